Source: an optimization exercise on an open RTL-to-GDS flow (aim: small area, a short achievable clock period and few clock cycles per item). Production flows keep margins and buffers that such runs may drop. RTL that was checked went through simulation tests only; none was proved equivalent to the original. The runs stand in the order in which they began. Some may have run side by side, so a run need not build on the results above it, and the first need not be the original design. Not every run is shown, and edits may drop behaviour that the tests do not exercise. Function not checked in runs 3, 5 and 8: the RTL went through the layout flow alone. Power figures rest on the tool's default switching activity, not on a simulated workload.

--- flow/run.sh ---
#!/bin/bash
# synth_recipe.tcl (not shown) runs the flow's synth.tcl, then flattens the netlist and writes it again
# the make line also repeats each setting of config.mk as NAME=value (left out here)
make -C /OpenROAD-flow-scripts/flow DESIGN_CONFIG=/design/flow/config.mk WORK_HOME=/design/flow/orfs CLKGATE_MAP_FILE= SYNTH_SCRIPT=/design/flow/synth_recipe.tcl finish
--- flow/config.mk ---
export PLATFORM = sky130hd
export DESIGN_NAME = pm32
export DESIGN_NICKNAME = pm32
export VERILOG_FILES = /design/flow/design.v
export SDC_FILE = /design/flow/constraint.sdc
export NUM_CORES = 4
export LEC_CHECK = 0
export CAP_MARGIN = 20
export CORE_MARGIN = 2
export CORE_UTILIZATION = 40
export PLACE_DENSITY = 0.6
export SLEW_MARGIN = 20
--- flow/constraint.sdc ---
create_clock -name core_clock -period 3.0 [get_ports {clk}]
set_input_delay 0.6000 -clock core_clock [delete_from_list [all_inputs] [get_ports {clk}]]
set_output_delay 0.6000 -clock core_clock [all_outputs]
set_load 0.01 [all_outputs]
--- flow/design.v ---
`timescale    1ns/1ps
`default_nettype    none
module spm #(parameter SIZE = 32)(
    input wire              clk,
    input wire              rst,
    input wire              clr,
    input wire              y,
    input wire [SIZE-1:0]   x,
    output wire             p
);
    wire [SIZE-1:1]     pp;
    wire [SIZE-1:0]     xy;
    genvar i;
    CSADD csa0 (.clk(clk), .rst(rst), .clr(clr), .x(x[0]&y), .y(pp[1]), .sum(p));
    generate
        for(i=1; i<SIZE-1; i=i+1) begin : gen_csa
            CSADD csa (.clk(clk), .rst(rst), .clr(clr), .x(x[i]&y), .y(pp[i+1]), .sum(pp[i]));
        end
    endgenerate
    TCMP tcmp (.clk(clk), .rst(rst), .clr(clr), .a(x[SIZE-1]&y), .s(pp[SIZE-1]));
endmodule
module CSADD(
    input wire  clk,
    input wire  rst,
    input wire  clr,
    input wire  x,
    input wire  y,
    output reg  sum
);
    reg sc;
    wire hsum1, hco1;
    assign hsum1 = y ^ sc;
    assign hco1 = y & sc;
    wire hsum2, hco2;
    assign hsum2 = x ^ hsum1;
    assign hco2 = x & hsum1;
    always @(posedge clk or posedge rst) begin
        if (rst) begin
            sum <= 1'b0;
            sc <= 1'b0;
        end
        else if (clr) begin
            sum <= 1'b0;
            sc <= 1'b0;
        end
        else begin
            sum <= hsum2;
            sc <= hco1 ^ hco2;
        end
    end
endmodule
module TCMP (
    input wire  clk,
    input wire  rst,
    input wire  clr,
    input wire  a,
    output reg  s
);
    reg z;
    always @(posedge clk or posedge rst) begin
        if (rst) begin
            s <= 1'b0;
            z <= 1'b0;
        end
        else if (clr) begin
            s <= 1'b0;
            z <= 1'b0;
        end
        else begin
            z <= a | z;
            s <= a ^ z;
        end
    end
endmodule
`timescale    1ns/1ps
`default_nettype    none
/*verilator lint_off TIMESCALEMOD*/
module pm32 (
    input wire          clk,
    input wire          rst,
    input wire          start,
    input wire  [31:0]  mc,
    input wire  [31:0]  mp,
    output reg  [63:0]  p,
    output wire         done,
    input wire          op  
);
    wire        pw;
    reg [31:0]  Y;
    reg [7:0]   cnt, ncnt;
    reg [1:0]   state, nstate;
    localparam  IDLE=0, RUNNING=1, DONE=2;
    always @(posedge clk or posedge rst)
        if(rst)
            state  <= IDLE;
        else
            state <= nstate;
    always_comb
        case(state)
            IDLE    :   if(start) nstate = RUNNING; else nstate = IDLE;
            RUNNING :   if(cnt == 64) nstate = DONE; else nstate = RUNNING;
            DONE    :   if(start) nstate = RUNNING; else nstate = DONE;
            default :   nstate = IDLE;
        endcase
    always @(posedge clk)
        cnt <= ncnt;
    always_comb
        case(state)
            IDLE    :   ncnt = 0;
            RUNNING :   ncnt = cnt + 1;
            DONE    :   ncnt = 0;
            default :   ncnt = 0;
        endcase
    always @(posedge clk or posedge rst)
        if(rst)
            Y <= 32'b0;
        else if((start == 1'b1))
            Y <= mp;
        else if(state==RUNNING)
            Y <= (Y >> 1);
    always @(posedge clk or posedge rst)
        if(rst)
            p <= 64'b0;
        else if(start)
            p <= 64'b0;
        else if(state==RUNNING)
            p <= {pw, p[63:1]};
    wire y = (state==RUNNING) ? Y[0] : 1'b0;
    spm #(.SIZE(32)) spm32(
        .clk(clk),
        .rst(rst),
        .clr(start),
        .x(mc),
        .y(y),
        .p(pw)
    );
    assign done = (state == DONE);
endmodule
==> results of run 1 <==
-- layer usage --
layer  vias up  GRT usage
met5         -          0
met4         0    0.05369
met3        11    0.03923
met2       119     0.2330
met1      2468     0.2227
li1       2403          -
-- per-stage QoR --
stage	area, um^2	hold WS, ns	util	setup WS, ns	cells
2_1_floorplan	7347	0.4531	-	0.3432	672
6_report	9376	0.4943	0.5220	0.7726	1026
5_1_grt	9376	0.5446	0.5220	0.7087	1026
3_5_place_dp	8792	0.4877	0.4894	0.9119	994
3_3_place_gp	8792	0.4652	0.4894	0.9380	994
4_1_cts	9376	0.5000	0.5220	0.7351	1026
-- cells in the mapped netlist --
| cell | count |
|---|---|
| nand2_1 | 162 |
| nor2_1 | 6 |
| xor2_1 | 2 |
| nand4_2 | 1 |
| buf_2 | 14 |
| and2_1 | 1 |
| nand2b_1 | 1 |
| buf_4 | 5 |
| fa_1 | 31 |
| and2b_1 | 1 |
| nor4b_1 | 1 |
| xnor2_1 | 1 |
| or3_1 | 3 |
| o21ai_0 | 35 |
| dfrtp_1 | 162 |
| dfxtp_1 | 8 |
| nand3_1 | 6 |
| mux2i_1 | 31 |
| buf_6 | 6 |
| and3_1 | 31 |
| inv_1 | 6 |
| nor2b_1 | 64 |
| ha_1 | 3 |
| buf_8 | 1 |
| o2bb2ai_1 | 2 |
| a21oi_1 | 67 |
| clkbuf_1 | 21 |
-- final timing paths --
check / from / end / slack, ns / cells after the start
max: state[0] / done / 0.77 / 2
min: cnt[0] / cnt[0] / 0.49 / 1
max reg2reg: state[1] / spm32.gen_csa[22].csa.sum / 0.92 / 4
min reg2reg: cnt[0] / cnt[0] / 0.49 / 1
max in group asynchronous: rst / Y[19] / 1.73 / 3
min in group asynchronous: rst / spm32.gen_csa[16].csa.sum / 0.65 / 3
-- sequential cells by signal, summed over array words and instances (netlist names), 2 cells and up --
register and cells:
spm32.gen_csa.csa.sc 30, p 64, cnt 8, spm32.gen_csa.csa.sum 30, state 2, Y 32
-- final cells by class --
class,instances,area (um^2),area share
flip-flops and latches,170,4214,0.4494
multi-input cells,449,2848,0.3037
repair buffers,140,1418,0.1512
clock buffers,19,442.9,0.04724
well taps,229,286.5,0.03056
clock inverters,13,141.4,0.01508
inverters,6,26.28,0.002802
-- kinds of logic after synthesis --
kind of cell / Yosys count / share of synthesized area
buffers and inverters: 53 / 0.03970
adders and majority gates: 34 / 0.08962
and+or+nand+nor: 277 / 0.1791
muxes: 31 / 0.04226
AOI/OAI and AO/OA: 104 / 0.07190
DFF: 170 / 0.5739
xor gates and xnor gates: 3 / 0.003579
-- power groups by stage --
| stage | Combinational [mW] | Clock (mW) | Sequential, mW |
|---|---|---|---|
| floorplan | 0.540 | 0 | 2.61 |
| detailed placement | 0.720 | 0 | 2.65 |
| global route | 0.823 | 2.33 | 2.63 |
| CTS | 0.729 | 2.23 | 2.61 |
| global placement | 0.703 | 0 | 2.64 |
| finish | 0.712 | 2.16 | 2.60 |
-- placed cells by master (no fill, tap or decap) --
cell | synthesis | routed
dfrtp_1 | 162 | 162
nand2_1 | 162 | 162
clkdlybuf4s50_1 | 0 | 130
a21oi_1 | 67 | 67
nor2b_1 | 64 | 64
o21ai_0 | 35 | 35
and3_1 | 31 | 31
mux2i_1 | 31 | 31
fa_1 | 31 | 31
clkbuf_16 | 0 | 17
dfxtp_1 | 8 | 8
nand3_1 | 6 | 6
nor2_1 | 6 | 6
buf_4 | 5 | 6
inv_1 | 6 | 5
clkinvlp_4 | 0 | 4
inv_6 | 0 | 4
or3_1 | 3 | 3
ha_1 | 3 | 3
clkinv_2 | 0 | 3
buf_12 | 0 | 3
xor2_1 | 2 | 2
o2bb2ai_1 | 2 | 2
bufinv_16 | 0 | 2
and2b_4 | 0 | 1
nand2b_4 | 0 | 1
and2_1 | 1 | 1
nand4_2 | 1 | 1
xnor2_1 | 1 | 1
nor4b_1 | 1 | 1
clkinv_4 | 0 | 1
clkbuf_1 | 21 | 1
clkbuf_8 | 0 | 1
buf_6 | 6 | 1
==> summary.md, run 1 <==
| Metric | Value |
|---|---|
| Largest stage delay, worst path | approximately 0.6 ns |
| Final hold vios | 0 |
| Tightest Pin Transition | 0.9797 ns |
| Cell area after synthesis | around 7300 um^2 |
| Slew HR | 0.3469 |
| Combinational fraction of design power | 0.130 |
| Worst-case clock skew | 0.01042 ns |
| Pwr/cell area | 584.3 nW/um^2 |
| Post-synth top area share | 0.5521 |
| Worst-path clk slew | approximately 0.060 ns |
| Fillers | 1584 |
| WL met2 | ~6.7 mm |
| Area Overhead vs Synth | 27.69% |
| CP Max Fanout | 4 |
| Max layer used | met4 |
| Io pins | ~130 |
| Post-Route M1 WL | 7.019 mm |
| Core footprint | 17960 um^2 |
| Met3 wire len | 605 um |
| Die X | approximately 140 um |
| CTS tree | yes |
| Critical path type | reg2out |
| Root buffer cell | clkbuf_16 |
| Placement row count | about 50 |
| Seq cells post-synth | 170 |
| Vias in the first global route | between 4000 and 5000 |
| Final Power | 5.479 mW |
| Initial core utilization | 0.4088 |
| P_leak | around 4.2 nW |
| Clock buffer count from CTS | 17 |
| CTS sink count | 170 |
| Layout cell share with drive strength beyond 1 | 0.05646 |
| Highest-delay cell along the critical path | clkdlybuf4s50_1 |
| Crit-path cells | nor2b_1 -> clkdlybuf4s50_1 |
| Avg WL per Cell | ~14 um |
| GRT Util Overall | 0.1557 |
| Yosys warning total | 3 |
| Routed vias | around 5000 |
| First-pass GRT wire length | 24.43 mm |
| Status | no timing/DRC/antenna violations |
| Antenna cells | 0 |
| DRT Pass-1 Iters | 5 |
| Reg power frac | 0.475 |
| CTS Buffer Depth | 2 |
| CP Capture Type | primary output |
| Peak supply drop | roughly 0.39 mV |
| Largest cells by area after synthesis | dfrtp_1, fa_1, nand2_1 |
| TNS Setup | 0 ns |
| Initial antenna violation count | 0 |
| Unrepaired setup endpoints after global routing | false |
| Netlist cell types | 27 |
| Post-Syn Area per Cell | roughly 11 um^2 |
| Total grt overflow | 0 |
| Sw frac | 0.2610 |
| Post-CTS setup buffer count | 0 |
| Syn Inst Count | between 600 and 700 |
| Post-CTS Resized | 0 |
| # nets final | 886 |
| Syn Nets | just under 800 |
| Top cell type by total area after synthesis | dfrtp_1 |
| Final setup fails | 0 |
| CP top delay family | buffers and inverters |
| Pins Over Slew Limit | 0 |
| Crit path buffers/inverters | 1 |
| Max Cap Violations | 0 |
| Post-Route WL | between 10 and 15 mm |
| Min cycle time layout | roughly 2.2 ns |
| # hold bufs at CTS | 0 |
| DP HPWL | roughly 8.9 mm |
| Final ANT Viol Nets | 0 |
| Die area | 19460 um^2 |
| Worst Path Arrival | ~1.6 ns |
| Via/cell ratio | 4.874 |
| CP startpoint kind | flip-flop |
| Hold Path Class | reg2reg |
| IO Port Bufs | around 130 |
| Period Utilization, post-route | 0.7425 |
| Worst EP required | approximately 2.4 ns |
| Psw | ~1.4 mW |
| RePlAce Congestion | about 0.73 |
| Fmax | between 0.4 and 0.5 GHz |
| Sequential area share after synthesis | 0.5739 |
| DRC viols | 0 |
| Largest net degree at the start of global routing | 135 |
| Chip height | 139.5 um |
| Pint | 4.049 mW |
| CTS HTree Levels | 4 |
| Clock power share | 0.395 |
| Initial drt markers | 250 |
| Clk Latency, worst-skew pair | 0.42 ns |
Testbench counts, summed over its fixed seeds: cycles 158,408, items 2,400.
==> run 2: changes to the inputs <==
==> flow/design.v (replaced) <==
`timescale 1ns/1ps
`default_nettype none
module pm32 (
    input wire          clk,
    input wire          rst,
    input wire          start,
    input wire  [31:0]  mc,
    input wire  [31:0]  mp,
    output reg  [63:0]  p,
    output reg          done,
    input wire          op  
);
    reg  [1:0]      sx;
    reg  [33:0]     cs;
    reg             ci;
    reg  [3:0]      cnt;      
    reg             busy;     
    reg             fin;      
    reg  [1:0]      ng_r, one_r, two_r;    
    reg  [4:0]     wn;        
    always @* begin
        case (cnt)
            4'd0: wn = {mc[7], mc[6], mc[5], mc[4], mc[3]};
            4'd1: wn = {mc[11], mc[10], mc[9], mc[8], mc[7]};
            4'd2: wn = {mc[15], mc[14], mc[13], mc[12], mc[11]};
            4'd3: wn = {mc[19], mc[18], mc[17], mc[16], mc[15]};
            4'd4: wn = {mc[23], mc[22], mc[21], mc[20], mc[19]};
            4'd5: wn = {mc[27], mc[26], mc[25], mc[24], mc[23]};
            4'd6: wn = {mc[31], mc[30], mc[29], mc[28], mc[27]};
            default: wn = {5{1'b0}};
        endcase
    end
    wire [4:0] w0 = {mc[3:0], 1'b0};
    wire [1:0] ng0, one0, two0, ngn, onen, twon;
    assign ng0[0]  = w0[2] & ~(w0[1] & w0[0]);
    assign one0[0] = w0[1] ^ w0[0];
    assign two0[0] = (w0[2] & ~w0[1] & ~w0[0]) | (~w0[2] & w0[1] & w0[0]);
    assign ngn[0]  = wn[2] & ~(wn[1] & wn[0]);
    assign onen[0] = wn[1] ^ wn[0];
    assign twon[0] = (wn[2] & ~wn[1] & ~wn[0]) | (~wn[2] & wn[1] & wn[0]);
    assign ng0[1]  = w0[4] & ~(w0[3] & w0[2]);
    assign one0[1] = w0[3] ^ w0[2];
    assign two0[1] = (w0[4] & ~w0[3] & ~w0[2]) | (~w0[4] & w0[3] & w0[2]);
    assign ngn[1]  = wn[4] & ~(wn[3] & wn[2]);
    assign onen[1] = wn[3] ^ wn[2];
    assign twon[1] = (wn[4] & ~wn[3] & ~wn[2]) | (~wn[4] & wn[3] & wn[2]);
    wire [1:0] ng  = busy ? ng_r  : ng0;
    wire [1:0] one = busy ? one_r : one0;
    wire [1:0] two = busy ? two_r : two0;
    wire [32:0] mx = {1'b0, mp};
    wire [32:0] m2 = {mp, 1'b0};
    wire [32:0] e0 = (({33{one[0]}} & mx) | ({33{two[0]}} & m2)) ^ {33{ng[0]}};
    wire [32:0] e1 = (({33{one[1]}} & mx) | ({33{two[1]}} & m2)) ^ {33{ng[1]}};
    wire s1 = (p[32] & busy) ^ (cs[0] & busy);
    wire c2 = (p[32] & busy) & (cs[0] & busy);
    wire s3 = (p[34] & busy) ^ (cs[2] & busy);
    wire c4 = (p[34] & busy) & (cs[2] & busy);
    wire s5 = (p[35] & busy) ^ (cs[3] & busy);
    wire c6 = (p[35] & busy) & (cs[3] & busy);
    wire s7 = (p[36] & busy) ^ (cs[4] & busy);
    wire c8 = (p[36] & busy) & (cs[4] & busy);
    wire s9 = (p[37] & busy) ^ (cs[5] & busy);
    wire c10 = (p[37] & busy) & (cs[5] & busy);
    wire s11 = (p[38] & busy) ^ (cs[6] & busy);
    wire c12 = (p[38] & busy) & (cs[6] & busy);
    wire s13 = (p[39] & busy) ^ (cs[7] & busy);
    wire c14 = (p[39] & busy) & (cs[7] & busy);
    wire s15 = (p[40] & busy) ^ (cs[8] & busy);
    wire c16 = (p[40] & busy) & (cs[8] & busy);
    wire s17 = (p[41] & busy) ^ (cs[9] & busy);
    wire c18 = (p[41] & busy) & (cs[9] & busy);
    wire s19 = (p[42] & busy) ^ (cs[10] & busy);
    wire c20 = (p[42] & busy) & (cs[10] & busy);
    wire s21 = (p[43] & busy) ^ (cs[11] & busy);
    wire c22 = (p[43] & busy) & (cs[11] & busy);
    wire s23 = (p[44] & busy) ^ (cs[12] & busy);
    wire c24 = (p[44] & busy) & (cs[12] & busy);
    wire s25 = (p[45] & busy) ^ (cs[13] & busy);
    wire c26 = (p[45] & busy) & (cs[13] & busy);
    wire s27 = (p[46] & busy) ^ (cs[14] & busy);
    wire c28 = (p[46] & busy) & (cs[14] & busy);
    wire s29 = (p[47] & busy) ^ (cs[15] & busy);
    wire c30 = (p[47] & busy) & (cs[15] & busy);
    wire s31 = (p[48] & busy) ^ (cs[16] & busy);
    wire c32 = (p[48] & busy) & (cs[16] & busy);
    wire s33 = (p[49] & busy) ^ (cs[17] & busy);
    wire c34 = (p[49] & busy) & (cs[17] & busy);
    wire s35 = (p[50] & busy) ^ (cs[18] & busy);
    wire c36 = (p[50] & busy) & (cs[18] & busy);
    wire s37 = (p[51] & busy) ^ (cs[19] & busy);
    wire c38 = (p[51] & busy) & (cs[19] & busy);
    wire s39 = (p[52] & busy) ^ (cs[20] & busy);
    wire c40 = (p[52] & busy) & (cs[20] & busy);
    wire s41 = (p[53] & busy) ^ (cs[21] & busy);
    wire c42 = (p[53] & busy) & (cs[21] & busy);
    wire s43 = (p[54] & busy) ^ (cs[22] & busy);
    wire c44 = (p[54] & busy) & (cs[22] & busy);
    wire s45 = (p[55] & busy) ^ (cs[23] & busy);
    wire c46 = (p[55] & busy) & (cs[23] & busy);
    wire s47 = (p[56] & busy) ^ (cs[24] & busy);
    wire c48 = (p[56] & busy) & (cs[24] & busy);
    wire s49 = (p[57] & busy) ^ (cs[25] & busy);
    wire c50 = (p[57] & busy) & (cs[25] & busy);
    wire s51 = (p[58] & busy) ^ (cs[26] & busy);
    wire c52 = (p[58] & busy) & (cs[26] & busy);
    wire s53 = (p[59] & busy) ^ (cs[27] & busy);
    wire c54 = (p[59] & busy) & (cs[27] & busy);
    wire s55 = (p[60] & busy) ^ (cs[28] & busy);
    wire c56 = (p[60] & busy) & (cs[28] & busy);
    wire s57 = (p[61] & busy) ^ (cs[29] & busy);
    wire c58 = (p[61] & busy) & (cs[29] & busy);
    wire s59 = (p[62] & busy) ^ (cs[30] & busy);
    wire c60 = (p[62] & busy) & (cs[30] & busy);
    wire s61 = (p[63] & busy) ^ (cs[31] & busy);
    wire c62 = (p[63] & busy) & (cs[31] & busy);
    wire s63 = (sx[0] & busy) ^ (cs[32] & busy);
    wire c64 = (sx[0] & busy) & (cs[32] & busy);
    wire s65 = (sx[1] | ~busy) ^ (cs[33] & busy);
    wire c66 = (sx[1] | ~busy) & (cs[33] & busy);
    wire s67 = (ci & busy) ^ ng[0];
    wire c68 = (ci & busy) & ng[0];
    wire s69 = (p[33] & busy) ^ (cs[1] & busy) ^ c2;
    wire c70 = ((p[33] & busy) & (cs[1] & busy)) | ((p[33] & busy) & c2) | ((cs[1] & busy) & c2);
    wire s71 = ng[1] ^ s3 ^ e0[2];
    wire c72 = (ng[1] & s3) | (ng[1] & e0[2]) | (s3 & e0[2]);
    wire s73 = c4 ^ s5 ^ e0[3];
    wire c74 = (c4 & s5) | (c4 & e0[3]) | (s5 & e0[3]);
    wire s75 = c6 ^ s7 ^ e0[4];
    wire c76 = (c6 & s7) | (c6 & e0[4]) | (s7 & e0[4]);
    wire s77 = c8 ^ s9 ^ e0[5];
    wire c78 = (c8 & s9) | (c8 & e0[5]) | (s9 & e0[5]);
    wire s79 = c10 ^ s11 ^ e0[6];
    wire c80 = (c10 & s11) | (c10 & e0[6]) | (s11 & e0[6]);
    wire s81 = c12 ^ s13 ^ e0[7];
    wire c82 = (c12 & s13) | (c12 & e0[7]) | (s13 & e0[7]);
    wire s83 = c14 ^ s15 ^ e0[8];
    wire c84 = (c14 & s15) | (c14 & e0[8]) | (s15 & e0[8]);
    wire s85 = c16 ^ s17 ^ e0[9];
    wire c86 = (c16 & s17) | (c16 & e0[9]) | (s17 & e0[9]);
    wire s87 = c18 ^ s19 ^ e0[10];
    wire c88 = (c18 & s19) | (c18 & e0[10]) | (s19 & e0[10]);
    wire s89 = c20 ^ s21 ^ e0[11];
    wire c90 = (c20 & s21) | (c20 & e0[11]) | (s21 & e0[11]);
    wire s91 = c22 ^ s23 ^ e0[12];
    wire c92 = (c22 & s23) | (c22 & e0[12]) | (s23 & e0[12]);
    wire s93 = c24 ^ s25 ^ e0[13];
    wire c94 = (c24 & s25) | (c24 & e0[13]) | (s25 & e0[13]);
    wire s95 = c26 ^ s27 ^ e0[14];
    wire c96 = (c26 & s27) | (c26 & e0[14]) | (s27 & e0[14]);
    wire s97 = c28 ^ s29 ^ e0[15];
    wire c98 = (c28 & s29) | (c28 & e0[15]) | (s29 & e0[15]);
    wire s99 = c30 ^ s31 ^ e0[16];
    wire c100 = (c30 & s31) | (c30 & e0[16]) | (s31 & e0[16]);
    wire s101 = c32 ^ s33 ^ e0[17];
    wire c102 = (c32 & s33) | (c32 & e0[17]) | (s33 & e0[17]);
    wire s103 = c34 ^ s35 ^ e0[18];
    wire c104 = (c34 & s35) | (c34 & e0[18]) | (s35 & e0[18]);
    wire s105 = c36 ^ s37 ^ e0[19];
    wire c106 = (c36 & s37) | (c36 & e0[19]) | (s37 & e0[19]);
    wire s107 = c38 ^ s39 ^ e0[20];
    wire c108 = (c38 & s39) | (c38 & e0[20]) | (s39 & e0[20]);
    wire s109 = c40 ^ s41 ^ e0[21];
    wire c110 = (c40 & s41) | (c40 & e0[21]) | (s41 & e0[21]);
    wire s111 = c42 ^ s43 ^ e0[22];
    wire c112 = (c42 & s43) | (c42 & e0[22]) | (s43 & e0[22]);
    wire s113 = c44 ^ s45 ^ e0[23];
    wire c114 = (c44 & s45) | (c44 & e0[23]) | (s45 & e0[23]);
    wire s115 = c46 ^ s47 ^ e0[24];
    wire c116 = (c46 & s47) | (c46 & e0[24]) | (s47 & e0[24]);
    wire s117 = c48 ^ s49 ^ e0[25];
    wire c118 = (c48 & s49) | (c48 & e0[25]) | (s49 & e0[25]);
    wire s119 = c50 ^ s51 ^ e0[26];
    wire c120 = (c50 & s51) | (c50 & e0[26]) | (s51 & e0[26]);
    wire s121 = c52 ^ s53 ^ e0[27];
    wire c122 = (c52 & s53) | (c52 & e0[27]) | (s53 & e0[27]);
    wire s123 = c54 ^ s55 ^ e0[28];
    wire c124 = (c54 & s55) | (c54 & e0[28]) | (s55 & e0[28]);
    wire s125 = c56 ^ s57 ^ e0[29];
    wire c126 = (c56 & s57) | (c56 & e0[29]) | (s57 & e0[29]);
    wire s127 = c58 ^ s59 ^ e0[30];
    wire c128 = (c58 & s59) | (c58 & e0[30]) | (s59 & e0[30]);
    wire s129 = c60 ^ s61 ^ e0[31];
    wire c130 = (c60 & s61) | (c60 & e0[31]) | (s61 & e0[31]);
    wire s131 = c62 ^ s63 ^ e0[32];
    wire c132 = (c62 & s63) | (c62 & e0[32]) | (s63 & e0[32]);
    wire s133 = ~ng[0] ^ c64 ^ s65;
    wire c134 = (~ng[0] & c64) | (~ng[0] & s65) | (c64 & s65);
    wire s135 = 1'b1 ^ c66;
    wire c136 = 1'b1 & c66;
    wire s137 = s1 ^ e0[0];
    wire c138 = s1 & e0[0];
    wire s139 = c68 ^ e0[1] ^ s69;
    wire c140 = (c68 & e0[1]) | (c68 & s69) | (e0[1] & s69);
    wire s141 = e1[0] ^ c70 ^ s71;
    wire c142 = (e1[0] & c70) | (e1[0] & s71) | (c70 & s71);
    wire s143 = e1[1] ^ c72 ^ s73;
    wire c144 = (e1[1] & c72) | (e1[1] & s73) | (c72 & s73);
    wire s145 = e1[2] ^ c74 ^ s75;
    wire c146 = (e1[2] & c74) | (e1[2] & s75) | (c74 & s75);
    wire s147 = e1[3] ^ c76 ^ s77;
    wire c148 = (e1[3] & c76) | (e1[3] & s77) | (c76 & s77);
    wire s149 = e1[4] ^ c78 ^ s79;
    wire c150 = (e1[4] & c78) | (e1[4] & s79) | (c78 & s79);
    wire s151 = e1[5] ^ c80 ^ s81;
    wire c152 = (e1[5] & c80) | (e1[5] & s81) | (c80 & s81);
    wire s153 = e1[6] ^ c82 ^ s83;
    wire c154 = (e1[6] & c82) | (e1[6] & s83) | (c82 & s83);
    wire s155 = e1[7] ^ c84 ^ s85;
    wire c156 = (e1[7] & c84) | (e1[7] & s85) | (c84 & s85);
    wire s157 = e1[8] ^ c86 ^ s87;
    wire c158 = (e1[8] & c86) | (e1[8] & s87) | (c86 & s87);
    wire s159 = e1[9] ^ c88 ^ s89;
    wire c160 = (e1[9] & c88) | (e1[9] & s89) | (c88 & s89);
    wire s161 = e1[10] ^ c90 ^ s91;
    wire c162 = (e1[10] & c90) | (e1[10] & s91) | (c90 & s91);
    wire s163 = e1[11] ^ c92 ^ s93;
    wire c164 = (e1[11] & c92) | (e1[11] & s93) | (c92 & s93);
    wire s165 = e1[12] ^ c94 ^ s95;
    wire c166 = (e1[12] & c94) | (e1[12] & s95) | (c94 & s95);
    wire s167 = e1[13] ^ c96 ^ s97;
    wire c168 = (e1[13] & c96) | (e1[13] & s97) | (c96 & s97);
    wire s169 = e1[14] ^ c98 ^ s99;
    wire c170 = (e1[14] & c98) | (e1[14] & s99) | (c98 & s99);
    wire s171 = e1[15] ^ c100 ^ s101;
    wire c172 = (e1[15] & c100) | (e1[15] & s101) | (c100 & s101);
    wire s173 = e1[16] ^ c102 ^ s103;
    wire c174 = (e1[16] & c102) | (e1[16] & s103) | (c102 & s103);
    wire s175 = e1[17] ^ c104 ^ s105;
    wire c176 = (e1[17] & c104) | (e1[17] & s105) | (c104 & s105);
    wire s177 = e1[18] ^ c106 ^ s107;
    wire c178 = (e1[18] & c106) | (e1[18] & s107) | (c106 & s107);
    wire s179 = e1[19] ^ c108 ^ s109;
    wire c180 = (e1[19] & c108) | (e1[19] & s109) | (c108 & s109);
    wire s181 = e1[20] ^ c110 ^ s111;
    wire c182 = (e1[20] & c110) | (e1[20] & s111) | (c110 & s111);
    wire s183 = e1[21] ^ c112 ^ s113;
    wire c184 = (e1[21] & c112) | (e1[21] & s113) | (c112 & s113);
    wire s185 = e1[22] ^ c114 ^ s115;
    wire c186 = (e1[22] & c114) | (e1[22] & s115) | (c114 & s115);
    wire s187 = e1[23] ^ c116 ^ s117;
    wire c188 = (e1[23] & c116) | (e1[23] & s117) | (c116 & s117);
    wire s189 = e1[24] ^ c118 ^ s119;
    wire c190 = (e1[24] & c118) | (e1[24] & s119) | (c118 & s119);
    wire s191 = e1[25] ^ c120 ^ s121;
    wire c192 = (e1[25] & c120) | (e1[25] & s121) | (c120 & s121);
    wire s193 = e1[26] ^ c122 ^ s123;
    wire c194 = (e1[26] & c122) | (e1[26] & s123) | (c122 & s123);
    wire s195 = e1[27] ^ c124 ^ s125;
    wire c196 = (e1[27] & c124) | (e1[27] & s125) | (c124 & s125);
    wire s197 = e1[28] ^ c126 ^ s127;
    wire c198 = (e1[28] & c126) | (e1[28] & s127) | (c126 & s127);
    wire s199 = e1[29] ^ c128 ^ s129;
    wire c200 = (e1[29] & c128) | (e1[29] & s129) | (c128 & s129);
    wire s201 = e1[30] ^ c130 ^ s131;
    wire c202 = (e1[30] & c130) | (e1[30] & s131) | (c130 & s131);
    wire s203 = e1[31] ^ s133 ^ c132;
    wire c204 = (e1[31] & s133) | (e1[31] & c132) | (s133 & c132);
    wire s205 = e1[32] ^ s135 ^ c134;
    wire c206 = (e1[32] & s135) | (e1[32] & c134) | (s135 & c134);
    wire s207 = ~ng[1] ^ c136;
    wire c208 = ~ng[1] & c136;
    wire [37:0] ra = {1'b0, 1'b1, s207, s205, s203, c200, c198, c196, c194, c192, c190, c188, c186, c184, c182, c180, c178, c176, c174, c172, c170, c168, c166, c164, c162, c160, c158, c156, c154, c152, c150, c148, c146, c144, c142, c140, c138, s67};
    wire [37:0] rb = {1'b0, c208, c206, c204, c202, s201, s199, s197, s195, s193, s191, s189, s187, s185, s183, s181, s179, s177, s175, s173, s171, s169, s167, s165, s163, s161, s159, s157, s155, s153, s151, s149, s147, s145, s143, s141, s139, s137};
    wire [4:0] lo = ra[3:0] + rb[3:0];    
    wire [31:0] hi = p[63:32] + cs[31:0] + {31'b0, ci};    
    always @(posedge clk) begin
        if (start | busy) begin
            p  <= {ra[35:4], lo[3:0], p[31:4]};
        end else if (fin) begin
            p[63:32] <= hi;
        end
        sx <= ra[37:36];
        cs <= rb[37:4];
        ci <= lo[4];
        ng_r  <= ngn;
        one_r <= onen;
        two_r <= twon;
    end
    always @(posedge clk or posedge rst) begin
        if (rst) begin
            cnt  <= 4'd0;
            busy <= 1'b0;
            fin  <= 1'b0;
            done <= 1'b0;
        end else begin
            if (start | busy)
                cnt <= cnt + 4'd1;
            else
                cnt <= 4'd0;
            busy <= (start | busy) & (cnt != 4'd7);
            fin  <= (start | busy) & (cnt == 4'd7);
            done <= fin | (done & ~start);
        end
    end
endmodule
==> run 2 against run 1 <==
Against the previous run:
- critical path depth is 9 higher
- global-route usage is 4.1 points higher
- die area is 22% higher
- critical endpoint is now p[31]
- flip-flop and latch count is 60 lower
==> summary.md, run 2 <==
| Metric | Value |
|---|---|
| Io pins | approximately 130 |
| Cell area after synthesis | about 9000 um^2 |
| Syn Nets | 1090 |
| Vias in the first global route | around 7500 |
| Largest cells by area after synthesis | edfxtp_1, fa_1, ha_1 |
| Initial antenna violation count | 1 |
| End of the worst register-to-register path | p[31] |
| Syn Inst Count | about 880 |
| Cell area after placement | approximately 11000 um^2 |
| Hold_ws | 0.4445 ns |
| CTS HTree Levels | 3 |
| Worst-path clk slew | around 0.08 ns |
| Tightest Pin Transition | ~0.61 ns |
| Worst EP required | 3.12 ns |
| Async SR Flop Fraction | 0.06364 |
| # nets final | approximately 1200 |
| DRC viols | 0 |
| Final ANT Viol Nets | 0 |
| DP HPWL | roughly 18 mm |
| Yosys warning total | 1 |
| Worst setup path end | p[31] |
| Top reg by flops | p |
| Seq cells post-synth | between 100 and 150 |
| Sequential area share after synthesis | 0.3195 |
| Period Utilization, post-route | 0.9782 |
| Fillers | 2003 |
| Min cycle time layout | ~2.9 ns |
| Crit-path cells | buf_6 -> and2_1 -> ha_2 -> inv_1 -> fa_1 -> fa_1 -> inv_1 -> ha_1 -> a21o_1 -> a21oi_4 -> xnor2_2 |
| Unrepaired setup endpoints after global routing | true |
| Clk Latency, worst-skew pair | 0.38 ns |
| DRT Pass-1 Iters | 5 |
| CTS sink count | 110 |
| Most common cell after layout, fill and taps aside | clkdlybuf4s50_1 |
| Post-synth EDFFs | 64 |
| R2r startpoint | busy |
| Post-route cell area | about 11000 um^2 |
| FF+latch area | between 2000 and 3000 um^2 |
| Fmax | between 0.3 and 0.4 GHz |
| Via/cell ratio | approximately 5.4 |
| Netlist cell types | 59 |
| Post-synth top area share | 0.2134 |
| Regs by FF count | p x64, cs x32, cnt x4 |
| CTS tree | yes |
| Max Cap Violations | 0 |
| Status | no timing/DRC/antenna violations |
| Initial core utilization | 0.4101 |
| Chip height | between 150 and 200 um |
| Worst-case reg-to-reg path depth | 11 |
| Root buffer cell | clkbuf_16 |
| Largest net degree at the start of global routing | 44 |
| Main synth FF type | edfxtp_1 |
| IO Port Bufs | around 130 |
| Die X | roughly 150 um |
| Initial drt markers | slightly below 500 |
| Die area | around 24000 um^2 |
| Worst Setup SP | busy |
| Worst Path Arrival | just over 3 ns |
| CP startpoint kind | flip-flop |
| GRT Util Overall | 0.1970 |
| Area of the multi-input gates | ~6000 um^2 |
| Area Overhead vs Synth | 26.87% |
| Post-Route WL | between 20 and 25 mm |
| Placement row count | 54 |
| Top cell type by total area after synthesis | edfxtp_1 |
| Post-Syn Area per Cell | slightly above 10 um^2 |
| Slew HR | 0.5906 |
| Avg WL per Cell | around 17 um |
| Largest stage delay, worst path | about 0.52 ns |
| CP Capture Type | flip-flop |
| Post-layout util | 0.5203 |
| Most frequent cells in the layout | clkdlybuf4s50_1, nand2_1, ha_1 |
| CP Max Fanout | 6 |
| Total grt overflow | 0 |
| Reg2reg setup slack | about 0.065 ns |
| CTS Buffer Depth | 2 |
| Worst-case clock skew | approximately 0.018 ns |
| # hold bufs at CTS | 0 |
| First-pass GRT wire length | between 30 and 40 mm |
| Largest register FFs | 64 |
| Layout cell share with drive strength beyond 1 | 0.1003 |
| Hold Path Class | reg2reg |
| Count leader, synth | nand2_1 |
| Final setup fails | 0 |
| Critical path type | reg2reg |
| Pins Over Slew Limit | 0 |
| Core footprint | roughly 22000 um^2 |
| RePlAce Congestion | roughly 0.9 |
| Final hold vios | 0 |
| Clock buffer count from CTS | 9 |
| Routed vias | 7097 |
| Highest-delay cell along the critical path | fa_1 |
| Top cells by count, synth | nand2_1, ha_1, fa_1 |
## run 2: changes by cell type after synthesis, moves of 60 or more
cell and change:
dfrtp_1 -155, nand2_1 -84, ha_1 +72, a22oi_1 +66, edfxtp_1 +64, and2_1 +63
nor2b_1 -60
## run 2: area by class of cell
class / count / share of cell area
well taps: 280 / 0.03066
clock buffers: 9 / 0.01971
multi-input cells: 696 / 0.5228
inverters: 26 / 0.008651
clock inverters: 7 / 0.008432
repair buffers: 189 / 0.1576
diodes: 1 / 0.0002190
flip-flops and latches: 110 / 0.2520
## run 2: layer usage
metal | share of wire | vias to the layer above | GRT usage | routed length [um]
met4 | 0.010 | 0 | 0.04762 | 237
met1 | 0.47 | 3469 | 0.2617 | 10580
met3 | 0.040 | 17 | 0.03354 | 905
met5 | 0 | - | 0 | 0
li1 | - | 3447 | - | -
met2 | 0.48 | 164 | 0.3359 | 10880
## run 2: cell families after synthesis
| kind of cell | count (synthesis) | share of synthesized area |
|---|---|---|
| muxes | 4 | 0.004723 |
| adders and majority gates | 143 | 0.2553 |
| AOI/OAI and AO/OA | 229 | 0.1752 |
| xor gates and xnor gates | 93 | 0.09044 |
| buffers and inverters | 73 | 0.03140 |
| and+or+nand+nor | 227 | 0.1234 |
| DFF | 110 | 0.3195 |
## run 2: what timing repair did
| item | in CTS | in global routing |
|---|---|---|
| buffers inserted | 1 | 3 |
| pin swaps | 5 | 14 |
| resized for setup | 7 | 12 |
| endpoints found under the setup margin | 5 | 11 |
## run 2: stage by stage
stage / std cells / TNS (ns) / setup WS (ns)
5_1_grt: 1318 / -0.07071 / -0.05024
6_report: 1318 / 0 / 0.06531
3_5_place_dp: 1297 / -13.12 / -0.5535
3_3_place_gp: 1297 / -11.24 / -0.4843
4_1_cts: 1314 / 0 / 0.01336
2_1_floorplan: 879 / -0.03709 / -0.03709
## run 2: worst min-delay path by stage
stage / from / to / cells past startpoint
after floorplan: rst / busy / 1
after global placement: p[21] / p[17] / 0
after detailed placement: p[28] / p[24] / 0
after CTS: rst / cnt[1] / 2
after global routing: p[28] / p[24] / 0
final: p[28] / p[24] / 0
## run 2: critical path: cells and delay by family (launching register included)
family | cells | cell delay (ns)
AO/OA/AOI/OAI | 2 | 0.37
adder cells (fa/ha/maj) | 4 | 1.38
flip-flops | 1 | 0.48
XOR/XNOR | 1 | 0.07
buffers and inverters | 3 | 0.27
AND/OR/NAND/NOR | 1 | 0.14
Testbench counts for the RTL of run 2, summed over its fixed seeds: cycles 21,608, items 2,400.
Power of run 2 is not shown: default switching activity piles up to over one toggle a cycle in this logic, so the estimate is an artifact.
==> run 3: changes to the inputs <==
--- a/flow/design.v
+++ b/flow/design.v
@@ -11,9 +11,12 @@
     input wire          op  
 );
-    reg  [1:0]      sx;
-    reg  [33:0]     cs;
+    reg  [33:0]     ss, cs;
     reg             ci;
+    reg  [3:0]      lo_r;
     reg  [3:0]      cnt;      
     reg             busy;     
+    reg             acc;      
+    reg             sel;      
+    reg             sh;       
     reg             fin;      
     reg  [1:0]      ng_r, one_r, two_r;    
@@ -45,81 +48,81 @@
     assign onen[1] = wn[3] ^ wn[2];
     assign twon[1] = (wn[4] & ~wn[3] & ~wn[2]) | (~wn[4] & wn[3] & wn[2]);
-    wire [1:0] ng  = busy ? ng_r  : ng0;
-    wire [1:0] one = busy ? one_r : one0;
-    wire [1:0] two = busy ? two_r : two0;
+    wire [1:0] ng  = sel ? ng_r  : ng0;
+    wire [1:0] one = sel ? one_r : one0;
+    wire [1:0] two = sel ? two_r : two0;
     wire [32:0] mx = {1'b0, mp};
     wire [32:0] m2 = {mp, 1'b0};
     wire [32:0] e0 = (({33{one[0]}} & mx) | ({33{two[0]}} & m2)) ^ {33{ng[0]}};
     wire [32:0] e1 = (({33{one[1]}} & mx) | ({33{two[1]}} & m2)) ^ {33{ng[1]}};
-    wire s1 = (p[32] & busy) ^ (cs[0] & busy);
-    wire c2 = (p[32] & busy) & (cs[0] & busy);
-    wire s3 = (p[34] & busy) ^ (cs[2] & busy);
-    wire c4 = (p[34] & busy) & (cs[2] & busy);
-    wire s5 = (p[35] & busy) ^ (cs[3] & busy);
-    wire c6 = (p[35] & busy) & (cs[3] & busy);
-    wire s7 = (p[36] & busy) ^ (cs[4] & busy);
-    wire c8 = (p[36] & busy) & (cs[4] & busy);
-    wire s9 = (p[37] & busy) ^ (cs[5] & busy);
-    wire c10 = (p[37] & busy) & (cs[5] & busy);
-    wire s11 = (p[38] & busy) ^ (cs[6] & busy);
-    wire c12 = (p[38] & busy) & (cs[6] & busy);
-    wire s13 = (p[39] & busy) ^ (cs[7] & busy);
-    wire c14 = (p[39] & busy) & (cs[7] & busy);
-    wire s15 = (p[40] & busy) ^ (cs[8] & busy);
-    wire c16 = (p[40] & busy) & (cs[8] & busy);
-    wire s17 = (p[41] & busy) ^ (cs[9] & busy);
-    wire c18 = (p[41] & busy) & (cs[9] & busy);
-    wire s19 = (p[42] & busy) ^ (cs[10] & busy);
-    wire c20 = (p[42] & busy) & (cs[10] & busy);
-    wire s21 = (p[43] & busy) ^ (cs[11] & busy);
-    wire c22 = (p[43] & busy) & (cs[11] & busy);
-    wire s23 = (p[44] & busy) ^ (cs[12] & busy);
-    wire c24 = (p[44] & busy) & (cs[12] & busy);
-    wire s25 = (p[45] & busy) ^ (cs[13] & busy);
-    wire c26 = (p[45] & busy) & (cs[13] & busy);
-    wire s27 = (p[46] & busy) ^ (cs[14] & busy);
-    wire c28 = (p[46] & busy) & (cs[14] & busy);
-    wire s29 = (p[47] & busy) ^ (cs[15] & busy);
-    wire c30 = (p[47] & busy) & (cs[15] & busy);
-    wire s31 = (p[48] & busy) ^ (cs[16] & busy);
-    wire c32 = (p[48] & busy) & (cs[16] & busy);
-    wire s33 = (p[49] & busy) ^ (cs[17] & busy);
-    wire c34 = (p[49] & busy) & (cs[17] & busy);
-    wire s35 = (p[50] & busy) ^ (cs[18] & busy);
-    wire c36 = (p[50] & busy) & (cs[18] & busy);
-    wire s37 = (p[51] & busy) ^ (cs[19] & busy);
-    wire c38 = (p[51] & busy) & (cs[19] & busy);
-    wire s39 = (p[52] & busy) ^ (cs[20] & busy);
-    wire c40 = (p[52] & busy) & (cs[20] & busy);
-    wire s41 = (p[53] & busy) ^ (cs[21] & busy);
-    wire c42 = (p[53] & busy) & (cs[21] & busy);
-    wire s43 = (p[54] & busy) ^ (cs[22] & busy);
-    wire c44 = (p[54] & busy) & (cs[22] & busy);
-    wire s45 = (p[55] & busy) ^ (cs[23] & busy);
-    wire c46 = (p[55] & busy) & (cs[23] & busy);
-    wire s47 = (p[56] & busy) ^ (cs[24] & busy);
-    wire c48 = (p[56] & busy) & (cs[24] & busy);
-    wire s49 = (p[57] & busy) ^ (cs[25] & busy);
-    wire c50 = (p[57] & busy) & (cs[25] & busy);
-    wire s51 = (p[58] & busy) ^ (cs[26] & busy);
-    wire c52 = (p[58] & busy) & (cs[26] & busy);
-    wire s53 = (p[59] & busy) ^ (cs[27] & busy);
-    wire c54 = (p[59] & busy) & (cs[27] & busy);
-    wire s55 = (p[60] & busy) ^ (cs[28] & busy);
-    wire c56 = (p[60] & busy) & (cs[28] & busy);
-    wire s57 = (p[61] & busy) ^ (cs[29] & busy);
-    wire c58 = (p[61] & busy) & (cs[29] & busy);
-    wire s59 = (p[62] & busy) ^ (cs[30] & busy);
-    wire c60 = (p[62] & busy) & (cs[30] & busy);
-    wire s61 = (p[63] & busy) ^ (cs[31] & busy);
-    wire c62 = (p[63] & busy) & (cs[31] & busy);
-    wire s63 = (sx[0] & busy) ^ (cs[32] & busy);
-    wire c64 = (sx[0] & busy) & (cs[32] & busy);
-    wire s65 = (sx[1] | ~busy) ^ (cs[33] & busy);
-    wire c66 = (sx[1] | ~busy) & (cs[33] & busy);
-    wire s67 = (ci & busy) ^ ng[0];
-    wire c68 = (ci & busy) & ng[0];
-    wire s69 = (p[33] & busy) ^ (cs[1] & busy) ^ c2;
-    wire c70 = ((p[33] & busy) & (cs[1] & busy)) | ((p[33] & busy) & c2) | ((cs[1] & busy) & c2);
+    wire s1 = (ss[0] & acc) ^ (cs[0] & acc);
+    wire c2 = (ss[0] & acc) & (cs[0] & acc);
+    wire s3 = (ss[2] & acc) ^ (cs[2] & acc);
+    wire c4 = (ss[2] & acc) & (cs[2] & acc);
+    wire s5 = (ss[3] & acc) ^ (cs[3] & acc);
+    wire c6 = (ss[3] & acc) & (cs[3] & acc);
+    wire s7 = (ss[4] & acc) ^ (cs[4] & acc);
+    wire c8 = (ss[4] & acc) & (cs[4] & acc);
+    wire s9 = (ss[5] & acc) ^ (cs[5] & acc);
+    wire c10 = (ss[5] & acc) & (cs[5] & acc);
+    wire s11 = (ss[6] & acc) ^ (cs[6] & acc);
+    wire c12 = (ss[6] & acc) & (cs[6] & acc);
+    wire s13 = (ss[7] & acc) ^ (cs[7] & acc);
+    wire c14 = (ss[7] & acc) & (cs[7] & acc);
+    wire s15 = (ss[8] & acc) ^ (cs[8] & acc);
+    wire c16 = (ss[8] & acc) & (cs[8] & acc);
+    wire s17 = (ss[9] & acc) ^ (cs[9] & acc);
+    wire c18 = (ss[9] & acc) & (cs[9] & acc);
+    wire s19 = (ss[10] & acc) ^ (cs[10] & acc);
+    wire c20 = (ss[10] & acc) & (cs[10] & acc);
+    wire s21 = (ss[11] & acc) ^ (cs[11] & acc);
+    wire c22 = (ss[11] & acc) & (cs[11] & acc);
+    wire s23 = (ss[12] & acc) ^ (cs[12] & acc);
+    wire c24 = (ss[12] & acc) & (cs[12] & acc);
+    wire s25 = (ss[13] & acc) ^ (cs[13] & acc);
+    wire c26 = (ss[13] & acc) & (cs[13] & acc);
+    wire s27 = (ss[14] & acc) ^ (cs[14] & acc);
+    wire c28 = (ss[14] & acc) & (cs[14] & acc);
+    wire s29 = (ss[15] & acc) ^ (cs[15] & acc);
+    wire c30 = (ss[15] & acc) & (cs[15] & acc);
+    wire s31 = (ss[16] & acc) ^ (cs[16] & acc);
+    wire c32 = (ss[16] & acc) & (cs[16] & acc);
+    wire s33 = (ss[17] & acc) ^ (cs[17] & acc);
+    wire c34 = (ss[17] & acc) & (cs[17] & acc);
+    wire s35 = (ss[18] & acc) ^ (cs[18] & acc);
+    wire c36 = (ss[18] & acc) & (cs[18] & acc);
+    wire s37 = (ss[19] & acc) ^ (cs[19] & acc);
+    wire c38 = (ss[19] & acc) & (cs[19] & acc);
+    wire s39 = (ss[20] & acc) ^ (cs[20] & acc);
+    wire c40 = (ss[20] & acc) & (cs[20] & acc);
+    wire s41 = (ss[21] & acc) ^ (cs[21] & acc);
+    wire c42 = (ss[21] & acc) & (cs[21] & acc);
+    wire s43 = (ss[22] & acc) ^ (cs[22] & acc);
+    wire c44 = (ss[22] & acc) & (cs[22] & acc);
+    wire s45 = (ss[23] & acc) ^ (cs[23] & acc);
+    wire c46 = (ss[23] & acc) & (cs[23] & acc);
+    wire s47 = (ss[24] & acc) ^ (cs[24] & acc);
+    wire c48 = (ss[24] & acc) & (cs[24] & acc);
+    wire s49 = (ss[25] & acc) ^ (cs[25] & acc);
+    wire c50 = (ss[25] & acc) & (cs[25] & acc);
+    wire s51 = (ss[26] & acc) ^ (cs[26] & acc);
+    wire c52 = (ss[26] & acc) & (cs[26] & acc);
+    wire s53 = (ss[27] & acc) ^ (cs[27] & acc);
+    wire c54 = (ss[27] & acc) & (cs[27] & acc);
+    wire s55 = (ss[28] & acc) ^ (cs[28] & acc);
+    wire c56 = (ss[28] & acc) & (cs[28] & acc);
+    wire s57 = (ss[29] & acc) ^ (cs[29] & acc);
+    wire c58 = (ss[29] & acc) & (cs[29] & acc);
+    wire s59 = (ss[30] & acc) ^ (cs[30] & acc);
+    wire c60 = (ss[30] & acc) & (cs[30] & acc);
+    wire s61 = (ss[31] & acc) ^ (cs[31] & acc);
+    wire c62 = (ss[31] & acc) & (cs[31] & acc);
+    wire s63 = (ss[32] & acc) ^ (cs[32] & acc);
+    wire c64 = (ss[32] & acc) & (cs[32] & acc);
+    wire s65 = (ss[33] | ~acc) ^ (cs[33] & acc);
+    wire c66 = (ss[33] | ~acc) & (cs[33] & acc);
+    wire s67 = (ci & acc) ^ ng[0];
+    wire c68 = (ci & acc) & ng[0];
+    wire s69 = (ss[1] & acc) ^ (cs[1] & acc) ^ c2;
+    wire c70 = ((ss[1] & acc) & (cs[1] & acc)) | ((ss[1] & acc) & c2) | ((cs[1] & acc) & c2);
     wire s71 = ng[1] ^ s3 ^ e0[2];
     wire c72 = (ng[1] & s3) | (ng[1] & e0[2]) | (s3 & e0[2]);
@@ -263,22 +266,27 @@
     wire [37:0] rb = {1'b0, c208, c206, c204, c202, s201, s199, s197, s195, s193, s191, s189, s187, s185, s183, s181, s179, s177, s175, s173, s171, s169, s167, s165, s163, s161, s159, s157, s155, s153, s151, s149, s147, s145, s143, s141, s139, s137};
     wire [4:0] lo = ra[3:0] + rb[3:0];    
-    wire [31:0] hi = p[63:32] + cs[31:0] + {31'b0, ci};    
+    wire [31:0] hs = ss[31:0] + cs[31:0] + {31'b0, ci};    
+    wire [31:0] ln = {lo_r, p[31:4]};    
     always @(posedge clk) begin
-        if (start | busy) begin
-            p  <= {ra[35:4], lo[3:0], p[31:4]};
-        end else if (fin) begin
-            p[63:32] <= hi;
-        end
-        sx <= ra[37:36];
+        if (sh)
+            p[31:0] <= ln[31:0];
+        if (fin)
+            p[63:32] <= hs;
+        ss <= ra[37:4];
         cs <= rb[37:4];
         ci <= lo[4];
+        lo_r <= lo[3:0];
         ng_r  <= ngn;
         one_r <= onen;
         two_r <= twon;
     end
+    wire more = (start | busy) & (cnt != 4'd7);
     always @(posedge clk or posedge rst) begin
         if (rst) begin
             cnt  <= 4'd0;
             busy <= 1'b0;
+            acc  <= 1'b0;
+            sel  <= 1'b0;
+            sh   <= 1'b0;
             fin  <= 1'b0;
             done <= 1'b0;
@@ -288,5 +296,8 @@
             else
                 cnt <= 4'd0;
-            busy <= (start | busy) & (cnt != 4'd7);
+            busy <= more;
+            acc  <= more;
+            sel  <= more;
+            sh   <= start | busy;
             fin  <= (start | busy) & (cnt == 4'd7);
             done <= fin | (done & ~start);
==> run 3 against run 2 <==
Against the previous run:
- synthesized cell count shrank 1.4%
- via count shrank 2.9%
- core utilization decreased by 0.65 points
- non-clock buffer count shrank 1
- wire length is 1.4% lower
- sequential share of layout area rose by 4.8 points
- critical path depth unchanged
- flip-flop and latch count rose by 37
- fmax grew 1.3%
- count of clock-buffer cells in the layout grew 8
- final cell count increased by 1.4%
- critical endpoint is now ci
==> summary.md, run 3 <==
| Metric | Value |
|---|---|
| CP startpoint kind | flip-flop |
| Chip height | roughly 160 um |
| Count leader, synth | xnor2_1 |
| Period Utilization, post-route | 0.9661 |
| CP Max Fanout | 7 |
| Cell area after synthesis | 9602 um^2 |
| Core footprint | 23540 um^2 |
| Avg WL per Cell | 16.68 um |
| # nets final | between 1000 and 1500 |
| CP Capture Type | flip-flop |
| Slew HR | 0.6004 |
| Worst-path clk slew | 0.07 ns |
| CTS tree | yes |
| Syn Inst Count | between 800 and 900 |
| Via/cell ratio | 5.156 |
| Async SR Flop Fraction | 0.05442 |
| Top cells by count, synth | xnor2_1, dfxtp_1, ha_1 |
| Top cell type by total area after synthesis | edfxtp_1 |
| Post-synth EDFFs | 64 |
| Largest register FFs | 64 |
| Largest net degree at the start of global routing | between 40 and 50 |
| Reg2reg setup slack | around 0.1 ns |
| Syn Nets | about 1100 |
| Max Cap Violations | 0 |
| Yosys warning total | 1 |
| Netlist cell types | slightly below 60 |
| Placement row count | 56 |
| IO Port Bufs | around 130 |
| Root buffer cell | clkbuf_16 |
| Final setup fails | 0 |
| DRT Pass-1 Iters | 6 |
| CTS HTree Levels | 4 |
| Clock buffer count from CTS | 17 |
| Initial core utilization | 0.4078 |
| Final ANT Viol Nets | 0 |
| Die X | between 150 and 200 um |
| Pre-CTS setup slack | -0.4063 ns |
| Crit-path cells | mux2_4 -> a22oi_2 -> xnor2_2 -> fa_1 -> inv_2 -> fa_1 -> inv_2 -> ha_4 -> nor2b_1 -> o21ai_1 -> nand2b_1 |
| CTS sink count | ~150 |
| Regs by FF count | p x64, cs x32, ss x32 |
| Die area | ~25000 um^2 |
| First-pass GRT wire length | around 37 mm |
| Unrepaired setup endpoints after global routing | true |
| Top reg by flops | p |
| Area Overhead vs Synth | 26.00% |
| DRC viols | 0 |
| Total grt overflow | 0 |
| DP HPWL | 17.27 mm |
| Largest cells by area after synthesis | edfxtp_1, dfxtp_1, fa_1 |
| Hold Path Class | in2async |
| Post-Route WL | about 22 mm |
| CTS Buffer Depth | 2 |
| Routed vias | about 6900 |
| Clk Latency, worst-skew pair | between 0.4 and 0.5 ns |
| Worst EP required | ~3.3 ns |
| Layout cell share with drive strength beyond 1 | 0.1150 |
| Antenna cells | 0 |
| Largest stage delay, worst path | around 0.56 ns |
| Post-Syn Area per Cell | ~11 um^2 |
| Fmax | 0.3450 GHz |
| Initial drt markers | ~400 |
| Tightest Pin Transition | around 0.60 ns |
| Main synth FF type | dfxtp_1 |
| # hold bufs at CTS | 0 |
| Seq cells post-synth | 147 |
| Vias in the first global route | ~6900 |
| RePlAce Congestion | between 0.8 and 0.9 |
| Sequential area share after synthesis | 0.3774 |
| Final WS setup | ~0.1 ns |
| Initial antenna violation count | 0 |
| Min cycle time layout | just under 3 ns |
| Most common cell after layout, fill and taps aside | clkdlybuf4s50_1 |
| Pins Over Slew Limit | 0 |
| Critical path type | reg2reg |
| Worst-case clock skew | between 0.01 and 0.015 ns |
| GRT Util Overall | 0.1815 |
| Io pins | 133 |
| Most frequent cells in the layout | clkdlybuf4s50_1, xnor2_1, dfxtp_1 |
| Post-synth top area share | 0.2002 |
| Highest-delay cell along the critical path | fa_1 |
| Worst Path Arrival | about 3.2 ns |
| Status | no timing/DRC/antenna violations |
| Final hold vios | 0 |
-- run 3: stage by stage --
stage / std cells / hold WS, ns / cell area, um^2 / TNS [ns] / utilization
finish: 1336 / 0.4051 / 12100 / 0 / 0.5139
global route: 1336 / 0.4134 / 12100 / -0.01151 / 0.5139
CTS: 1334 / 0.4063 / 12030 / 0 / 0.5109
detailed placement: 1302 / 0.3887 / 11400 / -8.056 / 0.4843
global placement: 1302 / 0.3870 / 11400 / -7.485 / 0.4843
floorplan: 867 / 0.3855 / 9692 / -0.03758 / -
-- run 3: final cells by class --
type | instances | area, um^2
timing repair buffer | 188 | 1754
fill | 2165 | 11440
multi-input combinational | 610 | 5558
tap | 319 | 399.1
clock buffer | 17 | 425.4
inverter | 40 | 152.6
sequential | 147 | 3625
clock inverter | 15 | 183.9
-- run 3: worst paths after layout --
check,start,to,cells after the start
worst max register to register,acc,ci,11
worst max-delay path,acc,ci,11
worst min-delay path,rst,done,2
min in group core_clock,lo_r[0],p[28],0
worst min register to register,lo_r[0],p[28],0
max in group asynchronous,rst,acc,2
-- run 3: timing repair --
action	CTS	global route
gates resized for setup	3	15
pin swaps	0	10
endpoints found under the hold margin	0	0
buffers inserted	0	2
endpoints found under the setup margin	2	9
-- run 3: logic make-up after synthesis --
group                      Yosys count  synth area share
muxes                                2          0.002345
AOI/OAI and AO/OA                  196            0.1430
and+or+nand+nor                    170           0.09239
xor gates and xnor gates            99           0.09030
DFF                                147            0.3774
buffers and inverters              110           0.05512
adders and majority gates          143            0.2395
-- run 3: per-layer routing --
metal  up-vias  GRT usage  share of wire
li1       3326          -              -
met1      3352     0.2404           0.45
met2       181     0.3021           0.48
met3        30    0.03126          0.043
met4         0    0.06281          0.021
met5         -          0              0
-- run 3: critical path: cells and delay by family (launching register included) --
| family | cells | cell delay [ns] |
|---|---|---|
| muxes | 1 | 0.35 |
| AOI/OAI and AO/OA | 2 | 0.34 |
| DFF | 1 | 0.47 |
| xor gates and xnor gates | 1 | 0.09 |
| and+or+nand+nor | 2 | 0.18 |
| buffers and inverters | 2 | 0.09 |
| adders and majority gates | 3 | 1.27 |
Power of run 3 is left out for the same reason.
==> run 4: changes to the inputs <==
==> flow/design.v: back to that of run 2 <==
==> flow/flow/run.sh (new file) <==
#!/bin/bash
# Layout: the standard flow (standard synthesis unchanged), except that the
# port buffers that global placement inserts are sky130_fd_sc_hd__buf_1 cells
# and timing repair aims for 0.3 ns of setup slack.
# The output of each step is kept in its own log file in this folder.
set -euo pipefail
cd "$(dirname "$0")/.."
bash standard.sh synth > flow_synth.log 2>&1
bash standard.sh "BUFFER_PORTS_ARGS=-buffer_cell sky130_fd_sc_hd__buf_1" SETUP_SLACK_MARGIN=0.3 finish > flow_layout.log 2>&1
==> flow/standard.sh (new file) <==
#!/bin/bash
# synth_recipe.tcl (not shown) runs the flow's synth.tcl, then flattens the netlist and writes it again
# the make line also repeats each setting of config.mk as NAME=value (left out here)
make -C /OpenROAD-flow-scripts/flow DESIGN_CONFIG=/design/flow/config.mk WORK_HOME=/design/flow/orfs CLKGATE_MAP_FILE= SYNTH_SCRIPT=/design/flow/synth_recipe.tcl "${@:-finish}"
removed: flow/run.sh
==> run 4 against run 3 <==
Against the previous run:
- clock skew rose by 0.0015 ns
- final cell count decreased by 1.9%
- area after synthesis is 6.2% lower
- wire length rose by 0.80%
- cell area down 9.9%
- critical endpoint is now p[31]
- core utilization down 1.8 points
- setup slack lost 0.013 ns
- critical path depth is the same
- synthesized cell count grew 1.4%
- count of clock-buffer cells in the layout decreased by 8
- hold slack worse by 0.29 ns
- global-route usage increased by 1.4 points
==> summary.md, run 4 <==
| Metric | Value |
|---|---|
| Status | no timing/DRC/antenna violations |
| Area Overhead vs Synth | 21.01% |
| Yosys warning total | 1 |
| Worst-case clock skew | between 0.01 and 0.015 ns |
| Most frequent cells in the layout | buf_1, nand2_1, ha_1 |
| First-pass GRT wire length | 37.43 mm |
| Routed vias | 7015 |
| DRT Pass-1 Iters | 5 |
| DP HPWL | roughly 17 mm |
| Post-Syn Area per Cell | 10.25 um^2 |
| IO Port Bufs | ~130 |
| Largest net degree at the start of global routing | between 60 and 70 |
| Seq cells post-synth | between 100 and 150 |
| Met3 GRT Util | 0.02762 |
| Die X | 154.1 um |
| Initial core utilization | 0.4101 |
| Final setup fails | 0 |
| Min cycle time layout | 2.912 ns |
| Total grt overflow | 0 |
| Worst EP required | between 3 and 4 ns |
| Unrepaired setup endpoints after global routing | true |
| Vias in the first global route | 7316 |
| Regs by FF count | p x64, cs x32, cnt x4 |
| CP Capture Type | flip-flop |
| Crit-path cells | buf_12 -> nand2_2 -> o21ai_4 -> a22oi_2 -> xnor2_2 -> fa_1 -> fa_1 -> inv_2 -> ha_4 -> a21oi_2 -> xnor2_1 |
| End of the worst register-to-register path | p[31] |
| Via/cell ratio | approximately 5.4 |
| Post-synth top area share | 0.2134 |
| CTS tree | yes |
| Period Utilization, post-route | 0.9705 |
| Layout cell share with drive strength beyond 1 | 0.1563 |
| CP Max Fanout | 12 |
| Most Crowded Layer GR | met2 |
| Pins Over Slew Limit | 0 |
| Core footprint | 21960 um^2 |
| RePlAce Congestion | between 0.8 and 0.9 |
| Worst Path Arrival | just over 3 ns |
| Tightest Pin Transition | approximately 0.50 ns |
| Hold Path Class | in2async |
| Avg WL per Cell | 17.15 um |
| Fmax | roughly 0.34 GHz |
| Highest-delay cell along the critical path | fa_1 |
| GRT Util Overall | 0.1959 |
| CTS Buffer Depth | 2 |
| Sequential area share after synthesis | 0.3195 |
| DRC viols | 0 |
| Top cell type by total area after synthesis | edfxtp_1 |
| CTS sink count | 110 |
| R2r startpoint | busy |
| # hold bufs at CTS | 0 |
| Final hold vios | 0 |
| Final ANT Viol Nets | 0 |
| Met2 usage | 0.3327 |
| Worst-case reg-to-reg path depth | 11 |
| Antenna cells | 0 |
| Top reg by flops | p |
| Clk Latency, worst-skew pair | about 0.37 ns |
| Largest register FFs | 64 |
| Most common cell after layout, fill and taps aside | buf_1 |
| # nets final | 1236 |
| Initial drt markers | 395 |
| Die area | about 24000 um^2 |
| Critical path type | reg2reg |
| Largest cells by area after synthesis | edfxtp_1, fa_1, ha_1 |
| Netlist cell types | 59 |
| Count leader, synth | nand2_1 |
| Reg2reg setup slack | 0.09 ns |
| Syn Inst Count | between 800 and 900 |
| Main synth FF type | edfxtp_1 |
| Initial antenna violation count | 0 |
| Cell area after synthesis | about 9000 um^2 |
| Worst-path clk slew | 0.08 ns |
| Fillers | ~2000 |
| Largest stage delay, worst path | around 0.53 ns |
| Met1 GRT Util | 0.2667 |
| Slew HR | 0.6681 |
| Clock buffer count from CTS | 9 |
| Io pins | 133 |
| Most common cell type on the critical path | fa_1 |
| CP startpoint kind | flip-flop |
| Syn Nets | roughly 1100 |
| Post-Route WL | 22.46 mm |
| Async SR Flop Fraction | 0.06364 |
| Root buffer cell | clkbuf_16 |
| Placement row count | 54 |
| Post-synth EDFFs | 64 |
| CTS HTree Levels | 3 |
| Top cells by count, synth | nand2_1, ha_1, fa_1 |
| Chip height | between 150 and 200 um |
| Post-layout util | 0.4963 |
| Max Cap Violations | 0 |
==> run 4: cell types whose count changed after synthesis, sizes merged, moves of 5 or more <==
cell   delta
a31oi     -8
o21ai    +26
inv      -15
xor2     +33
buf      -27
dfxtp    -36
a21o      +5
a21oi     +8
nand2    +36
xnor2    -39
nor2     +13
==> run 4: critical path, delay by kind of cell, from the launching register on <==
kind / cells / cell delay [ns]
xor gates and xnor gates: 2 / 0.22
DFF: 1 / 0.46
AOI/OAI and AO/OA: 3 / 0.47
buffers and inverters: 2 / 0.21
adders and majority gates: 3 / 1.23
and+or+nand+nor: 1 / 0.07
==> run 4: metrics by stage <==
step	setup TNS, ns	std cells	setup slack, ns	hold WS, ns	instance area, um^2
final	0	1310	0.08846	0.1185	10900
after global routing	-0.009143	1310	-0.006809	0.1268	10900
after CTS	0	1306	0.1063	0.1115	10620
after detailed placement	-1.039	1279	-0.2129	0.4317	10050
after global placement	-0.4665	1279	-0.1222	0.4258	10050
after floorplan	-0.03709	879	-0.03709	0.4034	9141
==> run 4: kinds of logic (layout without fill, tap and decap cells) <==
group	count (synthesis)	after routing	synth area share
XOR/XNOR	93	93	0.09044
buffers and inverters	73	224	0.03140
AND/OR/NAND/NOR	227	227	0.1234
AO/OA/AOI/OAI	229	229	0.1752
multiplexers	4	4	0.004723
flip-flops	110	110	0.3195
adder cells (fa/ha/maj)	143	143	0.2553
==> run 4: area by class of cell <==
type	count	area, um^2	area share
clock inverters	7	77.57	0.007118
well taps	280	350.3	0.03215
inverters	26	100.1	0.009185
multi-input cells	696	6282	0.5765
flip-flops and latches	110	2879	0.2642
repair buffers	182	983.4	0.09024
clock buffers	9	225.2	0.02067
==> run 4: worst max-delay path by stage <==
stage	from	end	slack, ns	cells past startpoint
finish	busy	p[31]	0.09	11
global route	busy	p[31]	-0.007	12
detailed placement	mc[0]	p[31]	-0.21	8
CTS	busy	p[31]	0.11	11
global placement	mc[0]	p[31]	-0.12	8
floorplan	mc[0]	p[31]	-0.04	10
==> run 4: timing repair <==
item | in CTS | in global routing
cloned | 0 | 1
pin swaps | 35 | 41
resized for setup | 45 | 49
setup buffers | 11 | 3
endpoints found under the setup margin | 31 | 36
==> run 4: metal layers <==
layer  part of all wire  up-vias  routed length, um
li1                   -     3443                  -
met1               0.47     3425              10640
met2               0.48      134              10820
met3              0.034       13                758
met4              0.010        0                235
met5                  0        -                  0
Testbench counts for the RTL of run 4, summed over its fixed seeds: cycles 21,608, items 2,400.
Power of run 4 is left out for the same reason.
==> run 5: changes to the inputs <==
--- a/flow/design.v
+++ b/flow/design.v
@@ -18,4 +18,6 @@
     reg             fin;      
     reg  [1:0]      ng_r, one_r, two_r;    
+    reg             acc, sel;
+    wire            more = (start | busy) & (cnt != 4'd7);    
     reg  [4:0]     wn;        
     always @* begin
@@ -45,81 +47,81 @@
     assign onen[1] = wn[3] ^ wn[2];
     assign twon[1] = (wn[4] & ~wn[3] & ~wn[2]) | (~wn[4] & wn[3] & wn[2]);
-    wire [1:0] ng  = busy ? ng_r  : ng0;
-    wire [1:0] one = busy ? one_r : one0;
-    wire [1:0] two = busy ? two_r : two0;
+    wire [1:0] ng  = sel ? ng_r  : ng0;
+    wire [1:0] one = sel ? one_r : one0;
+    wire [1:0] two = sel ? two_r : two0;
     wire [32:0] mx = {1'b0, mp};
     wire [32:0] m2 = {mp, 1'b0};
     wire [32:0] e0 = (({33{one[0]}} & mx) | ({33{two[0]}} & m2)) ^ {33{ng[0]}};
     wire [32:0] e1 = (({33{one[1]}} & mx) | ({33{two[1]}} & m2)) ^ {33{ng[1]}};
-    wire s1 = (p[32] & busy) ^ (cs[0] & busy);
-    wire c2 = (p[32] & busy) & (cs[0] & busy);
-    wire s3 = (p[34] & busy) ^ (cs[2] & busy);
-    wire c4 = (p[34] & busy) & (cs[2] & busy);
-    wire s5 = (p[35] & busy) ^ (cs[3] & busy);
-    wire c6 = (p[35] & busy) & (cs[3] & busy);
-    wire s7 = (p[36] & busy) ^ (cs[4] & busy);
-    wire c8 = (p[36] & busy) & (cs[4] & busy);
-    wire s9 = (p[37] & busy) ^ (cs[5] & busy);
-    wire c10 = (p[37] & busy) & (cs[5] & busy);
-    wire s11 = (p[38] & busy) ^ (cs[6] & busy);
-    wire c12 = (p[38] & busy) & (cs[6] & busy);
-    wire s13 = (p[39] & busy) ^ (cs[7] & busy);
-    wire c14 = (p[39] & busy) & (cs[7] & busy);
-    wire s15 = (p[40] & busy) ^ (cs[8] & busy);
-    wire c16 = (p[40] & busy) & (cs[8] & busy);
-    wire s17 = (p[41] & busy) ^ (cs[9] & busy);
-    wire c18 = (p[41] & busy) & (cs[9] & busy);
-    wire s19 = (p[42] & busy) ^ (cs[10] & busy);
-    wire c20 = (p[42] & busy) & (cs[10] & busy);
-    wire s21 = (p[43] & busy) ^ (cs[11] & busy);
-    wire c22 = (p[43] & busy) & (cs[11] & busy);
-    wire s23 = (p[44] & busy) ^ (cs[12] & busy);
-    wire c24 = (p[44] & busy) & (cs[12] & busy);
-    wire s25 = (p[45] & busy) ^ (cs[13] & busy);
-    wire c26 = (p[45] & busy) & (cs[13] & busy);
-    wire s27 = (p[46] & busy) ^ (cs[14] & busy);
-    wire c28 = (p[46] & busy) & (cs[14] & busy);
-    wire s29 = (p[47] & busy) ^ (cs[15] & busy);
-    wire c30 = (p[47] & busy) & (cs[15] & busy);
-    wire s31 = (p[48] & busy) ^ (cs[16] & busy);
-    wire c32 = (p[48] & busy) & (cs[16] & busy);
-    wire s33 = (p[49] & busy) ^ (cs[17] & busy);
-    wire c34 = (p[49] & busy) & (cs[17] & busy);
-    wire s35 = (p[50] & busy) ^ (cs[18] & busy);
-    wire c36 = (p[50] & busy) & (cs[18] & busy);
-    wire s37 = (p[51] & busy) ^ (cs[19] & busy);
-    wire c38 = (p[51] & busy) & (cs[19] & busy);
-    wire s39 = (p[52] & busy) ^ (cs[20] & busy);
-    wire c40 = (p[52] & busy) & (cs[20] & busy);
-    wire s41 = (p[53] & busy) ^ (cs[21] & busy);
-    wire c42 = (p[53] & busy) & (cs[21] & busy);
-    wire s43 = (p[54] & busy) ^ (cs[22] & busy);
-    wire c44 = (p[54] & busy) & (cs[22] & busy);
-    wire s45 = (p[55] & busy) ^ (cs[23] & busy);
-    wire c46 = (p[55] & busy) & (cs[23] & busy);
-    wire s47 = (p[56] & busy) ^ (cs[24] & busy);
-    wire c48 = (p[56] & busy) & (cs[24] & busy);
-    wire s49 = (p[57] & busy) ^ (cs[25] & busy);
-    wire c50 = (p[57] & busy) & (cs[25] & busy);
-    wire s51 = (p[58] & busy) ^ (cs[26] & busy);
-    wire c52 = (p[58] & busy) & (cs[26] & busy);
-    wire s53 = (p[59] & busy) ^ (cs[27] & busy);
-    wire c54 = (p[59] & busy) & (cs[27] & busy);
-    wire s55 = (p[60] & busy) ^ (cs[28] & busy);
-    wire c56 = (p[60] & busy) & (cs[28] & busy);
-    wire s57 = (p[61] & busy) ^ (cs[29] & busy);
-    wire c58 = (p[61] & busy) & (cs[29] & busy);
-    wire s59 = (p[62] & busy) ^ (cs[30] & busy);
-    wire c60 = (p[62] & busy) & (cs[30] & busy);
-    wire s61 = (p[63] & busy) ^ (cs[31] & busy);
-    wire c62 = (p[63] & busy) & (cs[31] & busy);
-    wire s63 = (sx[0] & busy) ^ (cs[32] & busy);
-    wire c64 = (sx[0] & busy) & (cs[32] & busy);
-    wire s65 = (sx[1] | ~busy) ^ (cs[33] & busy);
-    wire c66 = (sx[1] | ~busy) & (cs[33] & busy);
-    wire s67 = (ci & busy) ^ ng[0];
-    wire c68 = (ci & busy) & ng[0];
-    wire s69 = (p[33] & busy) ^ (cs[1] & busy) ^ c2;
-    wire c70 = ((p[33] & busy) & (cs[1] & busy)) | ((p[33] & busy) & c2) | ((cs[1] & busy) & c2);
+    wire s1 = (p[32] & acc) ^ cs[0];
+    wire c2 = (p[32] & acc) & cs[0];
+    wire s3 = (p[34] & acc) ^ cs[2];
+    wire c4 = (p[34] & acc) & cs[2];
+    wire s5 = (p[35] & acc) ^ cs[3];
+    wire c6 = (p[35] & acc) & cs[3];
+    wire s7 = (p[36] & acc) ^ cs[4];
+    wire c8 = (p[36] & acc) & cs[4];
+    wire s9 = (p[37] & acc) ^ cs[5];
+    wire c10 = (p[37] & acc) & cs[5];
+    wire s11 = (p[38] & acc) ^ cs[6];
+    wire c12 = (p[38] & acc) & cs[6];
+    wire s13 = (p[39] & acc) ^ cs[7];
+    wire c14 = (p[39] & acc) & cs[7];
+    wire s15 = (p[40] & acc) ^ cs[8];
+    wire c16 = (p[40] & acc) & cs[8];
+    wire s17 = (p[41] & acc) ^ cs[9];
+    wire c18 = (p[41] & acc) & cs[9];
+    wire s19 = (p[42] & acc) ^ cs[10];
+    wire c20 = (p[42] & acc) & cs[10];
+    wire s21 = (p[43] & acc) ^ cs[11];
+    wire c22 = (p[43] & acc) & cs[11];
+    wire s23 = (p[44] & acc) ^ cs[12];
+    wire c24 = (p[44] & acc) & cs[12];
+    wire s25 = (p[45] & acc) ^ cs[13];
+    wire c26 = (p[45] & acc) & cs[13];
+    wire s27 = (p[46] & acc) ^ cs[14];
+    wire c28 = (p[46] & acc) & cs[14];
+    wire s29 = (p[47] & acc) ^ cs[15];
+    wire c30 = (p[47] & acc) & cs[15];
+    wire s31 = (p[48] & acc) ^ cs[16];
+    wire c32 = (p[48] & acc) & cs[16];
+    wire s33 = (p[49] & acc) ^ cs[17];
+    wire c34 = (p[49] & acc) & cs[17];
+    wire s35 = (p[50] & acc) ^ cs[18];
+    wire c36 = (p[50] & acc) & cs[18];
+    wire s37 = (p[51] & acc) ^ cs[19];
+    wire c38 = (p[51] & acc) & cs[19];
+    wire s39 = (p[52] & acc) ^ cs[20];
+    wire c40 = (p[52] & acc) & cs[20];
+    wire s41 = (p[53] & acc) ^ cs[21];
+    wire c42 = (p[53] & acc) & cs[21];
+    wire s43 = (p[54] & acc) ^ cs[22];
+    wire c44 = (p[54] & acc) & cs[22];
+    wire s45 = (p[55] & acc) ^ cs[23];
+    wire c46 = (p[55] & acc) & cs[23];
+    wire s47 = (p[56] & acc) ^ cs[24];
+    wire c48 = (p[56] & acc) & cs[24];
+    wire s49 = (p[57] & acc) ^ cs[25];
+    wire c50 = (p[57] & acc) & cs[25];
+    wire s51 = (p[58] & acc) ^ cs[26];
+    wire c52 = (p[58] & acc) & cs[26];
+    wire s53 = (p[59] & acc) ^ cs[27];
+    wire c54 = (p[59] & acc) & cs[27];
+    wire s55 = (p[60] & acc) ^ cs[28];
+    wire c56 = (p[60] & acc) & cs[28];
+    wire s57 = (p[61] & acc) ^ cs[29];
+    wire c58 = (p[61] & acc) & cs[29];
+    wire s59 = (p[62] & acc) ^ cs[30];
+    wire c60 = (p[62] & acc) & cs[30];
+    wire s61 = (p[63] & acc) ^ cs[31];
+    wire c62 = (p[63] & acc) & cs[31];
+    wire s63 = (sx[0] & acc) ^ cs[32];
+    wire c64 = (sx[0] & acc) & cs[32];
+    wire s65 = (sx[1] | ~acc) ^ cs[33];
+    wire c66 = (sx[1] | ~acc) & cs[33];
+    wire s67 = ci ^ ng[0];
+    wire c68 = ci & ng[0];
+    wire s69 = (p[33] & acc) ^ cs[1] ^ c2;
+    wire c70 = ((p[33] & acc) & cs[1]) | ((p[33] & acc) & c2) | (cs[1] & c2);
     wire s71 = ng[1] ^ s3 ^ e0[2];
     wire c72 = (ng[1] & s3) | (ng[1] & e0[2]) | (s3 & e0[2]);
@@ -271,6 +273,8 @@
         end
         sx <= ra[37:36];
-        cs <= rb[37:4];
-        ci <= lo[4];
+        cs <= rb[37:4] & {34{start | busy}};
+        ci <= lo[4] & (start | busy);
+        acc <= more;
+        sel <= more;
         ng_r  <= ngn;
         one_r <= onen;
@@ -288,5 +292,5 @@
             else
                 cnt <= 4'd0;
-            busy <= (start | busy) & (cnt != 4'd7);
+            busy <= more;
             fin  <= (start | busy) & (cnt == 4'd7);
             done <= fin | (done & ~start);
==> flow/run.sh (new file) <==
#!/bin/bash
# synth_recipe.tcl (not shown) runs the flow's synth.tcl, then flattens the netlist and writes it again
# the make line also repeats each setting of config.mk as NAME=value (left out here)
make -C /OpenROAD-flow-scripts/flow DESIGN_CONFIG=/design/flow/config.mk WORK_HOME=/design/flow/orfs CLKGATE_MAP_FILE= SYNTH_SCRIPT=/design/flow/synth_recipe.tcl finish
removed: flow/flow/run.sh
removed: flow/standard.sh
==> run 5 against run 4 <==
Against the previous run:
- the layout now fails its checks (negative setup slack)
- area after synthesis rose by 0.93%
- critical endpoint unchanged
- fmax down 4.8%
- count of clock-buffer cells in the layout stayed put
- sequential share of layout area is 1.3 points lower
- critical path depth down 1
- setup slack worse by 0.15 ns
- synthesized cell count increased by 3.2%
- largest cell class unchanged
- cell area grew 6.2%
- die area is 0.90% higher
- clock skew fell by 0.00087 ns
- first-iteration DRC count up 15%
- wire length is 1.2% higher
==> summary.md, run 5 <==
| Metric | Value |
|---|---|
| Status | failed layout checks |
| Violated layout checks | negative setup slack |
| Syn Nets | 1118 |
| Fmax | approximately 0.33 GHz |
| Hold Path Class | reg2reg |
| Top cells by count, synth | inv_1, xnor2_1, ha_1 |
| Most common cell after layout, fill and taps aside | clkdlybuf4s50_1 |
| CP startpoint kind | input pin |
| GRT Util Overall | 0.1938 |
| R2r startpoint | p[32] |
| Netlist cell types | 53 |
| Reg2reg setup slack | -0.03 ns |
| Fillers | ~2000 |
| Slew HR | 0.6104 |
| Initial drt markers | approximately 460 |
| Post-Synth XOR/XNOR Area | 0.09250 |
| Async SR Flop Fraction | 0.06306 |
| Final ANT Viol Nets | 0 |
| Period Utilization, post-route | 1.019 |
| Count leader, synth | inv_1 |
| CTS HTree Levels | 3 |
| CP Max Fanout | 3 |
| Unrepaired setup endpoints after global routing | true |
| Avg WL per Cell | 16.76 um |
| Max Cap Violations | 0 |
| Top reg by flops | p |
| Hold Path End | p[17] |
| Post-synth top area share | 0.2114 |
| Die area | ~24000 um^2 |
| CP Capture Type | flip-flop |
| Largest family of logic cells by synthesized area | adder cells |
| Clock buffer count from CTS | 9 |
| Routed vias | between 7000 and 8000 |
| Total grt overflow | 0 |
| Post-Syn Area per Cell | 10.02 um^2 |
| Clk Latency, worst-skew pair | roughly 0.36 ns |
| Main synth FF type | edfxtp_1 |
| Layout cell share with drive strength beyond 1 | 0.1194 |
| Final hold vios | 0 |
| Yosys warning total | 1 |
| Worst Path Arrival | about 3.2 ns |
| Worst-case reg-to-reg path depth | 13 |
| Area share of and/or/nand/nor cells after synthesis | 0.09842 |
| DP HPWL | roughly 17 mm |
| Root buffer cell | clkbuf_16 |
| CTS tree | yes |
| Final setup fails | 2 |
| End of the worst register-to-register path | p[58] |
| Hold Crit Start | p[21] |
| Worst-path clk slew | roughly 0.08 ns |
| Post-Route WL | between 20 and 25 mm |
| Adder-cell share of the synthesized area | 0.2530 |
| RePlAce Congestion | between 0.8 and 0.9 |
| CTS Buffer Depth | 2 |
| Worst-case clock skew | about 0.012 ns |
| Most frequent cells in the layout | clkdlybuf4s50_1, inv_1, xnor2_1 |
| Via/cell ratio | about 5.2 |
| Regs by FF count | p x64, cs x32, cnt x4 |
| Largest register FFs | 64 |
| Area Overhead vs Synth | 27.32% |
| Synth Area in Compound Gates | 0.1655 |
| DRT Pass-1 Iters | 5 |
| Worst EP required | a little over 3 ns |
| IO Port Bufs | ~130 |
| Antenna cells | 0 |
| Chip height | between 150 and 200 um |
| Vias in the first global route | approximately 7000 |
| Critical path type | in2reg |
| Seq cells post-synth | roughly 110 |
| Pins Over Slew Limit | 0 |
| Largest cells by area after synthesis | edfxtp_1, fa_1, ha_1 |
| Min-Delay Path Depth | 0 |
| Min cycle time layout | 3.058 ns |
| First-pass GRT wire length | about 37 mm |
| Initial antenna violation count | 0 |
| Final WS setup | -0.05793 ns |
| Die X | 154.7 um |
| Io pins | about 130 |
| CTS sink count | between 100 and 150 |
| Top cell type by total area after synthesis | edfxtp_1 |
| Placement row count | 55 |
| Pre-CTS setup slack | -0.6723 ns |
| # hold bufs at CTS | 0 |
| Tightest Pin Transition | approximately 0.58 ns |
| Sequential area share after synthesis | 0.3188 |
| Largest net degree at the start of global routing | slightly above 50 |
| Cell area after synthesis | roughly 9100 um^2 |
| Core footprint | about 23000 um^2 |
| Syn Inst Count | a little over 900 |
| DRC viols | 0 |
| # nets final | between 1000 and 1500 |
| Worst Setup SP | mp[2] |
| Initial core utilization | 0.4039 |
| Mux contribution to synthesized area | 0.01487 |
| Post-synth EDFFs | 64 |
-- run 5: worst max path at each step --
| stage | endpoint | slack (ns) | cells past startpoint |
|---|---|---|---|
| global route | p[60] | -0.14 | 12 |
| finish | p[31] | -0.06 | 10 |
| global placement | p[31] | -0.59 | 12 |
| detailed placement | p[31] | -0.67 | 12 |
| floorplan | p[31] | -0.16 | 11 |
| CTS | p[31] | 0.0006 | 11 |
-- run 5: cell families after synthesis --
kind of cell    after synthesis
buf+inv                     138
flops                       111
compound gates              216
xor+xnor                     96
simple gates                190
mux                          13
fa+ha+maj                   143
-- run 5: worst max-delay path: stages --
cell             delay (ns)
clkdlybuf4s50_1        0.49
a22oi_2                0.30
xnor2_4                0.11
fa_1                   0.54
inv_1                  0.05
fa_1                   0.51
inv_2                  0.05
ha_4                   0.25
a21oi_4                0.18
xnor2_2                0.09
-- run 5: through the flow --
step           utilization  hold slack [ns]  instances  TNS (ns)  area, um^2
3_5_place_dp        0.4959           0.4321       1338    -23.48       11160
4_1_cts             0.5106           0.4477       1354         0       11490
2_1_floorplan            -           0.4034        907   -0.3655        9194
5_1_grt             0.5143           0.4544       1357   -0.7719       11570
6_report            0.5143           0.4432       1357  -0.08328       11570
3_3_place_gp        0.4959           0.4278       1338    -21.09       11160
-- run 5: cell type report --
class,count,area [um^2],area share
multi-input cells,658,5871,0.5072
flip-flops and latches,111,2902,0.2507
clock buffers,9,225.2,0.01946
clock inverters,7,63.81,0.005514
repair buffers,195,1808,0.1562
well taps,285,356.6,0.03081
inverters,92,347.8,0.03005
-- run 5: repair_timing --
item,CTS,global route
gates cloned,0,0
endpoints found under the hold margin,0,0
pin swaps,13,19
endpoints found under the setup margin,22,14
buffers inserted,0,4
resized for setup,15,21
-- run 5: metal layers --
layer,track usage,vias up,wire (um)
met1,0.2707,3401,10670
met3,0.03082,24,1059
met5,0,-,0
met4,0.04718,0,314
li1,-,3462,-
met2,0.3165,197,10690
Power of run 5 is left out for the same reason.
==> run 6: changes to the inputs <==
==> flow/design.v (replaced) <==
`timescale 1ns/1ps
`default_nettype none
module pm32 (
    input wire          clk,
    input wire          rst,
    input wire          start,
    input wire  [31:0]  mc,
    input wire  [31:0]  mp,
    output reg  [63:0]  p,
    output reg          done,
    input wire          op  
);
    reg  [1:0]      sx;
    reg  [33:0]     cs;
    reg             ci;
    reg  [3:0]      cnt;      
    reg             busy;     
    reg             fin;      
    reg  [1:0]      ng_r, one_r, two_r;    
    reg  [4:0]     wn;        
    always @* begin
        case (cnt)
            4'd0: wn = {mc[7], mc[6], mc[5], mc[4], mc[3]};
            4'd1: wn = {mc[11], mc[10], mc[9], mc[8], mc[7]};
            4'd2: wn = {mc[15], mc[14], mc[13], mc[12], mc[11]};
            4'd3: wn = {mc[19], mc[18], mc[17], mc[16], mc[15]};
            4'd4: wn = {mc[23], mc[22], mc[21], mc[20], mc[19]};
            4'd5: wn = {mc[27], mc[26], mc[25], mc[24], mc[23]};
            4'd6: wn = {mc[31], mc[30], mc[29], mc[28], mc[27]};
            default: wn = {5{1'b0}};
        endcase
    end
    wire [4:0] w0 = {mc[3:0], 1'b0};
    wire [1:0] ng0, one0, two0, ngn, onen, twon;
    assign ng0[0]  = w0[2] & ~(w0[1] & w0[0]);
    assign one0[0] = w0[1] ^ w0[0];
    assign two0[0] = (w0[2] & ~w0[1] & ~w0[0]) | (~w0[2] & w0[1] & w0[0]);
    assign ngn[0]  = wn[2] & ~(wn[1] & wn[0]);
    assign onen[0] = wn[1] ^ wn[0];
    assign twon[0] = (wn[2] & ~wn[1] & ~wn[0]) | (~wn[2] & wn[1] & wn[0]);
    assign ng0[1]  = w0[4] & ~(w0[3] & w0[2]);
    assign one0[1] = w0[3] ^ w0[2];
    assign two0[1] = (w0[4] & ~w0[3] & ~w0[2]) | (~w0[4] & w0[3] & w0[2]);
    assign ngn[1]  = wn[4] & ~(wn[3] & wn[2]);
    assign onen[1] = wn[3] ^ wn[2];
    assign twon[1] = (wn[4] & ~wn[3] & ~wn[2]) | (~wn[4] & wn[3] & wn[2]);
    wire [1:0] ng  = busy ? ng_r  : ng0;
    wire [1:0] one = busy ? one_r : one0;
    wire [1:0] two = busy ? two_r : two0;
    wire [32:0] mx = {1'b0, mp};
    wire [32:0] m2 = {mp, 1'b0};
    wire [32:0] e0 = (({33{one[0]}} & mx) | ({33{two[0]}} & m2)) ^ {33{ng[0]}};
    wire [32:0] e1 = (({33{one[1]}} & mx) | ({33{two[1]}} & m2)) ^ {33{ng[1]}};
    wire s1 = (cs[2] & busy) ^ (busy ? p[34] : vng[1]);
    wire c2 = (cs[2] & busy) & (busy ? p[34] : vng[1]);
    wire s3 = (p[35] & busy) ^ (cs[3] & busy) ^ e0[3];
    wire c4 = ((p[35] & busy) & (cs[3] & busy)) | ((p[35] & busy) & e0[3]) | ((cs[3] & busy) & e0[3]);
    wire s5 = (cs[4] & busy) ^ (busy ? p[36] : vng[2]) ^ e0[4];
    wire c6 = ((cs[4] & busy) & (busy ? p[36] : vng[2])) | ((cs[4] & busy) & e0[4]) | ((busy ? p[36] : vng[2]) & e0[4]);
    wire s7 = (p[37] & busy) ^ (cs[5] & busy) ^ e0[5];
    wire c8 = ((p[37] & busy) & (cs[5] & busy)) | ((p[37] & busy) & e0[5]) | ((cs[5] & busy) & e0[5]);
    wire s9 = (cs[6] & busy) ^ (busy ? p[38] : vng[3]) ^ e0[6];
    wire c10 = ((cs[6] & busy) & (busy ? p[38] : vng[3])) | ((cs[6] & busy) & e0[6]) | ((busy ? p[38] : vng[3]) & e0[6]);
    wire s11 = (p[39] & busy) ^ (cs[7] & busy) ^ e0[7];
    wire c12 = ((p[39] & busy) & (cs[7] & busy)) | ((p[39] & busy) & e0[7]) | ((cs[7] & busy) & e0[7]);
    wire s13 = (cs[8] & busy) ^ (busy ? p[40] : vng[4]) ^ e0[8];
    wire c14 = ((cs[8] & busy) & (busy ? p[40] : vng[4])) | ((cs[8] & busy) & e0[8]) | ((busy ? p[40] : vng[4]) & e0[8]);
    wire s15 = (p[41] & busy) ^ (cs[9] & busy) ^ e0[9];
    wire c16 = ((p[41] & busy) & (cs[9] & busy)) | ((p[41] & busy) & e0[9]) | ((cs[9] & busy) & e0[9]);
    wire s17 = (cs[10] & busy) ^ (busy ? p[42] : vng[5]) ^ e0[10];
    wire c18 = ((cs[10] & busy) & (busy ? p[42] : vng[5])) | ((cs[10] & busy) & e0[10]) | ((busy ? p[42] : vng[5]) & e0[10]);
    wire s19 = (p[43] & busy) ^ (cs[11] & busy) ^ e0[11];
    wire c20 = ((p[43] & busy) & (cs[11] & busy)) | ((p[43] & busy) & e0[11]) | ((cs[11] & busy) & e0[11]);
    wire s21 = (cs[12] & busy) ^ (busy ? p[44] : vng[6]) ^ e0[12];
    wire c22 = ((cs[12] & busy) & (busy ? p[44] : vng[6])) | ((cs[12] & busy) & e0[12]) | ((busy ? p[44] : vng[6]) & e0[12]);
    wire s23 = (p[45] & busy) ^ (cs[13] & busy) ^ e0[13];
    wire c24 = ((p[45] & busy) & (cs[13] & busy)) | ((p[45] & busy) & e0[13]) | ((cs[13] & busy) & e0[13]);
    wire s25 = (cs[14] & busy) ^ (busy ? p[46] : vng[7]) ^ e0[14];
    wire c26 = ((cs[14] & busy) & (busy ? p[46] : vng[7])) | ((cs[14] & busy) & e0[14]) | ((busy ? p[46] : vng[7]) & e0[14]);
    wire s27 = (p[47] & busy) ^ (cs[15] & busy) ^ e0[15];
    wire c28 = ((p[47] & busy) & (cs[15] & busy)) | ((p[47] & busy) & e0[15]) | ((cs[15] & busy) & e0[15]);
    wire s29 = (cs[16] & busy) ^ (busy ? p[48] : vng[8]) ^ e0[16];
    wire c30 = ((cs[16] & busy) & (busy ? p[48] : vng[8])) | ((cs[16] & busy) & e0[16]) | ((busy ? p[48] : vng[8]) & e0[16]);
    wire s31 = (p[49] & busy) ^ (cs[17] & busy) ^ e0[17];
    wire c32 = ((p[49] & busy) & (cs[17] & busy)) | ((p[49] & busy) & e0[17]) | ((cs[17] & busy) & e0[17]);
    wire s33 = (cs[18] & busy) ^ (busy ? p[50] : vng[9]) ^ e0[18];
    wire c34 = ((cs[18] & busy) & (busy ? p[50] : vng[9])) | ((cs[18] & busy) & e0[18]) | ((busy ? p[50] : vng[9]) & e0[18]);
    wire s35 = (p[51] & busy) ^ (cs[19] & busy) ^ e0[19];
    wire c36 = ((p[51] & busy) & (cs[19] & busy)) | ((p[51] & busy) & e0[19]) | ((cs[19] & busy) & e0[19]);
    wire s37 = (cs[20] & busy) ^ (busy ? p[52] : vng[10]) ^ e0[20];
    wire c38 = ((cs[20] & busy) & (busy ? p[52] : vng[10])) | ((cs[20] & busy) & e0[20]) | ((busy ? p[52] : vng[10]) & e0[20]);
    wire s39 = (p[53] & busy) ^ (cs[21] & busy) ^ e0[21];
    wire c40 = ((p[53] & busy) & (cs[21] & busy)) | ((p[53] & busy) & e0[21]) | ((cs[21] & busy) & e0[21]);
    wire s41 = (cs[22] & busy) ^ (busy ? p[54] : vng[11]) ^ e0[22];
    wire c42 = ((cs[22] & busy) & (busy ? p[54] : vng[11])) | ((cs[22] & busy) & e0[22]) | ((busy ? p[54] : vng[11]) & e0[22]);
    wire s43 = (p[55] & busy) ^ (cs[23] & busy) ^ e0[23];
    wire c44 = ((p[55] & busy) & (cs[23] & busy)) | ((p[55] & busy) & e0[23]) | ((cs[23] & busy) & e0[23]);
    wire s45 = (cs[24] & busy) ^ (busy ? p[56] : vng[12]) ^ e0[24];
    wire c46 = ((cs[24] & busy) & (busy ? p[56] : vng[12])) | ((cs[24] & busy) & e0[24]) | ((busy ? p[56] : vng[12]) & e0[24]);
    wire s47 = (p[57] & busy) ^ (cs[25] & busy) ^ e0[25];
    wire c48 = ((p[57] & busy) & (cs[25] & busy)) | ((p[57] & busy) & e0[25]) | ((cs[25] & busy) & e0[25]);
    wire s49 = (cs[26] & busy) ^ (busy ? p[58] : vng[13]) ^ e0[26];
    wire c50 = ((cs[26] & busy) & (busy ? p[58] : vng[13])) | ((cs[26] & busy) & e0[26]) | ((busy ? p[58] : vng[13]) & e0[26]);
    wire s51 = (p[59] & busy) ^ (cs[27] & busy) ^ e0[27];
    wire c52 = ((p[59] & busy) & (cs[27] & busy)) | ((p[59] & busy) & e0[27]) | ((cs[27] & busy) & e0[27]);
    wire s53 = (cs[28] & busy) ^ (busy ? p[60] : vng[14]) ^ e0[28];
    wire c54 = ((cs[28] & busy) & (busy ? p[60] : vng[14])) | ((cs[28] & busy) & e0[28]) | ((busy ? p[60] : vng[14]) & e0[28]);
    wire s55 = (p[61] & busy) ^ (cs[29] & busy) ^ e0[29];
    wire c56 = ((p[61] & busy) & (cs[29] & busy)) | ((p[61] & busy) & e0[29]) | ((cs[29] & busy) & e0[29]);
    wire s57 = (cs[30] & busy) ^ (busy ? p[62] : vng[15]) ^ e0[30];
    wire c58 = ((cs[30] & busy) & (busy ? p[62] : vng[15])) | ((cs[30] & busy) & e0[30]) | ((busy ? p[62] : vng[15]) & e0[30]);
    wire s59 = (p[63] & busy) ^ (cs[31] & busy) ^ e0[31];
    wire c60 = ((p[63] & busy) & (cs[31] & busy)) | ((p[63] & busy) & e0[31]) | ((cs[31] & busy) & e0[31]);
    wire s61 = (sx[0] & busy) ^ (cs[32] & busy) ^ e0[32];
    wire c62 = ((sx[0] & busy) & (cs[32] & busy)) | ((sx[0] & busy) & e0[32]) | ((cs[32] & busy) & e0[32]);
    wire s63 = (sx[1] | ~busy) ^ (cs[33] & busy) ^ ~ng[0];
    wire c64 = ((sx[1] | ~busy) & (cs[33] & busy)) | ((sx[1] | ~busy) & ~ng[0]) | ((cs[33] & busy) & ~ng[0]);
    wire s65 = (cs[0] & busy) ^ (busy ? p[32] : vng[0]);
    wire c66 = (cs[0] & busy) & (busy ? p[32] : vng[0]);
    wire s67 = (p[33] & busy) ^ (cs[1] & busy) ^ e0[1];
    wire c68 = ((p[33] & busy) & (cs[1] & busy)) | ((p[33] & busy) & e0[1]) | ((cs[1] & busy) & e0[1]);
    wire s69 = e0[2] ^ e1[0] ^ s1;
    wire c70 = (e0[2] & e1[0]) | (e0[2] & s1) | (e1[0] & s1);
    wire s71 = c2 ^ e1[1] ^ s3;
    wire c72 = (c2 & e1[1]) | (c2 & s3) | (e1[1] & s3);
    wire s73 = e1[2] ^ c4 ^ s5;
    wire c74 = (e1[2] & c4) | (e1[2] & s5) | (c4 & s5);
    wire s75 = e1[3] ^ c6 ^ s7;
    wire c76 = (e1[3] & c6) | (e1[3] & s7) | (c6 & s7);
    wire s77 = e1[4] ^ c8 ^ s9;
    wire c78 = (e1[4] & c8) | (e1[4] & s9) | (c8 & s9);
    wire s79 = e1[5] ^ c10 ^ s11;
    wire c80 = (e1[5] & c10) | (e1[5] & s11) | (c10 & s11);
    wire s81 = e1[6] ^ c12 ^ s13;
    wire c82 = (e1[6] & c12) | (e1[6] & s13) | (c12 & s13);
    wire s83 = e1[7] ^ c14 ^ s15;
    wire c84 = (e1[7] & c14) | (e1[7] & s15) | (c14 & s15);
    wire s85 = e1[8] ^ c16 ^ s17;
    wire c86 = (e1[8] & c16) | (e1[8] & s17) | (c16 & s17);
    wire s87 = e1[9] ^ c18 ^ s19;
    wire c88 = (e1[9] & c18) | (e1[9] & s19) | (c18 & s19);
    wire s89 = e1[10] ^ c20 ^ s21;
    wire c90 = (e1[10] & c20) | (e1[10] & s21) | (c20 & s21);
    wire s91 = e1[11] ^ c22 ^ s23;
    wire c92 = (e1[11] & c22) | (e1[11] & s23) | (c22 & s23);
    wire s93 = e1[12] ^ c24 ^ s25;
    wire c94 = (e1[12] & c24) | (e1[12] & s25) | (c24 & s25);
    wire s95 = e1[13] ^ c26 ^ s27;
    wire c96 = (e1[13] & c26) | (e1[13] & s27) | (c26 & s27);
    wire s97 = e1[14] ^ c28 ^ s29;
    wire c98 = (e1[14] & c28) | (e1[14] & s29) | (c28 & s29);
    wire s99 = e1[15] ^ c30 ^ s31;
    wire c100 = (e1[15] & c30) | (e1[15] & s31) | (c30 & s31);
    wire s101 = e1[16] ^ c32 ^ s33;
    wire c102 = (e1[16] & c32) | (e1[16] & s33) | (c32 & s33);
    wire s103 = e1[17] ^ c34 ^ s35;
    wire c104 = (e1[17] & c34) | (e1[17] & s35) | (c34 & s35);
    wire s105 = e1[18] ^ c36 ^ s37;
    wire c106 = (e1[18] & c36) | (e1[18] & s37) | (c36 & s37);
    wire s107 = e1[19] ^ c38 ^ s39;
    wire c108 = (e1[19] & c38) | (e1[19] & s39) | (c38 & s39);
    wire s109 = e1[20] ^ c40 ^ s41;
    wire c110 = (e1[20] & c40) | (e1[20] & s41) | (c40 & s41);
    wire s111 = e1[21] ^ c42 ^ s43;
    wire c112 = (e1[21] & c42) | (e1[21] & s43) | (c42 & s43);
    wire s113 = e1[22] ^ c44 ^ s45;
    wire c114 = (e1[22] & c44) | (e1[22] & s45) | (c44 & s45);
    wire s115 = e1[23] ^ c46 ^ s47;
    wire c116 = (e1[23] & c46) | (e1[23] & s47) | (c46 & s47);
    wire s117 = e1[24] ^ c48 ^ s49;
    wire c118 = (e1[24] & c48) | (e1[24] & s49) | (c48 & s49);
    wire s119 = e1[25] ^ c50 ^ s51;
    wire c120 = (e1[25] & c50) | (e1[25] & s51) | (c50 & s51);
    wire s121 = e1[26] ^ c52 ^ s53;
    wire c122 = (e1[26] & c52) | (e1[26] & s53) | (c52 & s53);
    wire s123 = e1[27] ^ c54 ^ s55;
    wire c124 = (e1[27] & c54) | (e1[27] & s55) | (c54 & s55);
    wire s125 = e1[28] ^ c56 ^ s57;
    wire c126 = (e1[28] & c56) | (e1[28] & s57) | (c56 & s57);
    wire s127 = e1[29] ^ c58 ^ s59;
    wire c128 = (e1[29] & c58) | (e1[29] & s59) | (c58 & s59);
    wire s129 = e1[30] ^ c60 ^ s61;
    wire c130 = (e1[30] & c60) | (e1[30] & s61) | (c60 & s61);
    wire s131 = e1[31] ^ s63 ^ c62;
    wire c132 = (e1[31] & s63) | (e1[31] & c62) | (s63 & c62);
    wire s133 = 1'b1 ^ e1[32] ^ c64;
    wire c134 = (1'b1 & e1[32]) | (1'b1 & c64) | (e1[32] & c64);
    wire [37:0] ra = {1'b0, 1'b1, ~ng[1], s133, s131, c128, c126, c124, c122, c120, c118, c116, c114, c112, c110, c108, c106, c104, c102, c100, c98, c96, c94, c92, c90, c88, c86, c84, c82, c80, c78, c76, c74, c72, c70, c68, c66, e0[0]};
    wire [37:0] rb = {1'b0, 1'b0, c134, c132, c130, s129, s127, s125, s123, s121, s119, s117, s115, s113, s111, s109, s107, s105, s103, s101, s99, s97, s95, s93, s91, s89, s87, s85, s83, s81, s79, s77, s75, s73, s71, s69, s67, s65};
    wire [15:0] vng;
    wire [32:0] mcx = {mc, 1'b0};
    genvar gd;
    generate
        for (gd = 0; gd < 16; gd = gd + 1) begin : g_vng
            assign vng[gd] = mcx[2*gd+2] & ~(mcx[2*gd+1] & mcx[2*gd]);
        end
    endgenerate
    wire [4:0] lo = ra[3:0] + rb[3:0] + {4'b0, ci & busy};    
    wire [31:0] hi = p[63:32] + cs[31:0] + {31'b0, ci};    
    always @(posedge clk) begin
        if (start | busy) begin
            p  <= {ra[35:4], lo[3:0], p[31:4]};
        end else if (fin) begin
            p[63:32] <= hi;
        end
        sx <= ra[37:36];
        cs <= rb[37:4];
        ci <= lo[4];
        ng_r  <= ngn;
        one_r <= onen;
        two_r <= twon;
    end
    always @(posedge clk or posedge rst) begin
        if (rst) begin
            cnt  <= 4'd0;
            busy <= 1'b0;
            fin  <= 1'b0;
            done <= 1'b0;
        end else begin
            if (start | busy)
                cnt <= cnt + 4'd1;
            else
                cnt <= 4'd0;
            busy <= (start | busy) & (cnt != 4'd7);
            fin  <= (start | busy) & (cnt == 4'd7);
            done <= fin | (done & ~start);
        end
    end
endmodule
==> run 6 against run 5 <==
Against the previous run:
- now clean on timing, DRC and antenna
- final cell count down 1.9%
- cell area down 5.1%
- flip-flop and latch count down 1
- first-iteration DRC count up 8.1%
- fmax up 5.4%
- setup slack better by 0.16 ns
- critical path type unchanged
- hold slack better by 0.0062 ns
- core utilization down 0.61 points
- non-clock buffer count down 14
- sequential share of layout area up 1.1 points
- clock skew down 0.00086 ns
==> summary.md, run 6 <==
| Metric | Value |
|---|---|
| Status | no timing/DRC/antenna violations |
| Count leader, synth | nand2_1 |
| Seq cells post-synth | 110 |
| Core footprint | ~22000 um^2 |
| Initial drt markers | between 400 and 500 |
| Critical path type | in2reg |
| Initial core utilization | 0.4041 |
| CTS Buffer Depth | 2 |
| Syn Nets | ~1100 |
| Avg WL per Cell | 18.26 um |
| Post-synth top area share | 0.2200 |
| Top cell type by total area after synthesis | edfxtp_1 |
| Met3 wire len | approximately 1.1 mm |
| Post-Route WL | ~24 mm |
| Largest register FFs | 64 |
| Area of the multi-input gates | around 5500 um^2 |
| DRC viols | 0 |
| CP top delay family | adder cells |
| CP Max Fanout | 4 |
| FF+latch area | 2879 um^2 |
| DRT Pass-1 Iters | 8 |
| Main synth FF type | edfxtp_1 |
| Crit-path cells | dlygate4sd2_1 -> mux2_4 -> a22oi_2 -> xnor2_1 -> fa_1 -> inv_1 -> fa_1 -> ha_4 -> xnor2_1 |
| # nets final | between 1000 and 1500 |
| Regs by FF count | p x64, cs x32, cnt x4 |
| Max layer used | met4 |
| Largest stage delay, worst path | 0.59 ns |
| Worst Setup SP | mc[0] |
| Post-Syn Area per Cell | between 9 and 10 um^2 |
| Pins Over Slew Limit | 0 |
| Yosys warning total | 1 |
| RePlAce Congestion | 0.8559 |
| TNS Setup | 0 ns |
| Placement row count | 54 |
| Crit path buffers/inverters | 2 |
| Largest cells by area after synthesis | edfxtp_1, fa_1, dfxtp_1 |
| Antenna cells | 0 |
| Worst-case clock skew | around 0.011 ns |
| Routed vias | approximately 7000 |
| Final ANT Viol Nets | 0 |
| Clk Latency, worst-skew pair | 0.37 ns |
| Top cells by count, synth | nand2_1, xnor2_1, inv_1 |
| Final hold vios | 0 |
| Hold Crit Start | p[24] |
| Cell area after synthesis | roughly 8700 um^2 |
| Max Cap Violations | 0 |
| Die X | between 150 and 200 um |
| CTS HTree Levels | 3 |
| Vias in the first global route | between 7000 and 8000 |
| WL met2 | approximately 12 mm |
| Most frequent cells in the layout | nand2_1, clkdlybuf4s50_1, xnor2_1 |
| Period Utilization, post-route | 0.9671 |
| Most common cell after layout, fill and taps aside | nand2_1 |
| Final setup fails | 0 |
| Total grt overflow | 0 |
| Chip height | 151.8 um |
| Largest net degree at the start of global routing | 55 |
| Sequential area share after synthesis | 0.3294 |
| GRT Util Overall | 0.2186 |
| # hold bufs at CTS | 0 |
| Layout cell share with drive strength beyond 1 | 0.09515 |
| Worst Path Arrival | ~3.0 ns |
| CP Capture Type | flip-flop |
| CTS tree | yes |
| Min-Delay Path Depth | 0 |
| Initial antenna violation count | 0 |
| Highest-delay cell along the critical path | fa_1 |
| Post-Route M1 WL | about 11 mm |
| Syn Inst Count | 905 |
| First-pass GRT wire length | between 30 and 40 mm |
| Via/cell ratio | 5.416 |
| Root buffer cell | clkbuf_16 |
| IO Port Bufs | 131 |
| Die area | roughly 23000 um^2 |
| Area Overhead vs Synth | 25.76% |
| Io pins | about 130 |
| Min cycle time layout | approximately 2.9 ns |
| Fillers | between 2000 and 2500 |
| Post-synth EDFFs | 64 |
| Worst EP required | around 3.1 ns |
| R2r startpoint | busy |
| Clock buffer count from CTS | 9 |
| Async SR Flop Fraction | 0.06364 |
| Fmax | between 0.3 and 0.4 GHz |
| CTS sink count | 110 |
| Cell count along the critical path | 9 |
| CP startpoint kind | input pin |
| Top reg by flops | p |
| Worst-path clk slew | 0.09 ns |
| DP HPWL | 18.98 mm |
| Hold Path Class | reg2reg |
| Worst-case reg-to-reg path depth | 8 |
| Slew HR | 0.6251 |
| Netlist cell types | 63 |
| Tightest Pin Transition | ~0.56 ns |
-- run 6: per-stage QoR --
stage	instance area [um^2]	utilization	instances	hold slack (ns)	worst slack (ns)
after floorplan	8780	-	905	0.4034	0.01436
after global placement	10600	0.4903	1314	0.4290	-0.4562
after detailed placement	10600	0.4903	1314	0.4354	-0.5041
after CTS	10940	0.5060	1330	0.4535	0.03427
after global routing	10990	0.5082	1331	0.4638	-0.001352
final	10990	0.5082	1331	0.4495	0.09856
-- run 6: worst paths after layout --
kind                       endpoint  slack [ns]
setup / recovery              p[31]         0.1
hold / removal                p[20]        0.45
setup reg to reg              p[31]        0.12
hold reg to reg               p[20]        0.45
max in group asynchronous      busy        2.28
min in group asynchronous    cnt[2]        0.47
-- run 6: worst reg2reg max path, delay by kind of cell (launching register included) --
kind	cells	cell delay, ns
AOI/OAI and AO/OA	1	0.17
DFF	1	0.48
muxes	1	0.35
buffers and inverters	1	0.06
adders and majority gates	3	1.35
xor gates and xnor gates	2	0.24
-- run 6: cell type report --
class,count,share of cell area
tap,280,0.03188
inverter,70,0.02391
clock buffer,9,0.02050
timing repair buffer,181,0.1561
clock inverter,7,0.008540
sequential,110,0.2620
multi-input combinational,674,0.4970
-- run 6: layer usage --
| metal | global-route usage | up-vias |
|---|---|---|
| met4 | 0.05046 | 0 |
| met5 | 0 | - |
| li1 | - | 3432 |
| met2 | 0.3646 | 221 |
| met1 | 0.3049 | 3538 |
| met3 | 0.02695 | 18 |
-- run 6: kinds of logic after synthesis --
| logic type | Yosys count | share of synthesized area |
|---|---|---|
| buf+inv | 121 | 0.05427 |
| flops | 110 | 0.3294 |
| compound gates | 236 | 0.1847 |
| simple gates | 225 | 0.1128 |
| mux | 5 | 0.006301 |
| fa+ha+maj | 110 | 0.2142 |
| xor+xnor | 98 | 0.09824 |
-- run 6: what timing repair did --
action                     in CTS  in global routing
pin swaps                       2                  1
hold endpoints to repair        0                  0
gates resized for setup         5                  8
setup buffers                   0                  1
setup endpoints to repair       4                 15
Testbench counts for the RTL of run 6, summed over its fixed seeds: cycles 21,608, items 2,400.
Power of run 6 is left out for the same reason.
==> run 7: changes to the inputs <==
==> flow/flow/run.sh (new file) <==
#!/bin/bash
# Layout: the standard flow (standard synthesis unchanged), except that the
# port buffers that global placement inserts are sky130_fd_sc_hd__buf_1 cells
# and timing repair aims for 0.3 ns of setup slack.
# The output of each step is kept in its own log file in this folder.
set -euo pipefail
cd "$(dirname "$0")/.."
bash standard.sh synth > flow_synth.log 2>&1
bash standard.sh "BUFFER_PORTS_ARGS=-buffer_cell sky130_fd_sc_hd__buf_1" SETUP_SLACK_MARGIN=0.3 finish > flow_layout.log 2>&1
==> flow/standard.sh (new file) <==
#!/bin/bash
# synth_recipe.tcl (not shown) runs the flow's synth.tcl, then flattens the netlist and writes it again
# the make line also repeats each setting of config.mk as NAME=value (left out here)
make -C /OpenROAD-flow-scripts/flow DESIGN_CONFIG=/design/flow/config.mk WORK_HOME=/design/flow/orfs CLKGATE_MAP_FILE= SYNTH_SCRIPT=/design/flow/synth_recipe.tcl "${@:-finish}"
removed: flow/run.sh
==> run 7 against run 6 <==
Against the previous run:
- area after synthesis unchanged
- count of clock-buffer cells in the layout unchanged
- highest routed layer unchanged
- first-iteration DRC count down 5.1%
==> summary.md, run 7 <==
| Metric | Value |
|---|---|
| Status | no timing/DRC/antenna violations |
| # hold bufs at CTS | 0 |
| DRC viols | 0 |
| Crit path buffers/inverters | 2 |
| First-pass GRT wire length | just under 40 mm |
| Synth Area in Compound Gates | 0.1847 |
| Cell area after synthesis | 8737 um^2 |
| Syn Nets | 1083 |
| Pins Over Slew Limit | 0 |
| Post-Route WL | 24.97 mm |
| Post-Syn Area per Cell | between 9 and 10 um^2 |
| Hold Path Class | in2async |
| GRT Util Overall | 0.2246 |
| Final ANT Viol Nets | 0 |
| Avg WL per Cell | 18.43 um |
| DP HPWL | 18.83 mm |
| Largest stage delay, worst path | approximately 0.5 ns |
| Area of the multi-input gates | 5746 um^2 |
| Count leader, synth | nand2_1 |
| Initial drt markers | between 400 and 500 |
| Met3 GRT Util | 0.03204 |
| CTS tree | yes |
| Area share of and/or/nand/nor cells after synthesis | 0.1128 |
| DRT Pass-1 Iters | 5 |
| Netlist cell types | 63 |
| Max Cap Violations | 0 |
| Most common cell after layout, fill and taps aside | nand2_1 |
| Post-synth top area share | 0.2200 |
| CP Capture Type | flip-flop |
| Chip height | about 150 um |
| # nets final | approximately 1200 |
| IO Port Bufs | around 130 |
| Tightest Pin Transition | ~0.52 ns |
| Crit-path cells | mux2_4 -> buf_12 -> a22oi_2 -> xnor2_2 -> fa_1 -> inv_1 -> fa_2 -> a211oi_2 -> nand3_1 |
| Via/cell ratio | around 5.4 |
| Main synth FF type | edfxtp_1 |
| Slew HR | 0.6506 |
| Initial antenna violation count | 0 |
| Io pins | between 100 and 150 |
| Highest-delay cell along the critical path | fa_1 |
| Unrepaired setup endpoints after global routing | true |
| Largest cells by area after synthesis | edfxtp_1, fa_1, dfxtp_1 |
| Mux contribution to synthesized area | 0.006301 |
| Yosys warning total | 1 |
| Die area | 23040 um^2 |
| Antenna cells | 0 |
| Final setup fails | 0 |
| Adder-cell share of the synthesized area | 0.2142 |
| Most frequent cells in the layout | nand2_1, buf_1, xnor2_1 |
| CTS HTree Levels | 3 |
| Clk Latency, worst-skew pair | roughly 0.37 ns |
| Initial core utilization | 0.4041 |
| Min cycle time layout | 2.781 ns |
| Sequential area share after synthesis | 0.3294 |
| RePlAce Congestion | just under 0.9 |
| Largest family of logic cells by synthesized area | adder cells |
| FF+latch area | 2879 um^2 |
| Seq cells post-synth | 110 |
| Fmax | 0.3596 GHz |
| Total grt overflow | 0 |
| Critical path type | reg2reg |
| Met2 usage | 0.3743 |
| Worst EP required | 3.11 ns |
| Post-Synth XOR/XNOR Area | 0.09824 |
| Worst Path Arrival | about 2.9 ns |
| Fillers | just over 2000 |
| Root buffer cell | clkbuf_16 |
| CP Max Fanout | 14 |
| Die X | ~150 um |
| Worst-path clk slew | 0.08 ns |
| Placement row count | 54 |
| Layout cell share with drive strength beyond 1 | 0.1600 |
| Top cell type by total area after synthesis | edfxtp_1 |
| Final hold vios | 0 |
| Area Overhead vs Synth | 24.06% |
| Post-synth EDFFs | 64 |
| Syn Inst Count | 905 |
| Regs by FF count | p x64, cs x32, cnt x4 |
| CP startpoint kind | flip-flop |
| R2r startpoint | busy |
| Worst-case clock skew | 0.01230 ns |
| CP top delay family | adder cells |
| Largest register FFs | 64 |
| Vias in the first global route | slightly above 7000 |
| Top cells by count, synth | nand2_1, xnor2_1, inv_1 |
| Finished Layout Cells | 1355 |
| Worst Setup SP | busy |
| Most Crowded Layer GR | met2 |
| CTS Buffer Depth | 2 |
| Placed Instances | 1307 |
| Met1 GRT Util | 0.3023 |
| Clock buffer count from CTS | 9 |
| Period Utilization, post-route | 0.9270 |
| Core footprint | roughly 22000 um^2 |
| Async SR Flop Fraction | 0.06364 |
| Routed vias | between 7000 and 8000 |
| Top reg by flops | p |
| CTS sink count | 110 |
| Largest net degree at the start of global routing | 40 |
run 7: cell type report:
class | instances | area share
multi-input combinational | 674 | 0.5301
sequential | 110 | 0.2656
timing repair buffer | 205 | 0.1176
tap | 280 | 0.03232
inverter | 70 | 0.02424
clock buffer | 9 | 0.02078
clock inverter | 7 | 0.009350
run 7: path summary, 6_finish.rpt:
path | slack (ns) | cells past startpoint | to
setup / recovery | 0.22 | 9 | p[44]
hold / removal | 0.13 | 2 | cnt[0]
setup reg to reg | 0.22 | 9 | p[44]
hold reg to reg | 0.45 | 0 | p[15]
max in group asynchronous | 2.62 | 2 | busy
min in group core_clock | 0.45 | 0 | p[15]
run 7: what timing repair did:
item	CTS	global route
setup endpoints to repair	38	34
cloned	2	2
pin swaps	10	22
resized for setup	33	45
buffers inserted	13	15
run 7: through the flow:
stage / utilization / setup slack [ns] / TNS, ns / cell area [um^2] / hold WS, ns
after floorplan: - / 0.08479 / 0 / 8801 / 0.4034
after global placement: 0.4536 / -0.04991 / -0.09674 / 9808 / 0.4265
after detailed placement: 0.4536 / -0.09466 / -0.2658 / 9808 / 0.4327
after CTS: 0.4843 / 0.2362 / 0 / 10470 / 0.1345
after global routing: 0.5013 / 0.1139 / 0 / 10840 / 0.1621
final: 0.5013 / 0.2191 / 0 / 10840 / 0.1314
run 7: kinds of logic (layout without fill, tap and decap cells):
kind of cell / count (synthesis) / in the layout
simple gates: 225 / 225
compound gates: 236 / 236
xor+xnor: 98 / 98
fa+ha+maj: 110 / 110
buf+inv: 121 / 291
flops: 110 / 110
mux: 5 / 5
run 7: layer usage:
metal | share of wire | routed length (um)
met5 | 0 | 0
met4 | 0.028 | 705
met3 | 0.049 | 1219
met2 | 0.49 | 12130
met1 | 0.44 | 10920
Power of run 7 is left out for the same reason.
==> run 8: changes to the inputs <==
--- a/flow/design.v
+++ b/flow/design.v
@@ -18,4 +18,6 @@
     reg             fin;      
     reg  [1:0]      ng_r, one_r, two_r;    
+    reg             sel;      
+    wire            more = (start | busy) & (cnt != 4'd7);    
     reg  [4:0]     wn;        
     always @* begin
@@ -45,7 +47,7 @@
     assign onen[1] = wn[3] ^ wn[2];
     assign twon[1] = (wn[4] & ~wn[3] & ~wn[2]) | (~wn[4] & wn[3] & wn[2]);
-    wire [1:0] ng  = busy ? ng_r  : ng0;
-    wire [1:0] one = busy ? one_r : one0;
-    wire [1:0] two = busy ? two_r : two0;
+    wire [1:0] ng  = sel ? ng_r  : ng0;
+    wire [1:0] one = sel ? one_r : one0;
+    wire [1:0] two = sel ? two_r : two0;
     wire [32:0] mx = {1'b0, mp};
     wire [32:0] m2 = {mp, 1'b0};
@@ -208,4 +210,5 @@
         ci <= lo[4];
         ng_r  <= ngn;
+        sel   <= more;
         one_r <= onen;
         two_r <= twon;
@@ -222,5 +225,5 @@
             else
                 cnt <= 4'd0;
-            busy <= (start | busy) & (cnt != 4'd7);
+            busy <= more;
             fin  <= (start | busy) & (cnt == 4'd7);
             done <= fin | (done & ~start);
==> flow/run.sh (new file) <==
#!/bin/bash
# synth_recipe.tcl (not shown) runs the flow's synth.tcl, then flattens the netlist and writes it again
# the make line also repeats each setting of config.mk as NAME=value (left out here)
make -C /OpenROAD-flow-scripts/flow DESIGN_CONFIG=/design/flow/config.mk WORK_HOME=/design/flow/orfs CLKGATE_MAP_FILE= SYNTH_SCRIPT=/design/flow/synth_recipe.tcl finish
removed: flow/flow/run.sh
removed: flow/standard.sh
==> run 8 against run 7 <==
Against the previous run:
- sequential share of layout area shrank 1.1 points
- area after synthesis is 3.4% higher
- wire length grew 5.1%
- register-to-register slack worse by 0.12 ns
- via count up 4.1%
- count of clock-buffer cells in the layout unchanged
- critical path type unchanged
- non-clock buffer count fell by 8
- fmax is 4.2% lower
- clock skew rose by 0.0027 ns
- die area grew 3.3%
- synthesized cell count grew 5.2%
==> summary.md, run 8 <==
| Metric | Value |
|---|---|
| Status | no timing/DRC/antenna violations |
| IO Port Bufs | ~130 |
| Crit path buffers/inverters | 1 |
| CTS sink count | about 110 |
| Final ANT Viol Nets | 0 |
| Fmax | between 0.3 and 0.4 GHz |
| Crit-path cells | fa_2 -> fa_2 -> a21o_1 -> a221o_1 -> buf_4 -> a31oi_2 -> o21ai_1 -> a311o_1 -> nand3_1 |
| Most common cell after layout, fill and taps aside | nand2_1 |
| Initial antenna violation count | 0 |
| Largest register FFs | 64 |
| DRT Pass-1 Iters | 7 |
| Top cells by count, synth | nand2_1, inv_1, a22oi_1 |
| Worst Setup SP | p[32] |
| Async SR Flop Fraction | 0.06306 |
| Max Cap Violations | 0 |
| CTS HTree Levels | 3 |
| Worst-case clock skew | 0.01499 ns |
| Period Utilization, post-route | 0.9680 |
| Tightest Pin Transition | around 0.53 ns |
| Final setup fails | 0 |
| Initial drt markers | roughly 630 |
| CP Max Fanout | 3 |
| Largest net degree at the start of global routing | 45 |
| Highest-delay cell along the critical path | edfxtp_1 |
| Min cycle time layout | approximately 2.9 ns |
| Worst EP required | around 3.2 ns |
| Unrepaired setup endpoints after global routing | false |
| CP startpoint kind | flip-flop |
| DRC viols | 0 |
| Hold Path Class | in2async |
| Post-Route WL | ~26 mm |
| Area Overhead vs Synth | 26.16% |
| CP Capture Type | flip-flop |
| Root buffer cell | clkbuf_16 |
| Routed vias | approximately 7600 |
| Regs by FF count | p x64, cs x32, cnt x4 |
| Most common cell type on the critical path | fa_2 |
| R2r startpoint | p[32] |
| Layout cell share with drive strength beyond 1 | 0.1033 |
| Die X | around 150 um |
| Most frequent cells in the layout | nand2_1, clkdlybuf4s50_1, inv_1 |
| Final hold vios | 0 |
| First-pass GRT wire length | just over 40 mm |
| Chip height | about 150 um |
| Clock buffer count from CTS | 9 |
| Seq cells post-synth | 111 |
| Largest stage delay, worst path | roughly 0.43 ns |
| Largest cells by area after synthesis | edfxtp_1, fa_1, dfxtp_1 |
| Clk Latency, worst-skew pair | 0.37 ns |
| Initial core utilization | 0.4101 |
| Worst-path clk slew | 0.09 ns |
| Io pins | approximately 130 |
| CP top delay family | compound AO/OA/AOI/OAI gates |
| Pre-CTS setup slack | -0.4992 ns |
| Total grt overflow | 0 |
| DP HPWL | roughly 21 mm |
| Placement row count | 54 |
| Antenna cells | 0 |
| Vias in the first global route | 7285 |
| Cell area after synthesis | around 9000 um^2 |
| Hold_ws | 0.4517 ns |
| GRT Util Overall | 0.2190 |
| Via/cell ratio | roughly 5.5 |
| Die area | roughly 24000 um^2 |
| Post-synth EDFFs | 64 |
| Critical path type | reg2reg |
| Sequential area share after synthesis | 0.3208 |
| Post-synth top area share | 0.2127 |
| Syn Nets | roughly 1100 |
| Yosys warning total | 1 |
| Netlist cell types | between 60 and 70 |
| Syn Inst Count | roughly 950 |
| Final WS setup | 0.09610 ns |
| Avg WL per Cell | between 15 and 20 um |
| Pins Over Slew Limit | 0 |
| CTS Buffer Depth | 2 |
| Core footprint | between 20000 and 25000 um^2 |
| Top reg by flops | p |
| Worst Path Arrival | 3.15 ns |
| Slew HR | 0.6438 |
| RePlAce Congestion | 0.8926 |
| Post-Syn Area per Cell | roughly 9.5 um^2 |
| Count leader, synth | nand2_1 |
| Top cell type by total area after synthesis | edfxtp_1 |
| CTS tree | yes |
| Main synth FF type | edfxtp_1 |
| # nets final | 1278 |
==> run 8: cell types whose count changed in the layout (fill, tap and decap cells not counted), sizes merged, moves of 7 or more <==
cell	previous run	this run
a21oi	50	57
and3	4	18
buf	201	66
clkdlybuf4s50	0	128
inv	75	85
nand2	142	133
nand4	5	17
o21ai	43	36
xnor2	77	47
xor2	21	41
==> run 8: final cells by class <==
type                            instances  area (um^2)
Clock inverter                          7        106.4
Timing Repair Buffer                  197         1849
Multi-Input combinational cell        697         5655
Fill cell                            2026        10630
Clock buffer                            9        225.2
Tap cell                              280        350.3
Sequential cell                       111         2899
Inverter                               83        311.5
==> run 8: kinds of logic (layout without fill, tap and decap cells) <==
group,after synthesis,count (layout),synth area share
mux,9,9,0.01080
xor+xnor,88,88,0.08532
simple gates,240,240,0.1181
flops,111,111,0.3208
compound gates,249,249,0.1939
fa+ha+maj,111,111,0.2086
buf+inv,144,296,0.06246
==> run 8: stage by stage <==
stage	instance area, um^2	utilization	std cells	setup TNS [ns]
3_5_place_dp	10990	0.4989	1364	-17.43
2_1_floorplan	9079	-	952	0
3_3_place_gp	10990	0.4989	1364	-15.90
6_report	11400	0.5174	1384	0
4_1_cts	11380	0.5167	1383	0
5_1_grt	11400	0.5174	1384	0
==> run 8: worst paths after layout <==
check	cells past startpoint	end	slack, ns
max reg2reg	9	p[44]	0.1
min	2	done	0.45
max in group asynchronous	2	busy	2.32
max	9	p[44]	0.1
min reg2reg	0	p[21]	0.45
min in group core_clock	0	p[21]	0.45
==> run 8: repair_timing <==
| action | 4_1_cts | 5_1_grt |
|---|---|---|
| hold buffers | 0 | 0 |
| pin swaps | 3 | 2 |
| setup buffers | 2 | 1 |
| resized for setup | 10 | 3 |
| cloned | 1 | 0 |
| setup endpoints to repair | 22 | 7 |
==> run 8: layer usage <==
layer,GRT usage,vias to the layer above,part of all wire
met3,0.03502,24,0.058
met2,0.3801,245,0.49
met1,0.2912,3661,0.44
met5,0,-,0
met4,0.04409,0,0.013
li1,-,3649,-
Power of run 8 is left out for the same reason.
==> run 9: changes to the inputs <==
==> flow/design.v (replaced) <==
`timescale 1ns/1ps
`default_nettype none
module pm32 (
    input wire          clk,
    input wire          rst,
    input wire          start,
    input wire  [31:0]  mc,
    input wire  [31:0]  mp,
    output reg  [63:0]  p,
    output reg          done,
    input wire          op  
);
    reg  [33:0]     ss, cs;
    reg             ci;
    reg  [3:0]      lo_r;
    reg  [3:0]      cnt;      
    reg             busy;     
    reg             sh;       
    reg             fin;      
    reg  [1:0]      ng_r, one_r, two_r;    
    reg  [4:0]     wn;        
    always @* begin
        case (cnt)
            4'd0: wn = {mc[7], mc[6], mc[5], mc[4], mc[3]};
            4'd1: wn = {mc[11], mc[10], mc[9], mc[8], mc[7]};
            4'd2: wn = {mc[15], mc[14], mc[13], mc[12], mc[11]};
            4'd3: wn = {mc[19], mc[18], mc[17], mc[16], mc[15]};
            4'd4: wn = {mc[23], mc[22], mc[21], mc[20], mc[19]};
            4'd5: wn = {mc[27], mc[26], mc[25], mc[24], mc[23]};
            4'd6: wn = {mc[31], mc[30], mc[29], mc[28], mc[27]};
            default: wn = {5{1'b0}};
        endcase
    end
    wire [4:0] w0 = {mc[3:0], 1'b0};
    wire [1:0] ng0, one0, two0, ngn, onen, twon;
    assign ng0[0]  = w0[2] & ~(w0[1] & w0[0]);
    assign one0[0] = w0[1] ^ w0[0];
    assign two0[0] = (w0[2] & ~w0[1] & ~w0[0]) | (~w0[2] & w0[1] & w0[0]);
    assign ngn[0]  = wn[2] & ~(wn[1] & wn[0]);
    assign onen[0] = wn[1] ^ wn[0];
    assign twon[0] = (wn[2] & ~wn[1] & ~wn[0]) | (~wn[2] & wn[1] & wn[0]);
    assign ng0[1]  = w0[4] & ~(w0[3] & w0[2]);
    assign one0[1] = w0[3] ^ w0[2];
    assign two0[1] = (w0[4] & ~w0[3] & ~w0[2]) | (~w0[4] & w0[3] & w0[2]);
    assign ngn[1]  = wn[4] & ~(wn[3] & wn[2]);
    assign onen[1] = wn[3] ^ wn[2];
    assign twon[1] = (wn[4] & ~wn[3] & ~wn[2]) | (~wn[4] & wn[3] & wn[2]);
    wire [1:0] ng  = busy ? ng_r  : ng0;
    wire [1:0] one = busy ? one_r : one0;
    wire [1:0] two = busy ? two_r : two0;
    wire [32:0] mx = {1'b0, mp};
    wire [32:0] m2 = {mp, 1'b0};
    wire [32:0] e0 = (({33{one[0]}} & mx) | ({33{two[0]}} & m2)) ^ {33{ng[0]}};
    wire [32:0] e1 = (({33{one[1]}} & mx) | ({33{two[1]}} & m2)) ^ {33{ng[1]}};
    wire s1 = (cs[2] & busy) ^ (busy ? ss[2] : vng[1]);
    wire c2 = (cs[2] & busy) & (busy ? ss[2] : vng[1]);
    wire s3 = (ss[3] & busy) ^ (cs[3] & busy) ^ e0[3];
    wire c4 = ((ss[3] & busy) & (cs[3] & busy)) | ((ss[3] & busy) & e0[3]) | ((cs[3] & busy) & e0[3]);
    wire s5 = (cs[4] & busy) ^ (busy ? ss[4] : vng[2]) ^ e0[4];
    wire c6 = ((cs[4] & busy) & (busy ? ss[4] : vng[2])) | ((cs[4] & busy) & e0[4]) | ((busy ? ss[4] : vng[2]) & e0[4]);
    wire s7 = (ss[5] & busy) ^ (cs[5] & busy) ^ e0[5];
    wire c8 = ((ss[5] & busy) & (cs[5] & busy)) | ((ss[5] & busy) & e0[5]) | ((cs[5] & busy) & e0[5]);
    wire s9 = (cs[6] & busy) ^ (busy ? ss[6] : vng[3]) ^ e0[6];
    wire c10 = ((cs[6] & busy) & (busy ? ss[6] : vng[3])) | ((cs[6] & busy) & e0[6]) | ((busy ? ss[6] : vng[3]) & e0[6]);
    wire s11 = (ss[7] & busy) ^ (cs[7] & busy) ^ e0[7];
    wire c12 = ((ss[7] & busy) & (cs[7] & busy)) | ((ss[7] & busy) & e0[7]) | ((cs[7] & busy) & e0[7]);
    wire s13 = (cs[8] & busy) ^ (busy ? ss[8] : vng[4]) ^ e0[8];
    wire c14 = ((cs[8] & busy) & (busy ? ss[8] : vng[4])) | ((cs[8] & busy) & e0[8]) | ((busy ? ss[8] : vng[4]) & e0[8]);
    wire s15 = (ss[9] & busy) ^ (cs[9] & busy) ^ e0[9];
    wire c16 = ((ss[9] & busy) & (cs[9] & busy)) | ((ss[9] & busy) & e0[9]) | ((cs[9] & busy) & e0[9]);
    wire s17 = (cs[10] & busy) ^ (busy ? ss[10] : vng[5]) ^ e0[10];
    wire c18 = ((cs[10] & busy) & (busy ? ss[10] : vng[5])) | ((cs[10] & busy) & e0[10]) | ((busy ? ss[10] : vng[5]) & e0[10]);
    wire s19 = (ss[11] & busy) ^ (cs[11] & busy) ^ e0[11];
    wire c20 = ((ss[11] & busy) & (cs[11] & busy)) | ((ss[11] & busy) & e0[11]) | ((cs[11] & busy) & e0[11]);
    wire s21 = (cs[12] & busy) ^ (busy ? ss[12] : vng[6]) ^ e0[12];
    wire c22 = ((cs[12] & busy) & (busy ? ss[12] : vng[6])) | ((cs[12] & busy) & e0[12]) | ((busy ? ss[12] : vng[6]) & e0[12]);
    wire s23 = (ss[13] & busy) ^ (cs[13] & busy) ^ e0[13];
    wire c24 = ((ss[13] & busy) & (cs[13] & busy)) | ((ss[13] & busy) & e0[13]) | ((cs[13] & busy) & e0[13]);
    wire s25 = (cs[14] & busy) ^ (busy ? ss[14] : vng[7]) ^ e0[14];
    wire c26 = ((cs[14] & busy) & (busy ? ss[14] : vng[7])) | ((cs[14] & busy) & e0[14]) | ((busy ? ss[14] : vng[7]) & e0[14]);
    wire s27 = (ss[15] & busy) ^ (cs[15] & busy) ^ e0[15];
    wire c28 = ((ss[15] & busy) & (cs[15] & busy)) | ((ss[15] & busy) & e0[15]) | ((cs[15] & busy) & e0[15]);
    wire s29 = (cs[16] & busy) ^ (busy ? ss[16] : vng[8]) ^ e0[16];
    wire c30 = ((cs[16] & busy) & (busy ? ss[16] : vng[8])) | ((cs[16] & busy) & e0[16]) | ((busy ? ss[16] : vng[8]) & e0[16]);
    wire s31 = (ss[17] & busy) ^ (cs[17] & busy) ^ e0[17];
    wire c32 = ((ss[17] & busy) & (cs[17] & busy)) | ((ss[17] & busy) & e0[17]) | ((cs[17] & busy) & e0[17]);
    wire s33 = (cs[18] & busy) ^ (busy ? ss[18] : vng[9]) ^ e0[18];
    wire c34 = ((cs[18] & busy) & (busy ? ss[18] : vng[9])) | ((cs[18] & busy) & e0[18]) | ((busy ? ss[18] : vng[9]) & e0[18]);
    wire s35 = (ss[19] & busy) ^ (cs[19] & busy) ^ e0[19];
    wire c36 = ((ss[19] & busy) & (cs[19] & busy)) | ((ss[19] & busy) & e0[19]) | ((cs[19] & busy) & e0[19]);
    wire s37 = (cs[20] & busy) ^ (busy ? ss[20] : vng[10]) ^ e0[20];
    wire c38 = ((cs[20] & busy) & (busy ? ss[20] : vng[10])) | ((cs[20] & busy) & e0[20]) | ((busy ? ss[20] : vng[10]) & e0[20]);
    wire s39 = (ss[21] & busy) ^ (cs[21] & busy) ^ e0[21];
    wire c40 = ((ss[21] & busy) & (cs[21] & busy)) | ((ss[21] & busy) & e0[21]) | ((cs[21] & busy) & e0[21]);
    wire s41 = (cs[22] & busy) ^ (busy ? ss[22] : vng[11]) ^ e0[22];
    wire c42 = ((cs[22] & busy) & (busy ? ss[22] : vng[11])) | ((cs[22] & busy) & e0[22]) | ((busy ? ss[22] : vng[11]) & e0[22]);
    wire s43 = (ss[23] & busy) ^ (cs[23] & busy) ^ e0[23];
    wire c44 = ((ss[23] & busy) & (cs[23] & busy)) | ((ss[23] & busy) & e0[23]) | ((cs[23] & busy) & e0[23]);
    wire s45 = (cs[24] & busy) ^ (busy ? ss[24] : vng[12]) ^ e0[24];
    wire c46 = ((cs[24] & busy) & (busy ? ss[24] : vng[12])) | ((cs[24] & busy) & e0[24]) | ((busy ? ss[24] : vng[12]) & e0[24]);
    wire s47 = (ss[25] & busy) ^ (cs[25] & busy) ^ e0[25];
    wire c48 = ((ss[25] & busy) & (cs[25] & busy)) | ((ss[25] & busy) & e0[25]) | ((cs[25] & busy) & e0[25]);
    wire s49 = (cs[26] & busy) ^ (busy ? ss[26] : vng[13]) ^ e0[26];
    wire c50 = ((cs[26] & busy) & (busy ? ss[26] : vng[13])) | ((cs[26] & busy) & e0[26]) | ((busy ? ss[26] : vng[13]) & e0[26]);
    wire s51 = (ss[27] & busy) ^ (cs[27] & busy) ^ e0[27];
    wire c52 = ((ss[27] & busy) & (cs[27] & busy)) | ((ss[27] & busy) & e0[27]) | ((cs[27] & busy) & e0[27]);
    wire s53 = (cs[28] & busy) ^ (busy ? ss[28] : vng[14]) ^ e0[28];
    wire c54 = ((cs[28] & busy) & (busy ? ss[28] : vng[14])) | ((cs[28] & busy) & e0[28]) | ((busy ? ss[28] : vng[14]) & e0[28]);
    wire s55 = (ss[29] & busy) ^ (cs[29] & busy) ^ e0[29];
    wire c56 = ((ss[29] & busy) & (cs[29] & busy)) | ((ss[29] & busy) & e0[29]) | ((cs[29] & busy) & e0[29]);
    wire s57 = (cs[30] & busy) ^ (busy ? ss[30] : vng[15]) ^ e0[30];
    wire c58 = ((cs[30] & busy) & (busy ? ss[30] : vng[15])) | ((cs[30] & busy) & e0[30]) | ((busy ? ss[30] : vng[15]) & e0[30]);
    wire s59 = (ss[31] & busy) ^ (cs[31] & busy) ^ e0[31];
    wire c60 = ((ss[31] & busy) & (cs[31] & busy)) | ((ss[31] & busy) & e0[31]) | ((cs[31] & busy) & e0[31]);
    wire s61 = (ss[32] & busy) ^ (cs[32] & busy) ^ e0[32];
    wire c62 = ((ss[32] & busy) & (cs[32] & busy)) | ((ss[32] & busy) & e0[32]) | ((cs[32] & busy) & e0[32]);
    wire s63 = (ss[33] | ~busy) ^ (cs[33] & busy) ^ ~ng[0];
    wire c64 = ((ss[33] | ~busy) & (cs[33] & busy)) | ((ss[33] | ~busy) & ~ng[0]) | ((cs[33] & busy) & ~ng[0]);
    wire s65 = (cs[0] & busy) ^ (busy ? ss[0] : vng[0]);
    wire c66 = (cs[0] & busy) & (busy ? ss[0] : vng[0]);
    wire s67 = (ss[1] & busy) ^ (cs[1] & busy) ^ e0[1];
    wire c68 = ((ss[1] & busy) & (cs[1] & busy)) | ((ss[1] & busy) & e0[1]) | ((cs[1] & busy) & e0[1]);
    wire s69 = e0[2] ^ e1[0] ^ s1;
    wire c70 = (e0[2] & e1[0]) | (e0[2] & s1) | (e1[0] & s1);
    wire s71 = c2 ^ e1[1] ^ s3;
    wire c72 = (c2 & e1[1]) | (c2 & s3) | (e1[1] & s3);
    wire s73 = e1[2] ^ c4 ^ s5;
    wire c74 = (e1[2] & c4) | (e1[2] & s5) | (c4 & s5);
    wire s75 = e1[3] ^ c6 ^ s7;
    wire c76 = (e1[3] & c6) | (e1[3] & s7) | (c6 & s7);
    wire s77 = e1[4] ^ c8 ^ s9;
    wire c78 = (e1[4] & c8) | (e1[4] & s9) | (c8 & s9);
    wire s79 = e1[5] ^ c10 ^ s11;
    wire c80 = (e1[5] & c10) | (e1[5] & s11) | (c10 & s11);
    wire s81 = e1[6] ^ c12 ^ s13;
    wire c82 = (e1[6] & c12) | (e1[6] & s13) | (c12 & s13);
    wire s83 = e1[7] ^ c14 ^ s15;
    wire c84 = (e1[7] & c14) | (e1[7] & s15) | (c14 & s15);
    wire s85 = e1[8] ^ c16 ^ s17;
    wire c86 = (e1[8] & c16) | (e1[8] & s17) | (c16 & s17);
    wire s87 = e1[9] ^ c18 ^ s19;
    wire c88 = (e1[9] & c18) | (e1[9] & s19) | (c18 & s19);
    wire s89 = e1[10] ^ c20 ^ s21;
    wire c90 = (e1[10] & c20) | (e1[10] & s21) | (c20 & s21);
    wire s91 = e1[11] ^ c22 ^ s23;
    wire c92 = (e1[11] & c22) | (e1[11] & s23) | (c22 & s23);
    wire s93 = e1[12] ^ c24 ^ s25;
    wire c94 = (e1[12] & c24) | (e1[12] & s25) | (c24 & s25);
    wire s95 = e1[13] ^ c26 ^ s27;
    wire c96 = (e1[13] & c26) | (e1[13] & s27) | (c26 & s27);
    wire s97 = e1[14] ^ c28 ^ s29;
    wire c98 = (e1[14] & c28) | (e1[14] & s29) | (c28 & s29);
    wire s99 = e1[15] ^ c30 ^ s31;
    wire c100 = (e1[15] & c30) | (e1[15] & s31) | (c30 & s31);
    wire s101 = e1[16] ^ c32 ^ s33;
    wire c102 = (e1[16] & c32) | (e1[16] & s33) | (c32 & s33);
    wire s103 = e1[17] ^ c34 ^ s35;
    wire c104 = (e1[17] & c34) | (e1[17] & s35) | (c34 & s35);
    wire s105 = e1[18] ^ c36 ^ s37;
    wire c106 = (e1[18] & c36) | (e1[18] & s37) | (c36 & s37);
    wire s107 = e1[19] ^ c38 ^ s39;
    wire c108 = (e1[19] & c38) | (e1[19] & s39) | (c38 & s39);
    wire s109 = e1[20] ^ c40 ^ s41;
    wire c110 = (e1[20] & c40) | (e1[20] & s41) | (c40 & s41);
    wire s111 = e1[21] ^ c42 ^ s43;
    wire c112 = (e1[21] & c42) | (e1[21] & s43) | (c42 & s43);
    wire s113 = e1[22] ^ c44 ^ s45;
    wire c114 = (e1[22] & c44) | (e1[22] & s45) | (c44 & s45);
    wire s115 = e1[23] ^ c46 ^ s47;
    wire c116 = (e1[23] & c46) | (e1[23] & s47) | (c46 & s47);
    wire s117 = e1[24] ^ c48 ^ s49;
    wire c118 = (e1[24] & c48) | (e1[24] & s49) | (c48 & s49);
    wire s119 = e1[25] ^ c50 ^ s51;
    wire c120 = (e1[25] & c50) | (e1[25] & s51) | (c50 & s51);
    wire s121 = e1[26] ^ c52 ^ s53;
    wire c122 = (e1[26] & c52) | (e1[26] & s53) | (c52 & s53);
    wire s123 = e1[27] ^ c54 ^ s55;
    wire c124 = (e1[27] & c54) | (e1[27] & s55) | (c54 & s55);
    wire s125 = e1[28] ^ c56 ^ s57;
    wire c126 = (e1[28] & c56) | (e1[28] & s57) | (c56 & s57);
    wire s127 = e1[29] ^ c58 ^ s59;
    wire c128 = (e1[29] & c58) | (e1[29] & s59) | (c58 & s59);
    wire s129 = e1[30] ^ c60 ^ s61;
    wire c130 = (e1[30] & c60) | (e1[30] & s61) | (c60 & s61);
    wire s131 = e1[31] ^ s63 ^ c62;
    wire c132 = (e1[31] & s63) | (e1[31] & c62) | (s63 & c62);
    wire s133 = 1'b1 ^ e1[32] ^ c64;
    wire c134 = (1'b1 & e1[32]) | (1'b1 & c64) | (e1[32] & c64);
    wire [37:0] ra = {1'b0, 1'b1, ~ng[1], s133, s131, c128, c126, c124, c122, c120, c118, c116, c114, c112, c110, c108, c106, c104, c102, c100, c98, c96, c94, c92, c90, c88, c86, c84, c82, c80, c78, c76, c74, c72, c70, c68, c66, e0[0]};
    wire [37:0] rb = {1'b0, 1'b0, c134, c132, c130, s129, s127, s125, s123, s121, s119, s117, s115, s113, s111, s109, s107, s105, s103, s101, s99, s97, s95, s93, s91, s89, s87, s85, s83, s81, s79, s77, s75, s73, s71, s69, s67, s65};
    wire [15:0] vng;
    wire [32:0] mcx = {mc, 1'b0};
    genvar gd;
    generate
        for (gd = 0; gd < 16; gd = gd + 1) begin : g_vng
            assign vng[gd] = mcx[2*gd+2] & ~(mcx[2*gd+1] & mcx[2*gd]);
        end
    endgenerate
    wire [4:0] lo = ra[3:0] + rb[3:0] + {4'b0, ci & busy};    
    wire [31:0] hs = ss[31:0] + cs[31:0] + {31'b0, ci};    
    wire [31:0] ln = {lo_r, p[31:4]};    
    always @(posedge clk) begin
        if (sh)
            p[31:0] <= ln[31:0];
        if (fin)
            p[63:32] <= hs;
        ss <= ra[37:4];
        cs <= rb[37:4];
        ci <= lo[4];
        lo_r <= lo[3:0];
        ng_r  <= ngn;
        one_r <= onen;
        two_r <= twon;
    end
    wire more = (start | busy) & (cnt != 4'd7);
    always @(posedge clk or posedge rst) begin
        if (rst) begin
            cnt  <= 4'd0;
            busy <= 1'b0;
            sh   <= 1'b0;
            fin  <= 1'b0;
            done <= 1'b0;
        end else begin
            if (start | busy)
                cnt <= cnt + 4'd1;
            else
                cnt <= 4'd0;
            busy <= more;
            sh   <= start | busy;
            fin  <= (start | busy) & (cnt == 4'd7);
            done <= fin | (done & ~start);
        end
    end
endmodule
==> flow/flow/run.sh (new file) <==
#!/bin/bash
# Layout: the standard flow (standard synthesis unchanged), except that the
# port buffers that global placement inserts are sky130_fd_sc_hd__buf_1 cells
# and timing repair aims for 0.3 ns of setup slack.
# The output of each step is kept in its own log file in this folder.
set -euo pipefail
cd "$(dirname "$0")/.."
bash standard.sh synth > flow_synth.log 2>&1
bash standard.sh "BUFFER_PORTS_ARGS=-buffer_cell sky130_fd_sc_hd__buf_1" SETUP_SLACK_MARGIN=0.3 finish > flow_layout.log 2>&1
==> flow/standard.sh (new file) <==
#!/bin/bash
# synth_recipe.tcl (not shown) runs the flow's synth.tcl, then flattens the netlist and writes it again
# the make line also repeats each setting of config.mk as NAME=value (left out here)
make -C /OpenROAD-flow-scripts/flow DESIGN_CONFIG=/design/flow/config.mk WORK_HOME=/design/flow/orfs CLKGATE_MAP_FILE= SYNTH_SCRIPT=/design/flow/synth_recipe.tcl "${@:-finish}"
removed: flow/run.sh
==> run 9 against run 8 <==
Against the previous run:
- global-route usage fell by 2.9 points
- die area rose by 3.2%
- flip-flop and latch count rose by 36
- non-clock buffer count fell by 39
- setup slack improved by 0.24 ns
- cell area fell by 5.7%
- hold slack got worse by 0.38 ns
- core utilization fell by 4.6 points
- fmax rose by 9.2%
- critical endpoint is now p[62]
- highest routed layer unchanged
==> summary.md, run 9 <==
| Metric | Value |
|---|---|
| CTS tree | yes |
| Top cells by count, synth | nand2_1, dfxtp_1, xnor2_1 |
| Io pins | 133 |
| Fmax | ~0.38 GHz |
| Die X | around 160 um |
| Syn Nets | around 1100 |
| Final WS setup | roughly 0.34 ns |
| Largest net degree at the start of global routing | 59 |
| Finished Layout Cells | around 1300 |
| Initial core utilization | 0.4097 |
| CP Max Fanout | 3 |
| FF+latch area | approximately 3600 um^2 |
| Max Cap Violations | 0 |
| Avg WL per Cell | about 18 um |
| Final setup fails | 0 |
| CTS Buffer Depth | 2 |
| Top cell type by total area after synthesis | edfxtp_1 |
| Placed Instances | around 1300 |
| Clock buffer count from CTS | 17 |
| Hold_ws | between 0.07 and 0.08 ns |
| CTS sink count | about 150 |
| Routed vias | approximately 6800 |
| Unrepaired setup endpoints after global routing | true |
| Post-Route WL | approximately 23 mm |
| CTS HTree Levels | 4 |
| DP HPWL | between 15 and 20 mm |
| GRT Util Overall | 0.1905 |
| Most frequent cells in the layout | buf_1, nand2_1, dfxtp_1 |
| Vias in the first global route | between 6000 and 7000 |
| Area of the multi-input gates | approximately 5200 um^2 |
| Count leader, synth | nand2_1 |
| Top reg by flops | p |
| Largest register FFs | 64 |
| Netlist cell types | between 60 and 70 |
| RePlAce Congestion | approximately 0.84 |
| Post-Syn Area per Cell | approximately 11 um^2 |
| IO Port Bufs | about 130 |
| Cell area after synthesis | roughly 9300 um^2 |
| # nets final | roughly 1200 |
| DRC viols | 0 |
| Slew HR | 0.5202 |
| Hold Path Class | in2async |
| Largest cells by area after synthesis | edfxtp_1, dfxtp_1, fa_1 |
| TNS Setup | 0 ns |
| Core footprint | 22780 um^2 |
| Initial drt markers | about 500 |
| Main synth FF type | dfxtp_1 |
| Antenna cells | 0 |
| Async SR Flop Fraction | 0.05442 |
| Syn Inst Count | ~900 |
| CP Capture Type | flip-flop |
| Worst Path Arrival | 2.85 ns |
| Final ANT Viol Nets | 0 |
| Reg2reg setup slack | 0.34 ns |
| Die area | 24570 um^2 |
| Chip height | 156.7 um |
| Most common cell after layout, fill and taps aside | buf_1 |
| Placement row count | 55 |
| Worst-path clk slew | roughly 0.07 ns |
| DRT Pass-1 Iters | 5 |
| First-pass GRT wire length | around 36 mm |
| Pre-CTS setup slack | roughly 0.0032 ns |
| Regs by FF count | p x64, cs x32, ss x32 |
| Layout cell share with drive strength beyond 1 | 0.1043 |
| Min cycle time layout | 2.660 ns |
| Fillers | 2158 |
| Status | no timing/DRC/antenna violations |
| Via/cell ratio | about 5.2 |
| Pins Over Slew Limit | 0 |
| Sequential area share after synthesis | 0.3883 |
| Post-synth EDFFs | 64 |
| Yosys warning total | 1 |
| Total grt overflow | 0 |
| Period Utilization, post-route | 0.8866 |
| Initial antenna violation count | 0 |
| Seq cells post-synth | 147 |
| Clk Latency, worst-skew pair | around 0.44 ns |
| Critical path type | reg2reg |
| Worst-case clock skew | just over 0.009 ns |
| Worst EP required | roughly 3.2 ns |
| Final hold vios | 0 |
| Tightest Pin Transition | ~0.7 ns |
| Root buffer cell | clkbuf_16 |
| CP startpoint kind | flip-flop |
| Area Overhead vs Synth | 15.16% |
| Post-synth top area share | 0.2059 |
-- run 9: cell types whose count changed in the layout (fill, tap and decap cells not counted), moves of 15 or more --
cell	previous run	this run
nand2_1	133	109
clkdlybuf4s50_1	128	0
a21oi_1	54	31
buf_4	60	20
and2_1	5	20
xnor2_1	47	72
and3_1	18	1
buf_1	0	131
inv_1	82	44
dfxtp_1	40	73
-- run 9: kinds of logic (layout without fill, tap and decap cells) --
group,after synthesis,in the layout,synth area share
adder cells (fa/ha/maj),110,110,0.2006
buffers and inverters,122,234,0.06864
flip-flops,147,147,0.3883
AO/OA/AOI/OAI,197,197,0.1479
AND/OR/NAND/NOR,196,196,0.09640
XOR/XNOR,101,101,0.09478
multiplexers,3,3,0.003486
-- run 9: metrics by stage --
step | area [um^2] | utilization
final | 10750 | 0.4718
after detailed placement | 9982 | 0.4382
after floorplan | 9380 | -
after global placement | 9982 | 0.4382
after CTS | 10660 | 0.4680
after global routing | 10750 | 0.4718
-- run 9: final timing paths --
| path | cells past startpoint | end | start |
|---|---|---|---|
| hold / removal | 2 | done | rst |
| hold reg to reg | 0 | p[29] | lo_r[1] |
| min in group core_clock | 0 | p[29] | lo_r[1] |
| setup / recovery | 10 | p[62] | ss[0] |
| max in group asynchronous | 2 | busy | rst |
| setup reg to reg | 10 | p[62] | ss[0] |
-- run 9: repair_timing --
action,in CTS,in global routing
resized for setup,13,16
hold buffers,0,0
setup buffers,0,2
endpoints found under the setup margin,7,18
pin swaps,9,8
-- run 9: per-layer routing --
| metal | wire length, um | share of wire | global-route usage | vias to the layer above |
|---|---|---|---|---|
| met1 | 10310 | 0.45 | 0.2553 | 3353 |
| met5 | 0 | 0 | 0 | - |
| met2 | 10850 | 0.47 | 0.3097 | 205 |
| met3 | 1387 | 0.060 | 0.04182 | 27 |
| li1 | - | - | - | 3211 |
| met4 | 433 | 0.019 | 0.05548 | 0 |
-- run 9: cell type report --
type,instances,area share
Clock inverter,15,0.01746
Timing Repair Buffer,158,0.06868
Tap cell,313,0.03644
Clock buffer,17,0.03958
Multi-Input combinational cell,607,0.4850
Sequential cell,147,0.3375
Inverter,44,0.01537
-- run 9: critical path, stage by stage, from the launching register on --
cell	delay (ns)
dfxtp_2	0.34
fa_2	0.42
fa_2	0.38
a21o_1	0.20
nand3_2	0.10
a31oi_4	0.11
a221oi_2	0.27
buf_4	0.18
o21ai_4	0.07
a211oi_2	0.25
xnor2_1	0.09
Testbench counts for the RTL of run 9, summed over its fixed seeds: cycles 21,608, items 2,400.
Power of run 9 is left out for the same reason.
==> run 10: changes to the inputs <==
==> flow/flow/run.sh (replaced) <==
#!/bin/bash
# Layout: the standard flow (standard synthesis unchanged), except that
#  - the port buffers that global placement inserts are sky130_fd_sc_hd__buf_1 cells,
#  - timing repair aims for 0.5 ns of setup slack and may resize a cell to any
#    footprint (MATCH_CELL_FOOTPRINT=0).
# The output of each step is kept in its own log file in this folder.
set -euo pipefail
cd "$(dirname "$0")/.."
bash standard.sh synth > flow_synth.log 2>&1
bash standard.sh "BUFFER_PORTS_ARGS=-buffer_cell sky130_fd_sc_hd__buf_1" SETUP_SLACK_MARGIN=0.5 \
  MATCH_CELL_FOOTPRINT=0 finish > flow_layout.log 2>&1
==> run 10 against run 9 <==
Against the previous run:
- global-route usage down 0.23 points
- wire length up 1.9%
- sequential share of layout area down 2.1 points
- flip-flop and latch count unchanged
- via count up 0.38%
- clock skew about the same
- hold slack worse by 0.0087 ns
- cell area up 6.5%
- synthesized cell count unchanged
- non-clock buffer count up 15
- critical endpoint is now ci
- largest cell class unchanged
==> summary.md, run 10 <==
| Metric | Value |
|---|---|
| GRT Util Overall | 0.1882 |
| Sequential area share after synthesis | 0.3883 |
| Tightest Pin Transition | between 0.8 and 0.9 ns |
| # hold bufs at CTS | 0 |
| Count leader, synth | nand2_1 |
| Worst EP required | between 3 and 4 ns |
| Largest family of logic cells by synthesized area | adder cells |
| Avg WL per Cell | 17.80 um |
| CP startpoint kind | flip-flop |
| Total grt overflow | 0 |
| Main synth FF type | dfxtp_1 |
| Status | no timing/DRC/antenna violations |
| Top reg by flops | p |
| Hold Path Class | in2async |
| Post-Route WL | 23.42 mm |
| Synth Area in Compound Gates | 0.1479 |
| First-pass GRT wire length | around 35 mm |
| Post-synth top area share | 0.2059 |
| Area of the multi-input gates | between 5000 and 6000 um^2 |
| CTS HTree Levels | 4 |
| Routed vias | just under 7000 |
| Post-Syn Area per Cell | approximately 11 um^2 |
| IO Port Bufs | 131 |
| Initial drt markers | between 400 and 500 |
| RePlAce Congestion | 0.8692 |
| Die area | ~25000 um^2 |
| Most common cell type on the critical path | fa_1 |
| Crit path buffers/inverters | 1 |
| Slew HR | 0.4503 |
| Final ANT Viol Nets | 0 |
| Largest stage delay, worst path | 0.52 ns |
| Chip height | ~160 um |
| Vias in the first global route | ~6600 |
| DP HPWL | 17.36 mm |
| Highest-delay cell along the critical path | fa_1 |
| Die X | about 160 um |
| Top cells by count, synth | nand2_1, dfxtp_1, xnor2_1 |
| Area Overhead vs Synth | 22.67% |
| Worst-path clk slew | 0.07 ns |
| Root buffer cell | clkbuf_16 |
| Area share of and/or/nand/nor cells after synthesis | 0.09639 |
| Regs by FF count | p x64, cs x32, ss x32 |
| Post-synth EDFFs | 64 |
| Pins Over Slew Limit | 0 |
| Unrepaired setup endpoints after global routing | true |
| Antenna cells | 0 |
| DRT Pass-1 Iters | 5 |
| Most common cell after layout, fill and taps aside | buf_1 |
| DRC viols | 0 |
| Io pins | approximately 130 |
| CP Max Fanout | 6 |
| Fmax | 0.3730 GHz |
| Worst-case clock skew | about 0.009 ns |
| Reg2reg setup slack | around 0.32 ns |
| Adder-cell share of the synthesized area | 0.2006 |
| Mux contribution to synthesized area | 0.003486 |
| Final setup fails | 0 |
| CTS tree | yes |
| Period Utilization, post-route | 0.8935 |
| Yosys warning total | 1 |
| Hold_ws | 0.06388 ns |
| Critical path type | reg2reg |
| Most frequent cells in the layout | buf_1, nand2_1, dfxtp_1 |
| Largest register FFs | 64 |
| CTS Buffer Depth | 2 |
| Largest cells by area after synthesis | edfxtp_1, dfxtp_1, fa_1 |
| Min cycle time layout | roughly 2.7 ns |
| Syn Nets | between 1000 and 1500 |
| CTS sink count | 147 |
| Initial antenna violation count | 0 |
| Netlist cell types | 68 |
| Async SR Flop Fraction | 0.05442 |
| Placement row count | between 50 and 60 |
| Core footprint | 22780 um^2 |
| Largest net degree at the start of global routing | 57 |
| CP Capture Type | flip-flop |
| Via/cell ratio | around 5.2 |
| Cell area after synthesis | a little over 9000 um^2 |
| Syn Inst Count | 876 |
| Fillers | 2053 |
| Seq cells post-synth | 147 |
| Clock buffer count from CTS | 17 |
| Initial core utilization | 0.4097 |
| Worst Path Arrival | ~3.0 ns |
| Post-Synth XOR/XNOR Area | 0.09478 |
| Max Cap Violations | 0 |
| # nets final | between 1000 and 1500 |
| Final hold vios | 0 |
| Crit-path cells | mux2_4 -> a22oi_2 -> xnor2_1 -> fa_1 -> inv_1 -> fa_1 -> ha_4 -> a21o_1 |
| Clk Latency, worst-skew pair | around 0.43 ns |
| CP top delay family | adder cells |
| Layout cell share with drive strength beyond 1 | 0.2104 |
| FF+latch area | 3626 um^2 |
| Top cell type by total area after synthesis | edfxtp_1 |
run 10: final cells by class:
class	instances	area share
multi-input combinational	607	0.4968
sequential	147	0.3167
timing repair buffer	173	0.08514
clock buffer	17	0.03716
tap	313	0.03421
clock inverter	15	0.01552
inverter	44	0.01443
run 10: worst paths after layout:
check	startpoint	endpoint	cells past startpoint
worst max-delay path	busy	ci	8
worst min-delay path	rst	done	2
worst min register to register	lo_r[3]	p[31]	0
worst max register to register	busy	ci	8
min in group core_clock	lo_r[3]	p[31]	0
max in group asynchronous	rst	busy	2
run 10: through the flow:
stage	setup WS, ns	util	instance area, um^2	instances	setup TNS (ns)
after floorplan	0.2208	-	9425	876	0
final	0.3194	0.5026	11450	1316	0
after CTS	0.2960	0.4754	10830	1300	0
after detailed placement	-0.01003	0.4380	9976	1260	-0.01556
after global placement	0.03148	0.4380	9976	1260	0
after global routing	0.2203	0.5026	11450	1316	0
run 10: logic make-up (layout without fill, tap and decap cells):
| group | Yosys count | count (layout) |
|---|---|---|
| compound gates | 197 | 197 |
| xor+xnor | 101 | 101 |
| fa+ha+maj | 110 | 110 |
| buf+inv | 122 | 249 |
| flops | 147 | 147 |
| mux | 3 | 3 |
| simple gates | 196 | 196 |
run 10: layer usage:
| layer | share of wire | wire length (um) | global-route usage |
|---|---|---|---|
| met1 | 0.45 | 10620 | 0.2615 |
| met2 | 0.47 | 11080 | 0.2947 |
| met3 | 0.054 | 1275 | 0.03600 |
| met4 | 0.019 | 449 | 0.06422 |
| met5 | 0 | 0 | 0 |
run 10: repair_timing:
item | 4_1_cts | 5_1_grt
gates cloned | 1 | 3
endpoints found under the setup margin | 43 | 69
pin swaps | 12 | 40
gates resized for setup | 35 | 106
setup buffers | 7 | 13
Power of run 10 is left out for the same reason.
==> run 11: changes to the inputs <==
==> flow/flow/run.sh (replaced) <==
#!/bin/bash
# Layout: the standard flow (standard synthesis unchanged), except that
#  - the port buffers that global placement inserts are sky130_fd_sc_hd__buf_1 cells,
#  - timing repair aims for 0.3 ns of setup slack,
#  - the core is 60% utilised with placement density 0.75.
# The output of each step is kept in its own log file in this folder.
set -euo pipefail
cd "$(dirname "$0")/.."
bash standard.sh synth > flow_synth.log 2>&1
bash standard.sh "BUFFER_PORTS_ARGS=-buffer_cell sky130_fd_sc_hd__buf_1" SETUP_SLACK_MARGIN=0.3 \
  CORE_UTILIZATION=60 PLACE_DENSITY=0.75 finish > flow_layout.log 2>&1
==> run 11 against run 10 <==
Against the previous run:
- synthesized cell count unchanged
- critical endpoint is now p[62]
- sequential share of layout area is 2.7 points higher
- core utilization up 19 points
- area after synthesis unchanged
- largest cell class unchanged
- fmax increased by 0.23%
- global-route usage increased by 7.4 points
==> summary.md, run 11 <==
| Metric | Value |
|---|---|
| Status | no timing/DRC/antenna violations |
| TNS Setup | 0 ns |
| Area Overhead vs Synth | 12.99% |
| Period Utilization, post-route | 0.8915 |
| Post-layout util | 0.6937 |
| Post-route cell area | approximately 11000 um^2 |
| DRC viols | 0 |
| DP HPWL | between 15 and 20 mm |
| Core footprint | between 15000 and 20000 um^2 |
| R2r startpoint | ss[0] |
| First-pass GRT wire length | 33.19 mm |
| Cell area after synthesis | 9333 um^2 |
| Highest-delay cell along the critical path | fa_2 |
| CP top delay family | compound AO/OA/AOI/OAI gates |
| Largest family of logic cells by synthesized area | adder cells |
| Clock buffer count from CTS | 17 |
| Count leader, synth | nand2_1 |
| Initial antenna violation count | 0 |
| Netlist cell types | 68 |
| Worst-case clock skew | just over 0.007 ns |
| RePlAce Congestion | 0.9463 |
| CP Capture Type | flip-flop |
| Sequential area share after synthesis | 0.3883 |
| Tightest Pin Transition | around 0.54 ns |
| DRT Pass-1 Iters | 7 |
| Io pins | about 130 |
| Max Cap Violations | 0 |
| Crit path buffers/inverters | 0 |
| Syn Nets | ~1100 |
| Worst-case reg-to-reg path depth | 9 |
| Worst EP required | between 3 and 4 ns |
| Post-Syn Area per Cell | roughly 11 um^2 |
| Synth Area in Compound Gates | 0.1479 |
| CTS HTree Levels | 4 |
| Post-synth top area share | 0.2059 |
| Avg WL per Cell | about 18 um |
| Seq cells post-synth | roughly 150 |
| Adder-cell share of the synthesized area | 0.2006 |
| Initial drt markers | 436 |
| # hold bufs at CTS | 0 |
| CP startpoint kind | flip-flop |
| Total grt overflow | 0 |
| Clk Latency, worst-skew pair | between 0.4 and 0.5 ns |
| Placed Instances | ~1100 |
| Chip height | between 100 and 150 um |
| Post-Synth XOR/XNOR Area | 0.09478 |
| Reg2reg setup slack | between 0.3 and 0.4 ns |
| Most frequent cells in the layout | buf_1, nand2_1, dfxtp_1 |
| Pins Over Slew Limit | 0 |
| Critical path type | reg2reg |
| Top cell type by total area after synthesis | edfxtp_1 |
| Post-Route WL | 21.08 mm |
| Hold Path Class | in2async |
| Crit-path cells | fa_2 -> fa_2 -> a21o_1 -> nand3_2 -> a31oi_4 -> a221oi_4 -> o21ai_4 -> a211oi_2 -> xnor2_1 |
| IO Port Bufs | roughly 130 |
| Unrepaired setup endpoints after global routing | true |
| End of the worst register-to-register path | p[62] |
| Min cycle time layout | between 2 and 3 ns |
| Area share of and/or/nand/nor cells after synthesis | 0.09639 |
| Root buffer cell | clkbuf_16 |
| # nets final | 1153 |
| Vias in the first global route | between 6000 and 7000 |
| Regs by FF count | p x64, cs x32, ss x32 |
| Syn Inst Count | between 800 and 900 |
| Mux contribution to synthesized area | 0.003486 |
| Worst-path clk slew | approximately 0.060 ns |
| GRT Util Overall | 0.2618 |
| Largest net degree at the start of global routing | between 50 and 60 |
| Fmax | ~0.37 GHz |
| CTS sink count | 147 |
| CTS Buffer Depth | 2 |
| Top reg by flops | p |
| Main synth FF type | dfxtp_1 |
| CP Max Fanout | 3 |
| Via/cell ratio | between 5 and 6 |
| Finished Layout Cells | between 1000 and 1500 |
| Largest cells by area after synthesis | edfxtp_1, dfxtp_1, fa_1 |
| CTS tree | yes |
| Placement row count | 45 |
| Cell count along the critical path | 9 |
| Post-synth EDFFs | 64 |
| Largest stage delay, worst path | between 0.4 and 0.5 ns |
| Async SR Flop Fraction | 0.05442 |
| Final hold vios | 0 |
| Routed vias | about 7000 |
| Slew HR | 0.6394 |
| Worst Path Arrival | between 2 and 3 ns |
| Top cells by count, synth | nand2_1, dfxtp_1, xnor2_1 |
| Largest register FFs | 64 |
| Die X | 128.7 um |
| Die area | between 15000 and 20000 um^2 |
| Antenna cells | 0 |
| Cell area after placement | around 9800 um^2 |
| Final ANT Viol Nets | 0 |
| Yosys warning total | 1 |
| Initial core utilization | 0.6139 |
| Worst Setup SP | ss[0] |
| Most common cell after layout, fill and taps aside | buf_1 |
| Most common cell type on the critical path | fa_2 |
| Final setup fails | 0 |
| Layout cell share with drive strength beyond 1 | 0.1032 |
[run 11: kinds of logic after synthesis]
| kind of cell | count (synthesis) |
|---|---|
| compound gates | 197 |
| simple gates | 196 |
| flops | 147 |
| buf+inv | 122 |
| fa+ha+maj | 110 |
| xor+xnor | 101 |
| mux | 3 |
[run 11: final cells by class]
class | instances | area [um^2]
multi-input combinational | 607 | 5266
sequential | 147 | 3626
clock inverter | 14 | 105.1
timing repair buffer | 158 | 718.2
fill | 1186 | 4657
tap | 188 | 235.2
inverter | 44 | 165.2
clock buffer | 18 | 429.2
[run 11: worst reg2reg max path: cells and delay by family (launching register included)]
kind	cells	cell delay, ns
fa+ha+maj	2	0.79
xor+xnor	1	0.09
simple gates	1	0.12
flops	1	0.34
compound gates	5	1.08
[run 11: worst max path at each step]
stage             to  slack, ns
2_1_floorplan     ci       0.20
3_3_place_gp      ci       0.03
3_5_place_dp      ci       0.03
4_1_cts           ci       0.30
5_1_grt        p[62]       0.24
6_report       p[62]       0.33
[run 11: routing by layer]
metal | track usage | up-vias | wire length, um
met4 | 0.1042 | 0 | 453
met5 | 0 | - | 0
li1 | - | 3213 | -
met2 | 0.4049 | 270 | 9788
met3 | 0.05447 | 34 | 1446
met1 | 0.3647 | 3292 | 9394
[run 11: timing repair]
item / in CTS / in global routing
hold endpoints to repair: 0 / 0
endpoints found under the setup margin: 9 / 12
pin swaps: 5 / 7
gates resized for setup: 13 / 18
buffers inserted: 1 / 2
[run 11: through the flow]
step / hold WS (ns) / setup slack (ns)
floorplan: 0.3855 / 0.1977
global placement: 0.3866 / 0.02725
detailed placement: 0.3896 / 0.03108
CTS: 0.07877 / 0.3018
global route: 0.09785 / 0.2439
finish: 0.07472 / 0.3255
Power of run 11 is left out for the same reason.
==> run 12: changes to the inputs <==
==> flow/flow/run.sh (replaced) <==
#!/bin/bash
# Layout: the standard flow (standard synthesis unchanged), except that the
# port buffers that global placement inserts are sky130_fd_sc_hd__buf_1 cells
# and timing repair aims for 0.2 ns of setup slack.
# The output of each step is kept in its own log file in this folder.
set -euo pipefail
cd "$(dirname "$0")/.."
bash standard.sh synth > flow_synth.log 2>&1
bash standard.sh "BUFFER_PORTS_ARGS=-buffer_cell sky130_fd_sc_hd__buf_1" SETUP_SLACK_MARGIN=0.2 finish > flow_layout.log 2>&1
==> run 12 against run 11 <==
Against the previous run:
- still clean on timing, DRC and antenna
- global-route usage shrank 6.8 points
- register-to-register slack lost 0.05 ns
- non-clock buffer count grew 5
- wire length grew 8.5%
- critical path depth grew 2
- cell area grew 2.1%
- core utilization shrank 22 points
- critical endpoint is now p[58]
- highest routed layer unchanged
==> summary.md, run 12 <==
| Metric | Value |
|---|---|
| Area Overhead vs Synth | 15.34% |
| Top reg by flops | p |
| Cell area after placement | around 10000 um^2 |
| Die X | 156.7 um |
| Syn Nets | around 1100 |
| Netlist cell types | between 60 and 70 |
| Largest net degree at the start of global routing | 53 |
| Post-Syn Area per Cell | 10.65 um^2 |
| CTS HTree Levels | 4 |
| Clk Latency, worst-skew pair | 0.43 ns |
| Core footprint | about 23000 um^2 |
| Vias in the first global route | 6705 |
| IO Port Bufs | ~130 |
| Clock buffer count from CTS | 17 |
| Initial core utilization | 0.4097 |
| CP startpoint kind | flip-flop |
| Avg WL per Cell | around 18 um |
| Tightest Pin Transition | between 0.7 and 0.8 ns |
| Worst Path Arrival | between 2 and 3 ns |
| Count leader, synth | nand2_1 |
| Unrepaired setup endpoints after global routing | true |
| Initial antenna violation count | 1 |
| Layout cell share with drive strength beyond 1 | 0.1037 |
| Worst-case clock skew | 0.01164 ns |
| Largest register FFs | 64 |
| Highest-delay cell along the critical path | fa_2 |
| Worst-path clk slew | 0.07 ns |
| CP top delay family | adder cells |
| DRT Pass-1 Iters | 6 |
| Slew HR | 0.5111 |
| Placement row count | 55 |
| Most common cell after layout, fill and taps aside | buf_1 |
| Finished Layout Cells | 1307 |
| Top cells by count, synth | nand2_1, dfxtp_1, xnor2_1 |
| Critical path type | reg2reg |
| DP HPWL | 17.89 mm |
| # nets final | about 1200 |
| GRT Util Overall | 0.1934 |
| Cell area after synthesis | ~9300 um^2 |
| Final hold vios | 0 |
| CTS sink count | about 150 |
| Sequential area share after synthesis | 0.3883 |
| Worst-case reg-to-reg path depth | 11 |
| Syn Inst Count | between 800 and 900 |
| TNS Setup | 0 ns |
| RePlAce Congestion | 0.8903 |
| R2r startpoint | ci |
| CP Capture Type | flip-flop |
| DRC viols | 0 |
| Crit path buffers/inverters | 2 |
| CP Max Fanout | 3 |
| Total grt overflow | 0 |
| Post-synth EDFFs | 64 |
| Seq cells post-synth | roughly 150 |
| Pins Over Slew Limit | 0 |
| Hold Path Class | in2async |
| Async SR Flop Fraction | 0.05442 |
| End of the worst register-to-register path | p[58] |
| Most frequent cells in the layout | buf_1, nand2_1, dfxtp_1 |
| Worst EP required | 3.18 ns |
| First-pass GRT wire length | roughly 36 mm |
| Root buffer cell | clkbuf_16 |
| Initial drt markers | 460 |
| Chip height | approximately 160 um |
| Hold_ws | ~0.076 ns |
| Yosys warning total | 1 |
| Final ANT Viol Nets | 0 |
| Die area | around 25000 um^2 |
| Main synth FF type | dfxtp_1 |
| CTS Buffer Depth | 2 |
| Reg2reg setup slack | approximately 0.28 ns |
| Io pins | around 130 |
| Routed vias | around 6700 |
| Largest cells by area after synthesis | edfxtp_1, dfxtp_1, fa_1 |
| Post-synth top area share | 0.2059 |
| Most common cell type on the critical path | fa_2 |
| Placed Instances | about 1300 |
| Status | no timing/DRC/antenna violations |
| Regs by FF count | p x64, cs x32, ss x32 |
| Min cycle time layout | around 2.7 ns |
| Post-route cell area | about 11000 um^2 |
| Post-Route WL | between 20 and 25 mm |
| Max Cap Violations | 0 |
| Top cell type by total area after synthesis | edfxtp_1 |
| Final setup fails | 0 |
| CTS tree | yes |
| Via/cell ratio | 5.158 |
| Period Utilization, post-route | 0.9079 |
| Crit-path cells | fa_2 -> fa_2 -> a21o_1 -> nand3_2 -> a31oi_4 -> a221oi_2 -> buf_4 -> o21ai_4 -> buf_6 -> a21boi_2 -> xnor2_1 |
| Fmax | approximately 0.37 GHz |
| Largest stage delay, worst path | approximately 0.43 ns |
[run 12: cell types whose count changed in the layout (fill, tap and decap cells not counted), sizes merged]
| cell | before | now |
|---|---|---|
| clkinvlp | 5 | 1 |
| bufinv | 0 | 2 |
| diode | 0 | 1 |
| buf | 158 | 163 |
| inv | 49 | 52 |
| clkbuf | 18 | 17 |
[run 12: per-layer routing]
layer / global-route usage / share of wire
met5: 0 / 0
met4: 0.06903 / 0.022
met3: 0.04348 / 0.059
met2: 0.3010 / 0.47
met1: 0.2651 / 0.45
[run 12: worst reg2reg max path, stage by stage, from the launching register on]
cell and delay [ns]:
dfxtp_2 0.34, fa_2 0.43, fa_2 0.43, a21o_1 0.22, nand3_2 0.10, a31oi_4 0.11, a221oi_2 0.26, buf_4 0.18
o21ai_4 0.08, buf_6 0.14, a21boi_2 0.12, xnor2_1 0.08
[run 12: final cells by class]
class                      instances  area, um^2
multi-input combinational        607        5191
timing repair buffer             163       752.0
inverter                          44       165.2
tap                              313       391.6
sequential                       147        3626
antenna                            1       2.502
clock inverter                    15       210.2
clock buffer                      17       425.4
fill                            2136       12010
[run 12: worst max-delay path by stage]
stage	startpoint	to	slack [ns]	depth (start not counted)
2_1_floorplan	mc[0]	ci	0.20	9
3_3_place_gp	ss[0]	p[58]	0.002	11
3_5_place_dp	ss[0]	p[60]	-0.01	11
4_1_cts	ss[0]	p[58]	0.20	11
5_1_grt	ci	p[62]	0.16	10
6_report	ci	p[58]	0.28	11
[run 12: timing repair]
action | in CTS | in global routing
buffers inserted | 0 | 4
pin swaps | 0 | 17
hold buffers | 0 | 0
hold endpoints to repair | 0 | 0
setup endpoints to repair | 7 | 10
gates resized for setup | 8 | 13
[run 12: cells by family after synthesis]
logic type | share of synthesized area
AO/OA/AOI/OAI | 0.1479
XOR/XNOR | 0.09478
adder cells (fa/ha/maj) | 0.2006
buffers and inverters | 0.06864
flip-flops | 0.3883
multiplexers | 0.003486
AND/OR/NAND/NOR | 0.09640
[run 12: stage by stage]
stage,utilization,setup slack (ns)
floorplan,-,0.1977
global placement,0.4387,0.002049
detailed placement,0.4387,-0.01400
CTS,0.4684,0.2044
global route,0.4726,0.1589
finish,0.4726,0.2763
Power of run 12 is left out for the same reason.
==> run 13: changes to the inputs <==
==> flow/flow/run.sh (replaced) <==
#!/bin/bash
# Layout: the standard flow (standard synthesis unchanged), except that
#  - the port buffers that global placement inserts are sky130_fd_sc_hd__buf_1 cells,
#  - timing repair aims for 0.3 ns of setup slack,
#  - the core is 60% utilised with placement density 0.75,
#  - clock tree clusters of up to 50 flip-flops within 100 um.
# The output of each step is kept in its own log file in this folder.
set -euo pipefail
cd "$(dirname "$0")/.."
bash standard.sh synth > flow_synth.log 2>&1
bash standard.sh "BUFFER_PORTS_ARGS=-buffer_cell sky130_fd_sc_hd__buf_1" SETUP_SLACK_MARGIN=0.3 \
  CORE_UTILIZATION=60 PLACE_DENSITY=0.75 CTS_CLUSTER_SIZE=50 CTS_CLUSTER_DIAMETER=100 finish > flow_layout.log 2>&1
==> run 13 against run 12 <==
Against the previous run:
- synthesized cell count did not move
- area after synthesis unchanged
- setup slack better by 0.049 ns
- fmax is 1.8% higher
- global-route usage is 6.8 points higher
- flip-flop and latch count is the same
==> summary.md, run 13 <==
| Metric | Value |
|---|---|
| Status | no timing/DRC/antenna violations |
| CP Max Fanout | 3 |
| Worst-case clock skew | slightly above 0.007 ns |
| Most frequent cells in the layout | buf_1, nand2_1, dfxtp_1 |
| Root buffer cell | clkbuf_16 |
| Largest net degree at the start of global routing | between 50 and 60 |
| Worst Path Arrival | around 2.9 ns |
| Tightest Pin Transition | about 0.54 ns |
| Max Cap Violations | 0 |
| Avg WL per Cell | 17.93 um |
| Via/cell ratio | about 5.8 |
| Count leader, synth | nand2_1 |
| Async SR Flop Fraction | 0.05442 |
| Die area | 16570 um^2 |
| DP HPWL | 15.45 mm |
| Post-Route WL | between 20 and 25 mm |
| Total grt overflow | 0 |
| Layout cell share with drive strength beyond 1 | 0.1032 |
| Chip height | ~130 um |
| IO Port Bufs | between 100 and 150 |
| Initial antenna violation count | 0 |
| Seq cells post-synth | roughly 150 |
| Syn Inst Count | 876 |
| Unrepaired setup endpoints after global routing | true |
| Area of the multi-input gates | approximately 5300 um^2 |
| Initial drt markers | roughly 440 |
| Fillers | between 1000 and 1500 |
| Clock buffer count from CTS | 17 |
| CP Capture Type | flip-flop |
| Worst-path clk slew | 0.06 ns |
| Crit path buffers/inverters | 0 |
| Slew HR | 0.6394 |
| Min cycle time layout | approximately 2.7 ns |
| CTS sink count | between 100 and 150 |
| Pins Over Slew Limit | 0 |
| Largest stage delay, worst path | between 0.4 and 0.5 ns |
| CP startpoint kind | flip-flop |
| Post-synth EDFFs | 64 |
| CTS Buffer Depth | 2 |
| Clk Latency, worst-skew pair | between 0.4 and 0.5 ns |
| Routed vias | 6809 |
| CTS HTree Levels | 4 |
| Yosys warning total | 1 |
| Area Overhead vs Synth | 12.99% |
| Most common cell type on the critical path | fa_2 |
| Vias in the first global route | 6484 |
| CTS tree | yes |
| Most common cell after layout, fill and taps aside | buf_1 |
| Cell area after synthesis | around 9300 um^2 |
| Largest cells by area after synthesis | edfxtp_1, dfxtp_1, fa_1 |
| Die X | about 130 um |
| Highest-delay cell along the critical path | fa_2 |
| Antenna cells | 0 |
| Critical path type | reg2reg |
| DRT Pass-1 Iters | 7 |
| Regs by FF count | p x64, cs x32, ss x32 |
| Core footprint | approximately 15000 um^2 |
| CP top delay family | compound AO/OA/AOI/OAI gates |
| Top cells by count, synth | nand2_1, dfxtp_1, xnor2_1 |
| Sequential area share after synthesis | 0.3883 |
| # hold bufs at CTS | 0 |
| # nets final | between 1000 and 1500 |
| Initial core utilization | 0.6139 |
| DRC viols | 0 |
| Post-synth top area share | 0.2059 |
| Worst EP required | between 3 and 4 ns |
| Final setup fails | 0 |
| Final hold vios | 0 |
| TNS Setup | 0 ns |
| First-pass GRT wire length | approximately 33 mm |
| Syn Nets | ~1100 |
| Main synth FF type | dfxtp_1 |
| Placement row count | 45 |
| Post-Syn Area per Cell | ~11 um^2 |
| Crit-path cells | fa_2 -> fa_2 -> a21o_1 -> nand3_2 -> a31oi_4 -> a221oi_4 -> o21ai_4 -> a211oi_2 -> xnor2_1 |
| Hold_ws | roughly 0.075 ns |
| RePlAce Congestion | 0.9463 |
| Top reg by flops | p |
| Io pins | 133 |
| Fmax | 0.3739 GHz |
| FF+latch area | between 3000 and 4000 um^2 |
| Hold Path Class | in2async |
| Largest register FFs | between 60 and 70 |
| GRT Util Overall | 0.2618 |
| Period Utilization, post-route | 0.8915 |
| Netlist cell types | 68 |
| Final ANT Viol Nets | 0 |
| Top cell type by total area after synthesis | edfxtp_1 |
-- run 13: cell counts after synthesis --
No cell type changed its count.
-- run 13: worst register-to-register path: stages, from the launching register on --
cell	delay (ns)
dfxtp_2	0.34
fa_2	0.43
fa_2	0.36
a21o_1	0.19
nand3_2	0.12
a31oi_4	0.13
a221oi_4	0.38
o21ai_4	0.11
a211oi_2	0.27
xnor2_1	0.09
-- run 13: area by class of cell --
class	instances	area share
clock inverter	14	0.009967
tap	188	0.02231
multi-input combinational	607	0.4994
sequential	147	0.3439
clock buffer	18	0.04070
timing repair buffer	158	0.06811
inverter	44	0.01566
-- run 13: routing by layer --
metal | global-route usage | share of wire | vias up
met5 | 0 | 0 | -
li1 | - | - | 3213
met1 | 0.3647 | 0.45 | 3292
met3 | 0.05447 | 0.069 | 34
met2 | 0.4049 | 0.46 | 270
met4 | 0.1042 | 0.021 | 0
-- run 13: timing repair --
item,in CTS,in global routing
pin swaps,5,7
endpoints found under the setup margin,9,12
gates cloned,0,0
setup buffers,1,2
resized for setup,13,18
-- run 13: logic make-up (layout without fill, tap and decap cells) --
family          Yosys count  count (layout)  synth area share
simple gates            196             196           0.09640
mux                       3               3          0.003486
fa+ha+maj               110             110            0.2006
compound gates          197             197            0.1479
flops                   147             147            0.3883
buf+inv                 122             234           0.06864
xor+xnor                101             101           0.09478
-- run 13: stage by stage --
stage                     utilization  std cells  worst slack (ns)  cell area [um^2]
after floorplan                     -        876            0.1977              9380
after global placement         0.6450       1141           0.02725              9806
after detailed placement       0.6450       1141           0.03108              9806
after CTS                      0.6858       1174            0.3018             10430
after global routing           0.6937       1176            0.2439             10550
final                          0.6937       1176            0.3255             10550
-- run 13: path summary, 6_finish.rpt --
kind                              start  endpoint  slack (ns)  depth (start not counted)
worst max-delay path              ss[0]     p[62]        0.33                          9
worst min-delay path                rst    cnt[2]        0.07                          2
worst min register to register  lo_r[1]     p[29]        0.41                          0
max in group asynchronous           rst      busy        2.68                          2
min in group core_clock         lo_r[1]     p[29]        0.41                          0
worst max register to register    ss[0]     p[62]        0.33                          9
Power of run 13 is left out for the same reason.
==> run 14: changes to the inputs <==
==> flow/flow/run.sh (replaced) <==
#!/bin/bash
# Layout: the standard flow (standard synthesis unchanged), except that
#  - the port buffers that global placement inserts are sky130_fd_sc_hd__buf_1 cells,
#  - timing repair aims for 0.3 ns of setup slack,
#  - the core is 60% utilised with placement density 0.75,
#  - timing repair may resize a cell to any footprint.
# The output of each step is kept in its own log file in this folder.
set -euo pipefail
cd "$(dirname "$0")/.."
bash standard.sh synth > flow_synth.log 2>&1
bash standard.sh "BUFFER_PORTS_ARGS=-buffer_cell sky130_fd_sc_hd__buf_1" SETUP_SLACK_MARGIN=0.3 \
  CORE_UTILIZATION=60 PLACE_DENSITY=0.75 MATCH_CELL_FOOTPRINT=0 finish > flow_layout.log 2>&1
==> run 14 against run 13 <==
Against the previous run:
- still clean
- wire length is 1.1% lower
- global-route usage increased by 0.31 points
- critical path depth shrank 1
- synthesized cell count is the same
- critical endpoint is now p[57]
==> summary.md, run 14 <==
| Metric | Value |
|---|---|
| Core footprint | 15200 um^2 |
| DRC viols | 0 |
| TNS Setup | 0 ns |
| Chip height | 128.7 um |
| # hold bufs at CTS | 0 |
| Async SR Flop Fraction | 0.05442 |
| Fillers | about 1200 |
| Io pins | ~130 |
| Met1 GRT Util | 0.3827 |
| Routed vias | just under 7000 |
| Worst Path Arrival | ~2.8 ns |
| DP HPWL | 15.70 mm |
| Die X | 128.7 um |
| Seq cells post-synth | between 100 and 150 |
| Worst EP required | around 3.2 ns |
| Largest net degree at the start of global routing | slightly below 60 |
| # nets final | approximately 1100 |
| Post-Syn Area per Cell | between 10 and 15 um^2 |
| CTS HTree Levels | 4 |
| Clock buffer count from CTS | 17 |
| Regs by FF count | p x64, cs x32, ss x32 |
| Avg WL per Cell | between 15 and 20 um |
| CP Capture Type | flip-flop |
| Syn Inst Count | 876 |
| Sequential area share after synthesis | 0.3883 |
| RePlAce Congestion | 0.9443 |
| Unrepaired setup endpoints after global routing | true |
| Worst-path clk slew | roughly 0.060 ns |
| Vias in the first global route | 6582 |
| Placement row count | 45 |
| GRT Util Overall | 0.2649 |
| CTS Buffer Depth | 2 |
| Post-Route WL | between 20 and 25 mm |
| Most common cell after layout, fill and taps aside | buf_1 |
| IO Port Bufs | 131 |
| Most frequent cells in the layout | buf_1, nand2_1, dfxtp_1 |
| First-pass GRT wire length | approximately 34 mm |
| Largest cells by area after synthesis | edfxtp_1, dfxtp_1, fa_1 |
| Total grt overflow | 0 |
| Main synth FF type | dfxtp_1 |
| Critical path type | reg2reg |
| Initial core utilization | 0.6139 |
| Top cells by count, synth | nand2_1, dfxtp_1, xnor2_1 |
| Tightest Pin Transition | ~0.53 ns |
| Clk Latency, worst-skew pair | 0.43 ns |
| Period Utilization, post-route | 0.8860 |
| Initial drt markers | a little under 600 |
| Fmax | between 0.3 and 0.4 GHz |
| Yosys warning total | 1 |
| CP Max Fanout | 5 |
| Layout cell share with drive strength beyond 1 | 0.09257 |
| CTS sink count | between 100 and 150 |
| Via/cell ratio | roughly 5.8 |
| DRT Pass-1 Iters | 7 |
| Netlist cell types | between 60 and 70 |
| Min cycle time layout | approximately 2.7 ns |
| Die area | 16570 um^2 |
| Pins Over Slew Limit | 0 |
| Count leader, synth | nand2_1 |
| Post-synth EDFFs | 64 |
| Top cell type by total area after synthesis | edfxtp_1 |
| Hold Path Class | in2async |
| Worst-case clock skew | 0.007055 ns |
| Final setup fails | 0 |
| Final ANT Viol Nets | 0 |
| Status | no timing/DRC/antenna violations |
| Slew HR | 0.6445 |
| Met3 GRT Util | 0.05696 |
| Area Overhead vs Synth | 12.23% |
| Met2 usage | 0.4024 |
| Syn Nets | 1054 |
| Max Cap Violations | 0 |
| CP startpoint kind | flip-flop |
| Largest register FFs | 64 |
| Top reg by flops | p |
| CTS tree | yes |
| Post-synth top area share | 0.2059 |
| Initial antenna violation count | 1 |
| Root buffer cell | clkbuf_16 |
| Final hold vios | 0 |
| Most Crowded Layer GR | met2 |
| Cell area after synthesis | around 9300 um^2 |
==> run 14: cell types whose count changed in the layout (fill, tap and decap cells not counted), sizes merged <==
cell,change
clkinv,+1
bufinv,+2
clkbuf,-1
diode,+1
clkinvlp,-3
inv,+1
buf,-5
==> run 14: cells by family after synthesis <==
group	count (synthesis)	synth area share
AND/OR/NAND/NOR	196	0.09640
multiplexers	3	0.003486
flip-flops	147	0.3883
XOR/XNOR	101	0.09478
buffers and inverters	122	0.06864
AO/OA/AOI/OAI	197	0.1479
adder cells (fa/ha/maj)	110	0.2006
==> run 14: timing repair <==
action / 4_1_cts / 5_1_grt
endpoints found under the setup margin: 10 / 19
gates resized for setup: 7 / 8
cloned: 0 / 0
buffers inserted: 2 / 0
pin swaps: 2 / 6
==> run 14: path summary, 6_finish.rpt <==
kind                              start  endpoint  slack (ns)  depth (start not counted)
worst min register to register  lo_r[2]     p[30]        0.40                          0
max in group asynchronous           rst      busy        2.68                          2
min in group core_clock         lo_r[2]     p[30]        0.40                          0
worst min-delay path                rst    cnt[1]        0.07                          2
worst max register to register    cs[4]     p[57]        0.34                          8
worst max-delay path              cs[4]     p[57]        0.34                          8
==> run 14: per-stage QoR <==
stage	instances	worst slack, ns	hold slack [ns]	cell area, um^2	utilization
2_1_floorplan	876	0.2208	0.3855	9378	-
3_3_place_gp	1137	0.02586	0.3875	9781	0.6434
3_5_place_dp	1137	0.01681	0.3895	9781	0.6434
4_1_cts	1171	0.3129	0.06547	10430	0.6858
5_1_grt	1172	0.2348	0.09686	10470	0.6890
6_report	1172	0.3420	0.07421	10470	0.6890
==> run 14: layout make-up <==
class | count | area [um^2] | area share
tap | 188 | 235.2 | 0.02246
sequential | 147 | 3625 | 0.3461
clock buffer | 17 | 425.4 | 0.04062
inverter | 44 | 165.2 | 0.01577
timing repair buffer | 153 | 673.1 | 0.06427
multi-input combinational | 607 | 5176 | 0.4942
antenna | 1 | 2.502 | 0.0002389
clock inverter | 15 | 171.4 | 0.01637
==> run 14: metal layers <==
metal  part of all wire  up-vias
met5                  0        -
met3              0.077       29
li1                   -     3213
met4              0.019        0
met1               0.45     3289
met2               0.46      294
==> run 14: critical path, stage by stage, from the launching register on <==
cell and delay (ns):
dfxtp_1 0.34, ha_1 0.38, a21oi_2 0.32, nand2_2 0.13, o2111ai_2 0.37, a21oi_1 0.27, a21oi_1 0.32, o21bai_1 0.11
xor2_1 0.15
Power of run 14 is left out for the same reason.
==> run 15: changes to the inputs <==
==> flow/flow/run.sh (replaced) <==
#!/bin/bash
# Layout: the standard flow (standard synthesis unchanged), except that
#  - the port buffers that global placement inserts are sky130_fd_sc_hd__buf_1 cells,
#  - timing repair aims for 0.4 ns of setup slack,
#  - the core is 60% utilised with placement density 0.75,
#  - timing repair may resize a cell to any footprint.
# The output of each step is kept in its own log file in this folder.
set -euo pipefail
cd "$(dirname "$0")/.."
bash standard.sh synth > flow_synth.log 2>&1
bash standard.sh "BUFFER_PORTS_ARGS=-buffer_cell sky130_fd_sc_hd__buf_1" SETUP_SLACK_MARGIN=0.4 \
  CORE_UTILIZATION=60 PLACE_DENSITY=0.75 MATCH_CELL_FOOTPRINT=0 finish > flow_layout.log 2>&1
==> run 15 against run 14 <==
Against the previous run:
- area after synthesis unchanged
- die area unchanged
- first-iteration DRC count increased by 22%
- fmax decreased by 2.0%
- critical endpoint is now p[62]
- core utilization increased by 2.2 points
- setup slack got worse by 0.055 ns
- non-clock buffer count increased by 8
- still clean
- hold slack got worse by 0.010 ns
==> summary.md, run 15 <==
| Metric | Value |
|---|---|
| Status | no timing/DRC/antenna violations |
| Worst-path clk slew | roughly 0.070 ns |
| Clock buffer count from CTS | 17 |
| Seq cells post-synth | 147 |
| Synth Area in Compound Gates | 0.1479 |
| Critical path type | reg2reg |
| Placed Instances | around 1100 |
| Fillers | ~1100 |
| Yosys warning total | 1 |
| Layout cell share with drive strength beyond 1 | 0.1292 |
| Largest cells by area after synthesis | edfxtp_1, dfxtp_1, fa_1 |
| CTS tree | yes |
| Final setup fails | 0 |
| CTS HTree Levels | 4 |
| Die X | around 130 um |
| Main synth FF type | dfxtp_1 |
| IO Port Bufs | around 130 |
| Top cells by count, synth | nand2_1, dfxtp_1, xnor2_1 |
| Mux contribution to synthesized area | 0.003486 |
| Largest family of logic cells by synthesized area | adder cells |
| Final hold vios | 0 |
| Initial antenna violation count | 0 |
| Worst-case clock skew | roughly 0.015 ns |
| Period Utilization, post-route | 0.9043 |
| Netlist cell types | just under 70 |
| Tightest Pin Transition | about 0.47 ns |
| Reg2reg setup slack | ~0.29 ns |
| Placement row count | 45 |
| CP Max Fanout | 3 |
| End of the worst register-to-register path | p[62] |
| Area of the multi-input gates | between 5000 and 6000 um^2 |
| CTS Buffer Depth | 2 |
| Post-Route WL | approximately 22 mm |
| DP HPWL | around 15 mm |
| Syn Inst Count | 876 |
| Final WS setup | around 0.29 ns |
| Vias in the first global route | about 6700 |
| Core footprint | about 15000 um^2 |
| Post-route cell area | ~11000 um^2 |
| R2r startpoint | ci |
| Slew HR | 0.6897 |
| Area Overhead vs Synth | 15.82% |
| Most common cell after layout, fill and taps aside | buf_1 |
| Via/cell ratio | roughly 5.8 |
| Cell area after placement | slightly below 10000 um^2 |
| Worst-case reg-to-reg path depth | 9 |
| Fmax | ~0.37 GHz |
| GRT Util Overall | 0.2693 |
| Largest net degree at the start of global routing | 36 |
| Cell area after synthesis | roughly 9300 um^2 |
| Min cycle time layout | about 2.7 ns |
| DRC viols | 0 |
| Area share of and/or/nand/nor cells after synthesis | 0.09639 |
| Max Cap Violations | 0 |
| CP startpoint kind | flip-flop |
| Pre-CTS setup slack | -0.04008 ns |
| Syn Nets | around 1100 |
| First-pass GRT wire length | roughly 34 mm |
| Largest register FFs | 64 |
| Hold Path Class | in2async |
| # nets final | about 1200 |
| Post-synth top area share | 0.2059 |
| DRT Pass-1 Iters | 7 |
| FF+latch area | about 3600 um^2 |
| Unrepaired setup endpoints after global routing | true |
| Routed vias | ~7000 |
| Top cell type by total area after synthesis | edfxtp_1 |
| Worst Path Arrival | approximately 2.9 ns |
| Top reg by flops | p |
| Worst EP required | ~3.2 ns |
| Sequential area share after synthesis | 0.3883 |
| Post-synth EDFFs | between 60 and 70 |
| Post-Syn Area per Cell | 10.65 um^2 |
| Io pins | 133 |
| Chip height | around 130 um |
| # hold bufs at CTS | 0 |
| Pins Over Slew Limit | 0 |
| Initial core utilization | 0.6139 |
| CTS sink count | roughly 150 |
| Finished Layout Cells | 1180 |
| Die area | about 17000 um^2 |
| Post-Synth XOR/XNOR Area | 0.09478 |
| Regs by FF count | p x64, cs x32, ss x32 |
| RePlAce Congestion | 0.9204 |
| Total grt overflow | 0 |
| Adder-cell share of the synthesized area | 0.2006 |
| Most frequent cells in the layout | buf_1, nand2_1, xnor2_1 |
| Avg WL per Cell | ~18 um |
| Initial drt markers | about 720 |
| Async SR Flop Fraction | 0.05442 |
| Clk Latency, worst-skew pair | 0.43 ns |
| Root buffer cell | clkbuf_16 |
| Count leader, synth | nand2_1 |
| CP Capture Type | flip-flop |
| TNS Setup | 0 ns |
| Final ANT Viol Nets | 0 |
[run 15: cell families after synthesis]
family	after synthesis
AO/OA/AOI/OAI	197
flip-flops	147
XOR/XNOR	101
adder cells (fa/ha/maj)	110
multiplexers	3
AND/OR/NAND/NOR	196
buffers and inverters	122
[run 15: worst max path at each step]
stage,startpoint,endpoint,slack (ns),cells past startpoint
4_1_cts,ci,p[62],0.31,9
5_1_grt,ci,p[62],0.22,9
2_1_floorplan,mc[0],ci,0.22,9
3_3_place_gp,mc[1],ci,-0.0008,10
3_5_place_dp,mc[1],ci,-0.04,10
6_report,ci,p[62],0.29,9
[run 15: layer usage]
layer / global-route usage / vias up / routed length, um
li1: - / 3223 / -
met3: 0.06653 / 38 / 1557
met2: 0.4161 / 282 / 10120
met5: 0 / - / 0
met1: 0.3755 / 3301 / 9532
met4: 0.09207 / 0 / 449
[run 15: timing repair]
action / 4_1_cts / 5_1_grt
buffers inserted: 5 / 9
pin swaps: 11 / 21
setup endpoints to repair: 57 / 62
gates resized for setup: 23 / 45
endpoints found under the hold margin: 0 / 0
[run 15: cell type report]
cell class	instances	share of cell area
Antenna cell	1	0.0002315
Clock buffer	17	0.03936
Clock inverter	15	0.01366
Inverter	44	0.01528
Multi-Input combinational cell	607	0.5026
Sequential cell	147	0.3358
Tap cell	188	0.02176
Timing Repair Buffer	161	0.07130
[run 15: critical path, cell delays in order (launching register included)]
cell and delay (ns):
dfxtp_2 0.33, fa_2 0.41, fa_2 0.37, a21o_1 0.20, nand3_2 0.11, a31oi_4 0.13, a221oi_4 0.38, o21ai_4 0.12
a211oi_2 0.26, xnor2_1 0.11
[run 15: through the flow]
step	hold WS, ns	utilization
finish	0.06419	0.7110
CTS	0.07993	0.6901
global route	0.1099	0.7109
floorplan	0.3855	-
global placement	0.3867	0.6424
detailed placement	0.3887	0.6424
Power of run 15 is left out for the same reason.
==> run 16: changes to the inputs <==
==> flow/flow/run.sh (replaced) <==
#!/bin/bash
# Layout: the standard flow (standard synthesis unchanged), except that
#  - the port buffers that global placement inserts are sky130_fd_sc_hd__buf_1 cells,
#  - timing repair aims for 0.3 ns of setup slack,
#  - the core is 70% utilised with placement density 0.85,
#  - timing repair may resize a cell to any footprint.
# The output of each step is kept in its own log file in this folder.
set -euo pipefail
cd "$(dirname "$0")/.."
bash standard.sh synth > flow_synth.log 2>&1
bash standard.sh "BUFFER_PORTS_ARGS=-buffer_cell sky130_fd_sc_hd__buf_1" SETUP_SLACK_MARGIN=0.3 \
  CORE_UTILIZATION=70 PLACE_DENSITY=0.85 MATCH_CELL_FOOTPRINT=0 finish > flow_layout.log 2>&1
==> run 16 against run 15 <==
Against the previous run:
- hold slack improved by 0.0080 ns
- core utilization is 11 points higher
- flip-flop and latch count is the same
==> summary.md, run 16 <==
| Metric | Value |
|---|---|
| CP top delay family | adder cells |
| Worst EP required | between 3 and 4 ns |
| Vias in the first global route | approximately 6700 |
| Largest stage delay, worst path | slightly below 0.5 ns |
| Final ANT Viol Nets | 0 |
| Unrepaired setup endpoints after global routing | true |
| Worst-path clk slew | 0.07 ns |
| Async SR Flop Fraction | 0.05442 |
| Avg WL per Cell | between 20 and 25 um |
| Syn Nets | 1054 |
| Initial drt markers | about 960 |
| Pins Over Slew Limit | 0 |
| CTS sink count | 147 |
| Final hold vios | 0 |
| TNS Setup | 0 ns |
| CTS tree | yes |
| Via/cell ratio | 6.220 |
| Seq cells post-synth | 147 |
| CTS Buffer Depth | 2 |
| Post-Synth XOR/XNOR Area | 0.09478 |
| Status | no timing/DRC/antenna violations |
| Adder-cell share of the synthesized area | 0.2006 |
| Chip height | approximately 120 um |
| Post-layout util | 0.8179 |
| Period Utilization, post-route | 0.9207 |
| GRT Util Overall | 0.3237 |
| Routed vias | 7284 |
| Worst-case clock skew | approximately 0.013 ns |
| Syn Inst Count | roughly 880 |
| Cell area after synthesis | slightly above 9000 um^2 |
| Fmax | about 0.36 GHz |
| CP startpoint kind | flip-flop |
| Highest-delay cell along the critical path | dfrtp_2 |
| Most frequent cells in the layout | buf_1, nand2_1, dfxtp_1 |
| Largest register FFs | 64 |
| Crit-path cells | mux2_4 -> buf_4 -> a22oi_1 -> xnor2_1 -> fa_1 -> inv_1 -> fa_1 |
| Post-Route WL | roughly 24 mm |
| Count leader, synth | nand2_1 |
| RePlAce Congestion | 0.9428 |
| CP Max Fanout | 27 |
| Netlist cell types | 68 |
| Placement row count | 42 |
| Sequential area share after synthesis | 0.3883 |
| Top cells by count, synth | nand2_1, dfxtp_1, xnor2_1 |
| Total grt overflow | 0 |
| Slew HR | 0.6817 |
| Die area | approximately 14000 um^2 |
| Core footprint | 13140 um^2 |
| Clock buffer count from CTS | 17 |
| CTS HTree Levels | 4 |
| # nets final | approximately 1200 |
| Most common cell after layout, fill and taps aside | buf_1 |
| Initial antenna violation count | 0 |
| Regs by FF count | p x64, cs x32, ss x32 |
| Post-Syn Area per Cell | about 11 um^2 |
| Main synth FF type | dfxtp_1 |
| Initial core utilization | 0.7104 |
| Largest cells by area after synthesis | edfxtp_1, dfxtp_1, fa_1 |
| Post-synth EDFFs | 64 |
| CP Capture Type | flip-flop |
| DP HPWL | approximately 16 mm |
| Largest family of logic cells by synthesized area | adder cells |
| Top cell type by total area after synthesis | edfxtp_1 |
| Top reg by flops | p |
| Die X | ~120 um |
| Critical path type | reg2reg |
| Most common cell type on the critical path | fa_1 |
| Tightest Pin Transition | around 0.48 ns |
| Io pins | approximately 130 |
| Hold Path Class | in2async |
| Worst Path Arrival | between 3 and 4 ns |
| DRT Pass-1 Iters | 6 |
| First-pass GRT wire length | roughly 35 mm |
| Clk Latency, worst-skew pair | ~0.43 ns |
| Post-synth top area share | 0.2059 |
| Yosys warning total | 1 |
| Final setup fails | 0 |
| Synth Area in Compound Gates | 0.1479 |
| IO Port Bufs | roughly 130 |
| Largest net degree at the start of global routing | 51 |
| DRC viols | 0 |
| Layout cell share with drive strength beyond 1 | 0.1318 |
| Mux contribution to synthesized area | 0.003486 |
| Min cycle time layout | roughly 2.8 ns |
| Max Cap Violations | 0 |
| Crit path buffers/inverters | 2 |
| Area Overhead vs Synth | 15.14% |
| Area share of and/or/nand/nor cells after synthesis | 0.09639 |
| Root buffer cell | clkbuf_16 |
run 16: cell count changes in the layout (fill, tap and decap cells not counted), moves of 4 or more:
cell / previous run / this run
inv_6: 2 / 7
ha_1: 32 / 40
xor2_1: 28 / 24
buf_6: 7 / 3
buf_4: 20 / 27
a22oi_2: 6 / 13
xor2_2: 0 / 4
ha_4: 9 / 3
a22oi_1: 62 / 55
run 16: worst paths after layout:
kind / cells after the start / slack (ns) / to / from
max in group asynchronous: 2 / 2.67 / busy / rst
hold reg to reg: 0 / 0.41 / p[28] / lo_r[0]
setup / recovery: 7 / 0.24 / cs[17] / busy
min in group core_clock: 0 / 0.41 / p[28] / lo_r[0]
hold / removal: 2 / 0.07 / done / rst
setup reg to reg: 7 / 0.24 / cs[17] / busy
run 16: kinds of logic after synthesis:
| group | after synthesis |
|---|---|
| XOR/XNOR | 101 |
| multiplexers | 3 |
| AND/OR/NAND/NOR | 196 |
| buffers and inverters | 122 |
| flip-flops | 147 |
| AO/OA/AOI/OAI | 197 |
| adder cells (fa/ha/maj) | 110 |
run 16: per-stage QoR:
stage / setup slack (ns) / hold WS, ns / instance area, um^2 / std cells
2_1_floorplan: 0.2208 / 0.3855 / 9378 / 876
3_3_place_gp: 0.02664 / 0.3877 / 9758 / 1124
3_5_place_dp: -0.02882 / 0.3887 / 9758 / 1124
4_1_cts: 0.2910 / 0.07338 / 10470 / 1158
5_1_grt: 0.1601 / 0.08596 / 10740 / 1170
6_report: 0.2378 / 0.07220 / 10750 / 1171
run 16: area by class of cell:
cell class | instances | area, um^2
antenna | 1 | 2.502
inverter | 44 | 165.2
multi-input combinational | 607 | 5373
sequential | 147 | 3626
clock buffer | 17 | 425.4
fill | 738 | 2392
clock inverter | 15 | 145.1
tap | 176 | 220.2
timing repair buffer | 164 | 788.3
run 16: repair_timing:
item                       4_1_cts  5_1_grt
setup endpoints to repair       29       34
pin swaps                        8       15
resized for setup               22       28
hold buffers                     0        0
buffers inserted                 2       11
gates cloned                     0        1
run 16: layer usage:
metal,up-vias,global-route usage,wire [um]
met4,0,0.1140,801
met3,81,0.09052,2443
met2,492,0.5164,11310
met1,3485,0.4278,9221
met5,-,0,0
li1,3226,-,-
Power of run 16 is left out for the same reason.

==> afterwards: timing with drivers on the ports <==
How much do the figures lean on ideal ports? The routed layouts below were timed once more, with nothing changed but the port constraints.
Step 1, drivers: a clkbuf_16 drives clk and a buf_2 each remaining input, both assumed.
Step 2 also shifts input and output timing later by t, the mid clock arrival at the registers, as if the neighbouring blocks saw the same clock.
Three values: ideal ports, drivers, drivers and shift; two values: the first two.
| run | shift t [ns] | slack for setup (ns) | hold WS [ns] | worst setup path after step 2 |
|---|---|---|---|---|
| run 1 | 0.461 | 0.773 / 0.731 / 0.919 | 0.494 / 0.494 / 0.494 | register to register |
| run 2 | 0.415 | 0.065 / 0.065 / -0.309 | 0.445 / 0.425 / 0.445 | input to register |
| run 3 | 0.478 | 0.102 / 0.102 / -0.270 | 0.405 / 0.384 / 0.405 | input to register |
| run 4 | 0.412 | 0.088 / 0.088 / -0.158 | 0.119 / 0.091 / 0.443 | input to register |
| run 5 | 0.401 | -0.058 / -0.032 / -0.433 | 0.443 / 0.443 / 0.443 | input to register |
| run 6 | 0.408 | 0.099 / 0.118 / -0.279 | 0.449 / 0.447 / 0.449 | input to register |
| run 7 | 0.415 | 0.219 / 0.219 / -0.081 | 0.131 / 0.101 / 0.451 | input to register |
| run 8 | 0.411 | 0.096 / 0.096 / -0.226 | 0.452 / 0.424 / 0.453 | input to register |
| run 9 | 0.478 | 0.340 / 0.340 / 0.025 | 0.073 / 0.050 / 0.405 | input to register |
| run 10 | 0.475 | 0.319 / 0.319 / -0.001 | 0.064 / 0.040 / 0.403 | input to register |
| run 11 | 0.471 | 0.325 / 0.325 / -0.058 | 0.075 / 0.052 / 0.406 | input to register |
| run 12 | 0.470 | 0.276 / 0.276 / -0.022 | 0.076 / 0.052 / 0.406 | input to register |
| run 13 | 0.471 | 0.325 / 0.325 / -0.058 | 0.075 / 0.052 / 0.406 | input to register |
| run 14 | 0.472 | 0.342 / 0.342 / -0.032 | 0.074 / 0.050 / 0.404 | input to register |
| run 15 | 0.472 | 0.287 / 0.287 / -0.023 | 0.064 / 0.041 / 0.404 | input to register |
| run 16 | 0.469 | 0.238 / 0.238 / -0.039 | 0.072 / 0.049 / 0.408 | input to register |
Met with ideal ports but missed after step 2: setup timing in 13 of these runs.
